This design comes from an exercise in tuning for small area on the open sky130 flow, not from production work.
RTL that was checked went through simulation tests only; none was proved equivalent to the original.
The runs stand in the order in which they began. Some may have run side by side, so a run need not build on the results above it, and the first need not be the original design.
Not every run is shown, and edits may drop behaviour that the tests do not exercise.
For runs 1, 2 and 12, only the layout was checked, not whether the RTL still works.
In runs 8 to 17 the design's own scripts or RTL, not TritonCTS, make the clock network.
No driver is modelled on the clock port, so clock power and skew are understated where the tree is cut down; a real chip needs a root buffer or a tree.
No activity file was given, so power comes from the tool's default toggle rates.

<file path="run.sh">
#!/bin/bash
# synth_recipe.tcl (not shown) runs the flow's synth.tcl, then flattens the netlist and writes it again
# the make line also repeats each setting of config.mk as NAME=value (left out here)
make -C /OpenROAD-flow-scripts/flow DESIGN_CONFIG=/design/flow/config.mk WORK_HOME=/design/flow/orfs CLKGATE_MAP_FILE= SYNTH_SCRIPT=/design/flow/synth_recipe.tcl finish
</file>
<file path="config.mk">
export PLATFORM = sky130hd
export DESIGN_NAME = mem32
export DESIGN_NICKNAME = mem32
export VERILOG_FILES = /design/flow/design.v
export SDC_FILE = /design/flow/constraint.sdc
export NUM_CORES = 4
export LEC_CHECK = 0
export CAP_MARGIN = 20
export CORE_MARGIN = 2
export CORE_UTILIZATION = 40
export SLEW_MARGIN = 20
</file>
<file path="constraint.sdc">
create_clock -name core_clock -period 5.0 [get_ports {Clk}]
set_input_delay 1.0000 -clock core_clock [delete_from_list [all_inputs] [get_ports {Clk}]]
set_output_delay 1.0000 -clock core_clock [all_outputs]
set_load 0.01 [all_outputs]
</file>
<file path="design.v">
`timescale 1ns / 1ps
module mem32 (
    input Clk,                
    input rst,              
    input wr,         
    input rd,            
    input [3:0] in_add,      
    input [31:0] Data_in_32,  
    output reg [31:0] Data_out_32,  
    output reg valid
);
    reg [7:0] A [0:15];  
    always @(posedge Clk or posedge rst) begin
        if (rst) begin
            Data_out_32 <= 32'b0;
            valid <= 0;
        end else begin
            case ({wr, rd}) 
                2'b10: begin
                    if (in_add <= 12) begin  
                        A[in_add]     <= Data_in_32[7:0];    
                        A[in_add + 1] <= Data_in_32[15:8];   
                        A[in_add + 2] <= Data_in_32[23:16];  
                        A[in_add + 3] <= Data_in_32[31:24];  
                        valid <= 0;
                    end
                end
                2'b01: begin
                    if (in_add <= 12) begin  
                        Data_out_32[7:0]    <= A[in_add];      
                        Data_out_32[15:8]   <= A[in_add + 1];  
                        Data_out_32[23:16]  <= A[in_add + 2];  
                        Data_out_32[31:24]  <= A[in_add + 3]; 
                        valid <= 1; 
                    end else begin
                        Data_out_32 <= 32'b0; 
                        valid <= 0; 
                    end
                end
                default: begin
                    Data_out_32 <= 32'b0;  
                    valid <= 0;
                end
            endcase
        end
    end
endmodule
</file>
==> flow_summary.html, run 1 <==
<table>
<tr><th>Metric</th><th>Value</th></tr>
<tr><th colspan="2">Run status</th></tr>
<tr><td>Result of the run</td><td>timing/DRC/antenna clean</td></tr>
<tr><th colspan="2">Global routing</th></tr>
<tr><td>Global-route total usage across every layer</td><td>49.0%</td></tr>
<tr><td>Initial antenna violation count</td><td>9</td></tr>
<tr><td>Grt ovf</td><td>0</td></tr>
<tr><td>Pin count of the biggest net entering global routing</td><td>63</td></tr>
<tr><td>Vias in the first global route</td><td>14753</td></tr>
<tr><td>Wire length of the first global-routing pass</td><td>123000 um</td></tr>
<tr><th colspan="2">Pwr</th></tr>
<tr><td>Power density normalized to cell area</td><td>260 nW/um2</td></tr>
<tr><td>Worst VDD drop</td><td>0.252 mV</td></tr>
<tr><td>Sequential share of power</td><td>38.4%</td></tr>
<tr><td>Total leakage power</td><td>5.95 nW</td></tr>
<tr><td>Part of the power in combinational logic</td><td>28.1%</td></tr>
<tr><td>Power Internal</td><td>2.66 mW</td></tr>
<tr><td>Switching share of power</td><td>36.0%</td></tr>
<tr><td>Clock share of power</td><td>33.5%</td></tr>
<tr><td>Switching Power</td><td>1.50 mW</td></tr>
<tr><th colspan="2">Route</th></tr>
<tr><td>Post-detailed-route count of antenna-violating nets</td><td>0</td></tr>
<tr><td>Total number of vias</td><td>16108</td></tr>
<tr><td>Vias per cell</td><td>7.54</td></tr>
<tr><td>Wire length per cell after detailed routing</td><td>41.9 um</td></tr>
<tr><td>DRC violation count after routing</td><td>0</td></tr>
<tr><td>First drt pass iteration count</td><td>8</td></tr>
<tr><td>Detailed-route wire length</td><td>89500 um</td></tr>
<tr><td>Drt first-iter violations</td><td>2853</td></tr>
<tr><th colspan="2">Synth</th></tr>
<tr><td>Post-synthesis average cell area</td><td>8.52 um2</td></tr>
<tr><td>Gate count after technology mapping</td><td>1646</td></tr>
<tr><td>Post-synth cell types</td><td>86</td></tr>
<tr><td>Post-synth ARST share</td><td>20.5%</td></tr>
<tr><td>Library cell occupying the most area in the post-synthesis netlist</td><td>edfxtp_1</td></tr>
<tr><td>EDFF count, synth</td><td>128</td></tr>
<tr><td>Cell area after synthesis</td><td>14000 um2</td></tr>
<tr><td>Register bit total from synthesis</td><td>161</td></tr>
<tr><td>Leading cell types by total area after synthesis</td><td>edfxtp_1 27%, mux2i_1 10%, dfrtp_1 5.9%</td></tr>
<tr><td>Count of warnings emitted by yosys</td><td>2</td></tr>
<tr><td>Most instantiated cells after synthesis</td><td>195 x nand2_1, 142 x mux2i_1, 138 x nor2_1</td></tr>
<tr><td>Share of synthesized area occupied by flip-flops and latches</td><td>33.3%</td></tr>
<tr><td>Net count after synthesis</td><td>1688</td></tr>
<tr><td>Cell with the most instances after synthesis</td><td>nand2_1</td></tr>
<tr><td>Post-synth top flop</td><td>edfxtp_1</td></tr>
<tr><td>Area share of the leading cell type in the synthesized netlist</td><td>27.4%</td></tr>
<tr><th colspan="2">Critical path</th></tr>
<tr><td>End of the worst register-to-register path</td><td>Data_out_32[19]$_DFFE_PP0P_</td></tr>
<tr><td>Crit path arrival time</td><td>4.28 ns</td></tr>
<tr><td>Most used cell, CP</td><td>buf_4</td></tr>
<tr><td>Critical Path RT</td><td>5.30 ns</td></tr>
<tr><td>Reg2Reg Setup Slack</td><td>2.46 ns</td></tr>
<tr><td>Max stage delay on crit path</td><td>0.86 ns</td></tr>
<tr><td>Endpoint class of the critical path</td><td>flip-flop</td></tr>
<tr><td>Slowest library cell on the worst path</td><td>xnor2_2</td></tr>
<tr><td>Critical path, cell by cell</td><td>buf_4 &gt; ha_1 &gt; xnor2_2 &gt; buf_4 &gt; mux2i_1 &gt; o22ai_1 &gt; a2111oi_1 &gt; a32oi_1</td></tr>
<tr><td>Start of the worst register-to-register path</td><td>A[5][3]$_DFFE_PP_</td></tr>
<tr><td>Depth of the most critical reg-to-reg path</td><td>5</td></tr>
<tr><td>Kind of launch point of the worst setup path</td><td>input pin</td></tr>
<tr><td>Peak fanout along the critical path</td><td>25</td></tr>
<tr><td>WS Path Type</td><td>input pin to flip-flop</td></tr>
<tr><th colspan="2">Die</th></tr>
<tr><td>Initial core utilization</td><td>40.6%</td></tr>
<tr><td>Core Rows</td><td>68</td></tr>
<tr><td>Area of the die</td><td>36600 um2</td></tr>
<tr><td>Core region area</td><td>34500 um2</td></tr>
<tr><td>Number of ports placed on the die boundary</td><td>73</td></tr>
<tr><td>Overall die height</td><td>191 um</td></tr>
<tr><td>Die Span X</td><td>191 um</td></tr>
<tr><th colspan="2">Clock tree</th></tr>
<tr><td>H-tree levels</td><td>4</td></tr>
<tr><td>Maximum root-to-sink buffer count</td><td>2</td></tr>
<tr><td>CTS hold repair buffers</td><td>0</td></tr>
<tr><td>Clock Pin Slew Worst Setup and Hold Paths</td><td>0.07 ns</td></tr>
<tr><td>Post-CTS Resized</td><td>0</td></tr>
<tr><td>Later-pin clock latency in the skew report</td><td>0.47 ns</td></tr>
<tr><td>Clock root buffer master</td><td>clkbuf_16</td></tr>
<tr><td>Clock tree from TritonCTS</td><td>done</td></tr>
<tr><td>TritonCTS buffer count</td><td>17</td></tr>
<tr><td>Clock Sinks</td><td>161</td></tr>
<tr><td>Post-CTS setup buffer count</td><td>0</td></tr>
<tr><th colspan="2">Cells and area</th></tr>
<tr><td>Number of fillers in the final layout</td><td>3486</td></tr>
<tr><td>Fin area</td><td>16000 um2</td></tr>
<tr><td>P&amp;R area growth vs syn</td><td>14.2%</td></tr>
<tr><td>Layout cells sized above 1</td><td>12.4%</td></tr>
<tr><td>Number of nets at the end of the flow</td><td>1706</td></tr>
<tr><th colspan="2">Job</th></tr>
<tr><td>Max Cap Violations</td><td>0</td></tr>
<tr><th colspan="2">STA</th></tr>
<tr><td>Unrepaired setup endpoints after global routing</td><td>false</td></tr>
<tr><td>Minimum clock period</td><td>3.99 ns</td></tr>
<tr><td>Tightest Pin Transition</td><td>1.20 ns</td></tr>
<tr><td>Final Max Slew Viols</td><td>0</td></tr>
<tr><td>Final Setup Violations</td><td>0</td></tr>
<tr><td>Part of the cycle the worst path needs</td><td>79.7%</td></tr>
<tr><td>Achievable clock frequency</td><td>0.251 GHz</td></tr>
<tr><td>Count of endpoints failing hold in the final timing report</td><td>0</td></tr>
<tr><td>Worst max-slew margin expressed relative to the limit</td><td>19.5%</td></tr>
<tr><td>Final-layout setup total negative slack</td><td>0 ns</td></tr>
<tr><td>Layout Skew</td><td>0.0162 ns</td></tr>
<tr><th colspan="2">Place</th></tr>
<tr><td>Post-DP Area</td><td>15400 um2</td></tr>
<tr><td>Half-perimeter wire length after detailed placement</td><td>64100 um</td></tr>
<tr><td>GP Congestion</td><td>1.09</td></tr>
<tr><td>Port Buf Inserts</td><td>72</td></tr>
<tr><th colspan="2">Min path</th></tr>
<tr><td>Start point of the worst min-delay path</td><td>Data_out_32[10]$_DFFE_PP0P_</td></tr>
<tr><td>Hold crit path type</td><td>flip-flop to flip-flop</td></tr>
<tr><td>Cell count of the worst hold path</td><td>2</td></tr>
<tr><td>Hold endpoint</td><td>Data_out_32[10]$_DFFE_PP0P_</td></tr>
</table>
-- critical path: cells and delay by family --
| kind | cells | cell delay [ns] |
|---|---|---|
| buffers and inverters | 2 | 0.60 |
| adder cells (fa/ha/maj) | 1 | 0.37 |
| AO/OA/AOI/OAI | 3 | 1.19 |
| XOR/XNOR | 1 | 0.86 |
| multiplexers | 1 | 0.24 |
-- how the worst max path moves through the flow --
| stage | startpoint | endpoint | slack (ns) |
|---|---|---|---|
| after detailed placement | in_add[1] | Data_out_32[26]$_DFFE_PP0P_ | 0.48 |
| after CTS | in_add[1] | Data_out_32[26]$_DFFE_PP0P_ | 0.96 |
| after global routing | in_add[1] | Data_out_32[26]$_DFFE_PP0P_ | 0.84 |
| after floorplan | in_add[1] | A[10][0]$_DFFE_PP_ | 1.12 |
| final | in_add[1] | Data_out_32[26]$_DFFE_PP0P_ | 1.01 |
| after global placement | in_add[1] | Data_out_32[26]$_DFFE_PP0P_ | 0.49 |
-- power groups by stage --
stage / logic (mW) / clock network, mW / registers, mW
floorplan: 0.641 / 0 / 1.58
CTS: 1.11 / 1.39 / 1.59
global placement: 1.11 / 0 / 1.62
detailed placement: 1.11 / 0 / 1.62
finish: 1.17 / 1.39 / 1.60
global route: 1.20 / 1.43 / 1.59
-- routing by layer --
| layer | vias to the layer above | routed length, um | global-route usage [%] |
|---|---|---|---|
| li1 | 6371 | - | - |
| met1 | 7753 | 32500 | 60.7 |
| met2 | 1562 | 36500 | 68.9 |
| met3 | 408 | 13500 | 21.4 |
| met4 | 14 | 6880 | 31.3 |
| met5 | - | 107 | 0 |
-- flip-flops by register name, summed over array words and instances, names as in the netlist --
name,flops
Data_out_32,32
A,128
valid,1
-- kinds of logic after synthesis --
family | after synthesis | share of synthesized area [%]
simple gates | 537 | 18.0
buf+inv | 192 | 6.07
flops | 161 | 33.3
xor+xnor | 2 | 0.178
fa+ha+maj | 2 | 0.178
compound gates | 578 | 29.1
mux | 174 | 13.2
-- per-stage QoR --
step | instances | worst slack, ns | utilization (%) | hold slack (ns) | total power [mW]
3_3_place_gp | 2100 | 0.491 | 44.6 | 0.454 | 2.73
6_report | 2136 | 1.01 | 46.4 | 0.488 | 4.16
3_5_place_dp | 2100 | 0.477 | 44.6 | 0.471 | 2.72
2_1_floorplan | 1646 | 1.12 | - | 0.507 | 2.22
5_1_grt | 2132 | 0.839 | 46.3 | 0.499 | 4.22
4_1_cts | 2132 | 0.958 | 46.3 | 0.488 | 4.08
-- cell usage in the layout (no fill, tap or decap), drive strengths merged, types with 11 or more instances in the layout --
master,n
and2,11
a22oi,31
nor2,146
a21oi,73
nor3,35
clkdlybuf4s50,68
mux2i,142
a32oi,36
edfxtp,128
and3,26
o21ai,89
buf,110
nor2b,15
a31oi,16
nand2,196
clkbuf,17
inv,15
dfrtp,33
a21o,86
a221oi,26
mux2,26
nand3,52
o211ai,11
a211oi,88
o22ai,30
-- layout make-up --
type | instances | area [um2] | area share (%)
repair buffers | 178 | 1550 | 9.69
multi-input cells | 1293 | 8590 | 53.6
inverters | 13 | 48.8 | 0.305
diodes | 4 | 10.0 | 0.0625
clock buffers | 17 | 425 | 2.66
clock inverters | 15 | 158 | 0.984
flip-flops and latches | 161 | 4670 | 29.2
well taps | 455 | 569 | 3.55
==> run 2: changes to the inputs <==
==> design.v (replaced) <==
module mem32 (
    input Clk,
    input rst,
    input wr,
    input rd,
    input [3:0] in_add,
    input [31:0] Data_in_32,
    output [31:0] Data_out_32,
    output reg valid
);
    reg [127:0] mem;    
    reg [3:0]   ra;     
    wire       in_range = ~(in_add[3] & in_add[2] & (in_add[1] | in_add[0]));
    wire       do_wr    = wr & ~rd & in_range & ~rst;   
    wire       do_rd    = rd & ~wr & in_range;
    wire [1:0] ws       = in_add[1:0];
    wire [1:0] wrow     = in_add[3:2];
    reg  [31:0] wd;
    integer b, r, k;
    always @(*) begin
        for (b = 0; b < 4; b = b + 1)
            wd[8*b +: 8] = Data_in_32[8*((b - ws) & 3) +: 8];
    end
    always @(posedge Clk) begin
        for (b = 0; b < 4; b = b + 1)
            for (r = 0; r < 4; r = r + 1)
                if (do_wr && (r == wrow + (b < ws)))
                    mem[32*r + 8*b +: 8] <= wd[8*b +: 8];
        if (rd)
            ra <= in_add;
    end
    always @(posedge Clk or posedge rst) begin
        if (rst)
            valid <= 1'b0;
        else if (!(wr && !rd && !in_range))
            valid <= do_rd;
    end
    reg [31:0] bd;
    reg [31:0] dout;
    always @(*) begin
        for (b = 0; b < 4; b = b + 1)
            bd[8*b +: 8] = mem[32*((ra[3:2] + (b < ra[1:0])) & 3) + 8*b +: 8];
        for (k = 0; k < 4; k = k + 1)
            dout[8*k +: 8] = bd[8*((k + ra[1:0]) & 3) +: 8];
    end
    assign Data_out_32 = dout;
endmodule
==> flow_summary.html, run 2 <==
<table>
<tr><th>Metric</th><th>Value</th></tr>
<tr><th colspan="2">Run status</th></tr>
<tr><td>Result of the run</td><td>timing/DRC/antenna clean</td></tr>
<tr><th colspan="2">STA</th></tr>
<tr><td>Count of endpoints failing hold in the final timing report</td><td>0</td></tr>
<tr><td>Minimum clock period</td><td>4.69 ns</td></tr>
<tr><td>Achievable clock frequency</td><td>0.213 GHz</td></tr>
<tr><td>Tightest Pin Transition</td><td>0.885 ns</td></tr>
<tr><td>Final Setup Violations</td><td>0</td></tr>
<tr><td>Part of the cycle the worst path needs</td><td>93.9%</td></tr>
<tr><td>Final Max Slew Viols</td><td>0</td></tr>
<tr><td>Unrepaired setup endpoints after global routing</td><td>false</td></tr>
<tr><td>Final-layout setup total negative slack</td><td>0 ns</td></tr>
<tr><td>Worst max-slew margin expressed relative to the limit</td><td>40.8%</td></tr>
<tr><td>Layout Skew</td><td>0 ns</td></tr>
<tr><td>Worst hold slack</td><td>0.568 ns</td></tr>
<tr><th colspan="2">Clock tree</th></tr>
<tr><td>Maximum root-to-sink buffer count</td><td>2</td></tr>
<tr><td>Post-CTS Resized</td><td>0</td></tr>
<tr><td>Clock Sinks</td><td>133</td></tr>
<tr><td>Clock root buffer master</td><td>clkbuf_16</td></tr>
<tr><td>Clock Pin Slew Worst Setup and Hold Paths</td><td>0.06 ns</td></tr>
<tr><td>Post-CTS setup buffer count</td><td>0</td></tr>
<tr><td>H-tree levels</td><td>4</td></tr>
<tr><td>Later-pin clock latency in the skew report</td><td>0.41 ns</td></tr>
<tr><td>TritonCTS buffer count</td><td>17</td></tr>
<tr><td>CTS hold repair buffers</td><td>0</td></tr>
<tr><td>Clock tree from TritonCTS</td><td>done</td></tr>
<tr><th colspan="2">Cells and area</th></tr>
<tr><td>Most frequent standard cell in the layout excluding fill and tap cells</td><td>edfxtp_1</td></tr>
<tr><td>Antenna fix cells</td><td>0</td></tr>
<tr><td>P&amp;R area growth vs syn</td><td>25.1%</td></tr>
<tr><td>Number of fillers in the final layout</td><td>1339</td></tr>
<tr><td>Flip-flop count of the largest register, all copies and words added</td><td>128</td></tr>
<tr><td>Core utilization of the finished layout</td><td>51.3%</td></tr>
<tr><td>Leading registers by flop count</td><td>mem (128), ra (4), valid (1)</td></tr>
<tr><td>Largest Register</td><td>mem</td></tr>
<tr><td>Number of nets at the end of the flow</td><td>443</td></tr>
<tr><td>Layout cells sized above 1</td><td>31.3%</td></tr>
<tr><td>Most frequent cells in the layout</td><td>132 x edfxtp_1, 71 x clkdlybuf4s50_1, 62 x mux4_2</td></tr>
<tr><th colspan="2">Route</th></tr>
<tr><td>Detailed-route wire length</td><td>15500 um</td></tr>
<tr><td>Total number of vias</td><td>3643</td></tr>
<tr><td>Post-detailed-route count of antenna-violating nets</td><td>0</td></tr>
<tr><td>DRC violation count after routing</td><td>0</td></tr>
<tr><td>First drt pass iteration count</td><td>4</td></tr>
<tr><td>Drt first-iter violations</td><td>255</td></tr>
<tr><td>Wire length per cell after detailed routing</td><td>24.9 um</td></tr>
<tr><td>Vias per cell</td><td>5.85</td></tr>
<tr><th colspan="2">Critical path</th></tr>
<tr><td>Endpoint class of the critical path</td><td>primary output</td></tr>
<tr><td>Start of the worst register-to-register path</td><td>valid$_DFFE_PP0N_</td></tr>
<tr><td>Launching instance or port of the critical path</td><td>ra[1]$_DFFE_PP_</td></tr>
<tr><td>Critical Path RT</td><td>4.00 ns</td></tr>
<tr><td>Reg2Reg Setup Slack</td><td>4.27 ns</td></tr>
<tr><td>Crit path arrival time</td><td>3.69 ns</td></tr>
<tr><td>Peak fanout along the critical path</td><td>9</td></tr>
<tr><td>Kind of launch point of the worst setup path</td><td>flip-flop</td></tr>
<tr><td>WS Path Type</td><td>flip-flop to primary output</td></tr>
<tr><th colspan="2">Synth</th></tr>
<tr><td>Post-synthesis average cell area</td><td>23.0 um2</td></tr>
<tr><td>Net count after synthesis</td><td>348</td></tr>
<tr><td>Register bit total from synthesis</td><td>133</td></tr>
<tr><td>Share of synthesized area occupied by flip-flops and latches</td><td>58.7%</td></tr>
<tr><td>Dominant combinational cell family by area after synthesis</td><td>multiplexers</td></tr>
<tr><td>Post-synth ARST share</td><td>0.752%</td></tr>
<tr><td>Library cell occupying the most area in the post-synthesis netlist</td><td>edfxtp_1</td></tr>
<tr><td>Cell with the most instances after synthesis</td><td>edfxtp_1</td></tr>
<tr><td>Gate count after technology mapping</td><td>295</td></tr>
<tr><td>Count of warnings emitted by yosys</td><td>1</td></tr>
<tr><td>Most instantiated cells after synthesis</td><td>132 x edfxtp_1, 62 x mux4_2, 34 x mux4_1</td></tr>
<tr><td>Leading cell types by total area after synthesis</td><td>edfxtp_1 58%, mux4_2 21%, mux4_1 13%</td></tr>
<tr><td>Area share of the leading cell type in the synthesized netlist</td><td>58.3%</td></tr>
<tr><td>Post-synthesis adder-cell area fraction</td><td>2.39%</td></tr>
<tr><td>Post-synth top flop</td><td>edfxtp_1</td></tr>
<tr><td>Multiplexer fraction of the synthesized cell area</td><td>33.7%</td></tr>
<tr><td>Share of the synthesized area in compound gates (AO/OA/AOI/OAI)</td><td>0.258%</td></tr>
<tr><td>Xor-xnor portion of the synthesized cell area</td><td>0.608%</td></tr>
<tr><td>Post-synth cell types</td><td>25</td></tr>
<tr><td>Cell area after synthesis</td><td>6790 um2</td></tr>
<tr><td>Post-synthesis share of cell area spent on and, or, nand and nor gates</td><td>2.23%</td></tr>
<tr><td>EDFF count, synth</td><td>132</td></tr>
<tr><th colspan="2">Global routing</th></tr>
<tr><td>Pin count of the biggest net entering global routing</td><td>35</td></tr>
<tr><td>Vias in the first global route</td><td>3607</td></tr>
<tr><td>Global-route total usage across every layer</td><td>18.1%</td></tr>
<tr><td>Wire length of the first global-routing pass</td><td>23200 um</td></tr>
<tr><td>Initial antenna violation count</td><td>0</td></tr>
<tr><td>Grt ovf</td><td>0</td></tr>
<tr><th colspan="2">Place</th></tr>
<tr><td>Port Buf Inserts</td><td>72</td></tr>
<tr><td>Half-perimeter wire length after detailed placement</td><td>11500 um</td></tr>
<tr><td>GP Congestion</td><td>0.784</td></tr>
<tr><th colspan="2">Die</th></tr>
<tr><td>Area of the die</td><td>18000 um2</td></tr>
<tr><td>Number of ports placed on the die boundary</td><td>73</td></tr>
<tr><td>Core region area</td><td>16600 um2</td></tr>
<tr><td>Die Span X</td><td>134 um</td></tr>
<tr><td>Core Rows</td><td>47</td></tr>
<tr><td>Overall die height</td><td>134 um</td></tr>
<tr><td>Initial core utilization</td><td>41.0%</td></tr>
<tr><th colspan="2">Pwr</th></tr>
<tr><td>Total leakage power</td><td>2.85 nW</td></tr>
<tr><td>Worst VDD drop</td><td>0.245 mV</td></tr>
<tr><td>Power density normalized to cell area</td><td>378 nW/um2</td></tr>
<tr><th colspan="2">Min path</th></tr>
<tr><td>Hold crit path type</td><td>flip-flop to flip-flop</td></tr>
<tr><td>Start point of the worst min-delay path</td><td>valid$_DFFE_PP0N_</td></tr>
<tr><th colspan="2">Job</th></tr>
<tr><td>Max Cap Violations</td><td>0</td></tr>
</table>
run 2: changes by cell type after synthesis, moves of 66 or more:
cell	previous run	this run
a211oi_1	88	0
a21o_1	86	0
a21oi_1	72	0
buf_2	69	3
clkbuf_1	90	9
mux2i_1	142	0
nand2_1	195	1
nor2_1	138	1
o21ai_0	84	2
run 2: final cells by class:
cell class                      instances  area (um2)  area share (%)
Timing Repair Buffer                   96         896            10.5
Sequential cell                       133        3990            46.9
Clock buffer                           17         425            5.01
Inverter                                7        26.3           0.309
Tap cell                              220         275            3.24
Clock inverter                         15         188            2.21
Multi-Input combinational cell        135        2700            31.8
run 2: report_power, final:
part           internal, mW  total [mW]  switching, mW
Sequential             1.28        1.29         0.0120
Combinational         0.363       0.652          0.289
Clock                 0.827        1.27          0.446
Total                  2.47        3.21          0.747
run 2: metal layers:
metal	up-vias	share of wire, %	global-route usage [%]
li1	1568	-	-
met1	1948	43	24.1
met2	116	52	29.8
met3	11	4.6	4.08
met4	0	0.88	5.96
met5	-	0	0
run 2: metrics by stage:
step / worst slack, ns / total power [mW] / cell area, um2 / std cells
2_1_floorplan: 1.16 / 1.69 / 6790 / 295
3_3_place_gp: 0.737 / 1.96 / 7890 / 591
3_5_place_dp: 0.716 / 1.97 / 7890 / 591
4_1_cts: 0.280 / 3.25 / 8500 / 623
5_1_grt: 0.198 / 3.33 / 8500 / 623
6_report: 0.307 / 3.21 / 8500 / 623
run 2: final timing paths:
path | endpoint | cells after the start
setup / recovery | Data_out_32[21] | 7
hold / removal | valid$_DFFE_PP0N_ | 2
setup reg to reg | valid$_DFFE_PP0N_ | 2
hold reg to reg | valid$_DFFE_PP0N_ | 2
max in group asynchronous | valid$_DFFE_PP0N_ | 2
min in group asynchronous | valid$_DFFE_PP0N_ | 2
run 2: critical path: stages, from the launching register on:
cell,delay [ns]
edfxtp_1,0.51
inv_2,0.25
ha_1,0.19
inv_1,0.04
ha_1,0.56
mux4_1,0.69
mux4_1,0.55
clkdlybuf4s50_1,0.50
run 2: cell families (layout without fill, tap and decap cells):
| kind of cell | count (synthesis) | after routing |
|---|---|---|
| AO/OA/AOI/OAI | 3 | 3 |
| XOR/XNOR | 3 | 3 |
| adder cells (fa/ha/maj) | 13 | 13 |
| buffers and inverters | 27 | 135 |
| flip-flops | 133 | 133 |
| multiplexers | 96 | 96 |
| AND/OR/NAND/NOR | 20 | 20 |
==> run 3: changes to the inputs <==
==> design.v (replaced) <==
module mem32 (
    input Clk,
    input rst,
    input wr,
    input rd,
    input [3:0] in_add,
    input [31:0] Data_in_32,
    output [31:0] Data_out_32,
    output reg valid
);
    reg [127:0] mem;    
    reg [3:0]   ra;     
    wire in_range = ~(in_add[3] & in_add[2] & (in_add[1] | in_add[0]));
    wire do_wr    = wr & ~rd & in_range & ~rst;   
    wire do_rd    = rd & ~wr & in_range;
    integer b, r, k;
    function [3:0] onehot2(input [1:0] v);
        onehot2 = 4'b0001 << v;
    endfunction
    wire [3:0] wsh = onehot2(in_add[1:0]);
    reg  [31:0] wd;
    reg  [15:0] we;     
    always @(*) begin
        for (b = 0; b < 4; b = b + 1) begin
            wd[8*b +: 8] = 8'h00;
            for (k = 0; k < 4; k = k + 1)
                wd[8*b +: 8] = wd[8*b +: 8] |
                    ({8{wsh[(b - k) & 3]}} & Data_in_32[8*k +: 8]);
        end
        for (b = 0; b < 4; b = b + 1)
            for (r = 0; r < 4; r = r + 1)
                we[4*r + b] = do_wr &
                    (r == ((in_add[3:2] + (b < in_add[1:0])) & 3));
    end
    always @(posedge Clk) begin
        for (b = 0; b < 4; b = b + 1)
            for (r = 0; r < 4; r = r + 1)
                if (we[4*r + b])
                    mem[32*r + 8*b +: 8] <= wd[8*b +: 8];
        if (rd)
            ra <= in_add;
    end
    always @(posedge Clk or posedge rst) begin
        if (rst)
            valid <= 1'b0;
        else if (!(wr && !rd && !in_range))
            valid <= do_rd;
    end
    wire [3:0] rsh = onehot2(ra[1:0]);
    reg  [15:0] rrow;   
    reg  [31:0] bd;
    reg  [31:0] dout;
    always @(*) begin
        for (b = 0; b < 4; b = b + 1)
            for (r = 0; r < 4; r = r + 1)
                rrow[4*r + b] = (r == ((ra[3:2] + (b < ra[1:0])) & 3));
        for (b = 0; b < 4; b = b + 1) begin
            bd[8*b +: 8] = 8'h00;
            for (r = 0; r < 4; r = r + 1)
                bd[8*b +: 8] = bd[8*b +: 8] |
                    ({8{rrow[4*r + b]}} & mem[32*r + 8*b +: 8]);
        end
        for (k = 0; k < 4; k = k + 1) begin
            dout[8*k +: 8] = 8'h00;
            for (b = 0; b < 4; b = b + 1)
                dout[8*k +: 8] = dout[8*k +: 8] |
                    ({8{rsh[(b - k) & 3]}} & bd[8*b +: 8]);
        end
    end
    assign Data_out_32 = dout;
endmodule
--- a/config.mk
+++ b/config.mk
@@ -9,3 +9,7 @@
 export CORE_MARGIN = 2
-export CORE_UTILIZATION = 40
+export CORE_UTILIZATION = 70
+export CTS_BUF_LIST = sky130_fd_sc_hd__clkbuf_8
+export CTS_CLUSTER_DIAMETER = 200
+export CTS_CLUSTER_SIZE = 50
+export GPL_TIMING_DRIVEN = 0
 export SLEW_MARGIN = 20
==> flow_summary.html, run 3 <==
<table>
<tr><th>Metric</th><th>Value</th></tr>
<tr><th colspan="2">Critical path</th></tr>
<tr><td>Reg2Reg Setup Slack</td><td>4.30 ns</td></tr>
<tr><td>Buffers and inverters on the worst path</td><td>4</td></tr>
<tr><td>Most used cell, CP</td><td>buf_6</td></tr>
<tr><td>WS Path Type</td><td>flip-flop to primary output</td></tr>
<tr><td>Peak fanout along the critical path</td><td>10</td></tr>
<tr><td>Slowest library cell on the worst path</td><td>mux4_2</td></tr>
<tr><td>Critical path, cell by cell</td><td>buf_6 &gt; or2_1 &gt; buf_6 &gt; buf_2 &gt; ha_1 &gt; xor2_2 &gt; mux4_2 &gt; o22ai_1 &gt; a31oi_1 &gt; clkdlybuf4s50_1</td></tr>
<tr><td>Critical Path RT</td><td>4.00 ns</td></tr>
<tr><td>Family of cells with the greatest summed delay on the critical path</td><td>buffers and inverters</td></tr>
<tr><td>Kind of launch point of the worst setup path</td><td>flip-flop</td></tr>
<tr><td>Start of the worst register-to-register path</td><td>valid$_DFFE_PP0N_</td></tr>
<tr><td>Depth of the most critical reg-to-reg path</td><td>2</td></tr>
<tr><td>End of the worst register-to-register path</td><td>valid$_DFFE_PP0N_</td></tr>
<tr><td>Endpoint class of the critical path</td><td>primary output</td></tr>
<tr><td>Logic depth of the worst path, buffers included</td><td>10</td></tr>
<tr><td>Max stage delay on crit path</td><td>0.64 ns</td></tr>
<tr><td>Crit path arrival time</td><td>3.70 ns</td></tr>
<tr><th colspan="2">Route</th></tr>
<tr><td>Total number of vias</td><td>4324</td></tr>
<tr><td>DRC violation count after routing</td><td>0</td></tr>
<tr><td>First drt pass iteration count</td><td>6</td></tr>
<tr><td>Vias per cell</td><td>7.28</td></tr>
<tr><td>Detailed-route wire length</td><td>17500 um</td></tr>
<tr><td>Wire length per cell after detailed routing</td><td>29.5 um</td></tr>
<tr><td>Drt first-iter violations</td><td>545</td></tr>
<tr><td>Post-detailed-route count of antenna-violating nets</td><td>0</td></tr>
<tr><th colspan="2">Synth</th></tr>
<tr><td>Post-synth ARST share</td><td>0.752%</td></tr>
<tr><td>Area share of the leading cell type in the synthesized netlist</td><td>59.7%</td></tr>
<tr><td>Share of synthesized area occupied by flip-flops and latches</td><td>60.1%</td></tr>
<tr><td>Most instantiated cells after synthesis</td><td>132 x edfxtp_1, 56 x mux4_2, 32 x o22ai_1</td></tr>
<tr><td>Post-synth cell types</td><td>38</td></tr>
<tr><td>Leading cell types by total area after synthesis</td><td>edfxtp_1 60%, mux4_2 19%, mux4_1 3.2%</td></tr>
<tr><td>Post-synthesis average cell area</td><td>18.4 um2</td></tr>
<tr><td>Gate count after technology mapping</td><td>360</td></tr>
<tr><td>Cell with the most instances after synthesis</td><td>edfxtp_1</td></tr>
<tr><td>Net count after synthesis</td><td>406</td></tr>
<tr><td>Register bit total from synthesis</td><td>133</td></tr>
<tr><td>Library cell occupying the most area in the post-synthesis netlist</td><td>edfxtp_1</td></tr>
<tr><td>Post-synth top flop</td><td>edfxtp_1</td></tr>
<tr><td>EDFF count, synth</td><td>132</td></tr>
<tr><td>Count of warnings emitted by yosys</td><td>1</td></tr>
<tr><td>Cell area after synthesis</td><td>6640 um2</td></tr>
<tr><th colspan="2">Pwr</th></tr>
<tr><td>Clock share of power</td><td>34.3%</td></tr>
<tr><td>Switching share of power</td><td>26.8%</td></tr>
<tr><td>Part of the power in combinational logic</td><td>21.4%</td></tr>
<tr><td>Power density normalized to cell area</td><td>363 nW/um2</td></tr>
<tr><td>Total leakage power</td><td>2.65 nW</td></tr>
<tr><td>Sequential share of power</td><td>44.3%</td></tr>
<tr><td>Switching Power</td><td>776 uW</td></tr>
<tr><td>Power Internal</td><td>2.12 mW</td></tr>
<tr><td>Power Total</td><td>2.89 mW</td></tr>
<tr><td>Worst VDD drop</td><td>0.258 mV</td></tr>
<tr><th colspan="2">STA</th></tr>
<tr><td>Achievable clock frequency</td><td>0.213 GHz</td></tr>
<tr><td>Minimum clock period</td><td>4.70 ns</td></tr>
<tr><td>Final Max Slew Viols</td><td>0</td></tr>
<tr><td>Final-layout setup total negative slack</td><td>0 ns</td></tr>
<tr><td>Tightest Pin Transition</td><td>0.818 ns</td></tr>
<tr><td>Part of the cycle the worst path needs</td><td>94.0%</td></tr>
<tr><td>Worst max-slew margin expressed relative to the limit</td><td>45.2%</td></tr>
<tr><td>Layout Skew</td><td>0 ns</td></tr>
<tr><td>Unrepaired setup endpoints after global routing</td><td>false</td></tr>
<tr><td>Final Setup Violations</td><td>0</td></tr>
<tr><td>Count of endpoints failing hold in the final timing report</td><td>0</td></tr>
<tr><th colspan="2">Die</th></tr>
<tr><td>Area of the die</td><td>10300 um2</td></tr>
<tr><td>Core region area</td><td>9240 um2</td></tr>
<tr><td>Number of ports placed on the die boundary</td><td>73</td></tr>
<tr><td>Overall die height</td><td>101 um</td></tr>
<tr><td>Initial core utilization</td><td>71.9%</td></tr>
<tr><td>Core Rows</td><td>35</td></tr>
<tr><td>Die Span X</td><td>101 um</td></tr>
<tr><th colspan="2">Global routing</th></tr>
<tr><td>Initial antenna violation count</td><td>0</td></tr>
<tr><td>Pin count of the biggest net entering global routing</td><td>17</td></tr>
<tr><td>Busiest grt layer</td><td>met2</td></tr>
<tr><td>Vias in the first global route</td><td>4333</td></tr>
<tr><td>Grt ovf</td><td>0</td></tr>
<tr><td>Met2 usage</td><td>58.7%</td></tr>
<tr><td>Global Route met3 Usage</td><td>11.2%</td></tr>
<tr><td>Routing usage on met1</td><td>47.7%</td></tr>
<tr><td>Global-route total usage across every layer</td><td>36.7%</td></tr>
<tr><td>Wire length of the first global-routing pass</td><td>26100 um</td></tr>
<tr><th colspan="2">Place</th></tr>
<tr><td>Half-perimeter wire length after detailed placement</td><td>12400 um</td></tr>
<tr><td>GP Congestion</td><td>0.959</td></tr>
<tr><td>Port Buf Inserts</td><td>72</td></tr>
<tr><th colspan="2">Cells and area</th></tr>
<tr><td>Number of nets at the end of the flow</td><td>498</td></tr>
<tr><td>Leading registers by flop count</td><td>mem (128), ra (4), valid (1)</td></tr>
<tr><td>Flip-flop count of the largest register, all copies and words added</td><td>128</td></tr>
<tr><td>Area of the multi-input gates</td><td>2430 um2</td></tr>
<tr><td>Storage cell area</td><td>3990 um2</td></tr>
<tr><td>Number of fillers in the final layout</td><td>391</td></tr>
<tr><td>P&amp;R area growth vs syn</td><td>19.9%</td></tr>
<tr><td>Largest Register</td><td>mem</td></tr>
<tr><td>Antenna fix cells</td><td>0</td></tr>
<tr><td>Most frequent standard cell in the layout excluding fill and tap cells</td><td>edfxtp_1</td></tr>
<tr><td>Most frequent cells in the layout</td><td>132 x edfxtp_1, 72 x clkdlybuf4s50_1, 56 x mux4_2</td></tr>
<tr><td>Layout cells sized above 1</td><td>26.7%</td></tr>
<tr><th colspan="2">Clock tree</th></tr>
<tr><td>Post-CTS setup buffer count</td><td>0</td></tr>
<tr><td>Later-pin clock latency in the skew report</td><td>0.42 ns</td></tr>
<tr><td>TritonCTS buffer count</td><td>17</td></tr>
<tr><td>CTS hold repair buffers</td><td>0</td></tr>
<tr><td>Clock Sinks</td><td>133</td></tr>
<tr><td>Clock Pin Slew Worst Setup and Hold Paths</td><td>0.08 ns</td></tr>
<tr><td>Maximum root-to-sink buffer count</td><td>2</td></tr>
<tr><td>H-tree levels</td><td>4</td></tr>
<tr><td>Clock tree from TritonCTS</td><td>done</td></tr>
<tr><td>Clock root buffer master</td><td>clkbuf_8</td></tr>
<tr><td>Post-CTS Resized</td><td>0</td></tr>
<tr><th colspan="2">Min path</th></tr>
<tr><td>Cell count of the worst hold path</td><td>2</td></tr>
<tr><td>Start point of the worst min-delay path</td><td>valid$_DFFE_PP0N_</td></tr>
<tr><td>Hold crit path type</td><td>flip-flop to flip-flop</td></tr>
<tr><td>Hold endpoint</td><td>valid$_DFFE_PP0N_</td></tr>
<tr><th colspan="2">Job</th></tr>
<tr><td>Max Cap Violations</td><td>0</td></tr>
<tr><th colspan="2">Run status</th></tr>
<tr><td>Result of the run</td><td>timing/DRC/antenna clean</td></tr>
</table>
run 3: changes by cell type after synthesis, moves of 8 or more:
| cell | change |
|---|---|
| a21oi_1 | +16 |
| nand2_1 | +9 |
| mux4_1 | -26 |
| clkbuf_1 | -8 |
| nand2b_1 | +11 |
| o22ai_1 | +32 |
| mux2i_1 | +8 |
| buf_2 | +10 |
| a31oi_1 | +16 |
run 3: power by group through the flow:
stage               logic, mW  registers, mW  clock network, mW
finish                  0.619           1.28              0.993
detailed placement      0.603           1.31                  0
CTS                     0.610           1.28              0.994
global placement        0.588           1.30                  0
floorplan               0.350           1.30                  0
global route            0.648           1.28               1.04
run 3: metal layers:
layer | vias up | part of all wire (%) | wire length [um]
li1 | 1741 | - | -
met1 | 2064 | 33 | 5790
met2 | 445 | 49 | 8530
met3 | 74 | 13 | 2360
met4 | 0 | 4.7 | 828
met5 | - | 0 | 0
run 3: layout make-up:
class / instances / area share, %
plain buffers: 27 / 2.59
inverters: 3 / 0.173
repair buffers: 73 / 9.11
clock buffers: 17 / 2.94
clock inverters: 15 / 2.54
flip-flops and latches: 133 / 50.1
well taps: 129 / 2.03
multi-input cells: 197 / 30.5
run 3: kinds of logic after synthesis:
| family | after synthesis | synth area share, % |
|---|---|---|
| adders and majority gates | 6 | 1.13 |
| DFF | 133 | 60.1 |
| buffers and inverters | 30 | 3.32 |
| muxes | 72 | 23.4 |
| xor gates and xnor gates | 9 | 1.87 |
| and+or+nand+nor | 44 | 4.31 |
| AOI/OAI and AO/OA | 66 | 5.95 |
run 3: worst min-delay path: cells and delay by family (launching register included):
family | cells | cell delay [ns]
compound gates | 1 | 0.07
flops | 1 | 0.39
simple gates | 1 | 0.11
run 3: worst max-delay path by stage:
stage	endpoint	slack, ns	from
after floorplan	Data_out_32[6]	1.60	ra[0]$_DFFE_PP_
after global placement	Data_out_32[14]	0.86	ra[0]$_DFFE_PP_
after CTS	Data_out_32[6]	0.32	ra[0]$_DFFE_PP_
after detailed placement	Data_out_32[6]	0.81	ra[0]$_DFFE_PP_
final	Data_out_32[14]	0.30	ra[0]$_DFFE_PP_
after global routing	Data_out_32[14]	0.14	ra[0]$_DFFE_PP_
run 3: per-stage QoR:
step / setup WS (ns) / util, % / area [um2] / hold slack, ns / std cells
after detailed placement: 0.814 / 81.5 / 7530 / 0.586 / 562
after floorplan: 1.60 / - / 6640 / 0.576 / 360
after CTS: 0.316 / 86.2 / 7970 / 0.596 / 594
after global placement: 0.855 / 81.4 / 7520 / 0.550 / 561
final: 0.302 / 86.2 / 7970 / 0.611 / 594
after global routing: 0.138 / 86.2 / 7970 / 0.638 / 594
==> run 4: changes to the inputs <==
--- a/config.mk
+++ b/config.mk
@@ -9,7 +9,6 @@
 export CORE_MARGIN = 2
-export CORE_UTILIZATION = 70
+export CORE_UTILIZATION = 40
 export CTS_BUF_LIST = sky130_fd_sc_hd__clkbuf_8
-export CTS_CLUSTER_DIAMETER = 200
-export CTS_CLUSTER_SIZE = 50
-export GPL_TIMING_DRIVEN = 0
+export CTS_CLUSTER_DIAMETER = 100
+export CTS_CLUSTER_SIZE = 40
 export SLEW_MARGIN = 20
==> flow_summary.html, run 4 <==
<table>
<tr><th>Metric</th><th>Value</th></tr>
<tr><th colspan="2">Route</th></tr>
<tr><td>Detailed-route wire length</td><td>15800 um</td></tr>
<tr><td>Vias per cell</td><td>5.87</td></tr>
<tr><td>Post-detailed-route count of antenna-violating nets</td><td>0</td></tr>
<tr><td>Wire length per cell after detailed routing</td><td>23.9 um</td></tr>
<tr><td>Total number of vias</td><td>3894</td></tr>
<tr><td>DRC violation count after routing</td><td>0</td></tr>
<tr><td>First drt pass iteration count</td><td>5</td></tr>
<tr><td>Drt first-iter violations</td><td>336</td></tr>
<tr><th colspan="2">Synth</th></tr>
<tr><td>Register bit total from synthesis</td><td>133</td></tr>
<tr><td>Post-synth ARST share</td><td>0.752%</td></tr>
<tr><td>Net count after synthesis</td><td>406</td></tr>
<tr><td>Cell area after synthesis</td><td>6640 um2</td></tr>
<tr><td>Gate count after technology mapping</td><td>360</td></tr>
<tr><td>Leading cell types by total area after synthesis</td><td>edfxtp_1 60%, mux4_2 19%, mux4_1 3.2%</td></tr>
<tr><td>Library cell occupying the most area in the post-synthesis netlist</td><td>edfxtp_1</td></tr>
<tr><td>Cell with the most instances after synthesis</td><td>edfxtp_1</td></tr>
<tr><td>Area share of the leading cell type in the synthesized netlist</td><td>59.7%</td></tr>
<tr><td>EDFF count, synth</td><td>132</td></tr>
<tr><td>Share of synthesized area occupied by flip-flops and latches</td><td>60.1%</td></tr>
<tr><td>Count of warnings emitted by yosys</td><td>1</td></tr>
<tr><td>Post-synth cell types</td><td>38</td></tr>
<tr><td>Most instantiated cells after synthesis</td><td>132 x edfxtp_1, 56 x mux4_2, 32 x o22ai_1</td></tr>
<tr><td>Post-synthesis average cell area</td><td>18.4 um2</td></tr>
<tr><td>Post-synth top flop</td><td>edfxtp_1</td></tr>
<tr><th colspan="2">Critical path</th></tr>
<tr><td>Start of the worst register-to-register path</td><td>valid$_DFFE_PP0N_</td></tr>
<tr><td>Peak fanout along the critical path</td><td>8</td></tr>
<tr><td>WS Path Type</td><td>flip-flop to primary output</td></tr>
<tr><td>Family of cells with the greatest summed delay on the critical path</td><td>multiplexers</td></tr>
<tr><td>Buffers and inverters on the worst path</td><td>1</td></tr>
<tr><td>Kind of launch point of the worst setup path</td><td>flip-flop</td></tr>
<tr><td>Launching instance or port of the critical path</td><td>ra[1]$_DFFE_PP_</td></tr>
<tr><td>Critical Path RT</td><td>4.00 ns</td></tr>
<tr><td>Critical path, cell by cell</td><td>or2_1 &gt; ha_1 &gt; mux4_1 &gt; o22ai_1 &gt; a31oi_1 &gt; clkdlybuf4s50_1</td></tr>
<tr><td>Reg2Reg Setup Slack</td><td>4.31 ns</td></tr>
<tr><td>Slowest library cell on the worst path</td><td>mux4_1</td></tr>
<tr><td>Max stage delay on crit path</td><td>0.73 ns</td></tr>
<tr><td>Crit path arrival time</td><td>3.45 ns</td></tr>
<tr><td>Endpoint class of the critical path</td><td>primary output</td></tr>
<tr><th colspan="2">Place</th></tr>
<tr><td>GP Congestion</td><td>0.810</td></tr>
<tr><td>Post-DP Area</td><td>7470 um2</td></tr>
<tr><td>Half-perimeter wire length after detailed placement</td><td>11700 um</td></tr>
<tr><td>Port Buf Inserts</td><td>72</td></tr>
<tr><td>Cell count after placement</td><td>631</td></tr>
<tr><th colspan="2">Die</th></tr>
<tr><td>Die Span X</td><td>133 um</td></tr>
<tr><td>Area of the die</td><td>17700 um2</td></tr>
<tr><td>Initial core utilization</td><td>40.5%</td></tr>
<tr><td>Number of ports placed on the die boundary</td><td>73</td></tr>
<tr><td>Core Rows</td><td>47</td></tr>
<tr><td>Core region area</td><td>16400 um2</td></tr>
<tr><td>Overall die height</td><td>133 um</td></tr>
<tr><th colspan="2">STA</th></tr>
<tr><td>Worst max-slew margin expressed relative to the limit</td><td>33.7%</td></tr>
<tr><td>Achievable clock frequency</td><td>0.225 GHz</td></tr>
<tr><td>Unrepaired setup endpoints after global routing</td><td>false</td></tr>
<tr><td>Minimum clock period</td><td>4.45 ns</td></tr>
<tr><td>Worst hold slack</td><td>0.608 ns</td></tr>
<tr><td>Final Max Slew Viols</td><td>0</td></tr>
<tr><td>Final Setup Violations</td><td>0</td></tr>
<tr><td>Count of endpoints failing hold in the final timing report</td><td>0</td></tr>
<tr><td>Final-layout setup total negative slack</td><td>0 ns</td></tr>
<tr><td>Tightest Pin Transition</td><td>0.994 ns</td></tr>
<tr><td>Part of the cycle the worst path needs</td><td>89.0%</td></tr>
<tr><td>Layout Skew</td><td>0 ns</td></tr>
<tr><th colspan="2">Job</th></tr>
<tr><td>Max Cap Violations</td><td>0</td></tr>
<tr><th colspan="2">Cells and area</th></tr>
<tr><td>Area of the multi-input gates</td><td>2430 um2</td></tr>
<tr><td>Largest Register</td><td>mem</td></tr>
<tr><td>Antenna fix cells</td><td>0</td></tr>
<tr><td>Leading registers by flop count</td><td>mem (128), ra (4), valid (1)</td></tr>
<tr><td>Fin area</td><td>7930 um2</td></tr>
<tr><td>Storage cell area</td><td>3990 um2</td></tr>
<tr><td>Number of nets at the end of the flow</td><td>476</td></tr>
<tr><td>Most frequent cells in the layout</td><td>132 x edfxtp_1, 70 x clkdlybuf4s50_1, 56 x mux4_2</td></tr>
<tr><td>Final cell count without fillers</td><td>663</td></tr>
<tr><td>P&amp;R area growth vs syn</td><td>19.4%</td></tr>
<tr><td>Flip-flop count of the largest register, all copies and words added</td><td>128</td></tr>
<tr><td>Most frequent standard cell in the layout excluding fill and tap cells</td><td>edfxtp_1</td></tr>
<tr><td>Number of fillers in the final layout</td><td>1335</td></tr>
<tr><td>Layout cells sized above 1</td><td>24.8%</td></tr>
<tr><th colspan="2">Clock tree</th></tr>
<tr><td>Clock Pin Slew Worst Setup and Hold Paths</td><td>0.07 ns</td></tr>
<tr><td>TritonCTS buffer count</td><td>17</td></tr>
<tr><td>Maximum root-to-sink buffer count</td><td>2</td></tr>
<tr><td>Clock Sinks</td><td>133</td></tr>
<tr><td>Clock root buffer master</td><td>clkbuf_8</td></tr>
<tr><td>Later-pin clock latency in the skew report</td><td>0.42 ns</td></tr>
<tr><td>Post-CTS setup buffer count</td><td>0</td></tr>
<tr><td>Clock tree from TritonCTS</td><td>done</td></tr>
<tr><td>CTS hold repair buffers</td><td>0</td></tr>
<tr><td>H-tree levels</td><td>4</td></tr>
<tr><td>Post-CTS Resized</td><td>0</td></tr>
<tr><th colspan="2">Global routing</th></tr>
<tr><td>Grt ovf</td><td>0</td></tr>
<tr><td>Initial antenna violation count</td><td>0</td></tr>
<tr><td>Pin count of the biggest net entering global routing</td><td>38</td></tr>
<tr><td>Global-route total usage across every layer</td><td>18.7%</td></tr>
<tr><td>Wire length of the first global-routing pass</td><td>23800 um</td></tr>
<tr><td>Vias in the first global route</td><td>3906</td></tr>
<tr><th colspan="2">Pwr</th></tr>
<tr><td>Power density normalized to cell area</td><td>365 nW/um2</td></tr>
<tr><td>Worst VDD drop</td><td>0.172 mV</td></tr>
<tr><td>Total leakage power</td><td>2.55 nW</td></tr>
<tr><th colspan="2">Min path</th></tr>
<tr><td>Hold crit path type</td><td>flip-flop to flip-flop</td></tr>
<tr><td>Start point of the worst min-delay path</td><td>valid$_DFFE_PP0N_</td></tr>
<tr><th colspan="2">Run status</th></tr>
<tr><td>Result of the run</td><td>timing/DRC/antenna clean</td></tr>
</table>
## run 4: worst min-delay path, delay by kind of cell, from the launching register on
kind	cells	cell delay [ns]
DFF	1	0.41
AOI/OAI and AO/OA	1	0.06
and+or+nand+nor	1	0.10
## run 4: worst paths after layout
check,depth (start not counted),to
worst min-delay path,2,valid$_DFFE_PP0N_
worst min register to register,2,valid$_DFFE_PP0N_
worst max register to register,2,valid$_DFFE_PP0N_
max in group asynchronous,2,valid$_DFFE_PP0N_
min in group asynchronous,2,valid$_DFFE_PP0N_
worst max-delay path,6,Data_out_32[0]
## run 4: power breakdown
part           total, mW  switching, mW  internal, mW  leakage [nW]
registers           1.29         0.0141          1.27          1.21
clock network       1.01          0.416         0.598         0.221
logic              0.588          0.304         0.284          1.12
total               2.89          0.735          2.15          2.55
## run 4: final cells by class
| class | instances | share of cell area (%) |
|---|---|---|
| clock buffers | 17 | 2.95 |
| inverters | 3 | 0.174 |
| clock inverters | 15 | 2.87 |
| repair buffers | 78 | 9.53 |
| multi-input cells | 197 | 30.7 |
| flip-flops and latches | 133 | 50.3 |
| well taps | 220 | 3.47 |
## run 4: cell families (layout without fill, tap and decap cells)
kind of cell	Yosys count	after routing	share of synthesized area, %
AOI/OAI and AO/OA	66	66	5.95
xor gates and xnor gates	9	9	1.87
adders and majority gates	6	6	1.13
buffers and inverters	30	113	3.32
DFF	133	133	60.1
muxes	72	72	23.4
and+or+nand+nor	44	44	4.31
## run 4: routing by layer
| metal | up-vias | global-route usage [%] | wire, um | part of all wire (%) |
|---|---|---|---|---|
| met5 | - | 0 | 0 | 0 |
| met4 | 0 | 6.27 | 370 | 2.3 |
| met3 | 19 | 4.98 | 949 | 6.0 |
| met2 | 159 | 29.5 | 7590 | 48 |
| met1 | 2026 | 25.3 | 6930 | 44 |
| li1 | 1690 | - | - | - |
## run 4: through the flow
stage	setup WS (ns)	util [%]	power, mW
6_report	0.548	48.3	2.89
5_1_grt	0.378	48.3	2.99
3_3_place_gp	0.985	45.5	1.89
2_1_floorplan	1.60	-	1.65
4_1_cts	0.497	48.3	2.91
3_5_place_dp	0.977	45.5	1.90
==> run 5: changes to the inputs <==
==> flow/run.sh (new file) <==
#!/bin/bash
# Layout: the standard ORFS flow (standard.sh, unchanged synthesis),
# with the port buffers made from the smallest buffer cell.
set -euo pipefail
export BUFFER_PORTS_ARGS="-buffer_cell sky130_fd_sc_hd__buf_1"
bash standard.sh finish > standard_flow.log 2>&1
==> standard.sh (new file) <==
#!/bin/bash
# synth_recipe.tcl (not shown) runs the flow's synth.tcl, then flattens the netlist and writes it again
# the make line also repeats each setting of config.mk as NAME=value (left out here)
make -C /OpenROAD-flow-scripts/flow DESIGN_CONFIG=/design/flow/config.mk WORK_HOME=/design/flow/orfs CLKGATE_MAP_FILE= SYNTH_SCRIPT=/design/flow/synth_recipe.tcl "${@:-finish}"
--- a/config.mk
+++ b/config.mk
@@ -10,5 +10,5 @@
 export CORE_UTILIZATION = 40
-export CTS_BUF_LIST = sky130_fd_sc_hd__clkbuf_8
+export CTS_BUF_LIST = sky130_fd_sc_hd__clkbuf_4
 export CTS_CLUSTER_DIAMETER = 100
-export CTS_CLUSTER_SIZE = 40
+export CTS_CLUSTER_SIZE = 30
 export SLEW_MARGIN = 20
removed: run.sh
==> flow_summary.html, run 5 <==
<table>
<tr><th>Metric</th><th>Value</th></tr>
<tr><th colspan="2">STA</th></tr>
<tr><td>Final Max Slew Viols</td><td>0</td></tr>
<tr><td>Tightest Pin Transition</td><td>1.01 ns</td></tr>
<tr><td>Unrepaired setup endpoints after global routing</td><td>false</td></tr>
<tr><td>Worst max-slew margin expressed relative to the limit</td><td>32.6%</td></tr>
<tr><td>Final-layout setup total negative slack</td><td>0 ns</td></tr>
<tr><td>Minimum clock period</td><td>4.57 ns</td></tr>
<tr><td>Final Setup Violations</td><td>0</td></tr>
<tr><td>Achievable clock frequency</td><td>0.219 GHz</td></tr>
<tr><td>Layout Skew</td><td>0 ns</td></tr>
<tr><td>Count of endpoints failing hold in the final timing report</td><td>0</td></tr>
<tr><td>Part of the cycle the worst path needs</td><td>91.5%</td></tr>
<tr><th colspan="2">Synth</th></tr>
<tr><td>Most instantiated cells after synthesis</td><td>132 x edfxtp_1, 56 x mux4_2, 32 x o22ai_1</td></tr>
<tr><td>Post-synth cell types</td><td>38</td></tr>
<tr><td>Count of warnings emitted by yosys</td><td>1</td></tr>
<tr><td>Leading cell types by total area after synthesis</td><td>edfxtp_1 60%, mux4_2 19%, mux4_1 3.2%</td></tr>
<tr><td>Cell with the most instances after synthesis</td><td>edfxtp_1</td></tr>
<tr><td>Library cell occupying the most area in the post-synthesis netlist</td><td>edfxtp_1</td></tr>
<tr><td>Gate count after technology mapping</td><td>360</td></tr>
<tr><td>Post-synthesis average cell area</td><td>18.4 um2</td></tr>
<tr><td>Post-synth ARST share</td><td>0.752%</td></tr>
<tr><td>Net count after synthesis</td><td>406</td></tr>
<tr><td>Post-synth top flop</td><td>edfxtp_1</td></tr>
<tr><td>Cell area after synthesis</td><td>6640 um2</td></tr>
<tr><td>Share of synthesized area occupied by flip-flops and latches</td><td>60.1%</td></tr>
<tr><td>EDFF count, synth</td><td>132</td></tr>
<tr><td>Register bit total from synthesis</td><td>133</td></tr>
<tr><td>Area share of the leading cell type in the synthesized netlist</td><td>59.7%</td></tr>
<tr><th colspan="2">Cells and area</th></tr>
<tr><td>Fin area</td><td>7330 um2</td></tr>
<tr><td>Most frequent standard cell in the layout excluding fill and tap cells</td><td>edfxtp_1</td></tr>
<tr><td>Layout cells sized above 1</td><td>24.4%</td></tr>
<tr><td>Core utilization of the finished layout</td><td>44.7%</td></tr>
<tr><td>Leading registers by flop count</td><td>mem (128), ra (4), valid (1)</td></tr>
<tr><td>Flip-flop count of the largest register, all copies and words added</td><td>128</td></tr>
<tr><td>Largest Register</td><td>mem</td></tr>
<tr><td>Most frequent cells in the layout</td><td>132 x edfxtp_1, 70 x buf_1, 56 x mux4_2</td></tr>
<tr><td>P&amp;R area growth vs syn</td><td>10.4%</td></tr>
<tr><td>Number of nets at the end of the flow</td><td>475</td></tr>
<tr><th colspan="2">Pwr</th></tr>
<tr><td>Switching share of power</td><td>28.0%</td></tr>
<tr><td>Sequential share of power</td><td>51.0%</td></tr>
<tr><td>Worst VDD drop</td><td>0.110 mV</td></tr>
<tr><td>Power Internal</td><td>1.82 mW</td></tr>
<tr><td>Part of the power in combinational logic</td><td>19.5%</td></tr>
<tr><td>Total leakage power</td><td>2.29 nW</td></tr>
<tr><td>Power Total</td><td>2.53 mW</td></tr>
<tr><td>Switching Power</td><td>706 uW</td></tr>
<tr><td>Clock share of power</td><td>29.5%</td></tr>
<tr><td>Power density normalized to cell area</td><td>345 nW/um2</td></tr>
<tr><th colspan="2">Clock tree</th></tr>
<tr><td>Post-CTS setup buffer count</td><td>0</td></tr>
<tr><td>Maximum root-to-sink buffer count</td><td>2</td></tr>
<tr><td>H-tree levels</td><td>4</td></tr>
<tr><td>Clock Pin Slew Worst Setup and Hold Paths</td><td>0.12 ns</td></tr>
<tr><td>Later-pin clock latency in the skew report</td><td>0.50 ns</td></tr>
<tr><td>Post-CTS Resized</td><td>0</td></tr>
<tr><td>Clock tree from TritonCTS</td><td>done</td></tr>
<tr><td>CTS hold repair buffers</td><td>0</td></tr>
<tr><td>Clock Sinks</td><td>133</td></tr>
<tr><td>TritonCTS buffer count</td><td>17</td></tr>
<tr><td>Clock root buffer master</td><td>clkbuf_4</td></tr>
<tr><th colspan="2">Route</th></tr>
<tr><td>Total number of vias</td><td>3863</td></tr>
<tr><td>Total met3 wirelength after detailed routing</td><td>742 um</td></tr>
<tr><td>Wire length per cell after detailed routing</td><td>23.3 um</td></tr>
<tr><td>Detailed-route wire length</td><td>15500 um</td></tr>
<tr><td>Post-detailed-route count of antenna-violating nets</td><td>0</td></tr>
<tr><td>Top Layer Used</td><td>met4</td></tr>
<tr><td>Vias per cell</td><td>5.83</td></tr>
<tr><td>First drt pass iteration count</td><td>5</td></tr>
<tr><td>Drt first-iter violations</td><td>372</td></tr>
<tr><td>DRC violation count after routing</td><td>0</td></tr>
<tr><td>DRT met1 WL</td><td>7000 um</td></tr>
<tr><td>Metal2 WL</td><td>7540 um</td></tr>
<tr><th colspan="2">Critical path</th></tr>
<tr><td>Peak fanout along the critical path</td><td>25</td></tr>
<tr><td>Endpoint class of the critical path</td><td>primary output</td></tr>
<tr><td>WS Path Type</td><td>flip-flop to primary output</td></tr>
<tr><td>Crit path arrival time</td><td>3.57 ns</td></tr>
<tr><td>Critical Path RT</td><td>4.00 ns</td></tr>
<tr><td>Kind of launch point of the worst setup path</td><td>flip-flop</td></tr>
<tr><th colspan="2">Die</th></tr>
<tr><td>Core Rows</td><td>47</td></tr>
<tr><td>Overall die height</td><td>133 um</td></tr>
<tr><td>Core region area</td><td>16400 um2</td></tr>
<tr><td>Area of the die</td><td>17700 um2</td></tr>
<tr><td>Initial core utilization</td><td>40.5%</td></tr>
<tr><td>Number of ports placed on the die boundary</td><td>73</td></tr>
<tr><td>Die Span X</td><td>133 um</td></tr>
<tr><th colspan="2">Global routing</th></tr>
<tr><td>Grt ovf</td><td>0</td></tr>
<tr><td>Vias in the first global route</td><td>3735</td></tr>
<tr><td>Initial antenna violation count</td><td>1</td></tr>
<tr><td>Pin count of the biggest net entering global routing</td><td>37</td></tr>
<tr><td>Wire length of the first global-routing pass</td><td>23200 um</td></tr>
<tr><td>Global-route total usage across every layer</td><td>18.2%</td></tr>
<tr><th colspan="2">Place</th></tr>
<tr><td>Half-perimeter wire length after detailed placement</td><td>11500 um</td></tr>
<tr><td>GP Congestion</td><td>0.803</td></tr>
<tr><td>Post-DP Area</td><td>7020 um2</td></tr>
<tr><td>Port Buf Inserts</td><td>72</td></tr>
<tr><th colspan="2">Min path</th></tr>
<tr><td>Hold crit path type</td><td>input pin to async pin</td></tr>
<tr><th colspan="2">Job</th></tr>
<tr><td>Max Cap Violations</td><td>0</td></tr>
<tr><th colspan="2">Run status</th></tr>
<tr><td>Result of the run</td><td>timing/DRC/antenna clean</td></tr>
</table>
[run 5: area by class of cell]
class,count,area [um2]
clock inverter,15,181
antenna,1,2.50
timing repair buffer,77,310
sequential,133,3990
tap,220,275
clock buffer,17,128
inverter,3,13.8
multi-input combinational,197,2430
fill,1455,9070
[run 5: logic make-up after synthesis]
kind of cell	after synthesis	synth area share, %
buffers and inverters	30	3.32
adder cells (fa/ha/maj)	6	1.13
AND/OR/NAND/NOR	44	4.31
XOR/XNOR	9	1.87
flip-flops	133	60.1
multiplexers	72	23.4
AO/OA/AOI/OAI	66	5.95
[run 5: path summary, 6_finish.rpt]
kind	slack, ns	cells past startpoint	endpoint	startpoint
max	0.43	8	Data_out_32[6]	ra[1]$_DFFE_PP_
min	0.34	2	valid$_DFFE_PP0N_	rst
max reg2reg	4.26	2	valid$_DFFE_PP0N_	valid$_DFFE_PP0N_
min reg2reg	0.66	2	valid$_DFFE_PP0N_	valid$_DFFE_PP0N_
max in group asynchronous	4.58	2	valid$_DFFE_PP0N_	rst
min in group core_clock	0.66	2	valid$_DFFE_PP0N_	valid$_DFFE_PP0N_
[run 5: stage by stage]
stage | instances | setup slack (ns) | hold WS (ns)
6_report | 663 | 0.426 | 0.336
3_3_place_gp | 630 | 1.09 | 0.605
5_1_grt | 663 | 0.130 | 0.286
3_5_place_dp | 630 | 0.968 | 0.637
4_1_cts | 662 | 0.384 | 0.281
2_1_floorplan | 360 | 1.60 | 0.576
[run 5: power groups by stage]
stage          Clock, mW  Sequential, mW  Combinational, mW
2_1_floorplan          0            1.30              0.350
3_3_place_gp           0            1.31              0.485
3_5_place_dp           0            1.31              0.495
4_1_cts            0.765            1.29              0.495
5_1_grt            0.813            1.29              0.535
6_report           0.746            1.29              0.492
[run 5: critical path: stages (launching register included)]
cell,delay [ns]
edfxtp_1,0.45
buf_4,0.31
or2_1,0.57
ha_1,0.32
xor2_2,0.38
mux4_2,0.62
o22ai_1,0.18
a31oi_1,0.07
buf_1,0.15
[run 5: layer usage]
layer / vias to the layer above / track usage, %
met3: 6 / 3.83
met2: 123 / 28.4
met5: - / 0
met1: 2037 / 26.1
li1: 1697 / -
met4: 0 / 5.44
==> run 6: changes to the inputs <==
--- a/config.mk
+++ b/config.mk
@@ -10,5 +10,5 @@
 export CORE_UTILIZATION = 40
-export CTS_BUF_LIST = sky130_fd_sc_hd__clkbuf_4
+export CTS_BUF_LIST = sky130_fd_sc_hd__clkbuf_8
 export CTS_CLUSTER_DIAMETER = 100
-export CTS_CLUSTER_SIZE = 30
+export CTS_CLUSTER_SIZE = 40
 export SLEW_MARGIN = 20
==> flow_summary.html, run 6 <==
<table>
<tr><th>Metric</th><th>Value</th></tr>
<tr><th colspan="2">Run status</th></tr>
<tr><td>Result of the run</td><td>timing/DRC/antenna clean</td></tr>
<tr><th colspan="2">Pwr</th></tr>
<tr><td>Switching share of power</td><td>27.2%</td></tr>
<tr><td>Sequential share of power</td><td>47.7%</td></tr>
<tr><td>Power Internal</td><td>1.97 mW</td></tr>
<tr><td>Part of the power in combinational logic</td><td>18.2%</td></tr>
<tr><td>Worst VDD drop</td><td>0.157 mV</td></tr>
<tr><td>Clock share of power</td><td>34.0%</td></tr>
<tr><td>Total leakage power</td><td>2.34 nW</td></tr>
<tr><td>Power Total</td><td>2.70 mW</td></tr>
<tr><td>Power density normalized to cell area</td><td>363 nW/um2</td></tr>
<tr><td>Switching Power</td><td>733 uW</td></tr>
<tr><th colspan="2">Job</th></tr>
<tr><td>Max Cap Violations</td><td>0</td></tr>
<tr><th colspan="2">Synth</th></tr>
<tr><td>Most instantiated cells after synthesis</td><td>132 x edfxtp_1, 56 x mux4_2, 32 x o22ai_1</td></tr>
<tr><td>Net count after synthesis</td><td>406</td></tr>
<tr><td>EDFF count, synth</td><td>132</td></tr>
<tr><td>Area share of the leading cell type in the synthesized netlist</td><td>59.7%</td></tr>
<tr><td>Library cell occupying the most area in the post-synthesis netlist</td><td>edfxtp_1</td></tr>
<tr><td>Cell area after synthesis</td><td>6640 um2</td></tr>
<tr><td>Cell with the most instances after synthesis</td><td>edfxtp_1</td></tr>
<tr><td>Count of warnings emitted by yosys</td><td>1</td></tr>
<tr><td>Post-synth ARST share</td><td>0.752%</td></tr>
<tr><td>Leading cell types by total area after synthesis</td><td>edfxtp_1 60%, mux4_2 19%, mux4_1 3.2%</td></tr>
<tr><td>Register bit total from synthesis</td><td>133</td></tr>
<tr><td>Share of synthesized area occupied by flip-flops and latches</td><td>60.1%</td></tr>
<tr><td>Post-synth top flop</td><td>edfxtp_1</td></tr>
<tr><td>Post-synth cell types</td><td>38</td></tr>
<tr><td>Gate count after technology mapping</td><td>360</td></tr>
<tr><td>Post-synthesis average cell area</td><td>18.4 um2</td></tr>
<tr><th colspan="2">Die</th></tr>
<tr><td>Initial core utilization</td><td>40.5%</td></tr>
<tr><td>Overall die height</td><td>133 um</td></tr>
<tr><td>Die Span X</td><td>133 um</td></tr>
<tr><td>Area of the die</td><td>17700 um2</td></tr>
<tr><td>Core region area</td><td>16400 um2</td></tr>
<tr><td>Number of ports placed on the die boundary</td><td>73</td></tr>
<tr><td>Core Rows</td><td>47</td></tr>
<tr><th colspan="2">Global routing</th></tr>
<tr><td>Grt ovf</td><td>0</td></tr>
<tr><td>Pin count of the biggest net entering global routing</td><td>37</td></tr>
<tr><td>Wire length of the first global-routing pass</td><td>23400 um</td></tr>
<tr><td>Initial antenna violation count</td><td>0</td></tr>
<tr><td>Vias in the first global route</td><td>3753</td></tr>
<tr><td>Global-route total usage across every layer</td><td>18.4%</td></tr>
<tr><th colspan="2">Critical path</th></tr>
<tr><td>Peak fanout along the critical path</td><td>25</td></tr>
<tr><td>Crit path arrival time</td><td>3.48 ns</td></tr>
<tr><td>WS Path Type</td><td>flip-flop to primary output</td></tr>
<tr><td>Kind of launch point of the worst setup path</td><td>flip-flop</td></tr>
<tr><td>Endpoint class of the critical path</td><td>primary output</td></tr>
<tr><td>Critical Path RT</td><td>4.00 ns</td></tr>
<tr><th colspan="2">STA</th></tr>
<tr><td>Layout Skew</td><td>0 ns</td></tr>
<tr><td>Worst hold slack</td><td>0.422 ns</td></tr>
<tr><td>Post-layout worst setup margin</td><td>0.520 ns</td></tr>
<tr><td>Final Setup Violations</td><td>0</td></tr>
<tr><td>Worst max-slew margin expressed relative to the limit</td><td>31.8%</td></tr>
<tr><td>Final-layout setup total negative slack</td><td>0 ns</td></tr>
<tr><td>Count of endpoints failing hold in the final timing report</td><td>0</td></tr>
<tr><td>Achievable clock frequency</td><td>0.223 GHz</td></tr>
<tr><td>Minimum clock period</td><td>4.48 ns</td></tr>
<tr><td>Final Max Slew Viols</td><td>0</td></tr>
<tr><td>Unrepaired setup endpoints after global routing</td><td>false</td></tr>
<tr><td>Part of the cycle the worst path needs</td><td>89.6%</td></tr>
<tr><td>Tightest Pin Transition</td><td>1.02 ns</td></tr>
<tr><th colspan="2">Clock tree</th></tr>
<tr><td>Post-CTS Resized</td><td>0</td></tr>
<tr><td>TritonCTS buffer count</td><td>17</td></tr>
<tr><td>Clock root buffer master</td><td>clkbuf_8</td></tr>
<tr><td>Clock Pin Slew Worst Setup and Hold Paths</td><td>0.08 ns</td></tr>
<tr><td>Later-pin clock latency in the skew report</td><td>0.43 ns</td></tr>
<tr><td>H-tree levels</td><td>4</td></tr>
<tr><td>Post-CTS setup buffer count</td><td>0</td></tr>
<tr><td>Maximum root-to-sink buffer count</td><td>2</td></tr>
<tr><td>CTS hold repair buffers</td><td>0</td></tr>
<tr><td>Clock tree from TritonCTS</td><td>done</td></tr>
<tr><td>Clock Sinks</td><td>133</td></tr>
<tr><th colspan="2">Route</th></tr>
<tr><td>Drt first-iter violations</td><td>424</td></tr>
<tr><td>DRC violation count after routing</td><td>0</td></tr>
<tr><td>Vias per cell</td><td>5.87</td></tr>
<tr><td>Post-detailed-route count of antenna-violating nets</td><td>0</td></tr>
<tr><td>First drt pass iteration count</td><td>4</td></tr>
<tr><td>Detailed-route wire length</td><td>15500 um</td></tr>
<tr><td>Total number of vias</td><td>3887</td></tr>
<tr><td>Wire length per cell after detailed routing</td><td>23.4 um</td></tr>
<tr><th colspan="2">Cells and area</th></tr>
<tr><td>Flip-flop count of the largest register, all copies and words added</td><td>128</td></tr>
<tr><td>Most frequent standard cell in the layout excluding fill and tap cells</td><td>edfxtp_1</td></tr>
<tr><td>Most frequent cells in the layout</td><td>132 x edfxtp_1, 70 x buf_1, 56 x mux4_2</td></tr>
<tr><td>Largest Register</td><td>mem</td></tr>
<tr><td>Final cell count without fillers</td><td>662</td></tr>
<tr><td>Layout cells sized above 1</td><td>24.4%</td></tr>
<tr><td>Number of nets at the end of the flow</td><td>475</td></tr>
<tr><td>P&amp;R area growth vs syn</td><td>12.0%</td></tr>
<tr><td>Antenna fix cells</td><td>0</td></tr>
<tr><td>Leading registers by flop count</td><td>mem (128), ra (4), valid (1)</td></tr>
<tr><th colspan="2">Place</th></tr>
<tr><td>Setup slack after placement</td><td>0.968 ns</td></tr>
<tr><td>Port Buf Inserts</td><td>72</td></tr>
<tr><td>Cell count after placement</td><td>630</td></tr>
<tr><td>GP Congestion</td><td>0.803</td></tr>
<tr><td>Half-perimeter wire length after detailed placement</td><td>11500 um</td></tr>
<tr><th colspan="2">Min path</th></tr>
<tr><td>Hold crit path type</td><td>input pin to async pin</td></tr>
</table>
[run 6: cell types whose count changed in the layout (fill, tap and decap cells not counted)]
cell,delta
diode_2,-1
clkbuf_4,-17
clkbuf_8,+17
[run 6: layer usage]
metal  up-vias  track usage [%]  part of all wire, %
met4         0             5.38                  1.4
met5         -                0                    0
met2       131             28.6                   48
li1       1694                -                    -
met1      2050             26.1                   45
met3        12             4.18                  5.1
[run 6: logic make-up (layout without fill, tap and decap cells)]
group	Yosys count	in the layout	share of synthesized area, %
xor+xnor	9	9	1.87
buf+inv	30	112	3.32
flops	133	133	60.1
fa+ha+maj	6	6	1.13
simple gates	44	44	4.31
compound gates	66	66	5.95
mux	72	72	23.4
[run 6: path summary, 6_finish.rpt]
kind                                    from                end  slack (ns)  depth (start not counted)
min in group core_clock    valid$_DFFE_PP0N_  valid$_DFFE_PP0N_        0.65                          2
hold reg to reg            valid$_DFFE_PP0N_  valid$_DFFE_PP0N_        0.65                          2
setup / recovery             ra[1]$_DFFE_PP_     Data_out_32[6]        0.52                          8
hold / removal                           rst  valid$_DFFE_PP0N_        0.42                          2
setup reg to reg           valid$_DFFE_PP0N_  valid$_DFFE_PP0N_        4.27                          2
max in group asynchronous                rst  valid$_DFFE_PP0N_        4.49                          2
[run 6: power by group through the flow]
stage	Combinational (mW)	Sequential (mW)	Clock, mW
3_3_place_gp	0.485	1.31	0
6_report	0.492	1.29	0.919
4_1_cts	0.496	1.29	0.935
5_1_grt	0.535	1.29	0.986
2_1_floorplan	0.350	1.30	0
3_5_place_dp	0.495	1.31	0
[run 6: layout make-up]
cell class / instances / area [um2]
fillers: 1433 / 8970
flip-flops and latches: 133 / 3990
multi-input cells: 197 / 2430
repair buffers: 77 / 310
well taps: 220 / 275
clock buffers: 17 / 234
clock inverters: 15 / 181
inverters: 3 / 13.8
[run 6: worst max-delay path, cell delays in order, from the launching register on]
cell,delay (ns)
edfxtp_1,0.43
buf_4,0.31
or2_1,0.58
ha_1,0.32
xor2_2,0.37
mux4_2,0.62
o22ai_1,0.18
a31oi_1,0.07
buf_1,0.14
[run 6: per-stage QoR]
step / cell area, um2 / util (%)
after floorplan: 6640 / -
after global placement: 7020 / 42.8
after detailed placement: 7020 / 42.8
after CTS: 7440 / 45.3
after global routing: 7440 / 45.3
final: 7440 / 45.3
==> run 7: changes to the inputs <==
==> flow/run.sh (replaced) <==
#!/bin/bash
# Layout: the standard ORFS flow (standard.sh, unchanged synthesis),
# with the port buffers made from the smallest buffer cell and larger
# clock-tree sink clusters.
set -euo pipefail
export BUFFER_PORTS_ARGS="-buffer_cell sky130_fd_sc_hd__buf_1"
export CTS_ARGS="-sink_clustering_enable -repair_clock_nets -buf_list sky130_fd_sc_hd__clkbuf_8 -sink_clustering_size 40 -sink_clustering_max_diameter 150 -sink_buffer_max_cap_derate 0.3"
bash standard.sh finish > standard_flow.log 2>&1
==> flow_summary.html, run 7 <==
<table>
<tr><th>Metric</th><th>Value</th></tr>
<tr><th colspan="2">Clock tree</th></tr>
<tr><td>Clock Pin Slew Worst Setup and Hold Paths</td><td>0.08 ns</td></tr>
<tr><td>Clock tree from TritonCTS</td><td>done</td></tr>
<tr><td>Clock Sinks</td><td>133</td></tr>
<tr><td>Clock root buffer master</td><td>clkbuf_8</td></tr>
<tr><td>Maximum root-to-sink buffer count</td><td>2</td></tr>
<tr><td>Later-pin clock latency in the skew report</td><td>0.43 ns</td></tr>
<tr><td>H-tree levels</td><td>4</td></tr>
<tr><td>CTS hold repair buffers</td><td>0</td></tr>
<tr><td>TritonCTS buffer count</td><td>17</td></tr>
<tr><td>Post-CTS Resized</td><td>0</td></tr>
<tr><td>Post-CTS setup buffer count</td><td>0</td></tr>
<tr><th colspan="2">Synth</th></tr>
<tr><td>EDFF count, synth</td><td>132</td></tr>
<tr><td>Net count after synthesis</td><td>406</td></tr>
<tr><td>Most instantiated cells after synthesis</td><td>132 x edfxtp_1, 56 x mux4_2, 32 x o22ai_1</td></tr>
<tr><td>Register bit total from synthesis</td><td>133</td></tr>
<tr><td>Leading cell types by total area after synthesis</td><td>edfxtp_1 60%, mux4_2 19%, mux4_1 3.2%</td></tr>
<tr><td>Gate count after technology mapping</td><td>360</td></tr>
<tr><td>Area share of the leading cell type in the synthesized netlist</td><td>59.7%</td></tr>
<tr><td>Post-synth top flop</td><td>edfxtp_1</td></tr>
<tr><td>Post-synth ARST share</td><td>0.752%</td></tr>
<tr><td>Post-synthesis average cell area</td><td>18.4 um2</td></tr>
<tr><td>Cell area after synthesis</td><td>6640 um2</td></tr>
<tr><td>Library cell occupying the most area in the post-synthesis netlist</td><td>edfxtp_1</td></tr>
<tr><td>Share of synthesized area occupied by flip-flops and latches</td><td>60.1%</td></tr>
<tr><td>Count of warnings emitted by yosys</td><td>1</td></tr>
<tr><td>Post-synth cell types</td><td>38</td></tr>
<tr><td>Cell with the most instances after synthesis</td><td>edfxtp_1</td></tr>
<tr><th colspan="2">STA</th></tr>
<tr><td>Final-layout setup total negative slack</td><td>0 ns</td></tr>
<tr><td>Achievable clock frequency</td><td>0.223 GHz</td></tr>
<tr><td>Minimum clock period</td><td>4.48 ns</td></tr>
<tr><td>Layout Skew</td><td>0 ns</td></tr>
<tr><td>Part of the cycle the worst path needs</td><td>89.6%</td></tr>
<tr><td>Final Max Slew Viols</td><td>0</td></tr>
<tr><td>Final Setup Violations</td><td>0</td></tr>
<tr><td>Count of endpoints failing hold in the final timing report</td><td>0</td></tr>
<tr><td>Worst max-slew margin expressed relative to the limit</td><td>31.8%</td></tr>
<tr><td>Post-layout worst setup margin</td><td>0.520 ns</td></tr>
<tr><td>Unrepaired setup endpoints after global routing</td><td>false</td></tr>
<tr><td>Tightest Pin Transition</td><td>1.02 ns</td></tr>
<tr><td>Worst hold slack</td><td>0.422 ns</td></tr>
<tr><th colspan="2">Critical path</th></tr>
<tr><td>Kind of launch point of the worst setup path</td><td>flip-flop</td></tr>
<tr><td>Crit path arrival time</td><td>3.48 ns</td></tr>
<tr><td>Critical Path RT</td><td>4.00 ns</td></tr>
<tr><td>Endpoint class of the critical path</td><td>primary output</td></tr>
<tr><td>WS Path Type</td><td>flip-flop to primary output</td></tr>
<tr><td>Peak fanout along the critical path</td><td>25</td></tr>
<tr><th colspan="2">Cells and area</th></tr>
<tr><td>Most frequent standard cell in the layout excluding fill and tap cells</td><td>edfxtp_1</td></tr>
<tr><td>Number of fillers in the final layout</td><td>1433</td></tr>
<tr><td>P&amp;R area growth vs syn</td><td>12.0%</td></tr>
<tr><td>Leading registers by flop count</td><td>mem (128), ra (4), valid (1)</td></tr>
<tr><td>Antenna fix cells</td><td>0</td></tr>
<tr><td>Storage cell area</td><td>3990 um2</td></tr>
<tr><td>Area of the multi-input gates</td><td>2430 um2</td></tr>
<tr><td>Layout cells sized above 1</td><td>24.4%</td></tr>
<tr><td>Most frequent cells in the layout</td><td>132 x edfxtp_1, 70 x buf_1, 56 x mux4_2</td></tr>
<tr><td>Core utilization of the finished layout</td><td>45.3%</td></tr>
<tr><td>Number of nets at the end of the flow</td><td>475</td></tr>
<tr><td>Largest Register</td><td>mem</td></tr>
<tr><td>Flip-flop count of the largest register, all copies and words added</td><td>128</td></tr>
<tr><th colspan="2">Route</th></tr>
<tr><td>Wire length per cell after detailed routing</td><td>23.4 um</td></tr>
<tr><td>DRC violation count after routing</td><td>0</td></tr>
<tr><td>Post-detailed-route count of antenna-violating nets</td><td>0</td></tr>
<tr><td>Vias per cell</td><td>5.87</td></tr>
<tr><td>First drt pass iteration count</td><td>4</td></tr>
<tr><td>Drt first-iter violations</td><td>424</td></tr>
<tr><td>Detailed-route wire length</td><td>15500 um</td></tr>
<tr><td>Total number of vias</td><td>3887</td></tr>
<tr><th colspan="2">Global routing</th></tr>
<tr><td>Global Route met3 Usage</td><td>4.18%</td></tr>
<tr><td>Wire length of the first global-routing pass</td><td>23400 um</td></tr>
<tr><td>Busiest grt layer</td><td>met2</td></tr>
<tr><td>Initial antenna violation count</td><td>0</td></tr>
<tr><td>Routing usage on met1</td><td>26.1%</td></tr>
<tr><td>Global-route total usage across every layer</td><td>18.4%</td></tr>
<tr><td>Met2 usage</td><td>28.6%</td></tr>
<tr><td>Vias in the first global route</td><td>3753</td></tr>
<tr><td>Grt ovf</td><td>0</td></tr>
<tr><td>Pin count of the biggest net entering global routing</td><td>37</td></tr>
<tr><th colspan="2">Die</th></tr>
<tr><td>Core Rows</td><td>47</td></tr>
<tr><td>Number of ports placed on the die boundary</td><td>73</td></tr>
<tr><td>Die Span X</td><td>133 um</td></tr>
<tr><td>Overall die height</td><td>133 um</td></tr>
<tr><td>Area of the die</td><td>17700 um2</td></tr>
<tr><td>Core region area</td><td>16400 um2</td></tr>
<tr><td>Initial core utilization</td><td>40.5%</td></tr>
<tr><th colspan="2">Place</th></tr>
<tr><td>Half-perimeter wire length after detailed placement</td><td>11500 um</td></tr>
<tr><td>Setup slack after placement</td><td>0.968 ns</td></tr>
<tr><td>Port Buf Inserts</td><td>72</td></tr>
<tr><td>GP Congestion</td><td>0.803</td></tr>
<tr><th colspan="2">Job</th></tr>
<tr><td>Max Cap Violations</td><td>0</td></tr>
<tr><th colspan="2">Pwr</th></tr>
<tr><td>Power Internal</td><td>1.97 mW</td></tr>
<tr><td>Total leakage power</td><td>2.34 nW</td></tr>
<tr><td>Switching Power</td><td>733 uW</td></tr>
<tr><td>Sequential share of power</td><td>47.7%</td></tr>
<tr><td>Power density normalized to cell area</td><td>363 nW/um2</td></tr>
<tr><td>Worst VDD drop</td><td>0.157 mV</td></tr>
<tr><td>Part of the power in combinational logic</td><td>18.2%</td></tr>
<tr><td>Clock share of power</td><td>34.0%</td></tr>
<tr><td>Switching share of power</td><td>27.2%</td></tr>
<tr><th colspan="2">Run status</th></tr>
<tr><td>Result of the run</td><td>timing/DRC/antenna clean</td></tr>
<tr><th colspan="2">Min path</th></tr>
<tr><td>Hold crit path type</td><td>input pin to async pin</td></tr>
</table>
-- run 7: final timing paths --
path / from / end / slack (ns) / cells after the start
min in group core_clock: valid$_DFFE_PP0N_ / valid$_DFFE_PP0N_ / 0.65 / 2
max in group asynchronous: rst / valid$_DFFE_PP0N_ / 4.49 / 2
hold / removal: rst / valid$_DFFE_PP0N_ / 0.42 / 2
setup reg to reg: valid$_DFFE_PP0N_ / valid$_DFFE_PP0N_ / 4.27 / 2
hold reg to reg: valid$_DFFE_PP0N_ / valid$_DFFE_PP0N_ / 0.65 / 2
setup / recovery: ra[1]$_DFFE_PP_ / Data_out_32[6] / 0.52 / 8
-- run 7: cell families (layout without fill, tap and decap cells) --
| logic type | after synthesis | after routing | synth area share (%) |
|---|---|---|---|
| AO/OA/AOI/OAI | 66 | 66 | 5.95 |
| XOR/XNOR | 9 | 9 | 1.87 |
| adder cells (fa/ha/maj) | 6 | 6 | 1.13 |
| buffers and inverters | 30 | 112 | 3.32 |
| flip-flops | 133 | 133 | 60.1 |
| multiplexers | 72 | 72 | 23.4 |
| AND/OR/NAND/NOR | 44 | 44 | 4.31 |
-- run 7: power groups by stage --
stage	sequential (mW)	combinational, mW	clock (mW)
final	1.29	0.492	0.919
after global routing	1.29	0.535	0.986
after CTS	1.29	0.496	0.935
after detailed placement	1.31	0.495	0
after global placement	1.31	0.485	0
after floorplan	1.30	0.350	0
-- run 7: layer usage --
metal,share of wire (%),wire length (um)
met5,0,0
met1,45,7030
met3,5.1,788
met4,1.4,211
met2,48,7490
-- run 7: per-stage QoR --
step | cells | area, um2 | power [mW]
after floorplan | 360 | 6640 | 1.65
after global placement | 630 | 7020 | 1.80
after detailed placement | 630 | 7020 | 1.81
after CTS | 662 | 7440 | 2.72
after global routing | 662 | 7440 | 2.81
final | 662 | 7440 | 2.70
-- run 7: layout make-up --
type,count,area share (%)
Multi-Input combinational cell,197,32.7
Clock inverter,15,2.44
Inverter,3,0.185
Clock buffer,17,3.15
Tap cell,220,3.70
Sequential cell,133,53.6
Timing Repair Buffer,77,4.17
-- run 7: worst max-delay path, stage by stage, from the launching register on --
cell and delay, ns:
edfxtp_1 0.43, buf_4 0.31, or2_1 0.58, ha_1 0.32, xor2_2 0.37, mux4_2 0.62
o22ai_1 0.18, a31oi_1 0.07, buf_1 0.14
==> run 8: changes to the inputs <==
==> flow/run.sh (replaced) <==
#!/bin/bash
# Layout: the standard ORFS flow (standard.sh, unchanged synthesis),
# with the port buffers made from the smallest buffer cell and a small
# hand-built clock tree (flow/cts_manual.tcl) in place of TritonCTS.
set -euo pipefail
here=$(pwd)
export BUFFER_PORTS_ARGS="-buffer_cell sky130_fd_sc_hd__buf_1"
export PRE_CTS_TCL="$here/flow/cts_manual.tcl"
export CTS_CLOCK_NET=Clk
export CTS_ROOT_CELL=sky130_fd_sc_hd__clkbuf_8
export CTS_LEAF_CELL=sky130_fd_sc_hd__clkbuf_16
export CTS_NX=2
export CTS_NY=2
bash standard.sh finish > standard_flow.log 2>&1
==> flow/cts_manual.tcl (new file) <==
# Clock tree built by hand in place of TritonCTS (sourced as PRE_CTS_TCL).
# The clock port drives one root buffer; the root drives one leaf buffer per
# cluster of registers; the clusters split the registers by position into
# CTS_NX columns and CTS_NY rows of about equal size, and each leaf sits at
# its cluster's centre. All registers are two buffers from the port.
set cts_root_cell $::env(CTS_ROOT_CELL)
set cts_leaf_cell $::env(CTS_LEAF_CELL)
set cts_nx $::env(CTS_NX)
set cts_ny $::env(CTS_NY)

set db [ord::get_db]
set block [ord::get_db_block]
set clk_net [$block findNet $::env(CTS_CLOCK_NET)]

set sinks {}
foreach it [$clk_net getITerms] {
  set inst [$it getInst]
  set bb [$inst getBBox]
  set x [expr {([$bb xMin] + [$bb xMax]) / 2}]
  set y [expr {([$bb yMin] + [$bb yMax]) / 2}]
  lappend sinks [list $it $x $y]
}
puts "manual CTS: [llength $sinks] sinks on [$clk_net getName]"

proc split_even {items n idx} {
  set items [lsort -integer -index $idx $items]
  set len [llength $items]
  set out {}
  for {set i 0} {$i < $n} {incr i} {
    set a [expr {($i * $len) / $n}]
    set b [expr {(($i + 1) * $len) / $n - 1}]
    lappend out [lrange $items $a $b]
  }
  return $out
}

set clusters {}
foreach col [split_even $sinks $cts_nx 1] {
  foreach c [split_even $col $cts_ny 2] {
    if {[llength $c] > 0} { lappend clusters $c }
  }
}

set root_master [$db findMaster $cts_root_cell]
set leaf_master [$db findMaster $cts_leaf_cell]

# root buffer: input on the clock port's net, output on a new net
set root [odb::dbInst_create $block $root_master "cts_root"]
set root_net [odb::dbNet_create $block "cts_root_net"]
$root_net setSigType CLOCK
[$root findITerm A] connect $clk_net
[$root findITerm X] connect $root_net

set sx 0; set sy 0; set sn 0
set k 0
foreach c $clusters {
  set cx 0; set cy 0
  foreach s $c { incr cx [lindex $s 1]; incr cy [lindex $s 2] }
  set cx [expr {$cx / [llength $c]}]
  set cy [expr {$cy / [llength $c]}]
  incr sx $cx; incr sy $cy; incr sn
  set leaf [odb::dbInst_create $block $leaf_master "cts_leaf_$k"]
  set net [odb::dbNet_create $block "cts_leaf_net_$k"]
  $net setSigType CLOCK
  foreach s $c {
    set it [lindex $s 0]
    $it disconnect
    $it connect $net
  }
  [$leaf findITerm A] connect $root_net
  [$leaf findITerm X] connect $net
  $leaf setLocation $cx $cy
  $leaf setPlacementStatus PLACED
  puts "manual CTS: leaf $k drives [llength $c] sinks at ($cx, $cy)"
  incr k
}
$root setLocation [expr {$sx / $sn}] [expr {$sy / $sn}]
$root setPlacementStatus PLACED

set_propagated_clock [all_clocks]

# the tree is built; TritonCTS is not run
rename clock_tree_synthesis ""
proc clock_tree_synthesis {args} { puts "manual CTS: clock_tree_synthesis skipped" }
--- a/config.mk
+++ b/config.mk
@@ -10,5 +10,2 @@
 export CORE_UTILIZATION = 40
-export CTS_BUF_LIST = sky130_fd_sc_hd__clkbuf_8
-export CTS_CLUSTER_DIAMETER = 100
-export CTS_CLUSTER_SIZE = 40
 export SLEW_MARGIN = 20
==> flow_summary.html, run 8 <==
<table>
<tr><th>Metric</th><th>Value</th></tr>
<tr><th colspan="2">Run status</th></tr>
<tr><td>Result of the run</td><td>timing/DRC/antenna clean</td></tr>
<tr><th colspan="2">Clock tree</th></tr>
<tr><td>Later-pin clock latency in the skew report</td><td>0.38 ns</td></tr>
<tr><td>Post-CTS setup buffer count</td><td>0</td></tr>
<tr><td>CTS hold repair buffers</td><td>0</td></tr>
<tr><td>Post-CTS Resized</td><td>0</td></tr>
<tr><td>Clock Pin Slew Worst Setup and Hold Paths</td><td>0.12 ns</td></tr>
<tr><th colspan="2">Critical path</th></tr>
<tr><td>Critical Path RT</td><td>4.00 ns</td></tr>
<tr><td>Crit path arrival time</td><td>3.45 ns</td></tr>
<tr><td>WS Path Type</td><td>flip-flop to primary output</td></tr>
<tr><td>Depth of the most critical reg-to-reg path</td><td>2</td></tr>
<tr><td>Peak fanout along the critical path</td><td>25</td></tr>
<tr><td>Kind of launch point of the worst setup path</td><td>flip-flop</td></tr>
<tr><td>Endpoint class of the critical path</td><td>primary output</td></tr>
<tr><th colspan="2">Global routing</th></tr>
<tr><td>Initial antenna violation count</td><td>0</td></tr>
<tr><td>Grt ovf</td><td>0</td></tr>
<tr><td>Global-route total usage across every layer</td><td>17.1%</td></tr>
<tr><td>Wire length of the first global-routing pass</td><td>22700 um</td></tr>
<tr><td>Vias in the first global route</td><td>3601</td></tr>
<tr><td>Pin count of the biggest net entering global routing</td><td>37</td></tr>
<tr><th colspan="2">Route</th></tr>
<tr><td>Total met3 wirelength after detailed routing</td><td>789 um</td></tr>
<tr><td>DRT met1 WL</td><td>6830 um</td></tr>
<tr><td>Top Layer Used</td><td>met4</td></tr>
<tr><td>Metal2 WL</td><td>7330 um</td></tr>
<tr><td>First drt pass iteration count</td><td>5</td></tr>
<tr><td>Detailed-route wire length</td><td>15200 um</td></tr>
<tr><td>DRC violation count after routing</td><td>0</td></tr>
<tr><td>Wire length per cell after detailed routing</td><td>24.0 um</td></tr>
<tr><td>Vias per cell</td><td>5.90</td></tr>
<tr><td>Drt first-iter violations</td><td>344</td></tr>
<tr><td>Total number of vias</td><td>3748</td></tr>
<tr><td>Post-detailed-route count of antenna-violating nets</td><td>0</td></tr>
<tr><th colspan="2">STA</th></tr>
<tr><td>Post-layout worst setup margin</td><td>0.547 ns</td></tr>
<tr><td>Minimum clock period</td><td>4.45 ns</td></tr>
<tr><td>Final Max Slew Viols</td><td>0</td></tr>
<tr><td>Worst hold slack</td><td>0.456 ns</td></tr>
<tr><td>Achievable clock frequency</td><td>0.225 GHz</td></tr>
<tr><td>Part of the cycle the worst path needs</td><td>89.1%</td></tr>
<tr><td>Layout Skew</td><td>0 ns</td></tr>
<tr><td>Count of endpoints failing hold in the final timing report</td><td>0</td></tr>
<tr><td>Final Setup Violations</td><td>0</td></tr>
<tr><td>Final-layout setup total negative slack</td><td>0 ns</td></tr>
<tr><td>Tightest Pin Transition</td><td>0.979 ns</td></tr>
<tr><td>Unrepaired setup endpoints after global routing</td><td>false</td></tr>
<tr><td>Worst max-slew margin expressed relative to the limit</td><td>34.8%</td></tr>
<tr><th colspan="2">Cells and area</th></tr>
<tr><td>Antenna fix cells</td><td>0</td></tr>
<tr><td>P&amp;R area growth vs syn</td><td>7.42%</td></tr>
<tr><td>Most frequent standard cell in the layout excluding fill and tap cells</td><td>edfxtp_1</td></tr>
<tr><td>Largest Register</td><td>mem</td></tr>
<tr><td>Final cell count without fillers</td><td>635</td></tr>
<tr><td>Layout cells sized above 1</td><td>20.0%</td></tr>
<tr><td>Flip-flop count of the largest register, all copies and words added</td><td>128</td></tr>
<tr><td>Core utilization of the finished layout</td><td>43.5%</td></tr>
<tr><td>Leading registers by flop count</td><td>mem (128), ra (4), valid (1)</td></tr>
<tr><td>Most frequent cells in the layout</td><td>132 x edfxtp_1, 70 x buf_1, 56 x mux4_2</td></tr>
<tr><td>Number of nets at the end of the flow</td><td>463</td></tr>
<tr><th colspan="2">Die</th></tr>
<tr><td>Core region area</td><td>16400 um2</td></tr>
<tr><td>Number of ports placed on the die boundary</td><td>73</td></tr>
<tr><td>Overall die height</td><td>133 um</td></tr>
<tr><td>Core Rows</td><td>47</td></tr>
<tr><td>Area of the die</td><td>17700 um2</td></tr>
<tr><td>Die Span X</td><td>133 um</td></tr>
<tr><td>Initial core utilization</td><td>40.5%</td></tr>
<tr><th colspan="2">Place</th></tr>
<tr><td>Half-perimeter wire length after detailed placement</td><td>11500 um</td></tr>
<tr><td>GP Congestion</td><td>0.803</td></tr>
<tr><td>Port Buf Inserts</td><td>72</td></tr>
<tr><td>Setup slack after placement</td><td>0.968 ns</td></tr>
<tr><td>Cell count after placement</td><td>630</td></tr>
<tr><th colspan="2">Synth</th></tr>
<tr><td>Post-synth cell types</td><td>38</td></tr>
<tr><td>Post-synthesis average cell area</td><td>18.4 um2</td></tr>
<tr><td>Register bit total from synthesis</td><td>133</td></tr>
<tr><td>Cell with the most instances after synthesis</td><td>edfxtp_1</td></tr>
<tr><td>Count of warnings emitted by yosys</td><td>1</td></tr>
<tr><td>Most instantiated cells after synthesis</td><td>132 x edfxtp_1, 56 x mux4_2, 32 x o22ai_1</td></tr>
<tr><td>Library cell occupying the most area in the post-synthesis netlist</td><td>edfxtp_1</td></tr>
<tr><td>Net count after synthesis</td><td>406</td></tr>
<tr><td>Post-synth ARST share</td><td>0.752%</td></tr>
<tr><td>EDFF count, synth</td><td>132</td></tr>
<tr><td>Post-synth top flop</td><td>edfxtp_1</td></tr>
<tr><td>Share of synthesized area occupied by flip-flops and latches</td><td>60.1%</td></tr>
<tr><td>Gate count after technology mapping</td><td>360</td></tr>
<tr><td>Area share of the leading cell type in the synthesized netlist</td><td>59.7%</td></tr>
<tr><td>Cell area after synthesis</td><td>6640 um2</td></tr>
<tr><td>Leading cell types by total area after synthesis</td><td>edfxtp_1 60%, mux4_2 19%, mux4_1 3.2%</td></tr>
<tr><th colspan="2">Job</th></tr>
<tr><td>Max Cap Violations</td><td>0</td></tr>
<tr><th colspan="2">Pwr</th></tr>
<tr><td>Power density normalized to cell area</td><td>313 nW/um2</td></tr>
<tr><td>Total leakage power</td><td>2.19 nW</td></tr>
<tr><td>Worst VDD drop</td><td>0.176 mV</td></tr>
<tr><th colspan="2">Min path</th></tr>
<tr><td>Hold crit path type</td><td>input pin to async pin</td></tr>
</table>
-- run 8: cell counts after synthesis --
No cell type changed its count.
-- run 8: metrics by stage --
| step | area (um2) | power [mW] |
|---|---|---|
| finish | 7130 | 2.23 |
| CTS | 7130 | 2.25 |
| floorplan | 6640 | 1.65 |
| detailed placement | 7020 | 1.81 |
| global placement | 7020 | 1.80 |
| global route | 7130 | 2.33 |
-- run 8: cells by family after synthesis --
logic type	Yosys count	synth area share, %
compound gates	66	5.95
xor+xnor	9	1.87
fa+ha+maj	6	1.13
buf+inv	30	3.32
flops	133	60.1
mux	72	23.4
simple gates	44	4.31
-- run 8: worst max-delay path, stage by stage (launching register included) --
cell and delay, ns:
edfxtp_1 0.45, buf_4 0.32, or2_1 0.58, ha_1 0.32
xor2_2 0.37, mux4_2 0.62, o22ai_1 0.18, a31oi_1 0.07
buf_1 0.15
-- run 8: cell type report --
class,count,area [um2]
Timing Repair Buffer,77,310
Multi-Input combinational cell,197,2430
Fill cell,1472,9270
Buffer,5,114
Tap cell,220,275
Sequential cell,133,3990
Inverter,3,13.8
-- run 8: per-layer routing --
| metal | vias to the layer above | GRT usage [%] |
|---|---|---|
| met5 | - | 0 |
| met4 | 0 | 2.45 |
| met3 | 10 | 1.19 |
| met2 | 134 | 28.0 |
| met1 | 1956 | 26.0 |
| li1 | 1648 | - |
-- run 8: path summary, 6_finish.rpt --
| path | from | endpoint | slack (ns) |
|---|---|---|---|
| min in group core_clock | valid$_DFFE_PP0N_ | valid$_DFFE_PP0N_ | 0.66 |
| worst min register to register | valid$_DFFE_PP0N_ | valid$_DFFE_PP0N_ | 0.66 |
| worst max register to register | valid$_DFFE_PP0N_ | valid$_DFFE_PP0N_ | 4.26 |
| max in group asynchronous | rst | valid$_DFFE_PP0N_ | 4.46 |
| worst max-delay path | ra[1]$_DFFE_PP_ | Data_out_32[6] | 0.55 |
| worst min-delay path | rst | valid$_DFFE_PP0N_ | 0.46 |
-- run 8: report_power, final --
group          internal [mW]  switching, mW
logic                  0.198          0.295
registers               1.27         0.0166
clock network          0.165          0.288
==> run 9: changes to the inputs <==
--- a/config.mk
+++ b/config.mk
@@ -9,3 +9,4 @@
 export CORE_MARGIN = 2
-export CORE_UTILIZATION = 40
+export CORE_UTILIZATION = 60
+export PLACE_DENSITY = 0.85
 export SLEW_MARGIN = 20
==> flow_summary.html, run 9 <==
<table>
<tr><th>Metric</th><th>Value</th></tr>
<tr><th colspan="2">Run status</th></tr>
<tr><td>Result of the run</td><td>timing/DRC/antenna clean</td></tr>
<tr><th colspan="2">Global routing</th></tr>
<tr><td>Global-route total usage across every layer</td><td>25.2%</td></tr>
<tr><td>Grt ovf</td><td>0</td></tr>
<tr><td>Pin count of the biggest net entering global routing</td><td>36</td></tr>
<tr><td>Global Route met3 Usage</td><td>3.29%</td></tr>
<tr><td>Vias in the first global route</td><td>3576</td></tr>
<tr><td>Busiest grt layer</td><td>met2</td></tr>
<tr><td>Routing usage on met1</td><td>37.9%</td></tr>
<tr><td>Wire length of the first global-routing pass</td><td>21700 um</td></tr>
<tr><td>Met2 usage</td><td>40.5%</td></tr>
<tr><td>Initial antenna violation count</td><td>0</td></tr>
<tr><th colspan="2">Synth</th></tr>
<tr><td>Area share of the leading cell type in the synthesized netlist</td><td>59.7%</td></tr>
<tr><td>Cell area after synthesis</td><td>6640 um2</td></tr>
<tr><td>Register bit total from synthesis</td><td>133</td></tr>
<tr><td>EDFF count, synth</td><td>132</td></tr>
<tr><td>Post-synth ARST share</td><td>0.752%</td></tr>
<tr><td>Count of warnings emitted by yosys</td><td>1</td></tr>
<tr><td>Net count after synthesis</td><td>406</td></tr>
<tr><td>Library cell occupying the most area in the post-synthesis netlist</td><td>edfxtp_1</td></tr>
<tr><td>Most instantiated cells after synthesis</td><td>132 x edfxtp_1, 56 x mux4_2, 32 x o22ai_1</td></tr>
<tr><td>Post-synth cell types</td><td>38</td></tr>
<tr><td>Post-synth top flop</td><td>edfxtp_1</td></tr>
<tr><td>Leading cell types by total area after synthesis</td><td>edfxtp_1 60%, mux4_2 19%, mux4_1 3.2%</td></tr>
<tr><td>Cell with the most instances after synthesis</td><td>edfxtp_1</td></tr>
<tr><td>Share of synthesized area occupied by flip-flops and latches</td><td>60.1%</td></tr>
<tr><td>Post-synthesis average cell area</td><td>18.4 um2</td></tr>
<tr><td>Gate count after technology mapping</td><td>360</td></tr>
<tr><th colspan="2">STA</th></tr>
<tr><td>Worst max-slew margin expressed relative to the limit</td><td>40.9%</td></tr>
<tr><td>Final Setup Violations</td><td>0</td></tr>
<tr><td>Final-layout setup total negative slack</td><td>0 ns</td></tr>
<tr><td>Layout Skew</td><td>0 ns</td></tr>
<tr><td>Part of the cycle the worst path needs</td><td>86.1%</td></tr>
<tr><td>Minimum clock period</td><td>4.31 ns</td></tr>
<tr><td>Final Max Slew Viols</td><td>0</td></tr>
<tr><td>Unrepaired setup endpoints after global routing</td><td>false</td></tr>
<tr><td>Post-layout worst setup margin</td><td>0.694 ns</td></tr>
<tr><td>Tightest Pin Transition</td><td>0.886 ns</td></tr>
<tr><td>Achievable clock frequency</td><td>0.232 GHz</td></tr>
<tr><td>Count of endpoints failing hold in the final timing report</td><td>0</td></tr>
<tr><th colspan="2">Critical path</th></tr>
<tr><td>Crit path arrival time</td><td>3.31 ns</td></tr>
<tr><td>Slowest library cell on the worst path</td><td>edfxtp_1</td></tr>
<tr><td>Buffers and inverters on the worst path</td><td>1</td></tr>
<tr><td>Depth of the most critical reg-to-reg path</td><td>2</td></tr>
<tr><td>Endpoint class of the critical path</td><td>primary output</td></tr>
<tr><td>Critical path, cell by cell</td><td>or2_1 &gt; ha_1 &gt; xor2_2 &gt; mux4_2 &gt; o22ai_1 &gt; a31oi_1 &gt; buf_1</td></tr>
<tr><td>Kind of launch point of the worst setup path</td><td>flip-flop</td></tr>
<tr><td>WS Path Type</td><td>flip-flop to primary output</td></tr>
<tr><td>Logic depth of the worst path, buffers included</td><td>7</td></tr>
<tr><td>Peak fanout along the critical path</td><td>20</td></tr>
<tr><td>Critical Path RT</td><td>4.00 ns</td></tr>
<tr><td>Family of cells with the greatest summed delay on the critical path</td><td>flip-flops</td></tr>
<tr><td>Max stage delay on crit path</td><td>0.72 ns</td></tr>
<tr><th colspan="2">Die</th></tr>
<tr><td>Number of ports placed on the die boundary</td><td>73</td></tr>
<tr><td>Core Rows</td><td>38</td></tr>
<tr><td>Area of the die</td><td>11900 um2</td></tr>
<tr><td>Die Span X</td><td>109 um</td></tr>
<tr><td>Initial core utilization</td><td>61.3%</td></tr>
<tr><td>Core region area</td><td>10800 um2</td></tr>
<tr><td>Overall die height</td><td>109 um</td></tr>
<tr><th colspan="2">Cells and area</th></tr>
<tr><td>Flip-flop count of the largest register, all copies and words added</td><td>128</td></tr>
<tr><td>Layout cells sized above 1</td><td>20.0%</td></tr>
<tr><td>P&amp;R area growth vs syn</td><td>5.92%</td></tr>
<tr><td>Largest Register</td><td>mem</td></tr>
<tr><td>Leading registers by flop count</td><td>mem (128), ra (4), valid (1)</td></tr>
<tr><td>Most frequent standard cell in the layout excluding fill and tap cells</td><td>edfxtp_1</td></tr>
<tr><td>Number of fillers in the final layout</td><td>757</td></tr>
<tr><td>Core utilization of the finished layout</td><td>64.9%</td></tr>
<tr><td>Fin area</td><td>7030 um2</td></tr>
<tr><td>Most frequent cells in the layout</td><td>132 x edfxtp_1, 70 x buf_1, 56 x mux4_2</td></tr>
<tr><td>Antenna fix cells</td><td>0</td></tr>
<tr><td>Number of nets at the end of the flow</td><td>463</td></tr>
<tr><th colspan="2">Place</th></tr>
<tr><td>GP Congestion</td><td>0.863</td></tr>
<tr><td>Half-perimeter wire length after detailed placement</td><td>10800 um</td></tr>
<tr><td>Post-DP Area</td><td>6920 um2</td></tr>
<tr><td>Port Buf Inserts</td><td>72</td></tr>
<tr><td>Setup slack after placement</td><td>1.18 ns</td></tr>
<tr><th colspan="2">Pwr</th></tr>
<tr><td>Power Internal</td><td>1.63 mW</td></tr>
<tr><td>Power density normalized to cell area</td><td>316 nW/um2</td></tr>
<tr><td>Clock share of power</td><td>20.1%</td></tr>
<tr><td>Total leakage power</td><td>2.19 nW</td></tr>
<tr><td>Sequential share of power</td><td>58.2%</td></tr>
<tr><td>Power Total</td><td>2.23 mW</td></tr>
<tr><td>Switching share of power</td><td>26.6%</td></tr>
<tr><td>Worst VDD drop</td><td>0.205 mV</td></tr>
<tr><td>Switching Power</td><td>591 uW</td></tr>
<tr><td>Part of the power in combinational logic</td><td>21.6%</td></tr>
<tr><th colspan="2">Route</th></tr>
<tr><td>Vias per cell</td><td>7.06</td></tr>
<tr><td>DRC violation count after routing</td><td>0</td></tr>
<tr><td>Post-detailed-route count of antenna-violating nets</td><td>0</td></tr>
<tr><td>Wire length per cell after detailed routing</td><td>26.5 um</td></tr>
<tr><td>Drt first-iter violations</td><td>514</td></tr>
<tr><td>Detailed-route wire length</td><td>14700 um</td></tr>
<tr><td>Total number of vias</td><td>3916</td></tr>
<tr><td>First drt pass iteration count</td><td>5</td></tr>
<tr><th colspan="2">Clock tree</th></tr>
<tr><td>Post-CTS Resized</td><td>0</td></tr>
<tr><td>Later-pin clock latency in the skew report</td><td>0.37 ns</td></tr>
<tr><td>Post-CTS setup buffer count</td><td>0</td></tr>
<tr><td>CTS hold repair buffers</td><td>0</td></tr>
<tr><td>Clock Pin Slew Worst Setup and Hold Paths</td><td>0.11 ns</td></tr>
<tr><th colspan="2">Min path</th></tr>
<tr><td>Hold crit path type</td><td>input pin to async pin</td></tr>
<tr><th colspan="2">Job</th></tr>
<tr><td>Max Cap Violations</td><td>0</td></tr>
</table>
## run 9: cell counts after synthesis
No cell type changed its count.
## run 9: area by class of cell
cell class / count / area (um2) / area share [%]
Sequential cell: 133 / 3990 / 56.7
Timing Repair Buffer: 77 / 310 / 4.41
Tap cell: 140 / 175 / 2.49
Multi-Input combinational cell: 197 / 2430 / 34.6
Buffer: 5 / 114 / 1.62
Inverter: 3 / 13.8 / 0.196
## run 9: power by group through the flow
stage / clock network, mW / logic (mW) / registers, mW
4_1_cts: 0.455 / 0.477 / 1.30
3_5_place_dp: 0 / 0.474 / 1.32
6_report: 0.449 / 0.482 / 1.30
3_3_place_gp: 0 / 0.462 / 1.32
5_1_grt: 0.482 / 0.515 / 1.30
2_1_floorplan: 0 / 0.350 / 1.30
## run 9: cells by family after synthesis
kind of cell,count (synthesis),share of synthesized area [%]
adder cells (fa/ha/maj),6,1.13
flip-flops,133,60.1
buffers and inverters,30,3.32
XOR/XNOR,9,1.87
AO/OA/AOI/OAI,66,5.95
multiplexers,72,23.4
AND/OR/NAND/NOR,44,4.31
## run 9: worst paths after layout
kind / start / to / slack [ns]
worst max-delay path: ra[0]$_DFFE_PP_ / Data_out_32[6] / 0.69
worst min-delay path: rst / valid$_DFFE_PP0N_ / 0.45
worst max register to register: valid$_DFFE_PP0N_ / valid$_DFFE_PP0N_ / 4.33
worst min register to register: valid$_DFFE_PP0N_ / valid$_DFFE_PP0N_ / 0.59
max in group asynchronous: rst / valid$_DFFE_PP0N_ / 4.46
min in group core_clock: valid$_DFFE_PP0N_ / valid$_DFFE_PP0N_ / 0.59
## run 9: through the flow
step                      hold slack, ns  std cells
after floorplan                    0.576        360
final                              0.454        555
after global routing               0.458        555
after detailed placement           0.561        550
after CTS                          0.450        555
after global placement             0.539        550
## run 9: metal layers
layer | part of all wire (%) | wire length [um]
met1 | 39 | 5740
met2 | 47 | 6980
met3 | 11 | 1630
met4 | 2.5 | 375
met5 | 0 | 0
==> run 10: changes to the inputs <==
--- a/flow/run.sh
+++ b/flow/run.sh
@@ -13,2 +13,3 @@
 export CTS_NY=2
+export AREA_RECOVERY_TCL="$here/flow/downsize.tcl"
 bash standard.sh finish > standard_flow.log 2>&1
--- a/flow/cts_manual.tcl
+++ b/flow/cts_manual.tcl
@@ -84 +84,3 @@
 proc clock_tree_synthesis {args} { puts "manual CTS: clock_tree_synthesis skipped" }
+
+if {[info exists ::env(AREA_RECOVERY_TCL)]} { source $::env(AREA_RECOVERY_TCL) }
==> flow/downsize.tcl (new file) <==
# Area recovery (sourced from the PRE_CTS_TCL hook): every combinational
# cell that is not part of the clock tree is swapped for the smallest cell
# with the same function, then repair_design fixes any slew, capacitance or
# fanout limit that this breaks. repair_timing runs after this in cts.tcl.
sta::make_equiv_cells [get_libs *]
set saved 0.0
set swapped 0
foreach inst [get_cells *] {
  set name [get_full_name $inst]
  if {[string match "cts_*" $name]} { continue }
  set lc [get_property $inst liberty_cell]
  if {$lc == "" || $lc == "NULL"} { continue }
  if {[regexp {__(s?e?df|dl[xr]|s?dlclkp)} [get_name $lc]]} { continue }
  set eq [sta::find_equiv_cells $lc]
  if {[llength $eq] < 2} { continue }
  set best $lc
  set best_area [get_property $lc area]
  foreach e $eq {
    set en [get_name $e]
    if {[regexp {probe|lpflow|dly|clkdlybuf} $en]} { continue }
    set a [get_property $e area]
    if {$a < $best_area - 1e-6} { set best $e; set best_area $a }
  }
  if {$best != $lc} {
    set saved [expr {$saved + [get_property $lc area] - $best_area}]
    incr swapped
    replace_cell $inst $best
  }
}
puts "area recovery: swapped $swapped cells, [format %.1f $saved] um2 less"
estimate_parasitics -placement
repair_design -slew_margin $::env(SLEW_MARGIN) -cap_margin $::env(CAP_MARGIN)
==> flow_summary.html, run 10 <==
<table>
<tr><th>Metric</th><th>Value</th></tr>
<tr><th colspan="2">Cells and area</th></tr>
<tr><td>Largest Register</td><td>mem</td></tr>
<tr><td>Flip-flop count of the largest register, all copies and words added</td><td>128</td></tr>
<tr><td>Number of nets at the end of the flow</td><td>464</td></tr>
<tr><td>Most frequent standard cell in the layout excluding fill and tap cells</td><td>edfxtp_1</td></tr>
<tr><td>Most frequent cells in the layout</td><td>132 x edfxtp_1, 70 x buf_1, 64 x mux4_2</td></tr>
<tr><td>Leading registers by flop count</td><td>mem (128), ra (4), valid (1)</td></tr>
<tr><td>Antenna fix cells</td><td>0</td></tr>
<tr><td>P&amp;R area growth vs syn</td><td>4.60%</td></tr>
<tr><td>Layout cells sized above 1</td><td>19.7%</td></tr>
<tr><th colspan="2">Place</th></tr>
<tr><td>GP Congestion</td><td>0.863</td></tr>
<tr><td>Half-perimeter wire length after detailed placement</td><td>10800 um</td></tr>
<tr><td>Setup slack after placement</td><td>1.18 ns</td></tr>
<tr><td>Port Buf Inserts</td><td>72</td></tr>
<tr><th colspan="2">Synth</th></tr>
<tr><td>Register bit total from synthesis</td><td>133</td></tr>
<tr><td>Gate count after technology mapping</td><td>360</td></tr>
<tr><td>Most instantiated cells after synthesis</td><td>132 x edfxtp_1, 56 x mux4_2, 32 x o22ai_1</td></tr>
<tr><td>Count of warnings emitted by yosys</td><td>1</td></tr>
<tr><td>Post-synth ARST share</td><td>0.752%</td></tr>
<tr><td>Leading cell types by total area after synthesis</td><td>edfxtp_1 60%, mux4_2 19%, mux4_1 3.2%</td></tr>
<tr><td>EDFF count, synth</td><td>132</td></tr>
<tr><td>Area share of the leading cell type in the synthesized netlist</td><td>59.7%</td></tr>
<tr><td>Post-synthesis average cell area</td><td>18.4 um2</td></tr>
<tr><td>Post-synth top flop</td><td>edfxtp_1</td></tr>
<tr><td>Library cell occupying the most area in the post-synthesis netlist</td><td>edfxtp_1</td></tr>
<tr><td>Share of synthesized area occupied by flip-flops and latches</td><td>60.1%</td></tr>
<tr><td>Cell with the most instances after synthesis</td><td>edfxtp_1</td></tr>
<tr><td>Cell area after synthesis</td><td>6640 um2</td></tr>
<tr><td>Net count after synthesis</td><td>406</td></tr>
<tr><td>Post-synth cell types</td><td>38</td></tr>
<tr><th colspan="2">Critical path</th></tr>
<tr><td>WS Path Type</td><td>flip-flop to primary output</td></tr>
<tr><td>Max stage delay on crit path</td><td>0.78 ns</td></tr>
<tr><td>Critical Path RT</td><td>4.00 ns</td></tr>
<tr><td>Critical path, cell by cell</td><td>nand2_1 &gt; inv_2 &gt; ha_1 &gt; xor2_1 &gt; mux4_2 &gt; o22ai_1 &gt; a31oi_1 &gt; buf_1</td></tr>
<tr><td>Endpoint class of the critical path</td><td>primary output</td></tr>
<tr><td>Slowest library cell on the worst path</td><td>edfxtp_1</td></tr>
<tr><td>Peak fanout along the critical path</td><td>20</td></tr>
<tr><td>Kind of launch point of the worst setup path</td><td>flip-flop</td></tr>
<tr><td>Crit path arrival time</td><td>3.62 ns</td></tr>
<tr><th colspan="2">Pwr</th></tr>
<tr><td>Total leakage power</td><td>2.14 nW</td></tr>
<tr><td>Power density normalized to cell area</td><td>319 nW/um2</td></tr>
<tr><td>Worst VDD drop</td><td>0.203 mV</td></tr>
<tr><td>Power Total</td><td>2.22 mW</td></tr>
<tr><th colspan="2">Route</th></tr>
<tr><td>DRT met1 WL</td><td>5710 um</td></tr>
<tr><td>Top Layer Used</td><td>met4</td></tr>
<tr><td>Vias per cell</td><td>6.99</td></tr>
<tr><td>DRC violation count after routing</td><td>0</td></tr>
<tr><td>Post-detailed-route count of antenna-violating nets</td><td>0</td></tr>
<tr><td>Metal2 WL</td><td>6580 um</td></tr>
<tr><td>Wire length per cell after detailed routing</td><td>25.9 um</td></tr>
<tr><td>Total met3 wirelength after detailed routing</td><td>1630 um</td></tr>
<tr><td>Detailed-route wire length</td><td>14400 um</td></tr>
<tr><td>Total number of vias</td><td>3887</td></tr>
<tr><td>Drt first-iter violations</td><td>553</td></tr>
<tr><td>First drt pass iteration count</td><td>6</td></tr>
<tr><th colspan="2">Global routing</th></tr>
<tr><td>Initial antenna violation count</td><td>0</td></tr>
<tr><td>Grt ovf</td><td>0</td></tr>
<tr><td>Wire length of the first global-routing pass</td><td>21400 um</td></tr>
<tr><td>Global-route total usage across every layer</td><td>24.6%</td></tr>
<tr><td>Pin count of the biggest net entering global routing</td><td>35</td></tr>
<tr><td>Vias in the first global route</td><td>3581</td></tr>
<tr><th colspan="2">Job</th></tr>
<tr><td>Max Cap Violations</td><td>0</td></tr>
<tr><th colspan="2">Die</th></tr>
<tr><td>Area of the die</td><td>11900 um2</td></tr>
<tr><td>Initial core utilization</td><td>61.3%</td></tr>
<tr><td>Core Rows</td><td>38</td></tr>
<tr><td>Overall die height</td><td>109 um</td></tr>
<tr><td>Number of ports placed on the die boundary</td><td>73</td></tr>
<tr><td>Core region area</td><td>10800 um2</td></tr>
<tr><td>Die Span X</td><td>109 um</td></tr>
<tr><th colspan="2">Clock tree</th></tr>
<tr><td>Post-CTS setup buffer count</td><td>0</td></tr>
<tr><td>Clock Pin Slew Worst Setup and Hold Paths</td><td>0.11 ns</td></tr>
<tr><td>Later-pin clock latency in the skew report</td><td>0.38 ns</td></tr>
<tr><td>CTS hold repair buffers</td><td>0</td></tr>
<tr><td>Post-CTS Resized</td><td>0</td></tr>
<tr><th colspan="2">STA</th></tr>
<tr><td>Tightest Pin Transition</td><td>0.925 ns</td></tr>
<tr><td>Minimum clock period</td><td>4.62 ns</td></tr>
<tr><td>Layout Skew</td><td>0 ns</td></tr>
<tr><td>Final-layout setup total negative slack</td><td>0 ns</td></tr>
<tr><td>Post-layout worst setup margin</td><td>0.378 ns</td></tr>
<tr><td>Achievable clock frequency</td><td>0.216 GHz</td></tr>
<tr><td>Worst max-slew margin expressed relative to the limit</td><td>38.1%</td></tr>
<tr><td>Final Setup Violations</td><td>0</td></tr>
<tr><td>Worst hold slack</td><td>0.437 ns</td></tr>
<tr><td>Count of endpoints failing hold in the final timing report</td><td>0</td></tr>
<tr><td>Part of the cycle the worst path needs</td><td>92.4%</td></tr>
<tr><td>Final Max Slew Viols</td><td>0</td></tr>
<tr><td>Unrepaired setup endpoints after global routing</td><td>false</td></tr>
<tr><th colspan="2">Min path</th></tr>
<tr><td>Hold crit path type</td><td>input pin to async pin</td></tr>
<tr><th colspan="2">Run status</th></tr>
<tr><td>Result of the run</td><td>timing/DRC/antenna clean</td></tr>
</table>
run 10: cell counts after synthesis:
No cell type changed its count.
run 10: final timing paths:
| check | depth (start not counted) | slack (ns) | startpoint | end |
|---|---|---|---|---|
| max in group asynchronous | 2 | 4.48 | rst | valid$_DFFE_PP0N_ |
| hold / removal | 2 | 0.44 | rst | valid$_DFFE_PP0N_ |
| min in group core_clock | 2 | 0.59 | valid$_DFFE_PP0N_ | valid$_DFFE_PP0N_ |
| setup reg to reg | 2 | 4.33 | valid$_DFFE_PP0N_ | valid$_DFFE_PP0N_ |
| hold reg to reg | 2 | 0.59 | valid$_DFFE_PP0N_ | valid$_DFFE_PP0N_ |
| setup / recovery | 8 | 0.38 | ra[0]$_DFFE_PP_ | Data_out_32[9] |
run 10: through the flow:
stage / area [um2] / cells / util [%]
after detailed placement: 6920 / 550 / 63.8
after floorplan: 6640 / 360 / -
final: 6950 / 556 / 64.1
after global placement: 6920 / 550 / 63.8
after global routing: 6950 / 556 / 64.1
after CTS: 6940 / 556 / 64.1
run 10: worst max-delay path, delay by kind of cell, from the launching register on:
family          cells  cell delay, ns
compound gates      2            0.36
xor+xnor            1            0.63
fa+ha+maj           1            0.17
buf+inv             2            0.33
flops               1            0.78
mux                 1            0.43
simple gates        1            0.55
run 10: per-layer routing:
layer	GRT usage (%)	vias up
met5	0	-
met4	6.24	0
met3	3.11	24
met2	38.1	255
met1	38.1	1963
li1	-	1645
run 10: report_power, final:
group          switching, mW  total (mW)  internal [mW]
registers             0.0210        1.29           1.27
clock network          0.282       0.447          0.165
logic                  0.282       0.479          0.197
total                  0.586        2.22           1.63
run 10: cells by family (layout without fill, tap and decap cells):
family,Yosys count,in the layout,synth area share [%]
XOR/XNOR,9,9,1.87
AO/OA/AOI/OAI,66,66,5.95
multiplexers,72,72,23.4
adder cells (fa/ha/maj),6,6,1.13
flip-flops,133,133,60.1
AND/OR/NAND/NOR,44,44,4.31
buffers and inverters,30,86,3.32
run 10: final cells by class:
type / count / area (um2)
inverter: 3 / 11.3
sequential: 133 / 3990
fill: 771 / 3890
multi-input combinational: 197 / 2340
timing repair buffer: 78 / 313
buffer: 5 / 114
tap: 140 / 175
==> run 11: changes to the inputs <==
--- a/flow/downsize.tcl
+++ b/flow/downsize.tcl
@@ -4,2 +4,3 @@
 # fanout limit that this breaks. repair_timing runs after this in cts.tcl.
+set_dont_use $::env(DONT_USE_CELLS)
 sta::make_equiv_cells [get_libs *]
@@ -19,3 +20,3 @@
     set en [get_name $e]
-    if {[regexp {probe|lpflow|dly|clkdlybuf} $en]} { continue }
+    if {[regexp {probe|lpflow|dly|clkdlybuf} $en] || [get_property $e dont_use]} { continue }
     set a [get_property $e area]
--- a/config.mk
+++ b/config.mk
@@ -7,3 +7,3 @@
 export LEC_CHECK = 0
-export CAP_MARGIN = 20
+export CAP_MARGIN = 5
 export CORE_MARGIN = 2
@@ -11,2 +11,2 @@
 export PLACE_DENSITY = 0.85
-export SLEW_MARGIN = 20
+export SLEW_MARGIN = 5
==> flow_summary.html, run 11 <==
<table>
<tr><th>Metric</th><th>Value</th></tr>
<tr><th colspan="2">Synth</th></tr>
<tr><td>Leading cell types by total area after synthesis</td><td>edfxtp_1 60%, mux4_2 19%, mux4_1 3.2%</td></tr>
<tr><td>EDFF count, synth</td><td>132</td></tr>
<tr><td>Register bit total from synthesis</td><td>133</td></tr>
<tr><td>Multiplexer fraction of the synthesized cell area</td><td>23.4%</td></tr>
<tr><td>Area share of the leading cell type in the synthesized netlist</td><td>59.7%</td></tr>
<tr><td>Post-synth ARST share</td><td>0.752%</td></tr>
<tr><td>Cell with the most instances after synthesis</td><td>edfxtp_1</td></tr>
<tr><td>Post-synthesis share of cell area spent on and, or, nand and nor gates</td><td>4.31%</td></tr>
<tr><td>Post-synth cell types</td><td>38</td></tr>
<tr><td>Share of synthesized area occupied by flip-flops and latches</td><td>60.1%</td></tr>
<tr><td>Post-synthesis average cell area</td><td>18.4 um2</td></tr>
<tr><td>Cell area after synthesis</td><td>6640 um2</td></tr>
<tr><td>Dominant combinational cell family by area after synthesis</td><td>multiplexers</td></tr>
<tr><td>Gate count after technology mapping</td><td>360</td></tr>
<tr><td>Post-synth top flop</td><td>edfxtp_1</td></tr>
<tr><td>Post-synthesis adder-cell area fraction</td><td>1.13%</td></tr>
<tr><td>Net count after synthesis</td><td>406</td></tr>
<tr><td>Xor-xnor portion of the synthesized cell area</td><td>1.87%</td></tr>
<tr><td>Share of the synthesized area in compound gates (AO/OA/AOI/OAI)</td><td>5.95%</td></tr>
<tr><td>Count of warnings emitted by yosys</td><td>1</td></tr>
<tr><td>Library cell occupying the most area in the post-synthesis netlist</td><td>edfxtp_1</td></tr>
<tr><td>Most instantiated cells after synthesis</td><td>132 x edfxtp_1, 56 x mux4_2, 32 x o22ai_1</td></tr>
<tr><th colspan="2">Cells and area</th></tr>
<tr><td>Most frequent cells in the layout</td><td>132 x edfxtp_1, 70 x buf_1, 64 x mux4_2</td></tr>
<tr><td>Most frequent standard cell in the layout excluding fill and tap cells</td><td>edfxtp_1</td></tr>
<tr><td>Fin area</td><td>6930 um2</td></tr>
<tr><td>Largest Register</td><td>mem</td></tr>
<tr><td>Leading registers by flop count</td><td>mem (128), ra (4), valid (1)</td></tr>
<tr><td>Final cell count without fillers</td><td>557</td></tr>
<tr><td>Antenna fix cells</td><td>0</td></tr>
<tr><td>Flip-flop count of the largest register, all copies and words added</td><td>128</td></tr>
<tr><td>Layout cells sized above 1</td><td>18.5%</td></tr>
<tr><td>P&amp;R area growth vs syn</td><td>4.33%</td></tr>
<tr><td>Number of nets at the end of the flow</td><td>465</td></tr>
<tr><th colspan="2">Die</th></tr>
<tr><td>Area of the die</td><td>11900 um2</td></tr>
<tr><td>Overall die height</td><td>109 um</td></tr>
<tr><td>Initial core utilization</td><td>61.3%</td></tr>
<tr><td>Core region area</td><td>10800 um2</td></tr>
<tr><td>Die Span X</td><td>109 um</td></tr>
<tr><td>Number of ports placed on the die boundary</td><td>73</td></tr>
<tr><td>Core Rows</td><td>38</td></tr>
<tr><th colspan="2">Place</th></tr>
<tr><td>Post-DP Area</td><td>6920 um2</td></tr>
<tr><td>Half-perimeter wire length after detailed placement</td><td>10800 um</td></tr>
<tr><td>GP Congestion</td><td>0.863</td></tr>
<tr><td>Cell count after placement</td><td>550</td></tr>
<tr><td>Port Buf Inserts</td><td>72</td></tr>
<tr><td>Setup slack after placement</td><td>1.18 ns</td></tr>
<tr><th colspan="2">Clock tree</th></tr>
<tr><td>Post-CTS Resized</td><td>0</td></tr>
<tr><td>Post-CTS setup buffer count</td><td>0</td></tr>
<tr><td>CTS hold repair buffers</td><td>0</td></tr>
<tr><td>Later-pin clock latency in the skew report</td><td>0.38 ns</td></tr>
<tr><td>Clock Pin Slew Worst Setup and Hold Paths</td><td>0.11 ns</td></tr>
<tr><th colspan="2">STA</th></tr>
<tr><td>Achievable clock frequency</td><td>0.217 GHz</td></tr>
<tr><td>Final Max Slew Viols</td><td>0</td></tr>
<tr><td>Final-layout setup total negative slack</td><td>0 ns</td></tr>
<tr><td>Minimum clock period</td><td>4.61 ns</td></tr>
<tr><td>Final Setup Violations</td><td>0</td></tr>
<tr><td>Layout Skew</td><td>0 ns</td></tr>
<tr><td>Worst max-slew margin expressed relative to the limit</td><td>6.09%</td></tr>
<tr><td>Tightest Pin Transition</td><td>1.40 ns</td></tr>
<tr><td>Post-layout worst setup margin</td><td>0.393 ns</td></tr>
<tr><td>Part of the cycle the worst path needs</td><td>92.1%</td></tr>
<tr><td>Unrepaired setup endpoints after global routing</td><td>false</td></tr>
<tr><td>Count of endpoints failing hold in the final timing report</td><td>0</td></tr>
<tr><th colspan="2">Run status</th></tr>
<tr><td>Result of the run</td><td>timing/DRC/antenna clean</td></tr>
<tr><th colspan="2">Min path</th></tr>
<tr><td>Hold crit path type</td><td>input pin to async pin</td></tr>
<tr><th colspan="2">Critical path</th></tr>
<tr><td>Critical Path RT</td><td>4.00 ns</td></tr>
<tr><td>Kind of launch point of the worst setup path</td><td>flip-flop</td></tr>
<tr><td>WS Path Type</td><td>flip-flop to primary output</td></tr>
<tr><td>Endpoint class of the critical path</td><td>primary output</td></tr>
<tr><td>Peak fanout along the critical path</td><td>20</td></tr>
<tr><td>Crit path arrival time</td><td>3.61 ns</td></tr>
<tr><th colspan="2">Route</th></tr>
<tr><td>DRC violation count after routing</td><td>0</td></tr>
<tr><td>Wire length per cell after detailed routing</td><td>26.3 um</td></tr>
<tr><td>Detailed-route wire length</td><td>14700 um</td></tr>
<tr><td>Drt first-iter violations</td><td>545</td></tr>
<tr><td>Total number of vias</td><td>3872</td></tr>
<tr><td>Post-detailed-route count of antenna-violating nets</td><td>0</td></tr>
<tr><td>First drt pass iteration count</td><td>5</td></tr>
<tr><td>Vias per cell</td><td>6.95</td></tr>
<tr><th colspan="2">Job</th></tr>
<tr><td>Max Cap Violations</td><td>0</td></tr>
<tr><th colspan="2">Global routing</th></tr>
<tr><td>Pin count of the biggest net entering global routing</td><td>35</td></tr>
<tr><td>Initial antenna violation count</td><td>0</td></tr>
<tr><td>Vias in the first global route</td><td>3615</td></tr>
<tr><td>Global-route total usage across every layer</td><td>25.2%</td></tr>
<tr><td>Grt ovf</td><td>0</td></tr>
<tr><td>Wire length of the first global-routing pass</td><td>21800 um</td></tr>
<tr><th colspan="2">Pwr</th></tr>
<tr><td>Total leakage power</td><td>2.14 nW</td></tr>
<tr><td>Power Total</td><td>2.22 mW</td></tr>
<tr><td>Worst VDD drop</td><td>0.201 mV</td></tr>
<tr><td>Power density normalized to cell area</td><td>320 nW/um2</td></tr>
</table>
==> run 11: cell counts after synthesis <==
No cell type changed its count.
==> run 11: area by class of cell <==
cell class	count	area [um2]
Fill cell	769	3910
Tap cell	140	175
Multi-Input combinational cell	197	2320
Timing Repair Buffer	79	315
Inverter	3	11.3
Buffer	5	114
Sequential cell	133	3990
==> run 11: path summary, 6_finish.rpt <==
path | from | to | slack, ns | cells past startpoint
hold / removal | rst | valid$_DFFE_PP0N_ | 0.44 | 2
max in group asynchronous | rst | valid$_DFFE_PP0N_ | 4.47 | 2
hold reg to reg | valid$_DFFE_PP0N_ | valid$_DFFE_PP0N_ | 0.59 | 2
setup reg to reg | valid$_DFFE_PP0N_ | valid$_DFFE_PP0N_ | 4.33 | 2
min in group core_clock | valid$_DFFE_PP0N_ | valid$_DFFE_PP0N_ | 0.59 | 2
setup / recovery | ra[0]$_DFFE_PP_ | Data_out_32[6] | 0.39 | 8
==> run 11: through the flow <==
step                utilization [%]  hold WS [ns]
floorplan                         -         0.576
global placement               63.8         0.539
detailed placement             63.8         0.561
CTS                            63.8         0.437
global route                   63.9         0.441
finish                         63.9         0.439
==> run 11: cell families (layout without fill, tap and decap cells) <==
kind of cell,count (synthesis),after routing
buffers and inverters,30,87
DFF,133,133
xor gates and xnor gates,9,9
and+or+nand+nor,44,44
muxes,72,72
AOI/OAI and AO/OA,66,66
adders and majority gates,6,6
==> run 11: worst max-delay path, stage by stage (launching register included) <==
cell and delay [ns]:
edfxtp_1 0.78, nand2_1 0.56, inv_2 0.13, ha_1 0.16, xor2_1 0.62, mux4_2 0.41
o22ai_1 0.10, a31oi_1 0.27, buf_1 0.18
==> run 11: power by group <==
group | internal (mW) | switching [mW] | total [mW]
sequential | 1.27 | 0.0214 | 1.29
combinational | 0.196 | 0.281 | 0.478
clock | 0.165 | 0.282 | 0.447
==> run 11: per-layer routing <==
layer  GRT usage [%]  wire length, um
met4            5.61              386
met3            2.93             1460
met2            39.9             6830
met5               0                0
met1            38.5             5980
==> run 12: changes to the inputs <==
==> design.v (replaced) <==
module mem32 (
    input Clk,
    input rst,
    input wr,
    input rd,
    input [3:0] in_add,
    input [31:0] Data_in_32,
    output [31:0] Data_out_32,
    output reg valid
);
    reg [127:0] mem;    
    reg [3:0]   ra;     
    wire in_range = ~(in_add[3] & in_add[2] & (in_add[1] | in_add[0]));
    wire do_wr    = wr & ~rd & in_range & ~rst;   
    wire do_rd    = rd & ~wr & in_range;
    function [2:0] carry(input [1:0] s);
        carry = {s[1] & s[0], s[1], s[1] | s[0]};
    endfunction
    wire [31:0] w1 = in_add[0] ? {Data_in_32[23:0], Data_in_32[31:24]} : Data_in_32;
    wire [31:0] wd = in_add[1] ? {w1[15:0], w1[31:16]} : w1;
    wire [2:0] wc = carry(in_add[1:0]);
    wire [3:0] wa;      
    assign wa[0] = do_wr & ~in_add[3] & ~in_add[2];
    assign wa[1] = do_wr & ~in_add[3] &  in_add[2];
    assign wa[2] = do_wr &  in_add[3] & ~in_add[2];
    assign wa[3] = do_wr &  in_add[3] &  in_add[2];
    reg [15:0] we;      
    integer b, r;
    always @(*) begin
        for (r = 0; r < 4; r = r + 1) begin
            we[4*r + 3] = wa[r];
            for (b = 0; b < 3; b = b + 1)
                we[4*r + b] = wc[b] ? (r > 0 && wa[(r + 3) & 3]) : wa[r];
        end
    end
    always @(posedge Clk) begin
        for (b = 0; b < 4; b = b + 1)
            for (r = 0; r < 4; r = r + 1)
                if (we[4*r + b])
                    mem[32*r + 8*b +: 8] <= wd[8*b +: 8];
        if (rd)
            ra <= in_add;
    end
    always @(posedge Clk or posedge rst) begin
        if (rst)
            valid <= 1'b0;
        else if (!(wr && !rd && !in_range))
            valid <= do_rd;
    end
    wire [2:0] rc = carry(ra[1:0]);
    reg  [1:0]  rr;
    reg  [31:0] bd;
    always @(*) begin
        for (b = 0; b < 4; b = b + 1) begin
            if (b == 3)
                rr = ra[3:2];
            else
                rr = {ra[3] | (ra[2] & rc[b]), ra[2] ^ rc[b]};
            bd[8*b +: 8] = mem[32*rr + 8*b +: 8];
        end
    end
    wire [3:0] rs = 4'b0001 << ra[1:0];       
    reg  [31:0] dout;
    integer k;
    always @(*) begin
        for (k = 0; k < 4; k = k + 1) begin
            dout[8*k +: 8] = 8'h00;
            for (b = 0; b < 4; b = b + 1)
                dout[8*k +: 8] = dout[8*k +: 8] |
                    ({8{rs[(b - k) & 3]}} & bd[8*b +: 8]);
        end
    end
    assign Data_out_32 = dout;
endmodule
==> flow_summary.html, run 12 <==
<table>
<tr><th>Metric</th><th>Value</th></tr>
<tr><th colspan="2">Clock tree</th></tr>
<tr><td>Post-CTS setup buffer count</td><td>0</td></tr>
<tr><td>Post-CTS Resized</td><td>0</td></tr>
<tr><td>CTS hold repair buffers</td><td>0</td></tr>
<tr><td>Clock Pin Slew Worst Setup and Hold Paths</td><td>0.12 ns</td></tr>
<tr><td>Later-pin clock latency in the skew report</td><td>0.36 ns</td></tr>
<tr><th colspan="2">Synth</th></tr>
<tr><td>EDFF count, synth</td><td>132</td></tr>
<tr><td>Library cell occupying the most area in the post-synthesis netlist</td><td>edfxtp_1</td></tr>
<tr><td>Share of synthesized area occupied by flip-flops and latches</td><td>61.5%</td></tr>
<tr><td>Gate count after technology mapping</td><td>366</td></tr>
<tr><td>Post-synth ARST share</td><td>0.752%</td></tr>
<tr><td>Leading cell types by total area after synthesis</td><td>edfxtp_1 61%, mux4_2 21%, a22oi_1 7.4%</td></tr>
<tr><td>Post-synthesis average cell area</td><td>17.7 um2</td></tr>
<tr><td>Register bit total from synthesis</td><td>133</td></tr>
<tr><td>Cell with the most instances after synthesis</td><td>edfxtp_1</td></tr>
<tr><td>Post-synth cell types</td><td>29</td></tr>
<tr><td>Net count after synthesis</td><td>409</td></tr>
<tr><td>Most instantiated cells after synthesis</td><td>132 x edfxtp_1, 64 x a22oi_1, 60 x mux4_2</td></tr>
<tr><td>Cell area after synthesis</td><td>6490 um2</td></tr>
<tr><td>Post-synth top flop</td><td>edfxtp_1</td></tr>
<tr><td>Count of warnings emitted by yosys</td><td>1</td></tr>
<tr><td>Area share of the leading cell type in the synthesized netlist</td><td>61.1%</td></tr>
<tr><th colspan="2">Cells and area</th></tr>
<tr><td>Most frequent cells in the layout</td><td>132 x edfxtp_1, 70 x buf_1, 64 x mux4_2, 64 x a22oi_1, 36 x nand2_1</td></tr>
<tr><td>Antenna fix cells</td><td>0</td></tr>
<tr><td>Largest Register</td><td>mem</td></tr>
<tr><td>Layout cells sized above 1</td><td>19.0%</td></tr>
<tr><td>Flip-flop count of the largest register, all copies and words added</td><td>128</td></tr>
<tr><td>P&amp;R area growth vs syn</td><td>7.35%</td></tr>
<tr><td>Number of nets at the end of the flow</td><td>471</td></tr>
<tr><td>Most frequent standard cell in the layout excluding fill and tap cells</td><td>edfxtp_1</td></tr>
<tr><td>Leading registers by flop count</td><td>mem (128), ra (4), valid (1)</td></tr>
<tr><td>Core utilization of the finished layout</td><td>66.9%</td></tr>
<tr><th colspan="2">Run status</th></tr>
<tr><td>Result of the run</td><td>timing/DRC/antenna clean</td></tr>
<tr><th colspan="2">Route</th></tr>
<tr><td>Total number of vias</td><td>3946</td></tr>
<tr><td>Detailed-route wire length</td><td>14200 um</td></tr>
<tr><td>Drt first-iter violations</td><td>669</td></tr>
<tr><td>First drt pass iteration count</td><td>7</td></tr>
<tr><td>DRC violation count after routing</td><td>0</td></tr>
<tr><td>Post-detailed-route count of antenna-violating nets</td><td>0</td></tr>
<tr><td>Vias per cell</td><td>7.02</td></tr>
<tr><td>Wire length per cell after detailed routing</td><td>25.3 um</td></tr>
<tr><th colspan="2">Global routing</th></tr>
<tr><td>Global-route total usage across every layer</td><td>25.3%</td></tr>
<tr><td>Grt ovf</td><td>0</td></tr>
<tr><td>Initial antenna violation count</td><td>0</td></tr>
<tr><td>Wire length of the first global-routing pass</td><td>21800 um</td></tr>
<tr><td>Vias in the first global route</td><td>3610</td></tr>
<tr><td>Pin count of the biggest net entering global routing</td><td>37</td></tr>
<tr><th colspan="2">Critical path</th></tr>
<tr><td>Kind of launch point of the worst setup path</td><td>flip-flop</td></tr>
<tr><td>Endpoint class of the critical path</td><td>primary output</td></tr>
<tr><td>Crit path arrival time</td><td>3.43 ns</td></tr>
<tr><td>Critical Path RT</td><td>4.00 ns</td></tr>
<tr><td>WS Path Type</td><td>flip-flop to primary output</td></tr>
<tr><td>Peak fanout along the critical path</td><td>33</td></tr>
<tr><th colspan="2">Pwr</th></tr>
<tr><td>Worst VDD drop</td><td>0.214 mV</td></tr>
<tr><td>Power Internal</td><td>1.61 mW</td></tr>
<tr><td>Switching share of power</td><td>25.6%</td></tr>
<tr><td>Clock share of power</td><td>20.4%</td></tr>
<tr><td>Part of the power in combinational logic</td><td>20.6%</td></tr>
<tr><td>Power Total</td><td>2.17 mW</td></tr>
<tr><td>Total leakage power</td><td>2.24 nW</td></tr>
<tr><td>Power density normalized to cell area</td><td>312 nW/um2</td></tr>
<tr><td>Switching Power</td><td>556 uW</td></tr>
<tr><td>Sequential share of power</td><td>59.0%</td></tr>
<tr><th colspan="2">Place</th></tr>
<tr><td>GP Congestion</td><td>0.810</td></tr>
<tr><td>Half-perimeter wire length after detailed placement</td><td>10600 um</td></tr>
<tr><td>Port Buf Inserts</td><td>72</td></tr>
<tr><th colspan="2">Die</th></tr>
<tr><td>Number of ports placed on the die boundary</td><td>73</td></tr>
<tr><td>Die Span X</td><td>108 um</td></tr>
<tr><td>Initial core utilization</td><td>62.3%</td></tr>
<tr><td>Core region area</td><td>10400 um2</td></tr>
<tr><td>Area of the die</td><td>11700 um2</td></tr>
<tr><td>Overall die height</td><td>108 um</td></tr>
<tr><td>Core Rows</td><td>37</td></tr>
<tr><th colspan="2">STA</th></tr>
<tr><td>Layout Skew</td><td>0 ns</td></tr>
<tr><td>Final-layout setup total negative slack</td><td>0 ns</td></tr>
<tr><td>Count of endpoints failing hold in the final timing report</td><td>0</td></tr>
<tr><td>Unrepaired setup endpoints after global routing</td><td>false</td></tr>
<tr><td>Worst max-slew margin expressed relative to the limit</td><td>22.5%</td></tr>
<tr><td>Final Setup Violations</td><td>0</td></tr>
<tr><td>Final Max Slew Viols</td><td>0</td></tr>
<tr><td>Achievable clock frequency</td><td>0.226 GHz</td></tr>
<tr><td>Tightest Pin Transition</td><td>1.13 ns</td></tr>
<tr><td>Minimum clock period</td><td>4.43 ns</td></tr>
<tr><td>Part of the cycle the worst path needs</td><td>88.6%</td></tr>
<tr><th colspan="2">Job</th></tr>
<tr><td>Max Cap Violations</td><td>0</td></tr>
<tr><th colspan="2">Min path</th></tr>
<tr><td>Hold crit path type</td><td>input pin to async pin</td></tr>
</table>
run 12: worst paths after layout:
kind | cells after the start | startpoint | slack [ns] | to
setup / recovery | 9 | ra[1]$_DFFE_PP_ | 0.57 | Data_out_32[13]
hold / removal | 2 | rst | 0.44 | valid$_DFFE_PP0N_
setup reg to reg | 2 | valid$_DFFE_PP0N_ | 4.30 | valid$_DFFE_PP0N_
hold reg to reg | 2 | valid$_DFFE_PP0N_ | 0.61 | valid$_DFFE_PP0N_
max in group asynchronous | 2 | rst | 4.47 | valid$_DFFE_PP0N_
min in group core_clock | 2 | valid$_DFFE_PP0N_ | 0.61 | valid$_DFFE_PP0N_
run 12: area by class of cell:
| class | count | area [um2] |
|---|---|---|
| timing repair buffer | 84 | 379 |
| tap | 136 | 170 |
| inverter | 8 | 30.0 |
| sequential | 133 | 3990 |
| multi-input combinational | 196 | 2280 |
| fill | 707 | 3450 |
| buffer | 5 | 114 |
run 12: critical path, cell delays in order (launching register included):
cell and delay, ns:
edfxtp_1 0.48, nor2_1 0.12, clkbuf_2 0.50, inv_1 0.12, ha_1 0.21, nor2_1 0.62
mux4_2 0.52, a22oi_1 0.21, nand2_1 0.11, buf_1 0.14
run 12: metrics by stage:
step,hold WS [ns],instance area (um2),cells,setup WS [ns]
floorplan,0.568,6490,366,1.63
global placement,0.523,6830,552,1.42
detailed placement,0.574,6830,552,1.32
CTS,0.430,6960,562,0.119
global route,0.437,6960,562,0.392
finish,0.444,6960,562,0.570
run 12: power by group through the flow:
| stage | logic [mW] | clock network, mW | registers, mW |
|---|---|---|---|
| floorplan | 0.307 | 0 | 1.30 |
| global placement | 0.416 | 0 | 1.30 |
| detailed placement | 0.435 | 0 | 1.31 |
| CTS | 0.441 | 0.450 | 1.28 |
| global route | 0.480 | 0.486 | 1.28 |
| finish | 0.446 | 0.443 | 1.28 |
run 12: per-layer routing:
| metal | track usage [%] | part of all wire (%) | vias up |
|---|---|---|---|
| li1 | - | - | 1663 |
| met1 | 37.9 | 37 | 1999 |
| met2 | 42.6 | 51 | 265 |
| met3 | 2.23 | 10 | 19 |
| met4 | 3.94 | 1.9 | 0 |
| met5 | 0 | 0 | - |
run 12: kinds of logic after synthesis:
group           synth area share (%)
simple gates                    3.82
flops                           61.5
compound gates                  7.93
buf+inv                         2.97
fa+ha+maj                      0.579
mux                             23.2
==> run 13: changes to the inputs <==
--- a/design.v
+++ b/design.v
@@ -18,4 +18,14 @@
     endfunction
-    wire [31:0] w1 = in_add[0] ? {Data_in_32[23:0], Data_in_32[31:24]} : Data_in_32;
-    wire [31:0] wd = in_add[1] ? {w1[15:0], w1[31:16]} : w1;
+    integer b, r;
+    wire [3:0] ws = 4'b0001 << in_add[1:0];    
+    reg  [31:0] wd;
+    integer k;
+    always @(*) begin
+        for (b = 0; b < 4; b = b + 1) begin
+            wd[8*b +: 8] = 8'h00;
+            for (k = 0; k < 4; k = k + 1)
+                wd[8*b +: 8] = wd[8*b +: 8] |
+                    ({8{ws[(b - k) & 3]}} & Data_in_32[8*k +: 8]);
+        end
+    end
     wire [2:0] wc = carry(in_add[1:0]);
@@ -27,3 +37,2 @@
     reg [15:0] we;      
-    integer b, r;
     always @(*) begin
@@ -58,17 +67,10 @@
                 rr = {ra[3] | (ra[2] & rc[b]), ra[2] ^ rc[b]};
-            bd[8*b +: 8] = mem[32*rr + 8*b +: 8];
+            bd[8*b +: 8] = ({8{rr == 2'd0}} & mem[8*b +: 8]) |
+                           ({8{rr == 2'd1}} & mem[32 + 8*b +: 8]) |
+                           ({8{rr == 2'd2}} & mem[64 + 8*b +: 8]) |
+                           ({8{rr == 2'd3}} & mem[96 + 8*b +: 8]);
         end
     end
-    wire [3:0] rs = 4'b0001 << ra[1:0];       
-    reg  [31:0] dout;
-    integer k;
-    always @(*) begin
-        for (k = 0; k < 4; k = k + 1) begin
-            dout[8*k +: 8] = 8'h00;
-            for (b = 0; b < 4; b = b + 1)
-                dout[8*k +: 8] = dout[8*k +: 8] |
-                    ({8{rs[(b - k) & 3]}} & bd[8*b +: 8]);
-        end
-    end
-    assign Data_out_32 = dout;
+    wire [31:0] r1 = ra[0] ? {bd[7:0], bd[31:8]} : bd;
+    assign Data_out_32 = ra[1] ? {r1[15:0], r1[31:16]} : r1;
 endmodule
--- a/flow/run.sh
+++ b/flow/run.sh
@@ -1,7 +1,16 @@
 #!/bin/bash
-# Layout: the standard ORFS flow (standard.sh, unchanged synthesis),
-# with the port buffers made from the smallest buffer cell and a small
-# hand-built clock tree (flow/cts_manual.tcl) in place of TritonCTS.
+# Layout: the standard ORFS flow (standard.sh) with these changes:
+# - synthesis maps the logic with an area-oriented ABC script
+#   (flow/abc_map.script in place of ORFS's abc_speed.script, in a copy of
+#   ORFS's scripts folder); registers are mapped before ABC runs, so they
+#   are the standard synthesis's, with the same names and cells;
+# - port buffers use the smallest buffer cell;
+# - a small hand-built clock tree (flow/cts_manual.tcl) replaces TritonCTS,
+#   followed by area recovery (flow/downsize.tcl).
 set -euo pipefail
 here=$(pwd)
+mkdir -p "$here/scripts"
+cp -r "$FLOW_HOME/scripts/." "$here/scripts/"
+cp "$here/flow/abc_map.script" "$here/scripts/abc_speed.script"
+export SCRIPTS_DIR="$here/scripts"
 export BUFFER_PORTS_ARGS="-buffer_cell sky130_fd_sc_hd__buf_1"
==> flow/abc_map.script (new file) <==
&get -n
&st
&dch -f
&nf -R 1000 -p
&put
dnsize -c
--- a/config.mk
+++ b/config.mk
@@ -9,4 +9,3 @@
 export CORE_MARGIN = 2
-export CORE_UTILIZATION = 60
-export PLACE_DENSITY = 0.85
+export CORE_UTILIZATION = 45
 export SLEW_MARGIN = 5
==> flow_summary.html, run 13 <==
<table>
<tr><th>Metric</th><th>Value</th></tr>
<tr><th colspan="2">Pwr</th></tr>
<tr><td>Sequential share of power</td><td>58.6%</td></tr>
<tr><td>Power Internal</td><td>1.59 mW</td></tr>
<tr><td>Clock share of power</td><td>20.3%</td></tr>
<tr><td>Power density normalized to cell area</td><td>331 nW/um2</td></tr>
<tr><td>Total leakage power</td><td>2.16 nW</td></tr>
<tr><td>Switching Power</td><td>625 uW</td></tr>
<tr><td>Worst VDD drop</td><td>0.197 mV</td></tr>
<tr><td>Part of the power in combinational logic</td><td>21.1%</td></tr>
<tr><td>Switching share of power</td><td>28.2%</td></tr>
<tr><th colspan="2">Global routing</th></tr>
<tr><td>Grt ovf</td><td>0</td></tr>
<tr><td>Vias in the first global route</td><td>3997</td></tr>
<tr><td>Pin count of the biggest net entering global routing</td><td>49</td></tr>
<tr><td>Wire length of the first global-routing pass</td><td>23100 um</td></tr>
<tr><td>Initial antenna violation count</td><td>0</td></tr>
<tr><td>Global-route total usage across every layer</td><td>21.3%</td></tr>
<tr><th colspan="2">Cells and area</th></tr>
<tr><td>P&amp;R area growth vs syn</td><td>11.4%</td></tr>
<tr><td>Storage cell area</td><td>3990 um2</td></tr>
<tr><td>Layout cells sized above 1</td><td>1.68%</td></tr>
<tr><td>Most frequent standard cell in the layout excluding fill and tap cells</td><td>nand2_1</td></tr>
<tr><td>Fin area</td><td>6690 um2</td></tr>
<tr><td>Area of the multi-input gates</td><td>2000 um2</td></tr>
<tr><td>Largest Register</td><td>mem</td></tr>
<tr><td>Flip-flop count of the largest register, all copies and words added</td><td>128</td></tr>
<tr><td>Antenna fix cells</td><td>0</td></tr>
<tr><td>Most frequent cells in the layout</td><td>141 x nand2_1, 132 x edfxtp_1, 72 x buf_1</td></tr>
<tr><td>Number of nets at the end of the flow</td><td>641</td></tr>
<tr><td>Leading registers by flop count</td><td>mem (128), ra (4), valid (1)</td></tr>
<tr><td>Number of fillers in the final layout</td><td>1162</td></tr>
<tr><th colspan="2">Clock tree</th></tr>
<tr><td>CTS hold repair buffers</td><td>0</td></tr>
<tr><td>Later-pin clock latency in the skew report</td><td>0.38 ns</td></tr>
<tr><td>Post-CTS setup buffer count</td><td>0</td></tr>
<tr><td>Clock Pin Slew Worst Setup and Hold Paths</td><td>0.11 ns</td></tr>
<tr><td>Post-CTS Resized</td><td>0</td></tr>
<tr><th colspan="2">Synth</th></tr>
<tr><td>Post-synth cell types</td><td>17</td></tr>
<tr><td>Post-synth top flop</td><td>edfxtp_1</td></tr>
<tr><td>Area share of the leading cell type in the synthesized netlist</td><td>66.0%</td></tr>
<tr><td>Library cell occupying the most area in the post-synthesis netlist</td><td>edfxtp_1</td></tr>
<tr><td>Count of warnings emitted by yosys</td><td>1</td></tr>
<tr><td>Post-synthesis average cell area</td><td>11.9 um2</td></tr>
<tr><td>Register bit total from synthesis</td><td>133</td></tr>
<tr><td>Share of synthesized area occupied by flip-flops and latches</td><td>66.4%</td></tr>
<tr><td>Net count after synthesis</td><td>546</td></tr>
<tr><td>Cell with the most instances after synthesis</td><td>nand2_1</td></tr>
<tr><td>EDFF count, synth</td><td>132</td></tr>
<tr><td>Gate count after technology mapping</td><td>503</td></tr>
<tr><td>Most instantiated cells after synthesis</td><td>141 x nand2_1, 132 x edfxtp_1, 64 x a222oi_1</td></tr>
<tr><td>Cell area after synthesis</td><td>6000 um2</td></tr>
<tr><td>Leading cell types by total area after synthesis</td><td>edfxtp_1 66%, a222oi_1 11%, nand2_1 8.8%</td></tr>
<tr><td>Post-synth ARST share</td><td>0.752%</td></tr>
<tr><th colspan="2">Route</th></tr>
<tr><td>DRC violation count after routing</td><td>0</td></tr>
<tr><td>Vias per cell</td><td>5.96</td></tr>
<tr><td>Detailed-route wire length</td><td>15500 um</td></tr>
<tr><td>Total number of vias</td><td>4598</td></tr>
<tr><td>First drt pass iteration count</td><td>12</td></tr>
<tr><td>Post-detailed-route count of antenna-violating nets</td><td>0</td></tr>
<tr><td>Drt first-iter violations</td><td>699</td></tr>
<tr><td>Wire length per cell after detailed routing</td><td>20.0 um</td></tr>
<tr><th colspan="2">Critical path</th></tr>
<tr><td>Kind of launch point of the worst setup path</td><td>flip-flop</td></tr>
<tr><td>Reg2Reg Setup Slack</td><td>4.36 ns</td></tr>
<tr><td>End of the worst register-to-register path</td><td>valid$_DFFE_PP0N_</td></tr>
<tr><td>Max stage delay on crit path</td><td>0.66 ns</td></tr>
<tr><td>Critical Path RT</td><td>4.00 ns</td></tr>
<tr><td>Crit path arrival time</td><td>3.28 ns</td></tr>
<tr><td>Slowest library cell on the worst path</td><td>edfxtp_1</td></tr>
<tr><td>Depth of the most critical reg-to-reg path</td><td>2</td></tr>
<tr><td>Critical path, cell by cell</td><td>or2_0 &gt; ha_1 &gt; nor2b_1 &gt; nand2_1 &gt; nand2_1 &gt; nand2_1 &gt; o21ai_0 &gt; nor2_1 &gt; a21oi_1 &gt; buf_1</td></tr>
<tr><td>Start of the worst register-to-register path</td><td>valid$_DFFE_PP0N_</td></tr>
<tr><td>WS Path Type</td><td>flip-flop to primary output</td></tr>
<tr><td>Endpoint class of the critical path</td><td>primary output</td></tr>
<tr><td>Most used cell, CP</td><td>nand2_1</td></tr>
<tr><td>Peak fanout along the critical path</td><td>20</td></tr>
<tr><th colspan="2">STA</th></tr>
<tr><td>Worst max-slew margin expressed relative to the limit</td><td>18.9%</td></tr>
<tr><td>Count of endpoints failing hold in the final timing report</td><td>0</td></tr>
<tr><td>Layout Skew</td><td>0 ns</td></tr>
<tr><td>Tightest Pin Transition</td><td>1.22 ns</td></tr>
<tr><td>Part of the cycle the worst path needs</td><td>85.7%</td></tr>
<tr><td>Unrepaired setup endpoints after global routing</td><td>false</td></tr>
<tr><td>Final-layout setup total negative slack</td><td>0 ns</td></tr>
<tr><td>Minimum clock period</td><td>4.28 ns</td></tr>
<tr><td>Achievable clock frequency</td><td>0.233 GHz</td></tr>
<tr><td>Final Max Slew Viols</td><td>0</td></tr>
<tr><td>Final Setup Violations</td><td>0</td></tr>
<tr><th colspan="2">Place</th></tr>
<tr><td>Port Buf Inserts</td><td>72</td></tr>
<tr><td>Post-DP Area</td><td>6620 um2</td></tr>
<tr><td>Half-perimeter wire length after detailed placement</td><td>11300 um</td></tr>
<tr><td>GP Congestion</td><td>0.829</td></tr>
<tr><th colspan="2">Die</th></tr>
<tr><td>Core region area</td><td>13100 um2</td></tr>
<tr><td>Initial core utilization</td><td>45.7%</td></tr>
<tr><td>Number of ports placed on the die boundary</td><td>73</td></tr>
<tr><td>Area of the die</td><td>14300 um2</td></tr>
<tr><td>Overall die height</td><td>120 um</td></tr>
<tr><td>Die Span X</td><td>120 um</td></tr>
<tr><td>Core Rows</td><td>42</td></tr>
<tr><th colspan="2">Run status</th></tr>
<tr><td>Result of the run</td><td>timing/DRC/antenna clean</td></tr>
<tr><th colspan="2">Min path</th></tr>
<tr><td>Hold crit path type</td><td>input pin to async pin</td></tr>
<tr><th colspan="2">Job</th></tr>
<tr><td>Max Cap Violations</td><td>0</td></tr>
</table>
## run 13: changes by cell type after synthesis, sizes merged, moves of 15 or more
cell    change
a222oi     +64
nor2       +38
o21ai      +31
nand2     +105
a21oi      +34
mux4       -64
a21boi     +16
a22oi      -64
clkbuf     -15
## run 13: how the worst max path moves through the flow
stage | endpoint | from | slack, ns | cells past startpoint
floorplan | mem[80]$_DFFE_PP_ | in_add[0] | 0.82 | 7
global placement | Data_out_32[26] | ra[1]$_DFFE_PP_ | 1.23 | 10
detailed placement | Data_out_32[26] | ra[1]$_DFFE_PP_ | 1.21 | 10
CTS | Data_out_32[26] | ra[1]$_DFFE_PP_ | 0.73 | 10
global route | Data_out_32[25] | ra[0]$_DFFE_PP_ | 0.47 | 11
finish | Data_out_32[26] | ra[1]$_DFFE_PP_ | 0.72 | 10
## run 13: layout make-up
type	instances	share of cell area [%]
Buffer	5	1.70
Inverter	5	0.281
Multi-Input combinational cell	365	29.9
Sequential cell	133	59.7
Tap cell	176	3.29
Timing Repair Buffer	88	5.16
## run 13: worst max-delay path, delay by kind of cell, from the launching register on
family,cells,cell delay [ns]
AO/OA/AOI/OAI,2,0.39
buffers and inverters,1,0.19
flip-flops,1,0.66
AND/OR/NAND/NOR,6,1.36
adder cells (fa/ha/maj),1,0.32
## run 13: per-stage QoR
stage / instances / hold slack (ns) / utilization [%] / total power [mW] / setup WS (ns)
after floorplan: 503 / 0.565 / - / 1.61 / 0.823
after global placement: 766 / 0.525 / 50.4 / 1.78 / 1.23
after detailed placement: 766 / 0.531 / 50.4 / 1.79 / 1.21
after CTS: 772 / 0.433 / 50.9 / 2.23 / 0.726
after global routing: 772 / 0.444 / 50.9 / 2.32 / 0.475
final: 772 / 0.444 / 50.9 / 2.21 / 0.715
## run 13: metal layers
layer  GRT usage (%)  part of all wire (%)  vias to the layer above  wire length (um)
met5               0                     0                        -                 0
met4            3.68                   2.0                        0               303
met3            1.43                   8.9                       15              1380
met2            34.1                    46                      231              7060
met1            32.7                    43                     2162              6710
li1                -                     -                     2190                 -
## run 13: logic make-up after synthesis
logic type               Yosys count  synth area share (%)
adder cells (fa/ha/maj)            3                 0.625
buffers and inverters              5                 0.313
flip-flops                       133                  66.4
AO/OA/AOI/OAI                    152                  18.7
AND/OR/NAND/NOR                  210                  13.9
## run 13: power groups by stage
stage / registers [mW] / logic (mW) / clock network (mW)
finish: 1.30 / 0.467 / 0.450
global route: 1.30 / 0.523 / 0.494
CTS: 1.30 / 0.467 / 0.464
detailed placement: 1.32 / 0.469 / 0
global placement: 1.32 / 0.461 / 0
floorplan: 1.33 / 0.278 / 0
==> run 14: changes to the inputs <==
--- a/config.mk
+++ b/config.mk
@@ -9,3 +9,4 @@
 export CORE_MARGIN = 2
-export CORE_UTILIZATION = 45
+export CORE_UTILIZATION = 35
+export PLACE_DENSITY = 0.5
 export SLEW_MARGIN = 5
==> flow_summary.html, run 14 <==
<table>
<tr><th>Metric</th><th>Value</th></tr>
<tr><th colspan="2">Run status</th></tr>
<tr><td>Result of the run</td><td>timing/DRC/antenna clean</td></tr>
<tr><th colspan="2">Critical path</th></tr>
<tr><td>Slowest library cell on the worst path</td><td>nor2_1</td></tr>
<tr><td>Endpoint class of the critical path</td><td>primary output</td></tr>
<tr><td>Buffers and inverters on the worst path</td><td>2</td></tr>
<tr><td>Max stage delay on crit path</td><td>0.53 ns</td></tr>
<tr><td>Kind of launch point of the worst setup path</td><td>flip-flop</td></tr>
<tr><td>Most used cell, CP</td><td>nor2_1</td></tr>
<tr><td>Critical Path RT</td><td>4.00 ns</td></tr>
<tr><td>Critical path, cell by cell</td><td>clkbuf_1 &gt; and2_0 &gt; ha_1 &gt; nor2_1 &gt; a222oi_1 &gt; nand2_1 &gt; nor2_1 &gt; a21oi_1 &gt; nor2_1 &gt; a21oi_1 &gt; buf_1</td></tr>
<tr><td>WS Path Type</td><td>flip-flop to primary output</td></tr>
<tr><td>Peak fanout along the critical path</td><td>12</td></tr>
<tr><td>Crit path arrival time</td><td>3.29 ns</td></tr>
<tr><td>Family of cells with the greatest summed delay on the critical path</td><td>simple AND/OR/NAND/NOR gates</td></tr>
<tr><th colspan="2">Synth</th></tr>
<tr><td>Dominant combinational cell family by area after synthesis</td><td>compound AO/OA/AOI/OAI gates</td></tr>
<tr><td>Library cell occupying the most area in the post-synthesis netlist</td><td>edfxtp_1</td></tr>
<tr><td>Cell area after synthesis</td><td>6000 um2</td></tr>
<tr><td>Leading cell types by total area after synthesis</td><td>edfxtp_1 66%, a222oi_1 11%, nand2_1 8.8%</td></tr>
<tr><td>Multiplexer fraction of the synthesized cell area</td><td>0%</td></tr>
<tr><td>Gate count after technology mapping</td><td>503</td></tr>
<tr><td>Post-synth ARST share</td><td>0.752%</td></tr>
<tr><td>Share of the synthesized area in compound gates (AO/OA/AOI/OAI)</td><td>18.7%</td></tr>
<tr><td>Post-synthesis average cell area</td><td>11.9 um2</td></tr>
<tr><td>Post-synthesis share of cell area spent on and, or, nand and nor gates</td><td>13.9%</td></tr>
<tr><td>Share of synthesized area occupied by flip-flops and latches</td><td>66.4%</td></tr>
<tr><td>Post-synth cell types</td><td>17</td></tr>
<tr><td>Area share of the leading cell type in the synthesized netlist</td><td>66.0%</td></tr>
<tr><td>Net count after synthesis</td><td>546</td></tr>
<tr><td>EDFF count, synth</td><td>132</td></tr>
<tr><td>Post-synth top flop</td><td>edfxtp_1</td></tr>
<tr><td>Register bit total from synthesis</td><td>133</td></tr>
<tr><td>Cell with the most instances after synthesis</td><td>nand2_1</td></tr>
<tr><td>Xor-xnor portion of the synthesized cell area</td><td>0%</td></tr>
<tr><td>Count of warnings emitted by yosys</td><td>1</td></tr>
<tr><td>Most instantiated cells after synthesis</td><td>141 x nand2_1, 132 x edfxtp_1, 64 x a222oi_1</td></tr>
<tr><td>Post-synthesis adder-cell area fraction</td><td>0.625%</td></tr>
<tr><th colspan="2">Die</th></tr>
<tr><td>Area of the die</td><td>18200 um2</td></tr>
<tr><td>Initial core utilization</td><td>36.0%</td></tr>
<tr><td>Core region area</td><td>16700 um2</td></tr>
<tr><td>Core Rows</td><td>47</td></tr>
<tr><td>Die Span X</td><td>135 um</td></tr>
<tr><td>Number of ports placed on the die boundary</td><td>73</td></tr>
<tr><td>Overall die height</td><td>135 um</td></tr>
<tr><th colspan="2">STA</th></tr>
<tr><td>Unrepaired setup endpoints after global routing</td><td>false</td></tr>
<tr><td>Achievable clock frequency</td><td>0.233 GHz</td></tr>
<tr><td>Part of the cycle the worst path needs</td><td>85.7%</td></tr>
<tr><td>Count of endpoints failing hold in the final timing report</td><td>0</td></tr>
<tr><td>Final Max Slew Viols</td><td>0</td></tr>
<tr><td>Final-layout setup total negative slack</td><td>0 ns</td></tr>
<tr><td>Layout Skew</td><td>0 ns</td></tr>
<tr><td>Final Setup Violations</td><td>0</td></tr>
<tr><td>Worst max-slew margin expressed relative to the limit</td><td>15.3%</td></tr>
<tr><td>Minimum clock period</td><td>4.29 ns</td></tr>
<tr><td>Worst hold slack</td><td>0.441 ns</td></tr>
<tr><td>Tightest Pin Transition</td><td>1.27 ns</td></tr>
<tr><th colspan="2">Clock tree</th></tr>
<tr><td>Post-CTS setup buffer count</td><td>0</td></tr>
<tr><td>Later-pin clock latency in the skew report</td><td>0.38 ns</td></tr>
<tr><td>Clock Pin Slew Worst Setup and Hold Paths</td><td>0.12 ns</td></tr>
<tr><td>Post-CTS Resized</td><td>0</td></tr>
<tr><td>CTS hold repair buffers</td><td>0</td></tr>
<tr><th colspan="2">Route</th></tr>
<tr><td>Drt first-iter violations</td><td>625</td></tr>
<tr><td>Wire length per cell after detailed routing</td><td>20.8 um</td></tr>
<tr><td>Post-detailed-route count of antenna-violating nets</td><td>0</td></tr>
<tr><td>Total number of vias</td><td>4637</td></tr>
<tr><td>Detailed-route wire length</td><td>17100 um</td></tr>
<tr><td>First drt pass iteration count</td><td>8</td></tr>
<tr><td>Vias per cell</td><td>5.66</td></tr>
<tr><td>DRC violation count after routing</td><td>0</td></tr>
<tr><th colspan="2">Global routing</th></tr>
<tr><td>Initial antenna violation count</td><td>0</td></tr>
<tr><td>Grt ovf</td><td>0</td></tr>
<tr><td>Pin count of the biggest net entering global routing</td><td>41</td></tr>
<tr><td>Vias in the first global route</td><td>4205</td></tr>
<tr><td>Wire length of the first global-routing pass</td><td>25200 um</td></tr>
<tr><td>Global-route total usage across every layer</td><td>18.2%</td></tr>
<tr><th colspan="2">Pwr</th></tr>
<tr><td>Switching Power</td><td>649 uW</td></tr>
<tr><td>Power Total</td><td>2.25 mW</td></tr>
<tr><td>Clock share of power</td><td>20.5%</td></tr>
<tr><td>Total leakage power</td><td>2.18 nW</td></tr>
<tr><td>Sequential share of power</td><td>57.5%</td></tr>
<tr><td>Worst VDD drop</td><td>0.193 mV</td></tr>
<tr><td>Power Internal</td><td>1.60 mW</td></tr>
<tr><td>Switching share of power</td><td>28.9%</td></tr>
<tr><td>Power density normalized to cell area</td><td>331 nW/um2</td></tr>
<tr><td>Part of the power in combinational logic</td><td>22.0%</td></tr>
<tr><th colspan="2">Cells and area</th></tr>
<tr><td>Most frequent cells in the layout</td><td>141 x nand2_1, 132 x edfxtp_1, 72 x buf_1</td></tr>
<tr><td>Number of nets at the end of the flow</td><td>644</td></tr>
<tr><td>Most frequent standard cell in the layout excluding fill and tap cells</td><td>nand2_1</td></tr>
<tr><td>P&amp;R area growth vs syn</td><td>13.1%</td></tr>
<tr><td>Largest Register</td><td>mem</td></tr>
<tr><td>Leading registers by flop count</td><td>mem (128), ra (4), valid (1)</td></tr>
<tr><td>Antenna fix cells</td><td>0</td></tr>
<tr><td>Layout cells sized above 1</td><td>2.00%</td></tr>
<tr><td>Flip-flop count of the largest register, all copies and words added</td><td>128</td></tr>
<tr><th colspan="2">Job</th></tr>
<tr><td>Max Cap Violations</td><td>0</td></tr>
<tr><th colspan="2">Place</th></tr>
<tr><td>Port Buf Inserts</td><td>72</td></tr>
<tr><td>Half-perimeter wire length after detailed placement</td><td>12500 um</td></tr>
<tr><td>GP Congestion</td><td>0.802</td></tr>
<tr><th colspan="2">Min path</th></tr>
<tr><td>Hold crit path type</td><td>input pin to async pin</td></tr>
</table>
[run 14: cell counts after synthesis]
No cell type changed its count.
[run 14: area by class of cell]
| type | instances | area [um2] |
|---|---|---|
| multi-input combinational | 365 | 2000 |
| timing repair buffer | 91 | 393 |
| fill | 1623 | 9910 |
| sequential | 133 | 3990 |
| tap | 220 | 275 |
| buffer | 5 | 114 |
| inverter | 5 | 18.8 |
[run 14: worst paths after layout]
check                                  startpoint           endpoint  slack [ns]  depth (start not counted)
worst max-delay path              ra[1]$_DFFE_PP_    Data_out_32[22]        0.71                         11
worst min-delay path                          rst  valid$_DFFE_PP0N_        0.44                          2
worst max register to register  valid$_DFFE_PP0N_  valid$_DFFE_PP0N_        4.36                          2
worst min register to register  valid$_DFFE_PP0N_  valid$_DFFE_PP0N_        0.56                          2
max in group asynchronous                     rst  valid$_DFFE_PP0N_        4.48                          2
min in group core_clock         valid$_DFFE_PP0N_  valid$_DFFE_PP0N_        0.56                          2
[run 14: power groups by stage]
stage / registers, mW / clock network (mW) / logic (mW)
global route: 1.29 / 0.509 / 0.552
global placement: 1.32 / 0 / 0.486
finish: 1.29 / 0.461 / 0.494
detailed placement: 1.32 / 0 / 0.493
floorplan: 1.33 / 0 / 0.278
CTS: 1.29 / 0.474 / 0.496
[run 14: per-layer routing]
layer	vias to the layer above	GRT usage, %	share of wire, %
li1	2196	-	-
met1	2232	27.0	46
met2	196	30.1	46
met3	13	1.65	6.6
met4	0	2.31	1.6
met5	-	0	0
[run 14: through the flow]
stage	utilization [%]	instance area, um2	worst slack [ns]	instances
after detailed placement	40.0	6680	1.24	811
after floorplan	-	6000	0.823	503
after CTS	40.7	6790	0.673	819
after global routing	40.7	6790	0.433	819
after global placement	40.0	6680	1.31	811
final	40.7	6790	0.714	819
[run 14: cells by family (layout without fill, tap and decap cells)]
| family | after synthesis | in the layout |
|---|---|---|
| AOI/OAI and AO/OA | 152 | 152 |
| and+or+nand+nor | 210 | 210 |
| buffers and inverters | 5 | 101 |
| DFF | 133 | 133 |
| adders and majority gates | 3 | 3 |
==> run 15: changes to the inputs <==
--- a/config.mk
+++ b/config.mk
@@ -8,5 +8,6 @@
 export CAP_MARGIN = 5
+export CELL_PAD_IN_SITES_DETAIL_PLACEMENT = 1
+export CELL_PAD_IN_SITES_GLOBAL_PLACEMENT = 1
 export CORE_MARGIN = 2
-export CORE_UTILIZATION = 35
-export PLACE_DENSITY = 0.5
+export CORE_UTILIZATION = 45
 export SLEW_MARGIN = 5
==> flow_summary.html, run 15 <==
<table>
<tr><th>Metric</th><th>Value</th></tr>
<tr><th colspan="2">Synth</th></tr>
<tr><td>Gate count after technology mapping</td><td>503</td></tr>
<tr><td>Post-synth cell types</td><td>17</td></tr>
<tr><td>Post-synth top flop</td><td>edfxtp_1</td></tr>
<tr><td>Count of warnings emitted by yosys</td><td>1</td></tr>
<tr><td>Cell with the most instances after synthesis</td><td>nand2_1</td></tr>
<tr><td>Post-synthesis adder-cell area fraction</td><td>0.625%</td></tr>
<tr><td>Post-synthesis share of cell area spent on and, or, nand and nor gates</td><td>13.9%</td></tr>
<tr><td>Library cell occupying the most area in the post-synthesis netlist</td><td>edfxtp_1</td></tr>
<tr><td>Cell area after synthesis</td><td>6000 um2</td></tr>
<tr><td>Xor-xnor portion of the synthesized cell area</td><td>0%</td></tr>
<tr><td>Post-synth ARST share</td><td>0.752%</td></tr>
<tr><td>Multiplexer fraction of the synthesized cell area</td><td>0%</td></tr>
<tr><td>Most instantiated cells after synthesis</td><td>141 x nand2_1, 132 x edfxtp_1, 64 x a222oi_1</td></tr>
<tr><td>Dominant combinational cell family by area after synthesis</td><td>compound AO/OA/AOI/OAI gates</td></tr>
<tr><td>EDFF count, synth</td><td>132</td></tr>
<tr><td>Post-synthesis average cell area</td><td>11.9 um2</td></tr>
<tr><td>Share of synthesized area occupied by flip-flops and latches</td><td>66.4%</td></tr>
<tr><td>Register bit total from synthesis</td><td>133</td></tr>
<tr><td>Area share of the leading cell type in the synthesized netlist</td><td>66.0%</td></tr>
<tr><td>Net count after synthesis</td><td>546</td></tr>
<tr><td>Share of the synthesized area in compound gates (AO/OA/AOI/OAI)</td><td>18.7%</td></tr>
<tr><td>Leading cell types by total area after synthesis</td><td>edfxtp_1 66%, a222oi_1 11%, nand2_1 8.8%</td></tr>
<tr><th colspan="2">Route</th></tr>
<tr><td>DRC violation count after routing</td><td>0</td></tr>
<tr><td>First drt pass iteration count</td><td>10</td></tr>
<tr><td>Detailed-route wire length</td><td>18000 um</td></tr>
<tr><td>Drt first-iter violations</td><td>642</td></tr>
<tr><td>Vias per cell</td><td>6.22</td></tr>
<tr><td>Total number of vias</td><td>4799</td></tr>
<tr><td>Post-detailed-route count of antenna-violating nets</td><td>0</td></tr>
<tr><td>Wire length per cell after detailed routing</td><td>23.4 um</td></tr>
<tr><th colspan="2">Global routing</th></tr>
<tr><td>Grt ovf</td><td>0</td></tr>
<tr><td>Busiest grt layer</td><td>met2</td></tr>
<tr><td>Global Route met3 Usage</td><td>1.66%</td></tr>
<tr><td>Wire length of the first global-routing pass</td><td>27100 um</td></tr>
<tr><td>Met2 usage</td><td>44.7%</td></tr>
<tr><td>Routing usage on met1</td><td>33.5%</td></tr>
<tr><td>Initial antenna violation count</td><td>0</td></tr>
<tr><td>Global-route total usage across every layer</td><td>25.1%</td></tr>
<tr><td>Vias in the first global route</td><td>4638</td></tr>
<tr><td>Pin count of the biggest net entering global routing</td><td>49</td></tr>
<tr><th colspan="2">Critical path</th></tr>
<tr><td>Family of cells with the greatest summed delay on the critical path</td><td>simple AND/OR/NAND/NOR gates</td></tr>
<tr><td>Critical path, cell by cell</td><td>and2_0 &gt; ha_1 &gt; nor3_1 &gt; clkbuf_1 &gt; a222oi_1 &gt; nand2_1 &gt; nor2_1 &gt; a21oi_1 &gt; nor2_1 &gt; a21oi_1 &gt; buf_1</td></tr>
<tr><td>Max stage delay on crit path</td><td>0.68 ns</td></tr>
<tr><td>Kind of launch point of the worst setup path</td><td>flip-flop</td></tr>
<tr><td>Peak fanout along the critical path</td><td>20</td></tr>
<tr><td>WS Path Type</td><td>flip-flop to primary output</td></tr>
<tr><td>Critical Path RT</td><td>4.00 ns</td></tr>
<tr><td>Slowest library cell on the worst path</td><td>edfxtp_1</td></tr>
<tr><td>Endpoint class of the critical path</td><td>primary output</td></tr>
<tr><td>Crit path arrival time</td><td>3.59 ns</td></tr>
<tr><td>Buffers and inverters on the worst path</td><td>2</td></tr>
<tr><th colspan="2">Clock tree</th></tr>
<tr><td>Post-CTS setup buffer count</td><td>0</td></tr>
<tr><td>Clock Pin Slew Worst Setup and Hold Paths</td><td>0.12 ns</td></tr>
<tr><td>Later-pin clock latency in the skew report</td><td>0.39 ns</td></tr>
<tr><td>CTS hold repair buffers</td><td>0</td></tr>
<tr><td>Post-CTS Resized</td><td>0</td></tr>
<tr><th colspan="2">STA</th></tr>
<tr><td>Minimum clock period</td><td>4.59 ns</td></tr>
<tr><td>Final-layout setup total negative slack</td><td>0 ns</td></tr>
<tr><td>Tightest Pin Transition</td><td>1.30 ns</td></tr>
<tr><td>Worst max-slew margin expressed relative to the limit</td><td>13.4%</td></tr>
<tr><td>Final Setup Violations</td><td>0</td></tr>
<tr><td>Unrepaired setup endpoints after global routing</td><td>false</td></tr>
<tr><td>Part of the cycle the worst path needs</td><td>91.7%</td></tr>
<tr><td>Final Max Slew Viols</td><td>0</td></tr>
<tr><td>Achievable clock frequency</td><td>0.218 GHz</td></tr>
<tr><td>Count of endpoints failing hold in the final timing report</td><td>0</td></tr>
<tr><td>Worst hold slack</td><td>0.438 ns</td></tr>
<tr><td>Layout Skew</td><td>0 ns</td></tr>
<tr><th colspan="2">Place</th></tr>
<tr><td>Cell count after placement</td><td>766</td></tr>
<tr><td>Post-DP Area</td><td>6620 um2</td></tr>
<tr><td>Half-perimeter wire length after detailed placement</td><td>13200 um</td></tr>
<tr><td>GP Congestion</td><td>0.773</td></tr>
<tr><td>Port Buf Inserts</td><td>72</td></tr>
<tr><th colspan="2">Die</th></tr>
<tr><td>Area of the die</td><td>14300 um2</td></tr>
<tr><td>Core Rows</td><td>42</td></tr>
<tr><td>Initial core utilization</td><td>45.7%</td></tr>
<tr><td>Die Span X</td><td>120 um</td></tr>
<tr><td>Overall die height</td><td>120 um</td></tr>
<tr><td>Core region area</td><td>13100 um2</td></tr>
<tr><td>Number of ports placed on the die boundary</td><td>73</td></tr>
<tr><th colspan="2">Pwr</th></tr>
<tr><td>Part of the power in combinational logic</td><td>21.3%</td></tr>
<tr><td>Clock share of power</td><td>20.9%</td></tr>
<tr><td>Total leakage power</td><td>2.16 nW</td></tr>
<tr><td>Power Internal</td><td>1.59 mW</td></tr>
<tr><td>Sequential share of power</td><td>57.8%</td></tr>
<tr><td>Worst VDD drop</td><td>0.183 mV</td></tr>
<tr><td>Switching Power</td><td>658 uW</td></tr>
<tr><td>Power density normalized to cell area</td><td>337 nW/um2</td></tr>
<tr><td>Switching share of power</td><td>29.2%</td></tr>
<tr><th colspan="2">Cells and area</th></tr>
<tr><td>Fin area</td><td>6680 um2</td></tr>
<tr><td>Layout cells sized above 1</td><td>1.68%</td></tr>
<tr><td>Number of nets at the end of the flow</td><td>641</td></tr>
<tr><td>Most frequent standard cell in the layout excluding fill and tap cells</td><td>nand2_1</td></tr>
<tr><td>Leading registers by flop count</td><td>mem (128), ra (4), valid (1)</td></tr>
<tr><td>P&amp;R area growth vs syn</td><td>11.3%</td></tr>
<tr><td>Antenna fix cells</td><td>0</td></tr>
<tr><td>Final cell count without fillers</td><td>772</td></tr>
<tr><td>Flip-flop count of the largest register, all copies and words added</td><td>128</td></tr>
<tr><td>Most frequent cells in the layout</td><td>141 x nand2_1, 132 x edfxtp_1, 72 x buf_1</td></tr>
<tr><td>Largest Register</td><td>mem</td></tr>
<tr><th colspan="2">Job</th></tr>
<tr><td>Max Cap Violations</td><td>0</td></tr>
<tr><th colspan="2">Run status</th></tr>
<tr><td>Result of the run</td><td>timing/DRC/antenna clean</td></tr>
<tr><th colspan="2">Min path</th></tr>
<tr><td>Hold crit path type</td><td>input pin to async pin</td></tr>
</table>
## run 15: layout make-up
cell class	count	area [um2]
buffer	5	114
timing repair buffer	88	343
tap	176	220
fill	1467	6460
multi-input combinational	365	2000
inverter	5	18.8
sequential	133	3990
## run 15: cells by family (layout without fill, tap and decap cells)
kind of cell	count (synthesis)	count (layout)
flops	133	133
compound gates	152	152
fa+ha+maj	3	3
simple gates	210	210
buf+inv	5	98
## run 15: routing by layer
metal / part of all wire, % / vias to the layer above / wire length (um)
met3: 5.2 / 25 / 939
li1: - / 2193 / -
met1: 42 / 2407 / 7610
met2: 49 / 174 / 8910
met4: 3.3 / 0 / 591
met5: 0 / - / 0
## run 15: per-stage QoR
stage	total power, mW	setup WS (ns)	utilization, %
global placement	1.79	0.964	50.4
finish	2.25	0.414	50.9
CTS	2.26	0.292	50.8
global route	2.35	0.138	50.9
floorplan	1.61	0.823	-
detailed placement	1.81	0.917	50.4
## run 15: path summary, 6_finish.rpt
check / startpoint / cells past startpoint / slack (ns) / to
setup reg to reg: valid$_DFFE_PP0N_ / 2 / 4.36 / valid$_DFFE_PP0N_
hold / removal: rst / 2 / 0.44 / valid$_DFFE_PP0N_
max in group asynchronous: rst / 2 / 4.48 / valid$_DFFE_PP0N_
min in group core_clock: valid$_DFFE_PP0N_ / 2 / 0.56 / valid$_DFFE_PP0N_
hold reg to reg: valid$_DFFE_PP0N_ / 2 / 0.56 / valid$_DFFE_PP0N_
setup / recovery: ra[1]$_DFFE_PP_ / 11 / 0.41 / Data_out_32[16]
## run 15: power by group through the flow
stage / clock (mW) / combinational [mW] / sequential (mW)
3_5_place_dp: 0 / 0.480 / 1.33
5_1_grt: 0.510 / 0.533 / 1.30
3_3_place_gp: 0 / 0.464 / 1.32
2_1_floorplan: 0 / 0.278 / 1.33
4_1_cts: 0.478 / 0.477 / 1.30
6_report: 0.471 / 0.479 / 1.30
## run 15: worst register-to-register path: stages (launching register included)
cell and delay, ns:
dfrtp_1 0.40, nand2_1 0.06, o22ai_1 0.07
==> run 16: changes to the inputs <==
--- a/config.mk
+++ b/config.mk
@@ -7,7 +7,5 @@
 export LEC_CHECK = 0
-export CAP_MARGIN = 5
-export CELL_PAD_IN_SITES_DETAIL_PLACEMENT = 1
-export CELL_PAD_IN_SITES_GLOBAL_PLACEMENT = 1
+export CAP_MARGIN = 0
 export CORE_MARGIN = 2
 export CORE_UTILIZATION = 45
-export SLEW_MARGIN = 5
+export SLEW_MARGIN = 0
==> flow_summary.html, run 16 <==
<table>
<tr><th>Metric</th><th>Value</th></tr>
<tr><th colspan="2">Critical path</th></tr>
<tr><td>Most used cell, CP</td><td>nand2_1</td></tr>
<tr><td>Endpoint class of the critical path</td><td>primary output</td></tr>
<tr><td>Slowest library cell on the worst path</td><td>edfxtp_1</td></tr>
<tr><td>Launching instance or port of the critical path</td><td>ra[1]$_DFFE_PP_</td></tr>
<tr><td>Start of the worst register-to-register path</td><td>valid$_DFFE_PP0N_</td></tr>
<tr><td>Family of cells with the greatest summed delay on the critical path</td><td>simple AND/OR/NAND/NOR gates</td></tr>
<tr><td>Crit path arrival time</td><td>3.28 ns</td></tr>
<tr><td>Kind of launch point of the worst setup path</td><td>flip-flop</td></tr>
<tr><td>Last element of the critical path</td><td>Data_out_32[26]</td></tr>
<tr><td>Reg2Reg Setup Slack</td><td>4.36 ns</td></tr>
<tr><td>Critical Path RT</td><td>4.00 ns</td></tr>
<tr><td>Peak fanout along the critical path</td><td>20</td></tr>
<tr><td>Logic depth of the worst path, buffers included</td><td>10</td></tr>
<tr><td>Critical path, cell by cell</td><td>or2_0 &gt; ha_1 &gt; nor2b_1 &gt; nand2_1 &gt; nand2_1 &gt; nand2_1 &gt; o21ai_0 &gt; nor2_1 &gt; a21oi_1 &gt; buf_1</td></tr>
<tr><td>Max stage delay on crit path</td><td>0.66 ns</td></tr>
<tr><td>WS Path Type</td><td>flip-flop to primary output</td></tr>
<tr><td>Depth of the most critical reg-to-reg path</td><td>2</td></tr>
<tr><td>End of the worst register-to-register path</td><td>valid$_DFFE_PP0N_</td></tr>
<tr><td>Buffers and inverters on the worst path</td><td>1</td></tr>
<tr><th colspan="2">STA</th></tr>
<tr><td>Count of endpoints failing hold in the final timing report</td><td>0</td></tr>
<tr><td>Part of the cycle the worst path needs</td><td>85.7%</td></tr>
<tr><td>Achievable clock frequency</td><td>0.233 GHz</td></tr>
<tr><td>Unrepaired setup endpoints after global routing</td><td>false</td></tr>
<tr><td>Worst max-slew margin expressed relative to the limit</td><td>18.9%</td></tr>
<tr><td>Tightest Pin Transition</td><td>1.22 ns</td></tr>
<tr><td>Final Setup Violations</td><td>0</td></tr>
<tr><td>Post-layout worst setup margin</td><td>0.715 ns</td></tr>
<tr><td>Final-layout setup total negative slack</td><td>0 ns</td></tr>
<tr><td>Final Max Slew Viols</td><td>0</td></tr>
<tr><td>Worst hold slack</td><td>0.444 ns</td></tr>
<tr><td>Layout Skew</td><td>0 ns</td></tr>
<tr><td>Minimum clock period</td><td>4.28 ns</td></tr>
<tr><th colspan="2">Route</th></tr>
<tr><td>Drt first-iter violations</td><td>699</td></tr>
<tr><td>Total number of vias</td><td>4598</td></tr>
<tr><td>DRC violation count after routing</td><td>0</td></tr>
<tr><td>First drt pass iteration count</td><td>12</td></tr>
<tr><td>Wire length per cell after detailed routing</td><td>20.0 um</td></tr>
<tr><td>Post-detailed-route count of antenna-violating nets</td><td>0</td></tr>
<tr><td>Vias per cell</td><td>5.96</td></tr>
<tr><td>Detailed-route wire length</td><td>15500 um</td></tr>
<tr><th colspan="2">Die</th></tr>
<tr><td>Overall die height</td><td>120 um</td></tr>
<tr><td>Core region area</td><td>13100 um2</td></tr>
<tr><td>Area of the die</td><td>14300 um2</td></tr>
<tr><td>Core Rows</td><td>42</td></tr>
<tr><td>Number of ports placed on the die boundary</td><td>73</td></tr>
<tr><td>Die Span X</td><td>120 um</td></tr>
<tr><td>Initial core utilization</td><td>45.7%</td></tr>
<tr><th colspan="2">Place</th></tr>
<tr><td>Half-perimeter wire length after detailed placement</td><td>11300 um</td></tr>
<tr><td>Port Buf Inserts</td><td>72</td></tr>
<tr><td>Post-DP Area</td><td>6620 um2</td></tr>
<tr><td>Setup slack after placement</td><td>1.21 ns</td></tr>
<tr><td>GP Congestion</td><td>0.829</td></tr>
<tr><th colspan="2">Cells and area</th></tr>
<tr><td>Fin area</td><td>6690 um2</td></tr>
<tr><td>Most frequent cells in the layout</td><td>141 x nand2_1, 132 x edfxtp_1, 72 x buf_1</td></tr>
<tr><td>P&amp;R area growth vs syn</td><td>11.4%</td></tr>
<tr><td>Number of fillers in the final layout</td><td>1162</td></tr>
<tr><td>Layout cells sized above 1</td><td>1.68%</td></tr>
<tr><td>Number of nets at the end of the flow</td><td>641</td></tr>
<tr><td>Antenna fix cells</td><td>0</td></tr>
<tr><td>Largest Register</td><td>mem</td></tr>
<tr><td>Most frequent standard cell in the layout excluding fill and tap cells</td><td>nand2_1</td></tr>
<tr><td>Flip-flop count of the largest register, all copies and words added</td><td>128</td></tr>
<tr><td>Area of the multi-input gates</td><td>2000 um2</td></tr>
<tr><td>Leading registers by flop count</td><td>mem (128), ra (4), valid (1)</td></tr>
<tr><td>Core utilization of the finished layout</td><td>50.9%</td></tr>
<tr><td>Storage cell area</td><td>3990 um2</td></tr>
<tr><th colspan="2">Global routing</th></tr>
<tr><td>Pin count of the biggest net entering global routing</td><td>49</td></tr>
<tr><td>Grt ovf</td><td>0</td></tr>
<tr><td>Wire length of the first global-routing pass</td><td>23100 um</td></tr>
<tr><td>Global-route total usage across every layer</td><td>21.3%</td></tr>
<tr><td>Vias in the first global route</td><td>3997</td></tr>
<tr><td>Initial antenna violation count</td><td>0</td></tr>
<tr><th colspan="2">Synth</th></tr>
<tr><td>Net count after synthesis</td><td>546</td></tr>
<tr><td>Post-synthesis average cell area</td><td>11.9 um2</td></tr>
<tr><td>Share of synthesized area occupied by flip-flops and latches</td><td>66.4%</td></tr>
<tr><td>Post-synth cell types</td><td>17</td></tr>
<tr><td>Cell area after synthesis</td><td>6000 um2</td></tr>
<tr><td>Post-synth ARST share</td><td>0.752%</td></tr>
<tr><td>Most instantiated cells after synthesis</td><td>141 x nand2_1, 132 x edfxtp_1, 64 x a222oi_1</td></tr>
<tr><td>Area share of the leading cell type in the synthesized netlist</td><td>66.0%</td></tr>
<tr><td>Gate count after technology mapping</td><td>503</td></tr>
<tr><td>Library cell occupying the most area in the post-synthesis netlist</td><td>edfxtp_1</td></tr>
<tr><td>EDFF count, synth</td><td>132</td></tr>
<tr><td>Register bit total from synthesis</td><td>133</td></tr>
<tr><td>Count of warnings emitted by yosys</td><td>1</td></tr>
<tr><td>Post-synth top flop</td><td>edfxtp_1</td></tr>
<tr><td>Cell with the most instances after synthesis</td><td>nand2_1</td></tr>
<tr><td>Leading cell types by total area after synthesis</td><td>edfxtp_1 66%, a222oi_1 11%, nand2_1 8.8%</td></tr>
<tr><th colspan="2">Job</th></tr>
<tr><td>Max Cap Violations</td><td>0</td></tr>
<tr><th colspan="2">Pwr</th></tr>
<tr><td>Total leakage power</td><td>2.16 nW</td></tr>
<tr><td>Worst VDD drop</td><td>0.197 mV</td></tr>
<tr><td>Power density normalized to cell area</td><td>331 nW/um2</td></tr>
<tr><th colspan="2">Clock tree</th></tr>
<tr><td>Later-pin clock latency in the skew report</td><td>0.38 ns</td></tr>
<tr><td>CTS hold repair buffers</td><td>0</td></tr>
<tr><td>Post-CTS Resized</td><td>0</td></tr>
<tr><td>Clock Pin Slew Worst Setup and Hold Paths</td><td>0.11 ns</td></tr>
<tr><td>Post-CTS setup buffer count</td><td>0</td></tr>
<tr><th colspan="2">Min path</th></tr>
<tr><td>Hold crit path type</td><td>input pin to async pin</td></tr>
<tr><th colspan="2">Run status</th></tr>
<tr><td>Result of the run</td><td>timing/DRC/antenna clean</td></tr>
</table>
-- run 16: kinds of logic after synthesis --
group                      count (synthesis)  synth area share [%]
AOI/OAI and AO/OA                        152                  18.7
and+or+nand+nor                          210                  13.9
DFF                                      133                  66.4
adders and majority gates                  3                 0.625
buffers and inverters                      5                 0.313
-- run 16: report_power, final --
part           switching, mW  internal [mW]  leakage [nW]
registers             0.0179           1.28          1.16
logic                  0.322          0.145         0.938
clock network          0.285          0.165        0.0565
-- run 16: how the worst min path moves through the flow --
stage	startpoint	endpoint	slack (ns)	depth (start not counted)
global placement	valid$_DFFE_PP0N_	valid$_DFFE_PP0N_	0.53	2
detailed placement	valid$_DFFE_PP0N_	valid$_DFFE_PP0N_	0.53	2
CTS	rst	valid$_DFFE_PP0N_	0.43	2
floorplan	valid$_DFFE_PP0N_	valid$_DFFE_PP0N_	0.57	2
finish	rst	valid$_DFFE_PP0N_	0.44	2
global route	rst	valid$_DFFE_PP0N_	0.44	2
-- run 16: layer usage --
metal | vias to the layer above | global-route usage [%] | share of wire [%]
li1 | 2190 | - | -
met1 | 2162 | 32.7 | 43
met2 | 231 | 34.1 | 46
met3 | 15 | 1.43 | 8.9
met4 | 0 | 3.68 | 2.0
met5 | - | 0 | 0
-- run 16: through the flow --
stage,total power [mW],std cells
6_report,2.21,772
5_1_grt,2.32,772
3_3_place_gp,1.78,766
4_1_cts,2.23,772
2_1_floorplan,1.61,503
3_5_place_dp,1.79,766
-- run 16: cell type report --
class | instances | area share (%)
Timing Repair Buffer | 88 | 5.16
Buffer | 5 | 1.70
Tap cell | 176 | 3.29
Sequential cell | 133 | 59.7
Multi-Input combinational cell | 365 | 29.9
Inverter | 5 | 0.281
==> run 17: changes to the inputs <==
--- a/config.mk
+++ b/config.mk
@@ -7,5 +7,6 @@
 export LEC_CHECK = 0
-export CAP_MARGIN = 0
+export CAP_MARGIN = 5
 export CORE_MARGIN = 2
 export CORE_UTILIZATION = 45
-export SLEW_MARGIN = 0
+export GPL_TIMING_DRIVEN = 0
+export SLEW_MARGIN = 5
==> flow_summary.html, run 17 <==
<table>
<tr><th>Metric</th><th>Value</th></tr>
<tr><th colspan="2">Die</th></tr>
<tr><td>Core Rows</td><td>42</td></tr>
<tr><td>Number of ports placed on the die boundary</td><td>73</td></tr>
<tr><td>Area of the die</td><td>14300 um2</td></tr>
<tr><td>Initial core utilization</td><td>45.7%</td></tr>
<tr><td>Core region area</td><td>13100 um2</td></tr>
<tr><td>Die Span X</td><td>120 um</td></tr>
<tr><td>Overall die height</td><td>120 um</td></tr>
<tr><th colspan="2">Pwr</th></tr>
<tr><td>Power density normalized to cell area</td><td>333 nW/um2</td></tr>
<tr><td>Total leakage power</td><td>2.15 nW</td></tr>
<tr><td>Worst VDD drop</td><td>0.193 mV</td></tr>
<tr><th colspan="2">Critical path</th></tr>
<tr><td>End of the worst register-to-register path</td><td>valid$_DFFE_PP0N_</td></tr>
<tr><td>Crit path arrival time</td><td>3.60 ns</td></tr>
<tr><td>Kind of launch point of the worst setup path</td><td>flip-flop</td></tr>
<tr><td>Max stage delay on crit path</td><td>0.54 ns</td></tr>
<tr><td>Launching instance or port of the critical path</td><td>ra[0]$_DFFE_PP_</td></tr>
<tr><td>Reg2Reg Setup Slack</td><td>4.36 ns</td></tr>
<tr><td>WS Path Type</td><td>flip-flop to primary output</td></tr>
<tr><td>Buffers and inverters on the worst path</td><td>2</td></tr>
<tr><td>Peak fanout along the critical path</td><td>24</td></tr>
<tr><td>Most used cell, CP</td><td>nand2_1</td></tr>
<tr><td>Endpoint class of the critical path</td><td>primary output</td></tr>
<tr><td>Depth of the most critical reg-to-reg path</td><td>2</td></tr>
<tr><td>Critical path, cell by cell</td><td>clkbuf_2 &gt; or2_0 &gt; ha_1 &gt; and2_0 &gt; a222oi_1 &gt; nand2_1 &gt; nand2_1 &gt; o21ai_0 &gt; nand2_1 &gt; o21ai_0 &gt; buf_1</td></tr>
<tr><td>Critical Path RT</td><td>4.00 ns</td></tr>
<tr><td>Family of cells with the greatest summed delay on the critical path</td><td>simple AND/OR/NAND/NOR gates</td></tr>
<tr><td>Slowest library cell on the worst path</td><td>edfxtp_1</td></tr>
<tr><td>Start of the worst register-to-register path</td><td>valid$_DFFE_PP0N_</td></tr>
<tr><th colspan="2">STA</th></tr>
<tr><td>Final Max Slew Viols</td><td>0</td></tr>
<tr><td>Worst max-slew margin expressed relative to the limit</td><td>10.3%</td></tr>
<tr><td>Post-layout worst setup margin</td><td>0.401 ns</td></tr>
<tr><td>Unrepaired setup endpoints after global routing</td><td>false</td></tr>
<tr><td>Achievable clock frequency</td><td>0.217 GHz</td></tr>
<tr><td>Tightest Pin Transition</td><td>1.33 ns</td></tr>
<tr><td>Count of endpoints failing hold in the final timing report</td><td>0</td></tr>
<tr><td>Part of the cycle the worst path needs</td><td>92.0%</td></tr>
<tr><td>Layout Skew</td><td>0 ns</td></tr>
<tr><td>Final Setup Violations</td><td>0</td></tr>
<tr><td>Minimum clock period</td><td>4.60 ns</td></tr>
<tr><th colspan="2">Cells and area</th></tr>
<tr><td>Core utilization of the finished layout</td><td>50.8%</td></tr>
<tr><td>Largest Register</td><td>mem</td></tr>
<tr><td>Most frequent standard cell in the layout excluding fill and tap cells</td><td>nand2_1</td></tr>
<tr><td>P&amp;R area growth vs syn</td><td>11.1%</td></tr>
<tr><td>Number of nets at the end of the flow</td><td>632</td></tr>
<tr><td>Layout cells sized above 1</td><td>2.39%</td></tr>
<tr><td>Leading registers by flop count</td><td>mem (128), ra (4), valid (1)</td></tr>
<tr><td>Antenna fix cells</td><td>0</td></tr>
<tr><td>Storage cell area</td><td>3990 um2</td></tr>
<tr><td>Most frequent cells in the layout</td><td>141 x nand2_1, 132 x edfxtp_1, 72 x buf_1</td></tr>
<tr><td>Flip-flop count of the largest register, all copies and words added</td><td>128</td></tr>
<tr><td>Area of the multi-input gates</td><td>2030 um2</td></tr>
<tr><td>Number of fillers in the final layout</td><td>1161</td></tr>
<tr><th colspan="2">Place</th></tr>
<tr><td>Port Buf Inserts</td><td>72</td></tr>
<tr><td>Setup slack after placement</td><td>0.0975 ns</td></tr>
<tr><td>GP Congestion</td><td>0.766</td></tr>
<tr><td>Half-perimeter wire length after detailed placement</td><td>11200 um</td></tr>
<tr><th colspan="2">Global routing</th></tr>
<tr><td>Busiest grt layer</td><td>met2</td></tr>
<tr><td>Global Route met3 Usage</td><td>1.76%</td></tr>
<tr><td>Global-route total usage across every layer</td><td>21.4%</td></tr>
<tr><td>Grt ovf</td><td>0</td></tr>
<tr><td>Vias in the first global route</td><td>4147</td></tr>
<tr><td>Wire length of the first global-routing pass</td><td>23400 um</td></tr>
<tr><td>Pin count of the biggest net entering global routing</td><td>41</td></tr>
<tr><td>Initial antenna violation count</td><td>0</td></tr>
<tr><td>Routing usage on met1</td><td>30.7%</td></tr>
<tr><td>Met2 usage</td><td>36.5%</td></tr>
<tr><th colspan="2">Synth</th></tr>
<tr><td>Xor-xnor portion of the synthesized cell area</td><td>0%</td></tr>
<tr><td>Library cell occupying the most area in the post-synthesis netlist</td><td>edfxtp_1</td></tr>
<tr><td>Post-synthesis adder-cell area fraction</td><td>0.625%</td></tr>
<tr><td>Post-synth cell types</td><td>17</td></tr>
<tr><td>Most instantiated cells after synthesis</td><td>141 x nand2_1, 132 x edfxtp_1, 64 x a222oi_1</td></tr>
<tr><td>Cell with the most instances after synthesis</td><td>nand2_1</td></tr>
<tr><td>Cell area after synthesis</td><td>6000 um2</td></tr>
<tr><td>Post-synth ARST share</td><td>0.752%</td></tr>
<tr><td>Gate count after technology mapping</td><td>503</td></tr>
<tr><td>Multiplexer fraction of the synthesized cell area</td><td>0%</td></tr>
<tr><td>Leading cell types by total area after synthesis</td><td>edfxtp_1 66%, a222oi_1 11%, nand2_1 8.8%</td></tr>
<tr><td>Share of synthesized area occupied by flip-flops and latches</td><td>66.4%</td></tr>
<tr><td>Area share of the leading cell type in the synthesized netlist</td><td>66.0%</td></tr>
<tr><td>EDFF count, synth</td><td>132</td></tr>
<tr><td>Count of warnings emitted by yosys</td><td>1</td></tr>
<tr><td>Net count after synthesis</td><td>546</td></tr>
<tr><td>Post-synth top flop</td><td>edfxtp_1</td></tr>
<tr><td>Register bit total from synthesis</td><td>133</td></tr>
<tr><td>Share of the synthesized area in compound gates (AO/OA/AOI/OAI)</td><td>18.7%</td></tr>
<tr><td>Post-synthesis average cell area</td><td>11.9 um2</td></tr>
<tr><td>Post-synthesis share of cell area spent on and, or, nand and nor gates</td><td>13.9%</td></tr>
<tr><td>Dominant combinational cell family by area after synthesis</td><td>compound AO/OA/AOI/OAI gates</td></tr>
<tr><th colspan="2">Route</th></tr>
<tr><td>Post-detailed-route count of antenna-violating nets</td><td>0</td></tr>
<tr><td>Wire length per cell after detailed routing</td><td>20.5 um</td></tr>
<tr><td>Vias per cell</td><td>5.97</td></tr>
<tr><td>DRC violation count after routing</td><td>0</td></tr>
<tr><td>Total number of vias</td><td>4552</td></tr>
<tr><td>Detailed-route wire length</td><td>15700 um</td></tr>
<tr><td>Drt first-iter violations</td><td>540</td></tr>
<tr><td>First drt pass iteration count</td><td>7</td></tr>
<tr><th colspan="2">Run status</th></tr>
<tr><td>Result of the run</td><td>timing/DRC/antenna clean</td></tr>
<tr><th colspan="2">Min path</th></tr>
<tr><td>Hold crit path type</td><td>input pin to async pin</td></tr>
<tr><th colspan="2">Job</th></tr>
<tr><td>Max Cap Violations</td><td>0</td></tr>
<tr><th colspan="2">Clock tree</th></tr>
<tr><td>Clock Pin Slew Worst Setup and Hold Paths</td><td>0.12 ns</td></tr>
<tr><td>Post-CTS setup buffer count</td><td>0</td></tr>
<tr><td>Later-pin clock latency in the skew report</td><td>0.39 ns</td></tr>
<tr><td>CTS hold repair buffers</td><td>0</td></tr>
</table>
[run 17: cell count changes in the layout (fill, tap and decap cells not counted)]
cell      delta
nor2b_2      -1
nor3_1       -4
nor2_4       +1
nor2_2       +1
buf_8        -1
o21ai_0      -3
o21ai_1      +3
nor2b_1      +1
nor3_2       +4
nor2_1       -2
clkbuf_1     -8
[run 17: worst max path at each step]
stage                             end  depth (start not counted)  slack [ns]
floorplan           mem[80]$_DFFE_PP_                          7        0.82
global placement    mem[87]$_DFFE_PP_                          8       -0.89
detailed placement  mem[87]$_DFFE_PP_                          8         0.1
CTS                   Data_out_32[17]                         10        0.08
global route           Data_out_32[1]                         10        0.10
finish                Data_out_32[13]                         11        0.40
[run 17: logic make-up after synthesis]
family,after synthesis
buffers and inverters,5
flip-flops,133
AO/OA/AOI/OAI,152
adder cells (fa/ha/maj),3
AND/OR/NAND/NOR,210
[run 17: layout make-up]
class                   instances  area share (%)
multi-input cells             365            30.4
inverters                       5           0.281
well taps                     176            3.30
plain buffers                   5            1.71
repair buffers                 79            4.50
flip-flops and latches        133            59.8
[run 17: what timing repair did]
action                                 in CTS  in global routing
resized for setup                           3                  6
endpoints found under the hold margin       0                  0
setup endpoints to repair                  23                 32
pin swaps                                   0                  0
[run 17: where the power goes]
group / switching [mW] / total [mW] / leakage, nW / internal, mW
clock network: 0.294 / 0.459 / 0.0565 / 0.165
registers: 0.0159 / 1.30 / 1.16 / 1.28
logic: 0.324 / 0.469 / 0.926 / 0.144
total: 0.634 / 2.22 / 2.15 / 1.59
[run 17: layer usage]
metal | wire (um) | part of all wire, %
met1 | 6780 | 43
met5 | 0 | 0
met3 | 1080 | 6.9
met2 | 7470 | 48
met4 | 331 | 2.1
[run 17: through the flow]
step | cell area [um2] | total power, mW | hold slack, ns | std cells | setup TNS, ns
floorplan | 6000 | 1.61 | 0.565 | 503 | 0
global placement | 6490 | 1.77 | 0.530 | 751 | -28.78
detailed placement | 6690 | 1.81 | 0.537 | 758 | 0
CTS | 6660 | 2.23 | 0.426 | 763 | 0
global route | 6670 | 2.33 | 0.429 | 763 | 0
finish | 6670 | 2.22 | 0.434 | 763 | 0

## port drivers added, routing unchanged
The results above use ideal ports. As a check the final layouts listed here were re-extracted and re-timed, cells and wires unchanged.
Step 1 assumes that a clkbuf_16 drives the clock port and a buf_2 every other input.
Step 2 times the ports against the registers' clock, not the clock port: input delays grow and output delays shrink by t, the midpoint of the rising clock arrivals with the driver on.
Slacks: ideal / step 1 / step 2; pairs: ideal / step 1.
| run | t, ns | setup WS [ns] | slew at the worst register clock pin (ns) | cell pins on the clock port's net |
|---|---|---|---|---|
| run 1 | 0.514 | 1.014 / 1.043 / 0.529 | 0.08 / 0.08 | 1 |
| run 2 | 0.443 | 0.307 / 0.267 / 0.710 | 0.06 / 0.06 | 1 |
| run 3 | 0.461 | 0.302 / 0.265 / 0.726 | 0.09 / 0.09 | 1 |
| run 4 | 0.464 | 0.548 / 0.509 / 0.973 | 0.08 / 0.08 | 1 |
| run 5 | 0.546 | 0.426 / 0.385 / 0.931 | 0.12 / 0.12 | 1 |
| run 6 | 0.467 | 0.520 / 0.478 / 0.945 | 0.08 / 0.08 | 1 |
| run 7 | 0.467 | 0.520 / 0.478 / 0.945 | 0.08 / 0.08 | 1 |
| run 8 | 0.423 | 0.547 / 0.503 / 0.927 | 0.12 / 0.12 | 1 |
| run 9 | 0.406 | 0.694 / 0.660 / 1.066 | 0.11 / 0.11 | 1 |
| run 10 | 0.406 | 0.378 / 0.345 / 0.752 | 0.11 / 0.11 | 1 |
| run 11 | 0.407 | 0.393 / 0.359 / 0.766 | 0.11 / 0.11 | 1 |
| run 12 | 0.396 | 0.570 / 0.539 / 0.935 | 0.12 / 0.12 | 1 |
| run 13 | 0.409 | 0.715 / 0.679 / 0.570 | 0.11 / 0.11 | 1 |
| run 14 | 0.414 | 0.714 / 0.675 / 0.967 | 0.12 / 0.12 | 1 |
| run 15 | 0.423 | 0.414 / 0.376 / 0.799 | 0.12 / 0.12 | 1 |
| run 16 | 0.409 | 0.715 / 0.679 / 0.570 | 0.11 / 0.11 | 1 |
| run 17 | 0.422 | 0.401 / 0.364 / 0.491 | 0.12 / 0.12 | 1 |
After both steps every run listed still meets setup and hold. The setup slack of run 1, which loses most, moves by +0.029 ns with the drivers and by -0.485 ns with both steps.
